From an optimization exercise on the open Yosys and OpenROAD flow, aimed at small area, a short achievable clock period and few clock cycles per item; shortcuts taken in it are not production practice.
In this exercise RTL edits were held to simulation tests only and were not proved equivalent to the original.
The runs stand in the order in which they began. Some may have run side by side, so a run need not build on the results above it, and the first need not be the original design.
The series may have gaps, and a smaller design here may also do less where the tests do not look.
Power is estimated from default activity; no workload was simulated.

## run.sh

```bash
#!/bin/bash
# synth_recipe.tcl (not shown) runs the flow's synth.tcl, then flattens the netlist and writes it again
# the make line also repeats each setting of config.mk as NAME=value (left out here)
make -C /OpenROAD-flow-scripts/flow DESIGN_CONFIG=/design/flow/config.mk WORK_HOME=/design/flow/orfs CLKGATE_MAP_FILE= SYNTH_SCRIPT=/design/flow/synth_recipe.tcl finish
```

## config.mk

```make
export PLATFORM = sky130hd
export DESIGN_NAME = pollings
export DESIGN_NICKNAME = pollings
export VERILOG_FILES = /design/flow/design.v
export SDC_FILE = /design/flow/constraint.sdc
export NUM_CORES = 4
export LEC_CHECK = 0
export CAP_MARGIN = 20
export CORE_MARGIN = 2
export CORE_UTILIZATION = 40
export SLEW_MARGIN = 20
```

## constraint.sdc

```tcl
create_clock -name core_clock -period 10.0 [get_ports {ap_clk}]
set_input_delay 2.0000 -clock core_clock [delete_from_list [all_inputs] [get_ports {ap_clk}]]
set_output_delay 2.0000 -clock core_clock [all_outputs]
set_load 0.01 [all_outputs]
```

## design.v

```verilog
`timescale 1ns/1ps
module pollings_control_s_axi (
    input  wire        ACLK,
    input  wire        ARESET,
    input  wire [5:0]  AWADDR,
    input  wire        AWVALID,
    output wire        AWREADY,
    input  wire [31:0] WDATA,
    input  wire [3:0]  WSTRB,
    input  wire        WVALID,
    output wire        WREADY,
    output wire [1:0]  BRESP,
    output wire        BVALID,
    input  wire        BREADY,
    input  wire [5:0]  ARADDR,
    input  wire        ARVALID,
    output wire        ARREADY,
    output wire [31:0] RDATA,
    output wire [1:0]  RRESP,
    output wire        RVALID,
    input  wire        RREADY,
    output wire        interrupt,
    output wire [63:0] in_img,
    output wire [63:0] max_pool,
    output wire [63:0] min_pool,
    output wire [63:0] avg_pool,
    output wire        ap_start,
    input  wire        ap_done,
    input  wire        ap_ready,
    input  wire        ap_idle
);
localparam
    ADDR_AP_CTRL         = 6'h00,
    ADDR_GIE             = 6'h04,
    ADDR_IER             = 6'h08,
    ADDR_ISR             = 6'h0c,
    ADDR_IN_IMG_DATA_0   = 6'h10,
    ADDR_IN_IMG_DATA_1   = 6'h14,
    ADDR_MAX_POOL_DATA_0 = 6'h1c,
    ADDR_MAX_POOL_DATA_1 = 6'h20,
    ADDR_MIN_POOL_DATA_0 = 6'h28,
    ADDR_MIN_POOL_DATA_1 = 6'h2c,
    ADDR_AVG_POOL_DATA_0 = 6'h34,
    ADDR_AVG_POOL_DATA_1 = 6'h38;
reg        wst_idle, wst_data, wst_resp;
reg  [5:0] waddr;
wire       aw_hs = AWVALID & wst_idle;
wire       w_hs  = WVALID & wst_data;
assign AWREADY = wst_idle;
assign WREADY  = wst_data;
assign BVALID  = wst_resp;
assign BRESP   = 2'b00;
always @(posedge ACLK) begin
    if (ARESET) begin
        wst_idle <= 1'b0;    
        wst_data <= 1'b0;
        wst_resp <= 1'b0;
    end else begin
        wst_idle <= (wst_idle & ~AWVALID) | (wst_resp & BREADY) | (~wst_idle & ~wst_data & ~wst_resp);
        wst_data <= (wst_idle & AWVALID) | (wst_data & ~WVALID);
        wst_resp <= (wst_data & WVALID) | (wst_resp & ~BREADY);
    end
end
always @(posedge ACLK) if (aw_hs) waddr <= {AWADDR[5:2], 2'b00};
reg        rst_idle, rst_data;
reg [31:0] rdata;
wire       ar_hs = ARVALID & rst_idle;
assign ARREADY = rst_idle;
assign RVALID  = rst_data;
assign RDATA   = rdata;
assign RRESP   = 2'b00;
always @(posedge ACLK) begin
    if (ARESET) begin
        rst_idle <= 1'b0;
        rst_data <= 1'b0;
    end else begin
        rst_idle <= (rst_idle & ~ARVALID) | (rst_data & RREADY) | (~rst_idle & ~rst_data);
        rst_data <= (rst_idle & ARVALID) | (rst_data & ~RREADY);
    end
end
reg        int_ap_idle, int_ap_ready, int_task_ap_done, int_ap_start, int_interrupt;
reg        int_auto_restart, auto_restart_status, int_gie;
reg  [1:0] int_ier, int_isr;
reg [63:0] int_in_img, int_max_pool, int_min_pool, int_avg_pool;
wire [5:0] raddr = ARADDR;
always @(posedge ACLK) begin
    if (ar_hs) begin
        case (raddr)
            ADDR_AP_CTRL:         rdata <= {22'd0, int_interrupt, 1'b0, int_auto_restart, 3'd0,
                                            int_ap_ready, int_ap_idle, int_task_ap_done, int_ap_start};
            ADDR_GIE:             rdata <= {31'd0, int_gie};
            ADDR_IER:             rdata <= {30'd0, int_ier};
            ADDR_ISR:             rdata <= {30'd0, int_isr};
            ADDR_IN_IMG_DATA_0:   rdata <= int_in_img[31:0];
            ADDR_IN_IMG_DATA_1:   rdata <= int_in_img[63:32];
            ADDR_MAX_POOL_DATA_0: rdata <= int_max_pool[31:0];
            ADDR_MAX_POOL_DATA_1: rdata <= int_max_pool[63:32];
            ADDR_MIN_POOL_DATA_0: rdata <= int_min_pool[31:0];
            ADDR_MIN_POOL_DATA_1: rdata <= int_min_pool[63:32];
            ADDR_AVG_POOL_DATA_0: rdata <= int_avg_pool[31:0];
            ADDR_AVG_POOL_DATA_1: rdata <= int_avg_pool[63:32];
            default:              rdata <= 32'd0;
        endcase
    end
end
wire auto_restart_done = auto_restart_status & ap_idle & ~int_ap_idle;
wire task_ap_done      = (ap_done & ~auto_restart_status) | auto_restart_done;
wire task_ap_ready     = ap_ready & ~int_auto_restart;
wire ctrl_rd           = ar_hs && raddr == ADDR_AP_CTRL;
wire wr_ctrl           = w_hs && waddr == ADDR_AP_CTRL && WSTRB[0];
wire wr_gie            = w_hs && waddr == ADDR_GIE && WSTRB[0];
wire wr_ier            = w_hs && waddr == ADDR_IER && WSTRB[0];
wire wr_isr            = w_hs && waddr == ADDR_ISR && WSTRB[0];
assign interrupt = int_interrupt;
assign ap_start  = int_ap_start;
assign in_img    = int_in_img;
assign max_pool  = int_max_pool;
assign min_pool  = int_min_pool;
assign avg_pool  = int_avg_pool;
always @(posedge ACLK) begin
    if (ARESET) begin
        int_interrupt       <= 1'b0;
        int_ap_start        <= 1'b0;
        int_task_ap_done    <= 1'b0;
        int_ap_idle         <= 1'b0;
        int_ap_ready        <= 1'b0;
        int_auto_restart    <= 1'b0;
        auto_restart_status <= 1'b0;
        int_gie             <= 1'b0;
        int_ier             <= 2'b0;
        int_isr             <= 2'b0;
    end else begin
        int_interrupt <= int_gie & (|int_isr);
        if (w_hs && waddr == ADDR_AP_CTRL && WSTRB[0] && WDATA[0])
            int_ap_start <= 1'b1;
        else if (ap_ready)
            int_ap_start <= int_auto_restart;
        if (task_ap_done)
            int_task_ap_done <= 1'b1;
        else if (ctrl_rd)
            int_task_ap_done <= 1'b0;
        int_ap_idle <= ap_idle;
        if (task_ap_ready)
            int_ap_ready <= 1'b1;
        else if (ctrl_rd)
            int_ap_ready <= 1'b0;
        if (wr_ctrl)
            int_auto_restart <= WDATA[7];
        if (int_auto_restart)
            auto_restart_status <= 1'b1;
        else if (ap_idle)
            auto_restart_status <= 1'b0;
        if (wr_gie)
            int_gie <= WDATA[0];
        if (wr_ier)
            int_ier <= WDATA[1:0];
        if (int_ier[0] & ap_done)
            int_isr[0] <= 1'b1;
        else if (wr_isr)
            int_isr[0] <= int_isr[0] ^ WDATA[0];
        if (int_ier[1] & ap_ready)
            int_isr[1] <= 1'b1;
        else if (wr_isr)
            int_isr[1] <= int_isr[1] ^ WDATA[1];
    end
end
genvar b;
generate
    for (b = 0; b < 4; b = b + 1) begin : lane
        always @(posedge ACLK) begin
            if (ARESET) begin
                int_in_img[8*b +: 8]       <= 8'd0;
                int_in_img[32+8*b +: 8]    <= 8'd0;
                int_max_pool[8*b +: 8]     <= 8'd0;
                int_max_pool[32+8*b +: 8]  <= 8'd0;
                int_min_pool[8*b +: 8]     <= 8'd0;
                int_min_pool[32+8*b +: 8]  <= 8'd0;
                int_avg_pool[8*b +: 8]     <= 8'd0;
                int_avg_pool[32+8*b +: 8]  <= 8'd0;
            end else if (w_hs && WSTRB[b]) begin
                if (waddr == ADDR_IN_IMG_DATA_0)   int_in_img[8*b +: 8]      <= WDATA[8*b +: 8];
                if (waddr == ADDR_IN_IMG_DATA_1)   int_in_img[32+8*b +: 8]   <= WDATA[8*b +: 8];
                if (waddr == ADDR_MAX_POOL_DATA_0) int_max_pool[8*b +: 8]    <= WDATA[8*b +: 8];
                if (waddr == ADDR_MAX_POOL_DATA_1) int_max_pool[32+8*b +: 8] <= WDATA[8*b +: 8];
                if (waddr == ADDR_MIN_POOL_DATA_0) int_min_pool[8*b +: 8]    <= WDATA[8*b +: 8];
                if (waddr == ADDR_MIN_POOL_DATA_1) int_min_pool[32+8*b +: 8] <= WDATA[8*b +: 8];
                if (waddr == ADDR_AVG_POOL_DATA_0) int_avg_pool[8*b +: 8]    <= WDATA[8*b +: 8];
                if (waddr == ADDR_AVG_POOL_DATA_1) int_avg_pool[32+8*b +: 8] <= WDATA[8*b +: 8];
            end
        end
    end
endgenerate
endmodule
`timescale 1 ns / 1 ps 
module pollings (
        ap_clk,
        ap_rst_n,
        m_axi_gmem_AWVALID,
        m_axi_gmem_AWREADY,
        m_axi_gmem_AWADDR,
        m_axi_gmem_AWID,
        m_axi_gmem_AWLEN,
        m_axi_gmem_AWSIZE,
        m_axi_gmem_AWBURST,
        m_axi_gmem_AWLOCK,
        m_axi_gmem_AWCACHE,
        m_axi_gmem_AWPROT,
        m_axi_gmem_AWQOS,
        m_axi_gmem_AWREGION,
        m_axi_gmem_AWUSER,
        m_axi_gmem_WVALID,
        m_axi_gmem_WREADY,
        m_axi_gmem_WDATA,
        m_axi_gmem_WSTRB,
        m_axi_gmem_WLAST,
        m_axi_gmem_WID,
        m_axi_gmem_WUSER,
        m_axi_gmem_ARVALID,
        m_axi_gmem_ARREADY,
        m_axi_gmem_ARADDR,
        m_axi_gmem_ARID,
        m_axi_gmem_ARLEN,
        m_axi_gmem_ARSIZE,
        m_axi_gmem_ARBURST,
        m_axi_gmem_ARLOCK,
        m_axi_gmem_ARCACHE,
        m_axi_gmem_ARPROT,
        m_axi_gmem_ARQOS,
        m_axi_gmem_ARREGION,
        m_axi_gmem_ARUSER,
        m_axi_gmem_RVALID,
        m_axi_gmem_RREADY,
        m_axi_gmem_RDATA,
        m_axi_gmem_RLAST,
        m_axi_gmem_RID,
        m_axi_gmem_RUSER,
        m_axi_gmem_RRESP,
        m_axi_gmem_BVALID,
        m_axi_gmem_BREADY,
        m_axi_gmem_BRESP,
        m_axi_gmem_BID,
        m_axi_gmem_BUSER,
        s_axi_control_AWVALID,
        s_axi_control_AWREADY,
        s_axi_control_AWADDR,
        s_axi_control_WVALID,
        s_axi_control_WREADY,
        s_axi_control_WDATA,
        s_axi_control_WSTRB,
        s_axi_control_ARVALID,
        s_axi_control_ARREADY,
        s_axi_control_ARADDR,
        s_axi_control_RVALID,
        s_axi_control_RREADY,
        s_axi_control_RDATA,
        s_axi_control_RRESP,
        s_axi_control_BVALID,
        s_axi_control_BREADY,
        s_axi_control_BRESP,
        interrupt
);
parameter    ap_ST_fsm_pp0_stage0 = 4'd1;
parameter    ap_ST_fsm_pp0_stage1 = 4'd2;
parameter    ap_ST_fsm_pp0_stage2 = 4'd4;
parameter    ap_ST_fsm_pp0_stage3 = 4'd8;
parameter    C_S_AXI_CONTROL_DATA_WIDTH = 32;
parameter    C_S_AXI_CONTROL_ADDR_WIDTH = 6;
parameter    C_S_AXI_DATA_WIDTH = 32;
parameter    C_M_AXI_GMEM_ID_WIDTH = 1;
parameter    C_M_AXI_GMEM_ADDR_WIDTH = 64;
parameter    C_M_AXI_GMEM_DATA_WIDTH = 32;
parameter    C_M_AXI_GMEM_AWUSER_WIDTH = 1;
parameter    C_M_AXI_GMEM_ARUSER_WIDTH = 1;
parameter    C_M_AXI_GMEM_WUSER_WIDTH = 1;
parameter    C_M_AXI_GMEM_RUSER_WIDTH = 1;
parameter    C_M_AXI_GMEM_BUSER_WIDTH = 1;
parameter    C_M_AXI_GMEM_USER_VALUE = 0;
parameter    C_M_AXI_GMEM_PROT_VALUE = 0;
parameter    C_M_AXI_GMEM_CACHE_VALUE = 3;
parameter    C_M_AXI_DATA_WIDTH = 32;
parameter C_S_AXI_CONTROL_WSTRB_WIDTH = (32 / 8);
parameter C_S_AXI_WSTRB_WIDTH = (32 / 8);
parameter C_M_AXI_GMEM_WSTRB_WIDTH = (32 / 8);
parameter C_M_AXI_WSTRB_WIDTH = (32 / 8);
input   ap_clk;
input   ap_rst_n;
output   m_axi_gmem_AWVALID;
input   m_axi_gmem_AWREADY;
output  [C_M_AXI_GMEM_ADDR_WIDTH - 1:0] m_axi_gmem_AWADDR;
output  [C_M_AXI_GMEM_ID_WIDTH - 1:0] m_axi_gmem_AWID;
output  [7:0] m_axi_gmem_AWLEN;
output  [2:0] m_axi_gmem_AWSIZE;
output  [1:0] m_axi_gmem_AWBURST;
output  [1:0] m_axi_gmem_AWLOCK;
output  [3:0] m_axi_gmem_AWCACHE;
output  [2:0] m_axi_gmem_AWPROT;
output  [3:0] m_axi_gmem_AWQOS;
output  [3:0] m_axi_gmem_AWREGION;
output  [C_M_AXI_GMEM_AWUSER_WIDTH - 1:0] m_axi_gmem_AWUSER;
output   m_axi_gmem_WVALID;
input   m_axi_gmem_WREADY;
output  [C_M_AXI_GMEM_DATA_WIDTH - 1:0] m_axi_gmem_WDATA;
output  [C_M_AXI_GMEM_WSTRB_WIDTH - 1:0] m_axi_gmem_WSTRB;
output   m_axi_gmem_WLAST;
output  [C_M_AXI_GMEM_ID_WIDTH - 1:0] m_axi_gmem_WID;
output  [C_M_AXI_GMEM_WUSER_WIDTH - 1:0] m_axi_gmem_WUSER;
output   m_axi_gmem_ARVALID;
input   m_axi_gmem_ARREADY;
output  [C_M_AXI_GMEM_ADDR_WIDTH - 1:0] m_axi_gmem_ARADDR;
output  [C_M_AXI_GMEM_ID_WIDTH - 1:0] m_axi_gmem_ARID;
output  [7:0] m_axi_gmem_ARLEN;
output  [2:0] m_axi_gmem_ARSIZE;
output  [1:0] m_axi_gmem_ARBURST;
output  [1:0] m_axi_gmem_ARLOCK;
output  [3:0] m_axi_gmem_ARCACHE;
output  [2:0] m_axi_gmem_ARPROT;
output  [3:0] m_axi_gmem_ARQOS;
output  [3:0] m_axi_gmem_ARREGION;
output  [C_M_AXI_GMEM_ARUSER_WIDTH - 1:0] m_axi_gmem_ARUSER;
input   m_axi_gmem_RVALID;
output   m_axi_gmem_RREADY;
input  [C_M_AXI_GMEM_DATA_WIDTH - 1:0] m_axi_gmem_RDATA;
input   m_axi_gmem_RLAST;
input  [C_M_AXI_GMEM_ID_WIDTH - 1:0] m_axi_gmem_RID;
input  [C_M_AXI_GMEM_RUSER_WIDTH - 1:0] m_axi_gmem_RUSER;
input  [1:0] m_axi_gmem_RRESP;
input   m_axi_gmem_BVALID;
output   m_axi_gmem_BREADY;
input  [1:0] m_axi_gmem_BRESP;
input  [C_M_AXI_GMEM_ID_WIDTH - 1:0] m_axi_gmem_BID;
input  [C_M_AXI_GMEM_BUSER_WIDTH - 1:0] m_axi_gmem_BUSER;
input   s_axi_control_AWVALID;
output   s_axi_control_AWREADY;
input  [C_S_AXI_CONTROL_ADDR_WIDTH - 1:0] s_axi_control_AWADDR;
input   s_axi_control_WVALID;
output   s_axi_control_WREADY;
input  [C_S_AXI_CONTROL_DATA_WIDTH - 1:0] s_axi_control_WDATA;
input  [C_S_AXI_CONTROL_WSTRB_WIDTH - 1:0] s_axi_control_WSTRB;
input   s_axi_control_ARVALID;
output   s_axi_control_ARREADY;
input  [C_S_AXI_CONTROL_ADDR_WIDTH - 1:0] s_axi_control_ARADDR;
output   s_axi_control_RVALID;
input   s_axi_control_RREADY;
output  [C_S_AXI_CONTROL_DATA_WIDTH - 1:0] s_axi_control_RDATA;
output  [1:0] s_axi_control_RRESP;
output   s_axi_control_BVALID;
input   s_axi_control_BREADY;
output  [1:0] s_axi_control_BRESP;
output   interrupt;
wire        rst = ~ap_rst_n;
wire [63:0] in_img, max_pool, min_pool, avg_pool;
wire        ap_start;
reg         ap_done;
wire        ap_ready = ap_done;
wire        ap_idle;
pollings_control_s_axi control_s_axi_U (
    .ACLK(ap_clk),
    .ARESET(rst),
    .AWADDR(s_axi_control_AWADDR),
    .AWVALID(s_axi_control_AWVALID),
    .AWREADY(s_axi_control_AWREADY),
    .WDATA(s_axi_control_WDATA),
    .WSTRB(s_axi_control_WSTRB),
    .WVALID(s_axi_control_WVALID),
    .WREADY(s_axi_control_WREADY),
    .BRESP(s_axi_control_BRESP),
    .BVALID(s_axi_control_BVALID),
    .BREADY(s_axi_control_BREADY),
    .ARADDR(s_axi_control_ARADDR),
    .ARVALID(s_axi_control_ARVALID),
    .ARREADY(s_axi_control_ARREADY),
    .RDATA(s_axi_control_RDATA),
    .RRESP(s_axi_control_RRESP),
    .RVALID(s_axi_control_RVALID),
    .RREADY(s_axi_control_RREADY),
    .interrupt(interrupt),
    .in_img(in_img),
    .max_pool(max_pool),
    .min_pool(min_pool),
    .avg_pool(avg_pool),
    .ap_start(ap_start),
    .ap_done(ap_done),
    .ap_ready(ap_ready),
    .ap_idle(ap_idle)
);
assign m_axi_gmem_AWID     = 1'b0;
assign m_axi_gmem_AWLEN    = 8'd0;
assign m_axi_gmem_AWSIZE   = 3'd2;
assign m_axi_gmem_AWBURST  = 2'd1;
assign m_axi_gmem_AWLOCK   = 2'd0;
assign m_axi_gmem_AWCACHE  = 4'd3;
assign m_axi_gmem_AWPROT   = 3'd0;
assign m_axi_gmem_AWQOS    = 4'd0;
assign m_axi_gmem_AWREGION = 4'd0;
assign m_axi_gmem_AWUSER   = 1'b0;
assign m_axi_gmem_WSTRB    = 4'hf;
assign m_axi_gmem_WLAST    = 1'b1;
assign m_axi_gmem_WID      = 1'b0;
assign m_axi_gmem_WUSER    = 1'b0;
assign m_axi_gmem_ARID     = 1'b0;
assign m_axi_gmem_ARLEN    = 8'd0;
assign m_axi_gmem_ARSIZE   = 3'd2;
assign m_axi_gmem_ARBURST  = 2'd1;
assign m_axi_gmem_ARLOCK   = 2'd0;
assign m_axi_gmem_ARCACHE  = 4'd3;
assign m_axi_gmem_ARPROT   = 3'd0;
assign m_axi_gmem_ARQOS    = 4'd0;
assign m_axi_gmem_ARREGION = 4'd0;
assign m_axi_gmem_ARUSER   = 1'b0;
assign m_axi_gmem_BREADY   = 1'b1;
reg        busy;
wire       start = ap_start & ~busy;
assign     ap_idle = ~busy & ~ap_start;
reg        arvalid;
reg [63:0] araddr;
reg  [9:0] ar_idx;           
wire       ar_hs = arvalid & m_axi_gmem_ARREADY;
wire [9:0] ar_nidx = start ? 10'd0 : ar_idx + 10'd1;
wire [11:0] ar_off = {ar_nidx[9:5], ar_nidx[0], ar_nidx[4:2], ar_nidx[1], 2'b00};
assign m_axi_gmem_ARVALID = arvalid;
assign m_axi_gmem_ARADDR  = araddr;
always @(posedge ap_clk) begin
    if (rst) begin
        arvalid <= 1'b0;
        ar_idx  <= 10'd0;
    end else if (start) begin
        arvalid <= 1'b1;
        ar_idx  <= 10'd0;
    end else if (ar_hs) begin
        arvalid <= ~&ar_idx;
        ar_idx  <= ar_nidx;
    end
end
always @(posedge ap_clk) if (start | ar_hs) araddr <= in_img + {52'd0, ar_off};
reg        awvalid;
reg [63:0] awaddr;
reg  [7:0] aw_g;             
reg  [1:0] aw_q;             
wire       aw_hs = awvalid & m_axi_gmem_AWREADY;
wire       aw_last = (aw_q == 2'd2) & (&aw_g);
wire [1:0] aw_nq = start ? 2'd0 : (aw_q == 2'd2) ? 2'd0 : aw_q + 2'd1;
wire [7:0] aw_ng = start ? 8'd0 : (aw_q == 2'd2) ? aw_g + 8'd1 : aw_g;
wire [63:0] aw_base = aw_nq[1] ? avg_pool : aw_nq[0] ? min_pool : max_pool;
assign m_axi_gmem_AWVALID = awvalid;
assign m_axi_gmem_AWADDR  = awaddr;
always @(posedge ap_clk) begin
    if (rst) begin
        awvalid <= 1'b0;
        aw_g    <= 8'd0;
        aw_q    <= 2'd0;
    end else if (start) begin
        awvalid <= 1'b1;
        aw_g    <= 8'd0;
        aw_q    <= 2'd0;
    end else if (aw_hs) begin
        awvalid <= ~aw_last;
        aw_g    <= aw_ng;
        aw_q    <= aw_nq;
    end
end
always @(posedge ap_clk) if (start | aw_hs) awaddr <= aw_base + {54'd0, aw_ng, 2'b00};
reg        rready;
reg [31:0] rreg;             
reg        rv;               
reg  [1:0] r_ph;             
reg  [1:0] c_ph;             
reg [31:0] top;              
reg [47:0] part;             
reg [95:0] slots;            
reg  [1:0] wcnt;
reg        wvalid;
wire       r_hs = rready & m_axi_gmem_RVALID;
wire       w_hs = wvalid & m_axi_gmem_WREADY;
wire       grp  = rv & (c_ph == 2'd3);
wire       load = grp & (wcnt == 2'd0);
wire       stall = grp & ~load;
assign m_axi_gmem_RREADY = rready;
assign m_axi_gmem_WVALID = wvalid;
assign m_axi_gmem_WDATA  = slots[31:0];
function [47:0] pool2;
    input [31:0] t;
    input [31:0] d;
    integer p;
    reg [7:0] a, b, c, e, mxt, mnt, mxb, mnb;
    reg [9:0] s;
    begin
        for (p = 0; p < 2; p = p + 1) begin
            a = t[16*p +: 8]; b = t[16*p+8 +: 8];
            c = d[16*p +: 8]; e = d[16*p+8 +: 8];
            mxt = (a > b) ? a : b;  mnt = (a > b) ? b : a;
            mxb = (c > e) ? c : e;  mnb = (c > e) ? e : c;
            s = {2'b00, a} + {2'b00, b} + {2'b00, c} + {2'b00, e};
            pool2[8*p +: 8]      = (mxt > mxb) ? mxt : mxb;
            pool2[16 + 8*p +: 8] = (mnt < mnb) ? mnt : mnb;
            pool2[32 + 8*p +: 8] = s[9:2];
        end
    end
endfunction
wire [47:0] pooled = pool2(top, rreg);
wire       rv_n    = r_hs | stall;
wire [1:0] wcnt_n  = load ? 2'd3 : wcnt - {1'b0, w_hs};
wire       next_b1 = r_hs ? (r_ph == 2'd3) : stall;
always @(posedge ap_clk) begin
    if (rst) begin
        rready <= 1'b0;
        rv     <= 1'b0;
        r_ph   <= 2'd0;
        c_ph   <= 2'd0;
        wcnt   <= 2'd0;
        wvalid <= 1'b0;
    end else begin
        rv     <= rv_n;
        if (r_hs) begin
            r_ph <= r_ph + 2'd1;
            c_ph <= r_ph;
        end
        wcnt   <= wcnt_n;
        wvalid <= wcnt_n != 2'd0;
        rready <= busy & ~(next_b1 & (wcnt_n != 2'd0));
        if (start) begin
            r_ph <= 2'd0;
        end
    end
end
always @(posedge ap_clk) begin
    if (r_hs) rreg <= m_axi_gmem_RDATA;
    if (rv & ~c_ph[0]) top <= rreg;
    if (rv & (c_ph == 2'd1)) part <= pooled;
    if (load)
        slots <= {pooled[47:32], part[47:32], pooled[31:16], part[31:16], pooled[15:0], part[15:0]};
    else if (w_hs)
        slots <= {32'd0, slots[95:32]};
end
reg  [9:0] bcnt;             
reg        last_b;           
wire       b_hs = m_axi_gmem_BVALID;
always @(*) ap_done = busy & last_b & b_hs;
always @(posedge ap_clk) begin
    if (rst) begin
        busy   <= 1'b0;
        bcnt   <= 10'd0;
        last_b <= 1'b0;
    end else if (start) begin
        busy   <= 1'b1;
        bcnt   <= 10'd0;
        last_b <= 1'b0;
    end else if (busy & b_hs) begin
        bcnt   <= bcnt + 10'd1;
        last_b <= bcnt == 10'd766;
        if (last_b) busy <= 1'b0;
    end
end
endmodule
```

==> results.yml, run 1 <==
critical_path:
  cp-end-kind: "flop"
  crit_path_top_delay_cell: "nor4_1"
  timing.critical_path.from: "aw_q[1]"
  cp-start-kind: "flop"
  r2r-start: "aw_q[1]"
  cp_max_fo: 45
  path_cells: "inv_1 -> nand2_4 -> o21ai_0 -> ha_1 -> a211oi_1 -> nor2_1 -> o31ai_1 -> a211oi_2 -> or4b_1 -> nor4_1 -> nand4_1 -> xnor2_1"
  critPathKind: "reg -> reg"
  critPathArrivalTime_ns: 5.91
  critPathMaxStageDelay_ns: 0.95
  crit_required_ns: 10.38
place:
  dp_hpwl_mm: 71.09
  port_buffers: 291
  gp_congestion: 0.8857
global_route:
  grt_pass1_vias: 24350
  antenna_found_initial: 8
  grt_pass1_wl_mm: 151.3
  grt_usage_pct: 21.99
  grt_max_degree: 122
  gr-total-overflow: 0
die:
  rows: 108
  dieArea_sq_mm: 0.08996
  core_sq_mm: 0.08675
  fp.dieW_um: 299.9
  pin_count: 379
  die_h_um: 299.9
  initial_core_util_pct: 40.38
logic_synthesis:
  synth_mux_area_share_pct: 11.99
  synth_edf_count: 372
  synth_compound_area_share_pct: 8.898
  ys_ff_latch: 688
  netlist_area_sq_mm: 0.03503
  synth-simple-area-share_pct: 14.41
  synthCells: 3319
  syn_area_per_cell_sq_um: 10.55
  async_reset_ff_share_pct: 0
  synth.distinct_cells: 96
  synth_top_family_by_area: "simple AND/OR/NAND/NOR gates"
  synth_xor_area_share_pct: 3.722
  synth_adder_area_share_pct: 5.515
  yosys_warnings: 2
  ys_seq_area_share_pct: 49.95
  dominantRegCellSynth: "edfxtp_1"
timing:
  tns_ns: 0
  period_needed_ns: 5.532
  max_freq_mhz: 180.8
  slew_violations: 0
  rsz0062_at_grt: "no"
  tightest_slew_ns: 1.168
  holdWs_ns: 0.4772
  final.setup_skew_ns: 0.06335
  setup_viol: 0
  hold_viol_final: 0
  finalCritPeriodShare_pct: 55.32
  relSlewSlack_pct: 21.87
cts:
  clk_latency_ns: 0.67
  cts_hold_buf: 0
  root_buffer: "clkbuf_16"
  cts_tree: "done"
  clkTransAtPathRegs_ns: 0.06
  cts_made_buffers: 78
  cts_setup_buffers: 0
  clock_path_buffers: 3
  post_cts_resized: 0
  cts_sinks: 688
  cts_htree_levels: 3
hold_path:
  worstHoldPathType: "reg -> reg"
  hp-start: "r_ph[1]"
routing:
  drtAntennaViolNets: 0
  drt_iter0_markers: 2198
  drt_wl_total_mm: 101.7
  vias: 25560
  post_drt_via_cell_ratio: 5.394
  wire_per_inst_um: 21.46
  first_pass_iters: 7
  drc: 0
finish:
  final_common_cell: "nor2_1"
  drive_gt1_share_pct: 6.618
  final_cell_mix: "nor2_1, mux2i_1, edfxtp_1"
  nets: 3753
  fin_util_pct: 47.46
  area_delta_synth_final_pct: 17.54
pwr:
  power_density_mw_per_mm2: 149.4
  leakage_uw: 0.01575
  vdd_ir_drop_max_v: 0.0001175
run:
  max_cap_viol_count: 0
outcome:
  run_status: "no timing/DRC/antenna violations"
per-layer routing:
metal,up-vias,share of wire (%),wire length (um),track usage [%]
met5,-,0.043,44,0
met4,8,3.0,3037,7.833
met3,169,7.0,7140,3.938
met2,896,45,45600,34.07
met1,12380,45,45840,30.83
li1,12100,-,-,-
sequential cells by signal, summed over array words and instances (netlist names), 2 cells and up:
| register | cells |
|---|---|
| araddr | 64 |
| control_s_axi_U.int_avg_pool | 64 |
| control_s_axi_U.int_max_pool | 64 |
| aw_g | 8 |
| c_ph | 2 |
| ar_idx | 10 |
| control_s_axi_U.int_ier | 2 |
| part | 48 |
| slots | 96 |
| awaddr | 64 |
| top | 32 |
| rreg | 32 |
| control_s_axi_U.rdata | 32 |
| aw_q | 2 |
| r_ph | 2 |
| control_s_axi_U.int_min_pool | 64 |
| bcnt | 10 |
| control_s_axi_U.waddr | 4 |
| control_s_axi_U.int_isr | 2 |
| control_s_axi_U.int_in_img | 64 |
| wcnt | 2 |
power breakdown:
part / total (uW) / leakage, uW / switching (uW) / internal (uW)
combinational: 207 / 0.00863 / 128 / 78.3
clock: 2920 / 0.00127 / 1220 / 1700
sequential: 3020 / 0.00585 / 18.6 / 3000
total: 6150 / 0.0157 / 1370 / 4780
kinds of logic (layout without fill, tap and decap cells):
kind of cell | Yosys count | after routing
DFF | 688 | 688
muxes | 416 | 416
AOI/OAI and AO/OA | 452 | 452
other | 2 | 78
buffers and inverters | 384 | 572
and+or+nand+nor | 1095 | 1095
adders and majority gates | 134 | 134
xor gates and xnor gates | 148 | 148
Yosys cell counts, types with 21 or more instances:
library cell  count  share of area [%]
o21ai_0          77                1.1
and2_1           41               0.73
nand2_1         295                3.2
clkbuf_1        113                1.2
nor3_1           58               0.83
nand3_1         100                1.4
a222oi_1         57                1.6
inv_1            99                1.1
a21oi_1         131                1.9
and3_1           21               0.38
buf_4           112                2.4
xnor2_1          94                2.4
xor2_1           53                1.3
o21a_1           22               0.47
dfxtp_1         316                 18
buf_1            36               0.39
nor2_1          425                4.6
mux2_2           27               0.87
mux2i_1         388                 11
edfxtp_1        372                 32
fa_1             34                1.9
a22oi_1          38               0.81
ha_1            100                3.6
nand4_1          31               0.55
final cells by class:
type | count | area, sq um
fillers | 8063 | 45580
flip-flops and latches | 688 | 17500
multi-input cells | 2321 | 16000
repair buffers | 328 | 3202
clock buffers | 122 | 2292
well taps | 1155 | 1445
inverters | 101 | 386.6
clock inverters | 21 | 340.3
diodes | 2 | 5.005
final timing paths:
| path | endpoint | slack [ns] | cells after the start |
|---|---|---|---|
| hold / removal | r_ph[1] | 0.48 | 2 |
| setup reg to reg | awaddr[61] | 4.47 | 12 |
| hold reg to reg | r_ph[1] | 0.48 | 2 |
| setup / recovery | awaddr[61] | 4.47 | 12 |
critical path, delay by kind of cell, from the launching register on:
kind / cells / cell delay, ns
XOR/XNOR: 1 / 0.17
buffers and inverters: 1 / 0.54
flip-flops: 1 / 0.31
AO/OA/AOI/OAI: 4 / 1.20
adder cells (fa/ha/maj): 1 / 0.27
AND/OR/NAND/NOR: 5 / 2.75
per-stage QoR:
step	power, uW	std cells	setup slack [ns]	cell area [sq um]
2_1_floorplan	3208	3393	5.212	35310
3_3_place_gp	3287	4590	4.581	38490
3_5_place_dp	3288	4591	4.577	38510
4_1_cts	6211	4734	4.596	41140
5_1_grt	6340	4737	4.387	41170
6_report	6151	4738	4.468	41170
Testbench counts, summed over its fixed seeds: cycles 12,996, images 12.
==> run 2: changes to the inputs <==
--- a/design.v
+++ b/design.v
@@ -166,2 +166,14 @@
 end
+wire [31:0] wd0 = WDATA & {32{~ARESET}};
+reg  [7:0]  wsel;
+always @(*) begin
+    wsel[0] = waddr == ADDR_IN_IMG_DATA_0;
+    wsel[1] = waddr == ADDR_IN_IMG_DATA_1;
+    wsel[2] = waddr == ADDR_MAX_POOL_DATA_0;
+    wsel[3] = waddr == ADDR_MAX_POOL_DATA_1;
+    wsel[4] = waddr == ADDR_MIN_POOL_DATA_0;
+    wsel[5] = waddr == ADDR_MIN_POOL_DATA_1;
+    wsel[6] = waddr == ADDR_AVG_POOL_DATA_0;
+    wsel[7] = waddr == ADDR_AVG_POOL_DATA_1;
+end
 genvar b;
@@ -169,22 +181,12 @@
     for (b = 0; b < 4; b = b + 1) begin : lane
+        wire we = w_hs & WSTRB[b];
         always @(posedge ACLK) begin
-            if (ARESET) begin
-                int_in_img[8*b +: 8]       <= 8'd0;
-                int_in_img[32+8*b +: 8]    <= 8'd0;
-                int_max_pool[8*b +: 8]     <= 8'd0;
-                int_max_pool[32+8*b +: 8]  <= 8'd0;
-                int_min_pool[8*b +: 8]     <= 8'd0;
-                int_min_pool[32+8*b +: 8]  <= 8'd0;
-                int_avg_pool[8*b +: 8]     <= 8'd0;
-                int_avg_pool[32+8*b +: 8]  <= 8'd0;
-            end else if (w_hs && WSTRB[b]) begin
-                if (waddr == ADDR_IN_IMG_DATA_0)   int_in_img[8*b +: 8]      <= WDATA[8*b +: 8];
-                if (waddr == ADDR_IN_IMG_DATA_1)   int_in_img[32+8*b +: 8]   <= WDATA[8*b +: 8];
-                if (waddr == ADDR_MAX_POOL_DATA_0) int_max_pool[8*b +: 8]    <= WDATA[8*b +: 8];
-                if (waddr == ADDR_MAX_POOL_DATA_1) int_max_pool[32+8*b +: 8] <= WDATA[8*b +: 8];
-                if (waddr == ADDR_MIN_POOL_DATA_0) int_min_pool[8*b +: 8]    <= WDATA[8*b +: 8];
-                if (waddr == ADDR_MIN_POOL_DATA_1) int_min_pool[32+8*b +: 8] <= WDATA[8*b +: 8];
-                if (waddr == ADDR_AVG_POOL_DATA_0) int_avg_pool[8*b +: 8]    <= WDATA[8*b +: 8];
-                if (waddr == ADDR_AVG_POOL_DATA_1) int_avg_pool[32+8*b +: 8] <= WDATA[8*b +: 8];
-            end
+            if (ARESET | (we & wsel[0])) int_in_img[8*b +: 8]       <= wd0[8*b +: 8];
+            if (ARESET | (we & wsel[1])) int_in_img[32+8*b +: 8]    <= wd0[8*b +: 8];
+            if (ARESET | (we & wsel[2])) int_max_pool[8*b +: 8]     <= wd0[8*b +: 8];
+            if (ARESET | (we & wsel[3])) int_max_pool[32+8*b +: 8]  <= wd0[8*b +: 8];
+            if (ARESET | (we & wsel[4])) int_min_pool[8*b +: 8]     <= wd0[8*b +: 8];
+            if (ARESET | (we & wsel[5])) int_min_pool[32+8*b +: 8]  <= wd0[8*b +: 8];
+            if (ARESET | (we & wsel[6])) int_avg_pool[8*b +: 8]     <= wd0[8*b +: 8];
+            if (ARESET | (we & wsel[7])) int_avg_pool[32+8*b +: 8]  <= wd0[8*b +: 8];
         end
@@ -415,6 +417,5 @@
 reg [63:0] araddr;
-reg  [9:0] ar_idx;           
+reg  [9:0] ar_n;
 wire       ar_hs = arvalid & m_axi_gmem_ARREADY;
-wire [9:0] ar_nidx = start ? 10'd0 : ar_idx + 10'd1;
-wire [11:0] ar_off = {ar_nidx[9:5], ar_nidx[0], ar_nidx[4:2], ar_nidx[1], 2'b00};
+wire [11:0] ar_off = {ar_n[9:5], ar_n[0], ar_n[4:2], ar_n[1], 2'b00};
 assign m_axi_gmem_ARVALID = arvalid;
@@ -424,9 +425,6 @@
         arvalid <= 1'b0;
-        ar_idx  <= 10'd0;
-    end else if (start) begin
-        arvalid <= 1'b1;
-        ar_idx  <= 10'd0;
-    end else if (ar_hs) begin
-        arvalid <= ~&ar_idx;
-        ar_idx  <= ar_nidx;
+        ar_n    <= 10'd0;
+    end else if (start | ar_hs) begin
+        arvalid <= start | (|ar_n);
+        if (start | (|ar_n)) ar_n <= ar_n + 10'd1;
     end
@@ -436,9 +434,7 @@
 reg [63:0] awaddr;
-reg  [7:0] aw_g;             
-reg  [1:0] aw_q;             
+reg  [2:0] aw_nq;
+reg  [7:0] aw_ng;
 wire       aw_hs = awvalid & m_axi_gmem_AWREADY;
-wire       aw_last = (aw_q == 2'd2) & (&aw_g);
-wire [1:0] aw_nq = start ? 2'd0 : (aw_q == 2'd2) ? 2'd0 : aw_q + 2'd1;
-wire [7:0] aw_ng = start ? 8'd0 : (aw_q == 2'd2) ? aw_g + 8'd1 : aw_g;
-wire [63:0] aw_base = aw_nq[1] ? avg_pool : aw_nq[0] ? min_pool : max_pool;
+wire       aw_wrap = aw_nq[0] & (aw_ng == 8'd0);
+wire [63:0] aw_base = ({64{aw_nq[0]}} & max_pool) | ({64{aw_nq[1]}} & min_pool) | ({64{aw_nq[2]}} & avg_pool);
 assign m_axi_gmem_AWVALID = awvalid;
@@ -448,12 +444,10 @@
         awvalid <= 1'b0;
-        aw_g    <= 8'd0;
-        aw_q    <= 2'd0;
-    end else if (start) begin
-        awvalid <= 1'b1;
-        aw_g    <= 8'd0;
-        aw_q    <= 2'd0;
-    end else if (aw_hs) begin
-        awvalid <= ~aw_last;
-        aw_g    <= aw_ng;
-        aw_q    <= aw_nq;
+        aw_nq   <= 3'b001;
+        aw_ng   <= 8'd0;
+    end else if (start | aw_hs) begin
+        awvalid <= start | ~aw_wrap;
+        if (start | ~aw_wrap) begin
+            aw_nq <= {aw_nq[1:0], aw_nq[2]};
+            if (aw_nq[2]) aw_ng <= aw_ng + 8'd1;
+        end
     end
@@ -468,3 +462,4 @@
 reg [47:0] part;             
-reg [95:0] slots;            
+reg [31:0] wd;               
+reg [63:0] hold;             
 reg  [1:0] wcnt;
@@ -478,3 +473,3 @@
 assign m_axi_gmem_WVALID = wvalid;
-assign m_axi_gmem_WDATA  = slots[31:0];
+assign m_axi_gmem_WDATA  = wd;
 function [47:0] pool2;
@@ -528,6 +523,9 @@
     if (rv & (c_ph == 2'd1)) part <= pooled;
-    if (load)
-        slots <= {pooled[47:32], part[47:32], pooled[31:16], part[31:16], pooled[15:0], part[15:0]};
-    else if (w_hs)
-        slots <= {32'd0, slots[95:32]};
+    if (load) begin
+        wd   <= {pooled[15:0], part[15:0]};
+        hold <= {pooled[47:32], part[47:32], pooled[31:16], part[31:16]};
+    end else if (w_hs) begin
+        wd          <= hold[31:0];
+        hold[31:0]  <= hold[63:32];
+    end
 end
==> run 2 against run 1 <==
Effect of this change:
- final cell count down 18%
- sequential cell count up 1
- synthesized area fell by 6.8%
- die area decreased by 6.7%
- first-iteration DRC count increased by 3.3%
- cell area fell by 5.2%
- global-route usage down 0.33 points
- register-to-register slack better by 0.12 ns
- power is 4.1% higher
- combinational power up 39%
- still clean
- critical path type unchanged
- clock power decreased by 3%
==> results.yml, run 2 <==
logic_synthesis:
  syn_area_per_cell_sq_um: 13.27
  ys_seq_area_share_pct: 61.52
  synthCells: 2460
  synth_top_family_by_area: "simple AND/OR/NAND/NOR gates"
  yosys_warnings: 2
  synth_compound_area_share_pct: 9.733
  synth_edf_count: 628
  synth_mux_area_share_pct: 3.699
  synth-simple-area-share_pct: 10.27
  ys_ff_latch: 689
  netlist_area_sq_mm: 0.03264
  netlist_top_cells_count: "edfxtp_1, nand2_1, inv_1"
  synthMostInstantiatedCell: "edfxtp_1"
  dominantRegCellSynth: "edfxtp_1"
  synth_xor_area_share_pct: 4.132
  async_reset_ff_share_pct: 0
  synth.area.top_cells: "edfxtp_1, ha_1, dfxtp_1"
  synth.distinct_cells: 83
  synth_top_area_share_pct: 57.78
  synth_adder_area_share_pct: 5.996
  yosysTopAreaCell: "edfxtp_1"
global_route:
  grt_pass1_vias: 21420
  grt_usage_pct: 21.66
  gr-total-overflow: 0
  grt_max_degree: 73
  grt_pass1_wl_mm: 135.1
  antenna_found_initial: 14
cts:
  clock_path_buffers: 3
  clk_latency_ns: 0.64
  post_cts_resized: 0
  cts_made_buffers: 76
  cts_hold_buf: 0
  cts_tree: "done"
  cts_setup_buffers: 0
  cts_sinks: 689
  root_buffer: "clkbuf_16"
  cts_htree_levels: 3
  clkTransAtPathRegs_ns: 0.06
place:
  place_inst: 3755
  dp_hpwl_mm: 65.18
  port_buffers: 291
  gp_congestion: 0.8839
die:
  initial_core_util_pct: 40.46
  core_sq_mm: 0.08068
  pin_count: 379
  dieArea_sq_mm: 0.08390
  fp.dieW_um: 289.7
  rows: 104
  die_h_um: 289.7
critical_path:
  critPathArrivalTime_ns: 5.78
  cp-start-kind: "flop"
  crit_path_top_delay_cell: "o31ai_4"
  timing.critical_path.from: "top[1]"
  rr_worst_depth: 14
  critPathKind: "reg -> reg"
  r2r-start: "top[1]"
  path_cells: "ha_1 -> nor2b_1 -> o211ai_1 -> a21oi_1 -> o31ai_4 -> mux2_2 -> ha_1 -> a21o_1 -> a21oi_1 -> o21ai_1 -> a41oi_1 -> nor2_1 -> o21a_1 -> mux2_2"
  critPathMaxStageDelay_ns: 0.85
  crit_required_ns: 10.36
  crit_end: "part[21]"
  rrSetupSlack_ns: 4.59
  cp_max_fo: 17
  worstReg2RegEnd: "part[21]"
  cp-end-kind: "flop"
pwr:
  power_density_mw_per_mm2: 164.0
  power_uw: 6402
  vdd_ir_drop_max_v: 0.0001300
  leakage_uw: 0.01419
finish:
  register_area_sq_mm: 0.02008
  area_delta_synth_final_pct: 19.59
  fin_util_pct: 48.38
  post_layout_nonfiller_instances: 3899
  final_common_cell: "edfxtp_1"
  multi_input_area_sq_mm: 0.01142
  drive_gt1_share_pct: 8.739
  final_cell_mix: "edfxtp_1, clkdlybuf4s50_1, nand2_1"
  nFillCells: 7045
  nets: 3014
timing:
  max_freq_mhz: 184.7
  tightest_slew_ns: 1.149
  relSlewSlack_pct: 22.85
  slew_violations: 0
  hold_viol_final: 0
  holdWs_ns: 0.4096
  setup_viol: 0
  rsz0062_at_grt: "no"
  final.setup_skew_ns: 0.03684
  finalCritPeriodShare_pct: 54.13
  period_needed_ns: 5.413
  tns_ns: 0
hold_path:
  worstHoldPathType: "reg -> reg"
routing:
  drt_wl_total_mm: 92.83
  drt_iter0_markers: 2270
  post_drt_via_cell_ratio: 5.511
  drc: 0
  first_pass_iters: 8
  vias: 21490
  wire_per_inst_um: 23.81
  drtAntennaViolNets: 0
run:
  max_cap_viol_count: 0
outcome:
  run_status: "no timing/DRC/antenna violations"
-- run 2: changes by cell type in the layout (fill, tap and decap cells not counted), sizes merged, moves of 18 or more --
cell | previous run | this run
a221oi | 8 | 33
a22oi | 38 | 58
nor3 | 60 | 39
xor2 | 53 | 78
xnor2 | 95 | 76
a22o | 1 | 31
dfxtp | 316 | 61
a21oi | 131 | 56
nor2 | 425 | 103
mux2i | 388 | 70
clkbuf | 122 | 95
edfxtp | 372 | 628
clkinv | 15 | 33
nand2 | 296 | 225
-- run 2: worst max-delay path, delay by kind of cell, from the launching register on --
kind	cells	cell delay, ns
compound gates	8	2.55
flops	1	0.46
simple gates	2	0.60
fa+ha+maj	2	0.65
mux	2	0.88
-- run 2: worst min path at each step --
| stage | from | end | slack, ns | cells after the start |
|---|---|---|---|---|
| floorplan | part[32] | hold[32] | 0.40 | 0 |
| detailed placement | part[36] | hold[36] | 0.40 | 0 |
| CTS | part[36] | hold[36] | 0.41 | 0 |
| global route | part[36] | hold[36] | 0.42 | 0 |
| global placement | part[42] | hold[42] | 0.40 | 0 |
| finish | part[36] | hold[36] | 0.41 | 0 |
-- run 2: layer usage --
metal	vias up	global-route usage (%)	part of all wire, %	routed length [um]
li1	9838	-	-	-
met1	10500	26.72	38	35600
met2	969	36.88	49	45790
met3	162	5.502	9.3	8662
met4	22	7.577	2.9	2650
met5	-	0	0.14	131
-- run 2: area by class of cell --
class | instances | area share [%]
repair buffers | 334 | 8.424
diodes | 1 | 0.006411
multi-input cells | 1565 | 29.26
clock buffers | 94 | 5.071
inverters | 111 | 1.071
well taps | 1060 | 3.398
clock inverters | 45 | 1.318
flip-flops and latches | 689 | 51.45
-- run 2: per-stage QoR --
step,setup WS (ns),area [sq um]
CTS,4.655,38930
global placement,4.709,36430
floorplan,5.392,32920
finish,4.587,39030
detailed placement,4.693,36430
global route,4.180,39030
-- run 2: kinds of logic after synthesis --
| logic type | count (synthesis) |
|---|---|
| and+or+nand+nor | 666 |
| AOI/OAI and AO/OA | 418 |
| buffers and inverters | 280 |
| muxes | 115 |
| adders and majority gates | 136 |
| DFF | 689 |
| other | 2 |
| xor gates and xnor gates | 154 |
-- run 2: power by group --
part	total, uW	internal (uW)	switching (uW)	leakage [uW]
logic	287	112	175	0.00646
clock network	2820	1630	1190	0.00121
registers	3300	3240	59.9	0.00652
Testbench counts for the RTL of run 2, summed over its fixed seeds: cycles 12,996, images 12.
==> run 3: changes to the inputs <==
--- a/config.mk
+++ b/config.mk
@@ -9,3 +9,5 @@
 export CORE_MARGIN = 2
-export CORE_UTILIZATION = 40
+export CORE_UTILIZATION = 60
+export SETUP_SLACK_MARGIN = 5
 export SLEW_MARGIN = 20
+export TNS_END_PERCENT = 100
==> run 3 against run 2 <==
Effect of this change:
- hold slack better by 0.0039 ns
- final cell count is 9.3% lower
- global-route usage is 8.7 points higher
- routed wire length is 7.4% lower
- critical path depth is 2 lower
- register-to-register slack better by 0.70 ns
- utilization is 23 points higher
- via count is 1.7% higher
- non-clock buffer count is 6 higher
- synthesized cell count stayed put
==> results.yml, run 3 <==
die:
  fp.dieW_um: 237.2
  dieArea_sq_mm: 0.05628
  initial_core_util_pct: 60.65
  pin_count: 379
  core_sq_mm: 0.05381
  rows: 85
  die_h_um: 237.2
cts:
  cts_htree_levels: 3
  root_buffer: "clkbuf_16"
  cts_tree: "done"
  clock_path_buffers: 3
  clkTransAtPathRegs_ns: 0.07
  clk_latency_ns: 0.62
  cts_made_buffers: 72
  cts_sinks: 689
finish:
  nFillCells: 3642
  design_area_sq_mm: 0.03847
  multi_input_area_sq_mm: 0.01141
  drive_gt1_share_pct: 8.850
  area_delta_synth_final_pct: 17.86
  fin_util_pct: 71.49
  final_common_cell: "edfxtp_1"
  nets: 3016
  final_cell_mix: "edfxtp_1, clkdlybuf4s50_1, nand2_1"
  register_area_sq_mm: 0.02008
logic_synthesis:
  syn_area_per_cell_sq_um: 13.27
  netlist_top_cells_count: "edfxtp_1, nand2_1, inv_1"
  ys_seq_area_share_pct: 61.52
  ys_ff_latch: 689
  dominantRegCellSynth: "edfxtp_1"
  synth_edf_count: 628
  synth.area.top_cells: "edfxtp_1, ha_1, dfxtp_1"
  async_reset_ff_share_pct: 0
  synthCells: 2460
  yosysTopAreaCell: "edfxtp_1"
  synthMostInstantiatedCell: "edfxtp_1"
  synth.distinct_cells: 83
  synth_top_area_share_pct: 57.78
  yosys_warnings: 2
  netlist_area_sq_mm: 0.03264
critical_path:
  cp_max_fo: 38
  cp-start-kind: "flop"
  cp-end-kind: "flop"
  crit_path_top_delay_cell: "a222oi_1"
  critPathArrivalTime_ns: 5.05
  crit_required_ns: 10.33
  critPathKind: "reg -> reg"
  path_cells: "buf_4 -> a222oi_1 -> inv_1 -> ha_1 -> fa_1 -> a21o_1 -> a21oi_1 -> nand2b_1 -> a211o_1 -> and3b_1 -> and2b_1 -> xnor2_1"
  critPathMaxStageDelay_ns: 0.59
place:
  pre_cts_ws_ns: 4.630
  port_buffers: 291
  gp_congestion: 0.9112
  detailed_place.area_sq_mm: 0.03599
  dp_hpwl_mm: 59.90
global_route:
  grt_pass1_vias: 21580
  grt_max_degree: 72
  grt_usage_pct: 30.32
  grt_pass1_wl_mm: 128.1
  gr-total-overflow: 0
  antenna_found_initial: 7
timing:
  setup_viol: 0
  final.setup_skew_ns: 0.02546
  tightest_slew_ns: 1.222
  finalCritPeriodShare_pct: 47.17
  hold_viol_final: 0
  rsz0062_at_grt: "no"
  finalWorstSetupSlack_ns: 5.283
  period_needed_ns: 4.717
  relSlewSlack_pct: 18.52
  tns_ns: 0
  slew_violations: 0
  max_freq_mhz: 212.0
pwr:
  power_density_mw_per_mm2: 163.5
  switchingPower_uw: 1333
  seq_power_share_pct: 52.4
  intPower_uw: 4956
  power_frac_comb_pct: 4.5
  leakage_uw: 0.01415
  clkPwrFrac_pct: 43.1
  vdd_ir_drop_max_v: 0.0001301
  swShare_pct: 21.20
  power_uw: 6289
routing:
  first_pass_iters: 7
  vias: 21850
  drt_iter0_markers: 2119
  wire_per_inst_um: 24.32
  drtAntennaViolNets: 0
  drc: 0
  post_drt_via_cell_ratio: 6.179
  drt_wl_total_mm: 85.99
run:
  max_cap_viol_count: 0
hold_path:
  worstHoldPathType: "reg -> reg"
outcome:
  run_status: "no timing/DRC/antenna violations"
==> run 3: critical path, delay by kind of cell (launching register included) <==
family | cells | cell delay [ns]
xor+xnor | 1 | 0.13
simple gates | 3 | 0.88
fa+ha+maj | 2 | 0.69
buf+inv | 2 | 0.63
flops | 1 | 0.55
compound gates | 4 | 1.54
==> run 3: power by group through the flow <==
stage                     Combinational [uW]  Clock, uW  Sequential, uW
after floorplan                          157          0            3340
after global placement                   273          0            3350
after global routing                     302       2860            3300
after detailed placement                 279          0            3350
after CTS                                280       2740            3290
final                                    283       2710            3290
==> run 3: per-stage QoR <==
step / instances / hold slack (ns)
finish: 3536 / 0.4135
CTS: 3530 / 0.4139
floorplan: 2534 / 0.4003
global route: 3533 / 0.4360
global placement: 3396 / 0.4004
detailed placement: 3396 / 0.4045
==> run 3: cells by family (layout without fill, tap and decap cells) <==
family	after synthesis	in the layout	synth area share, %
DFF	689	689	61.52
and+or+nand+nor	666	666	10.27
AOI/OAI and AO/OA	418	418	9.733
buffers and inverters	280	582	4.623
xor gates and xnor gates	154	154	4.133
adders and majority gates	136	136	5.996
muxes	115	115	3.699
other	2	80	0.02301
==> run 3: final cells by class <==
| class | count | share of cell area, % |
|---|---|---|
| Tap cell | 696 | 2.264 |
| Multi-Input combinational cell | 1565 | 29.67 |
| Inverter | 111 | 1.086 |
| Timing Repair Buffer | 340 | 8.515 |
| Antenna cell | 4 | 0.02602 |
| Clock buffer | 99 | 5.383 |
| Clock inverter | 32 | 0.8489 |
| Sequential cell | 689 | 52.21 |
==> run 3: timing repair <==
| action | CTS | global route |
|---|---|---|
| setup buffers | 3 | 0 |
| resized for setup | 1 | 4 |
| hold buffers | 0 | 0 |
| pin swaps | 1 | 0 |
| setup endpoints to repair | 23 | 27 |
==> run 3: final timing paths <==
path	to	startpoint	depth (start not counted)	slack (ns)
setup / recovery	awaddr[54]	aw_nq[0]	12	5.28
hold / removal	hold[37]	part[37]	0	0.41
hold reg to reg	hold[37]	part[37]	0	0.41
setup reg to reg	awaddr[54]	aw_nq[0]	12	5.28
==> run 3: metal layers <==
layer,global-route usage (%),vias up,part of all wire [%]
met5,0,-,0.063
met2,49.68,1125,48
met1,40.01,10680,39
li1,-,9843,-
met3,5.667,190,9.4
met4,12.88,8,3.8
==> run 4: changes to the inputs <==
==> flow/run.sh (new file) <==
#!/bin/bash
# Standard synthesis, then the standard layout steps with repair_timing aiming
# at a larger setup margin (each make run's full output in its own log here).
set -euo pipefail
MARGIN=$(cat flow/margin.txt)
bash standard.sh synth > synth.log 2>&1
bash standard.sh SETUP_SLACK_MARGIN=$MARGIN finish > layout.log 2>&1
==> flow/margin.txt (new file) <==
7
==> standard.sh (new file) <==
#!/bin/bash
# synth_recipe.tcl (not shown) runs the flow's synth.tcl, then flattens the netlist and writes it again
# the make line also repeats each setting of config.mk as NAME=value (left out here)
make -C /OpenROAD-flow-scripts/flow DESIGN_CONFIG=/design/flow/config.mk WORK_HOME=/design/flow/orfs CLKGATE_MAP_FILE= SYNTH_SCRIPT=/design/flow/synth_recipe.tcl "${@:-finish}"
--- a/config.mk
+++ b/config.mk
@@ -10,4 +10,2 @@
 export CORE_UTILIZATION = 60
-export SETUP_SLACK_MARGIN = 5
 export SLEW_MARGIN = 20
-export TNS_END_PERCENT = 100
removed: run.sh
==> run 4 against run 3 <==
Effect of this change:
- fmax rose by 18%
- via count up 11%
- power increased by 0.64%
- still clean on timing, DRC and antenna
- utilization increased by 9.1 points
- largest cell class unchanged
- non-clock buffer count up 248
- routed wire length rose by 20%
- sequential share of layout area shrank 5.8 points
==> results.yml, run 4 <==
pwr:
  vdd_ir_drop_max_v: 0.0001423
  power_uw: 6329
  leakage_uw: 0.01645
  power_density_mw_per_mm2: 146.0
timing:
  rsz0062_at_grt: "yes"
  hold_viol_final: 0
  setup_viol: 0
  max_freq_mhz: 250.5
  slew_violations: 0
  relSlewSlack_pct: 14.72
  period_needed_ns: 3.991
  tns_ns: 0
  final.setup_skew_ns: 0.02956
  tightest_slew_ns: 1.279
  finalCritPeriodShare_pct: 39.91
  holdWs_ns: 0.4171
critical_path:
  cp_num_buf_inv: 4
  critPathKind: "reg -> reg"
  critPathMaxStageDelay_ns: 0.45
  cp-start-kind: "flop"
  path_cells: "inv_2 -> ha_4 -> nor2b_4 -> o211ai_1 -> a21oi_2 -> o31ai_4 -> buf_6 -> buf_16 -> mux2i_4 -> ha_4 -> a21o_1 -> a21o_1 -> o21ai_2 -> a21oi_4 -> buf_6 -> mux2i_4 -> mux2_4"
  critPathArrivalTime_ns: 4.35
  crit_required_ns: 10.36
  rr_worst_depth: 17
  cp.depth: 17
  crit_path_top_delay_cell: "edfxtp_1"
  cp_max_fo: 4
  cp-end-kind: "flop"
  crit_family: "compound AO/OA/AOI/OAI gates"
routing:
  wire_per_inst_um: 27.27
  vias: 24300
  drtAntennaViolNets: 0
  drc: 0
  first_pass_iters: 9
  drt_iter0_markers: 3008
  post_drt_via_cell_ratio: 6.409
  drt_wl_total_mm: 103.4
die:
  die_h_um: 237.2
  core_sq_mm: 0.05381
  dieArea_sq_mm: 0.05628
  fp.dieW_um: 237.2
  initial_core_util_pct: 60.65
  pin_count: 379
  rows: 85
place:
  port_buffers: 291
  gp_congestion: 0.8933
  place_inst: 3373
  dp_hpwl_mm: 59.83
global_route:
  grt_usage_pct: 34.53
  grt_pass1_wl_mm: 144.2
  gr-total-overflow: 0
  antenna_found_initial: 7
  grt_max_degree: 65
  grt_pass1_vias: 23640
finish:
  final_cell_mix: "edfxtp_1, nand2_1, buf_2"
  nFillCells: 2912
  area_delta_synth_final_pct: 32.85
  final_common_cell: "edfxtp_1"
  post_layout_nonfiller_instances: 3791
  drive_gt1_share_pct: 34.36
  fin_util_pct: 80.57
  nets: 3271
cts:
  clk_latency_ns: 0.63
  cts_hold_buf: 0
  cts_sinks: 689
  clock_path_buffers: 3
  clkTransAtPathRegs_ns: 0.07
  cts_tree: "done"
  cts_htree_levels: 3
  root_buffer: "clkbuf_16"
  cts_made_buffers: 72
logic_synthesis:
  synth.distinct_cells: 83
  netlist_top_cells_count: "edfxtp_1, nand2_1, inv_1"
  synth_top_area_share_pct: 57.78
  yosysTopAreaCell: "edfxtp_1"
  syn_area_per_cell_sq_um: 13.27
  synthMostInstantiatedCell: "edfxtp_1"
  synthCells: 2460
  netlist_area_sq_mm: 0.03264
  yosys_warnings: 2
  synth_edf_count: 628
  async_reset_ff_share_pct: 0
  dominantRegCellSynth: "edfxtp_1"
  ys_seq_area_share_pct: 61.52
  synth.area.top_cells: "edfxtp_1, ha_1, dfxtp_1"
  ys_ff_latch: 689
hold_path:
  worstHoldPathType: "reg -> reg"
  hold_path_depth: 0
run:
  max_cap_viol_count: 0
outcome:
  run_status: "no timing/DRC/antenna violations"
## run 4: path summary, 6_finish.rpt
path             from  endpoint  slack [ns]
max          rreg[25]    wd[26]        6.01
min reg2reg  part[47]  hold[47]        0.42
max reg2reg  rreg[25]    wd[26]        6.01
min          part[47]  hold[47]        0.42
## run 4: per-layer routing
| layer | GRT usage, % | up-vias | share of wire [%] |
|---|---|---|---|
| met3 | 8.814 | 387 | 11 |
| met4 | 18.28 | 8 | 6.2 |
| met2 | 56.89 | 1671 | 48 |
| met5 | 0 | - | 0.055 |
| li1 | - | 10380 | - |
| met1 | 42.19 | 11850 | 35 |
## run 4: area by class of cell
cell class,instances,area [sq um],share of cell area (%)
sequential,689,20110,46.39
timing repair inverter,1,7.507,0.01731
timing repair buffer,588,5235,12.07
clock buffer,95,1993,4.597
antenna,4,10.01,0.02309
tap,696,870.8,2.008
inverter,111,441.7,1.019
clock inverter,36,329.1,0.7589
multi-input combinational,1571,14360,33.12
## run 4: worst reg2reg max path, stage by stage (launching register included)
cell      delay (ns)
edfxtp_1        0.45
inv_2           0.10
ha_4            0.20
nor2b_4         0.12
o211ai_1        0.29
a21oi_2         0.13
o31ai_4         0.36
buf_6           0.16
buf_16          0.12
mux2i_4         0.27
ha_4            0.24
a21o_1          0.19
a21o_1          0.21
o21ai_2         0.20
a21oi_4         0.06
buf_6           0.15
mux2i_4         0.20
mux2_4          0.28
## run 4: metrics by stage
| stage | cell area (sq um) | worst slack (ns) |
|---|---|---|
| 3_3_place_gp | 36960 | 5.168 |
| 5_1_grt | 43350 | 5.873 |
| 4_1_cts | 41560 | 6.185 |
| 2_1_floorplan | 34400 | 5.980 |
| 3_5_place_dp | 36960 | 5.076 |
| 6_report | 43360 | 6.009 |
## run 4: report_power, final
| group | leakage (uW) | switching, uW | internal [uW] |
|---|---|---|---|
| sequential | 0.00652 | 65.3 | 3230 |
| combinational | 0.00879 | 203 | 137 |
| clock | 0.00114 | 1150 | 1540 |
| total | 0.0164 | 1420 | 4910 |
## run 4: cells by family (layout without fill, tap and decap cells)
family | Yosys count | count (layout) | synth area share [%]
DFF | 689 | 689 | 61.52
and+or+nand+nor | 666 | 670 | 10.27
AOI/OAI and AO/OA | 418 | 420 | 9.733
buffers and inverters | 280 | 831 | 4.623
xor gates and xnor gates | 154 | 154 | 4.133
adders and majority gates | 136 | 136 | 5.996
muxes | 115 | 115 | 3.699
other | 2 | 80 | 0.02301
## run 4: timing repair
item,CTS,global route
cloned,13,2
gates resized for setup,1131,204
setup endpoints to repair,938,482
pin swaps,114,92
buffers inserted,188,78
==> run 5: changes to the inputs <==
--- a/design.v
+++ b/design.v
@@ -421,3 +421,3 @@
 assign m_axi_gmem_ARVALID = arvalid;
-assign m_axi_gmem_ARADDR  = araddr;
+assign m_axi_gmem_ARADDR  = {araddr[63:2], 2'b00};    
 always @(posedge ap_clk) begin
@@ -440,3 +440,3 @@
 assign m_axi_gmem_AWVALID = awvalid;
-assign m_axi_gmem_AWADDR  = awaddr;
+assign m_axi_gmem_AWADDR  = {awaddr[63:2], 2'b00};
 always @(posedge ap_clk) begin
@@ -456,6 +456,3 @@
 reg        rready;
-reg [31:0] rreg;             
-reg        rv;               
 reg  [1:0] r_ph;             
-reg  [1:0] c_ph;             
 reg [31:0] top;              
@@ -468,5 +465,3 @@
 wire       w_hs = wvalid & m_axi_gmem_WREADY;
-wire       grp  = rv & (c_ph == 2'd3);
-wire       load = grp & (wcnt == 2'd0);
-wire       stall = grp & ~load;
+wire       load = r_hs & (r_ph == 2'd3);
 assign m_axi_gmem_RREADY = rready;
@@ -493,6 +488,5 @@
 endfunction
-wire [47:0] pooled = pool2(top, rreg);
-wire       rv_n    = r_hs | stall;
-wire [1:0] wcnt_n  = load ? 2'd3 : wcnt - {1'b0, w_hs};
-wire       next_b1 = r_hs ? (r_ph == 2'd3) : stall;
+wire [47:0] pooled = pool2(top, m_axi_gmem_RDATA);
+wire [1:0]  r_ph_n = r_ph + {1'b0, r_hs};
+wire [1:0]  wcnt_n = load ? 2'd3 : wcnt - {1'b0, w_hs};
 always @(posedge ap_clk) begin
@@ -500,5 +494,3 @@
         rready <= 1'b0;
-        rv     <= 1'b0;
         r_ph   <= 2'd0;
-        c_ph   <= 2'd0;
         wcnt   <= 2'd0;
@@ -506,13 +498,6 @@
     end else begin
-        rv     <= rv_n;
-        if (r_hs) begin
-            r_ph <= r_ph + 2'd1;
-            c_ph <= r_ph;
-        end
+        r_ph   <= start ? 2'd0 : r_ph_n;
         wcnt   <= wcnt_n;
         wvalid <= wcnt_n != 2'd0;
-        rready <= busy & ~(next_b1 & (wcnt_n != 2'd0));
-        if (start) begin
-            r_ph <= 2'd0;
-        end
+        rready <= (busy | start) & ((r_ph_n != 2'd3) | (wcnt_n == 2'd0));
     end
@@ -520,5 +505,4 @@
 always @(posedge ap_clk) begin
-    if (r_hs) rreg <= m_axi_gmem_RDATA;
-    if (rv & ~c_ph[0]) top <= rreg;
-    if (rv & (c_ph == 2'd1)) part <= pooled;
+    if (r_hs & ~r_ph[0]) top <= m_axi_gmem_RDATA;
+    if (r_hs & (r_ph == 2'd1)) part <= pooled;
     if (load) begin
==> run 5 against run 4 <==
Effect of this change:
- the layout now fails its checks (slew limit)
- setup slack lost 0.97 ns
- sequential power shrank 5%
- die area shrank 4.7%
- non-clock buffer count grew 26
- register-to-register slack lost 0.70 ns
- sequential share of layout area shrank 1.7 points
- fmax shrank 20%
- global-route usage grew 1.1 points
- cell area shrank 2.0%
- via count shrank 1.7%
- largest power group unchanged
==> results.yml, run 5 <==
outcome:
  run_status: "failed layout checks"
  so_faults: "slew limit"
global_route:
  grt_max_degree: 68
  grt_pass1_vias: 22870
  antenna_found_initial: 8
  grt_usage_pct: 35.68
  grt_pass1_wl_mm: 140.9
  gr-total-overflow: 0
timing:
  tightest_slew_ns: 1.584
  finalCritPeriodShare_pct: 49.65
  max_freq_mhz: 201.4
  slew_violations: 4
  period_needed_ns: 4.965
  setup_viol: 0
  relSlewSlack_pct: -5.623
  hold_viol_final: 0
  tns_ns: 0
  final.setup_skew_ns: 0.02410
  rsz0062_at_grt: "yes"
logic_synthesis:
  synth.distinct_cells: 69
  ys_seq_area_share_pct: 60.93
  synth.area.top_cells: "edfxtp_1, ha_1, dfxtp_1"
  netlist_area_sq_mm: 0.03108
  ys_ff_latch: 650
  yosys_warnings: 2
  syn_area_per_cell_sq_um: 12.90
  synthCells: 2410
  yosysTopAreaCell: "edfxtp_1"
  dominantRegCellSynth: "edfxtp_1"
  netlist_top_cells_count: "edfxtp_1, nand2_1, o21ai_0"
  synth_top_area_share_pct: 57.20
  synth_edf_count: 592
  async_reset_ff_share_pct: 0
  synthMostInstantiatedCell: "edfxtp_1"
finish:
  area_delta_synth_final_pct: 36.73
  nFillCells: 2616
  drive_gt1_share_pct: 35.80
  final_common_cell: "edfxtp_1"
  multi_input_area_sq_mm: 0.01402
  nets: 3253
  post_layout_nonfiller_instances: 3745
  final_cell_mix: "edfxtp_1, nand2_1, buf_2"
  register_area_sq_mm: 0.01898
critical_path:
  critPathKind: "in -> reg"
  critPathArrivalTime_ns: 5.33
  timing.critical_path.from: "m_axi_gmem_RDATA[9]"
  worstReg2RegEnd: "wd[16]"
  cp_max_fo: 7
  rrSetupSlack_ns: 5.31
  r2r-start: "top[1]"
  crit_required_ns: 10.37
  crit_end: "hold[22]"
  rr_worst_depth: 18
  cp-end-kind: "flop"
  cp-start-kind: "input port"
routing:
  drtAntennaViolNets: 0
  first_pass_iters: 10
  vias: 23900
  post_drt_via_cell_ratio: 6.381
  wire_per_inst_um: 28.33
  drc: 0
  drt_iter0_markers: 3354
  drt_wl_total_mm: 106.1
cts:
  cts_tree: "done"
  root_buffer: "clkbuf_16"
  clk_latency_ns: 0.63
  clock_path_buffers: 3
  cts_hold_buf: 0
  cts_sinks: 650
  clkTransAtPathRegs_ns: 0.06
  cts_made_buffers: 69
  cts_htree_levels: 3
die:
  core_sq_mm: 0.05130
  die_h_um: 231.6
  fp.dieW_um: 231.6
  initial_core_util_pct: 60.58
  pin_count: 379
  rows: 83
  dieArea_sq_mm: 0.05364
pwr:
  vdd_ir_drop_max_v: 0.0001430
  power_density_mw_per_mm2: 151.7
  leakage_uw: 0.01663
hold_path:
  worstHoldPathType: "reg -> reg"
place:
  port_buffers: 287
  dp_hpwl_mm: 55.51
  gp_congestion: 0.9117
  place_inst: 3302
run:
  max_cap_viol_count: 0
[run 5: worst min path at each step]
stage                     startpoint        to  slack [ns]  cells after the start
after CTS                   part[35]  hold[35]        0.42                      0
final                       part[35]  hold[35]        0.42                      0
after detailed placement    part[35]  hold[35]        0.40                      0
after global placement      part[32]  hold[32]        0.40                      0
after global routing        part[42]  hold[42]        0.42                      0
after floorplan             part[32]  hold[32]        0.40                      0
[run 5: kinds of logic (layout without fill, tap and decap cells)]
group	count (synthesis)	count (layout)	share of synthesized area, %
muxes	124	124	4.155
DFF	650	650	60.93
other	2	81	0.02416
buffers and inverters	271	834	4.432
adders and majority gates	137	137	6.337
xor gates and xnor gates	154	154	4.340
AOI/OAI and AO/OA	386	389	8.917
and+or+nand+nor	686	696	10.86
[run 5: area by class of cell]
class | instances | share of cell area (%)
Clock inverter | 35 | 0.6536
Clock buffer | 85 | 4.352
Tap cell | 680 | 2.002
Sequential cell | 650 | 44.66
Timing Repair inverter | 2 | 0.05594
Inverter | 98 | 1.048
Multi-Input combinational cell | 1580 | 32.98
Antenna cell | 1 | 0.005889
Timing Repair Buffer | 614 | 14.24
[run 5: power breakdown]
| group | switching [uW] | total [uW] | internal, uW |
|---|---|---|---|
| combinational | 441 | 820 | 379 |
| sequential | 62.5 | 3140 | 3080 |
| clock | 1070 | 2490 | 1420 |
[run 5: metrics by stage]
stage | util, % | hold slack (ns) | power (uW) | instance area [sq um] | setup WS (ns)
floorplan | - | 0.4003 | 3526 | 32550 | 4.641
global placement | 68.56 | 0.4016 | 3699 | 35170 | 3.286
detailed placement | 68.56 | 0.4045 | 3716 | 35170 | 3.122
CTS | 79.06 | 0.4180 | 6307 | 40560 | 5.141
global route | 82.83 | 0.4218 | 6592 | 42490 | 4.851
finish | 82.84 | 0.4190 | 6448 | 42500 | 5.035
[run 5: worst max-delay path, cell delays in order]
cell and delay [ns]:
buf_12 0.11, inv_12 0.04, ha_4 0.19, nor2b_1 0.12
o211ai_1 0.17, buf_4 0.16, a21oi_4 0.06, o31ai_4 0.31
buf_6 0.20, nor2_1 0.08, a21oi_4 0.16, ha_4 0.22
a2111o_1 0.44, nor2_2 0.13, o211ai_1 0.16, buf_4 0.22
a21o_1 0.16, and2_4 0.15, mux2_2 0.25
[run 5: layer usage]
| layer | vias up | part of all wire [%] | global-route usage, % |
|---|---|---|---|
| met5 | - | 0.059 | 0.8272 |
| met2 | 1740 | 48 | 59.08 |
| met4 | 10 | 6.7 | 18.71 |
| met1 | 11570 | 33 | 43.32 |
| li1 | 10090 | - | - |
| met3 | 491 | 12 | 8.883 |
[run 5: what timing repair did]
action,in CTS,in global routing
gates cloned,32,12
setup buffers,175,100
endpoints found under the setup margin,1097,708
pin swaps,142,110
gates resized for setup,1423,199
Testbench counts for the RTL of run 5, summed over its fixed seeds: cycles 12,984, images 12.
==> run 6: changes to the inputs <==
--- a/design.v
+++ b/design.v
@@ -456,8 +456,11 @@
 reg        rready;
+reg [31:0] rreg;             
+reg        rv;               
 reg  [1:0] r_ph;             
+reg  [1:0] c_ph;             
 reg [31:0] top;              
-reg [47:0] part;             
+reg [15:0] part_mx;          
 reg [31:0] wd;               
 reg [63:0] hold;             
-reg  [1:0] wcnt;
+reg  [1:0] wcnt;             
 reg        wvalid;
@@ -465,3 +468,7 @@
 wire       w_hs = wvalid & m_axi_gmem_WREADY;
-wire       load = r_hs & (r_ph == 2'd3);
+wire       b0   = rv & (c_ph == 2'd1);
+wire       b1   = rv & (c_ph == 2'd3);
+wire       b0_go = b0 & (wcnt != 2'd3);      
+wire       load  = b1 & (wcnt == 2'd0);
+wire       stall = (b0 & ~b0_go) | (b1 & ~load);
 assign m_axi_gmem_RREADY = rready;
@@ -469,2 +476,14 @@
 assign m_axi_gmem_WDATA  = wd;
+function [31:0] pairs;
+    input [31:0] t;
+    integer p;
+    reg [7:0] a, b;
+    begin
+        for (p = 0; p < 2; p = p + 1) begin
+            a = t[16*p +: 8]; b = t[16*p+8 +: 8];
+            pairs[16*p +: 8]   = (a > b) ? a : b;
+            pairs[16*p+8 +: 8] = (a > b) ? b : a;
+        end
+    end
+endfunction
 function [47:0] pool2;
@@ -473,3 +492,4 @@
     integer p;
-    reg [7:0] a, b, c, e, mxt, mnt, mxb, mnb;
+    reg [7:0] mx, mn, c, e;
+    reg       ce;
     reg [9:0] s;
@@ -477,9 +497,8 @@
         for (p = 0; p < 2; p = p + 1) begin
-            a = t[16*p +: 8]; b = t[16*p+8 +: 8];
-            c = d[16*p +: 8]; e = d[16*p+8 +: 8];
-            mxt = (a > b) ? a : b;  mnt = (a > b) ? b : a;
-            mxb = (c > e) ? c : e;  mnb = (c > e) ? e : c;
-            s = {2'b00, a} + {2'b00, b} + {2'b00, c} + {2'b00, e};
-            pool2[8*p +: 8]      = (mxt > mxb) ? mxt : mxb;
-            pool2[16 + 8*p +: 8] = (mnt < mnb) ? mnt : mnb;
+            mx = t[16*p +: 8]; mn = t[16*p+8 +: 8];
+            c = d[16*p +: 8];  e = d[16*p+8 +: 8];
+            ce = c >= e;
+            s = {2'b00, mx} + {2'b00, mn} + {2'b00, c} + {2'b00, e};
+            pool2[8*p +: 8]      = (mx >= c && mx >= e) ? mx : (ce ? c : e);
+            pool2[16 + 8*p +: 8] = (mn <= c && mn <= e) ? mn : (ce ? e : c);
             pool2[32 + 8*p +: 8] = s[9:2];
@@ -488,5 +507,7 @@
 endfunction
-wire [47:0] pooled = pool2(top, m_axi_gmem_RDATA);
-wire [1:0]  r_ph_n = r_ph + {1'b0, r_hs};
-wire [1:0]  wcnt_n = load ? 2'd3 : wcnt - {1'b0, w_hs};
+wire [47:0] pooled = pool2(top, rreg);
+wire       rv_n    = r_hs | stall;
+wire [1:0] wcnt_n  = load ? 2'd3 : wcnt - {1'b0, w_hs};
+wire [1:0] ph_n    = r_hs ? r_ph : c_ph;
+wire       may_stall = rv_n & (((ph_n == 2'd3) & (wcnt_n != 2'd0)) | ((ph_n == 2'd1) & (wcnt_n == 2'd3)));
 always @(posedge ap_clk) begin
@@ -494,3 +515,5 @@
         rready <= 1'b0;
+        rv     <= 1'b0;
         r_ph   <= 2'd0;
+        c_ph   <= 2'd0;
         wcnt   <= 2'd0;
@@ -498,6 +521,13 @@
     end else begin
-        r_ph   <= start ? 2'd0 : r_ph_n;
+        rv     <= rv_n;
+        if (r_hs) begin
+            r_ph <= r_ph + 2'd1;
+            c_ph <= r_ph;
+        end
         wcnt   <= wcnt_n;
         wvalid <= wcnt_n != 2'd0;
-        rready <= (busy | start) & ((r_ph_n != 2'd3) | (wcnt_n == 2'd0));
+        rready <= busy & ~may_stall;
+        if (start) begin
+            r_ph <= 2'd0;
+        end
     end
@@ -505,11 +535,19 @@
 always @(posedge ap_clk) begin
-    if (r_hs & ~r_ph[0]) top <= m_axi_gmem_RDATA;
-    if (r_hs & (r_ph == 2'd1)) part <= pooled;
-    if (load) begin
-        wd   <= {pooled[15:0], part[15:0]};
-        hold <= {pooled[47:32], part[47:32], pooled[31:16], part[31:16]};
-    end else if (w_hs) begin
-        wd          <= hold[31:0];
-        hold[31:0]  <= hold[63:32];
-    end
+    if (r_hs) rreg <= m_axi_gmem_RDATA;
+    if (rv & ~c_ph[0]) top <= pairs(rreg);
+    if (b0_go) part_mx <= pooled[15:0];
+    if (load)
+        wd <= {pooled[15:0], part_mx};
+    else if (w_hs)
+        wd <= hold[31:0];
+    if (load)
+        hold[31:0] <= {pooled[31:16], hold[63:48]};
+    else if (w_hs)
+        hold[31:0] <= hold[63:32];
+    if (load)
+        hold[63:48] <= pooled[47:32];
+    else if (b0_go)
+        hold[63:48] <= pooled[31:16];
+    if (b0_go)
+        hold[47:32] <= pooled[47:32];
 end
==> flow/margin.txt (replaced) <==
6.7
==> run 6 against run 5 <==
Effect of this change:
- now clean on timing, DRC and antenna
- clock skew increased by 0.0012 ns
- sequential share of layout area is 3.9 points higher
- critical path depth shrank 5
- die area up 1.7%
==> results.yml, run 6 <==
logic_synthesis:
  synth_compound_area_share_pct: 9.724
  dominantRegCellSynth: "edfxtp_1"
  netlist_area_sq_mm: 0.03160
  syn_area_per_cell_sq_um: 12.84
  synth.distinct_cells: 76
  ys_ff_latch: 653
  synthMostInstantiatedCell: "edfxtp_1"
  synth_adder_area_share_pct: 6.928
  synth_xor_area_share_pct: 4.240
  netlist_top_cells_count: "edfxtp_1, nand2_1, inv_1"
  ys_seq_area_share_pct: 60.12
  synth-simple-area-share_pct: 10.61
  synthCells: 2461
  synth_edf_count: 592
  synth.area.top_cells: "edfxtp_1, ha_1, dfxtp_1"
  synth_top_area_share_pct: 56.25
  synth_top_family_by_area: "simple AND/OR/NAND/NOR gates"
  async_reset_ff_share_pct: 0
  yosysTopAreaCell: "edfxtp_1"
  yosys_warnings: 2
  synth_mux_area_share_pct: 3.698
pwr:
  power_uw: 5896
  leakage_uw: 0.01499
  vdd_ir_drop_max_v: 0.0001388
  power_density_mw_per_mm2: 150.7
critical_path:
  rr_worst_depth: 14
  critPathMaxStageDelay_ns: 0.63
  cp-end-kind: "flop"
  cp_max_fo: 8
  path_cells: "buf_16 -> a222oi_1 -> inv_1 -> ha_4 -> inv_2 -> fa_2 -> inv_2 -> a21oi_4 -> o22ai_4 -> o41a_4 -> nand3b_4 -> buf_12 -> nor3_2 -> xnor2_1"
  path_common_cell: "inv_2"
  critPathArrivalTime_ns: 3.82
  cp-start-kind: "flop"
  crit_required_ns: 10.30
  critPathKind: "reg -> reg"
  crit_path_top_delay_cell: "a222oi_1"
  rrSetupSlack_ns: 6.48
cts:
  cts_tree: "done"
  clk_latency_ns: 0.60
  cts_hold_buf: 0
  cts_htree_levels: 3
  cts_made_buffers: 67
  cts_sinks: 653
  root_buffer: "clkbuf_16"
  clock_path_buffers: 3
  clkTransAtPathRegs_ns: 0.06
routing:
  first_pass_iters: 7
  post_drt_via_cell_ratio: 6.283
  drc: 0
  drtAntennaViolNets: 0
  drt_wl_total_mm: 91.24
  wire_per_inst_um: 25.34
  drt_iter0_markers: 2686
  vias: 22620
global_route:
  grt_pass1_vias: 22000
  grt_usage_pct: 32.59
  globalRouteMet2Util_pct: 54.37
  grtUsageMet1_pct: 40.35
  antenna_found_initial: 10
  gr-total-overflow: 0
  top_usage_layer: "met2"
  grt_max_degree: 74
  grt_pass1_wl_mm: 131.4
  gr-usage-met3_pct: 8.240
die:
  pin_count: 379
  rows: 84
  fp.dieW_um: 233.5
  die_h_um: 233.5
  dieArea_sq_mm: 0.05452
  core_sq_mm: 0.05234
  initial_core_util_pct: 60.38
timing:
  finalCritPeriodShare_pct: 35.17
  tightest_slew_ns: 1.389
  slew_violations: 0
  rsz0062_at_grt: "yes"
  period_needed_ns: 3.517
  tns_ns: 0
  max_freq_mhz: 284.3
  setup_viol: 0
  final.setup_skew_ns: 0.02534
  hold_viol_final: 0
  relSlewSlack_pct: 7.405
place:
  dp_hpwl_mm: 57.60
  port_buffers: 287
  gp_congestion: 0.9234
finish:
  drive_gt1_share_pct: 17.14
  final_cell_mix: "edfxtp_1, nand2_1, ha_1"
  area_delta_synth_final_pct: 23.81
  final_common_cell: "edfxtp_1"
  nets: 3113
outcome:
  run_status: "no timing/DRC/antenna violations"
run:
  max_cap_viol_count: 0
hold_path:
  hold_path_depth: 1
  worstHoldPathType: "reg -> reg"
run 6: changes by cell type in the layout (fill, tap and decap cells not counted), sizes merged, moves of 21 or more:
| cell | before | now |
|---|---|---|
| dlygate4sd2 | 0 | 101 |
| inv | 98 | 126 |
| buf | 544 | 156 |
| a222oi | 88 | 63 |
| nor2 | 81 | 104 |
| nand2 | 279 | 214 |
| and3 | 34 | 13 |
| clkdlybuf4s50 | 47 | 81 |
| nor3 | 21 | 52 |
| a22o | 0 | 26 |
| a22oi | 8 | 67 |
| clkdlybuf4s15 | 0 | 64 |
| and2 | 69 | 40 |
run 6: what timing repair did:
item                                   CTS  global route
setup endpoints to repair              546           382
cloned                                  10             2
endpoints found under the hold margin    0             0
resized for setup                      431           180
pin swaps                               33            57
setup buffers                           63            30
run 6: stage by stage:
stage                     cells  worst slack (ns)  instance area [sq um]  util [%]  hold slack [ns]
after floorplan            2539             6.423                  32150         -           0.4428
after global placement     3373             5.225                  35080     67.03           0.4645
after detailed placement   3373             5.207                  35080     67.03           0.4733
after CTS                  3561             6.438                  38280     73.13           0.4801
after global routing       3597             6.375                  39120     74.74           0.4966
final                      3600             6.483                  39130     74.76           0.4755
run 6: kinds of logic after synthesis:
logic type / count (synthesis)
flip-flops: 653
AND/OR/NAND/NOR: 653
AO/OA/AOI/OAI: 433
buffers and inverters: 300
adder cells (fa/ha/maj): 155
XOR/XNOR: 153
multiplexers: 112
other: 2
run 6: area by class of cell:
type	instances	area, sq um
clock buffer	89	1854
multi-input combinational	1591	12570
inverter	126	476.7
tap	688	860.8
sequential	653	19010
clock inverter	26	252.7
antenna	7	17.52
timing repair inverter	1	7.507
timing repair buffer	419	4070
fill	3421	13210
run 6: path summary, 6_finish.rpt:
path	startpoint	endpoint
max	aw_nq[1]	awaddr[40]
min	control_s_axi_U.int_gie	control_s_axi_U.int_interrupt
max reg2reg	aw_nq[1]	awaddr[40]
min reg2reg	control_s_axi_U.int_gie	control_s_axi_U.int_interrupt
run 6: where the power goes:
group	leakage, uW	internal, uW	total, uW	switching [uW]
Sequential	0.00620	3070	3130	63.2
Combinational	0.00777	120	307	187
Clock	0.00102	1430	2450	1030
run 6: worst max-delay path, delay by kind of cell, from the launching register on:
family,cells,cell delay (ns)
adder cells (fa/ha/maj),2,0.43
AND/OR/NAND/NOR,2,0.20
buffers and inverters,5,0.58
XOR/XNOR,1,0.17
AO/OA/AOI/OAI,4,1.44
flip-flops,1,0.37
run 6: routing by layer:
layer  share of wire, %  vias up
met5              0.046        -
met4                4.7        6
met3                 11      283
met2                 48     1403
met1                 36    10990
li1                   -     9940
Testbench counts for the RTL of run 6, summed over its fixed seeds: cycles 12,996, images 12.
==> run 7: changes to the inputs <==
--- a/config.mk
+++ b/config.mk
@@ -10,2 +10,5 @@
 export CORE_UTILIZATION = 60
+export CTS_BUF_LIST = sky130_fd_sc_hd__clkbuf_16
+export CTS_CLUSTER_DIAMETER = 80
+export CTS_CLUSTER_SIZE = 22
 export SLEW_MARGIN = 20
==> run 7 against run 6 <==
Effect of this change:
- power fell by 15%
- combinational power fell by 1%
- clock power is 36% lower
- via count decreased by 1.4%
- critical endpoint is now hold[54]
==> results.yml, run 7 <==
outcome:
  run_status: "no timing/DRC/antenna violations"
critical_path:
  path_cells: "inv_2 -> fa_1 -> fa_1 -> inv_1 -> ha_1 -> and4b_1 -> o21a_1 -> o21a_1 -> o21a_1 -> o41ai_2 -> xnor2_1 -> mux2_2"
  crit_required_ns: 10.34
  critPathMaxStageDelay_ns: 0.55
  cp_max_fo: 2
  r2r-start: "top[10]"
  path_common_cell: "o21a_1"
  rr_worst_depth: 12
  rrSetupSlack_ns: 6.49
  worstReg2RegEnd: "hold[54]"
  critPathArrivalTime_ns: 3.85
  crit_path_top_delay_cell: "fa_1"
  timing.critical_path.from: "top[10]"
  critPathKind: "reg -> reg"
  cp-start-kind: "flop"
  crit_end: "hold[54]"
  cp-end-kind: "flop"
die:
  rows: 84
  initial_core_util_pct: 60.38
  core_sq_mm: 0.05234
  pin_count: 379
  fp.dieW_um: 233.5
  die_h_um: 233.5
  dieArea_sq_mm: 0.05452
routing:
  drt_iter0_markers: 2860
  drc: 0
  first_pass_iters: 9
  vias: 22300
  drt_wl_total_mm: 89.36
  post_drt_via_cell_ratio: 6.275
  drtAntennaViolNets: 0
  wire_per_inst_um: 25.15
logic_synthesis:
  ys_seq_area_share_pct: 60.12
  synthCells: 2461
  netlist_area_sq_mm: 0.03160
  ys_ff_latch: 653
  synth.area.top_cells: "edfxtp_1, ha_1, dfxtp_1"
  dominantRegCellSynth: "edfxtp_1"
  netlist_top_cells_count: "edfxtp_1, nand2_1, inv_1"
  async_reset_ff_share_pct: 0
  syn_area_per_cell_sq_um: 12.84
  yosys_warnings: 2
  synth.distinct_cells: 76
  synthMostInstantiatedCell: "edfxtp_1"
  yosysTopAreaCell: "edfxtp_1"
  synth_top_area_share_pct: 56.25
  synth_edf_count: 592
finish:
  nets: 3093
  final_cell_mix: "edfxtp_1, nand2_1, dlygate4sd2_1"
  final_common_cell: "edfxtp_1"
  area_delta_synth_final_pct: 20.49
  drive_gt1_share_pct: 15.99
pwr:
  power_density_mw_per_mm2: 131.7
  vdd_ir_drop_max_v: 0.0001762
  power_uw: 5016
  leakage_uw: 0.01454
timing:
  setup_viol: 0
  hold_viol_final: 0
  final.setup_skew_ns: 0.01861
  tightest_slew_ns: 1.201
  rsz0062_at_grt: "yes"
  max_freq_mhz: 285.2
  finalCritPeriodShare_pct: 35.06
  relSlewSlack_pct: 19.96
  period_needed_ns: 3.506
  tns_ns: 0
  slew_violations: 0
cts:
  cts_sinks: 653
  cts_htree_levels: 2
  cts_tree: "done"
  root_buffer: "clkbuf_16"
  clkTransAtPathRegs_ns: 0.09
  clock_path_buffers: 3
  clk_latency_ns: 0.58
  cts_made_buffers: 37
place:
  dp_hpwl_mm: 57.60
  gp_congestion: 0.9234
  port_buffers: 287
global_route:
  grt_pass1_vias: 21360
  grt_usage_pct: 31.87
  antenna_found_initial: 10
  grt_pass1_wl_mm: 128.7
  gr-total-overflow: 0
  grt_max_degree: 74
run:
  max_cap_viol_count: 0
hold_path:
  hold_path_depth: 2
  worstHoldPathType: "reg -> reg"
run 7: cell counts after synthesis:
No cell type changed its count.
run 7: worst max-delay path: cells and delay by family, from the launching register on:
kind | cells | cell delay (ns)
buf+inv | 2 | 0.14
flops | 1 | 0.43
mux | 1 | 0.28
simple gates | 1 | 0.20
compound gates | 4 | 0.81
xor+xnor | 1 | 0.15
fa+ha+maj | 3 | 1.26
run 7: cell type report:
| cell class | count | area [sq um] |
|---|---|---|
| sequential | 653 | 19010 |
| fill | 3568 | 14260 |
| tap | 688 | 860.8 |
| inverter | 126 | 476.7 |
| antenna | 7 | 17.52 |
| clock inverter | 20 | 111.4 |
| clock buffer | 38 | 950.9 |
| timing repair inverter | 1 | 7.507 |
| timing repair buffer | 430 | 4133 |
| multi-input combinational | 1590 | 12510 |
run 7: what timing repair did:
| action | CTS | global route |
|---|---|---|
| resized for setup | 400 | 170 |
| setup buffers | 53 | 50 |
| hold buffers | 0 | 0 |
| gates cloned | 10 | 2 |
| pin swaps | 27 | 57 |
| endpoints found under the setup margin | 554 | 339 |
run 7: where the power goes:
part	total (uW)	internal (uW)	leakage, uW	switching (uW)
clock network	1580	701	0.000568	883
logic	303	119	0.00778	184
registers	3130	3070	0.00620	63.3
total	5020	3890	0.0145	1130
run 7: worst min path at each step:
| stage | from | end |
|---|---|---|
| after floorplan | control_s_axi_U.int_gie | control_s_axi_U.int_interrupt |
| after global placement | control_s_axi_U.int_ier[1] | control_s_axi_U.int_ier[1] |
| after global routing | control_s_axi_U.int_gie | control_s_axi_U.int_interrupt |
| final | control_s_axi_U.int_ier[1] | control_s_axi_U.int_ier[1] |
| after CTS | control_s_axi_U.int_gie | control_s_axi_U.int_interrupt |
| after detailed placement | control_s_axi_U.int_ier[1] | control_s_axi_U.int_ier[1] |
run 7: logic make-up (layout without fill, tap and decap cells):
kind of cell / Yosys count / after routing / synth area share, %
and+or+nand+nor: 653 / 657 / 10.61
muxes: 112 / 112 / 3.698
buffers and inverters: 300 / 615 / 4.664
other: 2 / 87 / 0.02376
AOI/OAI and AO/OA: 433 / 433 / 9.724
adders and majority gates: 155 / 155 / 6.928
DFF: 653 / 653 / 60.12
xor gates and xnor gates: 153 / 153 / 4.240
run 7: metal layers:
metal  vias to the layer above  routed length (um)  track usage (%)
li1                       9868                   -                -
met1                     10930               32040            40.13
met2                      1258               44050            53.87
met3                       237                9419            6.995
met4                         6                3811            12.56
met5                         -                  42                0
run 7: metrics by stage:
stage	setup slack [ns]	hold slack, ns	utilization [%]	area [sq um]	std cells
floorplan	6.423	0.4428	-	32150	2539
global placement	5.225	0.4645	67.03	35080	3373
detailed placement	5.207	0.4733	67.03	35080	3373
CTS	6.281	0.4853	70.65	36980	3494
global route	6.370	0.5052	72.74	38070	3550
finish	6.494	0.4895	72.75	38080	3553
==> run 8: changes to the inputs <==
--- a/config.mk
+++ b/config.mk
@@ -11,4 +11,4 @@
 export CTS_BUF_LIST = sky130_fd_sc_hd__clkbuf_16
-export CTS_CLUSTER_DIAMETER = 80
-export CTS_CLUSTER_SIZE = 22
+export CTS_CLUSTER_DIAMETER = 100
+export CTS_CLUSTER_SIZE = 30
 export SLEW_MARGIN = 20
==> run 8 against run 7 <==
Effect of this change:
- clock skew is 0.016 ns higher
- still clean on timing, DRC and antenna
- critical path depth stayed put
- clock power is 17% lower
- sequential share of layout area is 0.54 points higher
- first-iteration DRC count is 9.5% lower
==> results.yml, run 8 <==
critical_path:
  rrSetupSlack_ns: 6.48
  timing.critical_path.from: "top[10]"
  worstReg2RegEnd: "hold[54]"
  cp_max_fo: 2
  path_common_cell: "o21a_1"
  critPathKind: "reg -> reg"
  cp-start-kind: "flop"
  path_cells: "inv_2 -> fa_1 -> fa_1 -> inv_1 -> ha_1 -> and4b_1 -> o21a_1 -> o21a_1 -> o21a_1 -> o41ai_2 -> xnor2_1 -> mux2_2"
  crit_path_top_delay_cell: "fa_1"
  critPathArrivalTime_ns: 3.89
  cp-end-kind: "flop"
  critPathMaxStageDelay_ns: 0.54
  crit_end: "hold[54]"
  rr_worst_depth: 12
  r2r-start: "top[10]"
  crit_required_ns: 10.36
  cp_num_buf_inv: 2
  crit_family: "adder cells"
  cp.depth: 12
die:
  die_h_um: 233.5
  initial_core_util_pct: 60.38
  fp.dieW_um: 233.5
  core_sq_mm: 0.05234
  dieArea_sq_mm: 0.05452
  pin_count: 379
  rows: 84
routing:
  post_drt_via_cell_ratio: 6.255
  first_pass_iters: 7
  drtAntennaViolNets: 0
  wire_per_inst_um: 25.43
  maxUsedRoutingLayer: "met5"
  drc: 0
  vias: 22090
  drt_iter0_markers: 2588
  drt_wl_total_mm: 89.82
  dr_wl_met2_mm: 44.21
  wl_met1_mm: 32.61
  wl_met3_mm: 8.825
timing:
  tightest_slew_ns: 1.267
  hold_viol_final: 0
  slew_violations: 0
  period_needed_ns: 3.525
  max_freq_mhz: 283.7
  relSlewSlack_pct: 15.55
  setup_viol: 0
  final.setup_skew_ns: 0.03493
  rsz0062_at_grt: "yes"
  tns_ns: 0
  finalCritPeriodShare_pct: 35.25
pwr:
  switchingPower_uw: 1066
  intPower_uw: 3675
  power_density_mw_per_mm2: 125.8
  swShare_pct: 22.48
  clkPwrFrac_pct: 27.6
  seq_power_share_pct: 66.0
  vdd_ir_drop_max_v: 0.0001165
  leakage_uw: 0.01432
  power_frac_comb_pct: 6.4
cts:
  cts_made_buffers: 25
  clock_path_buffers: 3
  clkTransAtPathRegs_ns: 0.12
  cts_htree_levels: 1
  clk_latency_ns: 0.63
  cts_sinks: 653
  cts_tree: "done"
  cts_hold_buf: 0
  root_buffer: "clkbuf_16"
finish:
  final_cell_mix: "edfxtp_1, nand2_1, inv_1"
  area_delta_synth_final_pct: 19.24
  nets: 3072
  final_common_cell: "edfxtp_1"
  drive_gt1_share_pct: 16.39
  post_layout_nonfiller_instances: 3532
logic_synthesis:
  synth_top_area_share_pct: 56.25
  yosysTopAreaCell: "edfxtp_1"
  synth.distinct_cells: 76
  synthMostInstantiatedCell: "edfxtp_1"
  yosys_warnings: 2
  syn_area_per_cell_sq_um: 12.84
  netlist_area_sq_mm: 0.03160
  dominantRegCellSynth: "edfxtp_1"
  synth.area.top_cells: "edfxtp_1, ha_1, dfxtp_1"
  ys_ff_latch: 653
  ys_seq_area_share_pct: 60.12
  synth_edf_count: 592
  async_reset_ff_share_pct: 0
  synthCells: 2461
  netlist_top_cells_count: "edfxtp_1, nand2_1, inv_1"
global_route:
  antenna_found_initial: 10
  grt_pass1_wl_mm: 129.9
  grt_pass1_vias: 21480
  grt_max_degree: 74
  grt_usage_pct: 32.03
  gr-total-overflow: 0
place:
  place_inst: 3373
  dp_hpwl_mm: 57.60
  port_buffers: 287
  gp_congestion: 0.9234
hold_path:
  worstHoldPathType: "reg -> reg"
outcome:
  run_status: "no timing/DRC/antenna violations"
run:
  max_cap_viol_count: 0
[run 8: cell counts after synthesis]
No cell type changed its count.
[run 8: how the worst min path moves through the flow]
| stage | start | to | depth (start not counted) |
|---|---|---|---|
| floorplan | control_s_axi_U.int_gie | control_s_axi_U.int_interrupt | 1 |
| global placement | control_s_axi_U.int_ier[1] | control_s_axi_U.int_ier[1] | 2 |
| detailed placement | control_s_axi_U.int_ier[1] | control_s_axi_U.int_ier[1] | 2 |
| CTS | control_s_axi_U.int_ier[1] | control_s_axi_U.int_ier[1] | 2 |
| global route | control_s_axi_U.int_ier[1] | control_s_axi_U.int_ier[1] | 2 |
| finish | arvalid | arvalid | 2 |
[run 8: worst reg2reg max path, delay by kind of cell, from the launching register on]
kind | cells | cell delay [ns]
AND/OR/NAND/NOR | 1 | 0.20
buffers and inverters | 2 | 0.15
adder cells (fa/ha/maj) | 3 | 1.25
multiplexers | 1 | 0.28
AO/OA/AOI/OAI | 4 | 0.82
flip-flops | 1 | 0.44
XOR/XNOR | 1 | 0.15
[run 8: power by group through the flow]
stage                     combinational (uW)  sequential [uW]  clock, uW
after detailed placement                 275             3190          0
after CTS                                290             3130       1310
final                                    302             3130       1310
after global placement                   271             3190          0
after floorplan                          160             3170          0
after global routing                     320             3140       1400
[run 8: metrics by stage]
stage / util, % / setup slack, ns / instance area [sq um] / total power [uW] / hold WS (ns)
2_1_floorplan: - / 6.423 / 32150 / 3332 / 0.4428
3_3_place_gp: 67.03 / 5.225 / 35080 / 3457 / 0.4645
3_5_place_dp: 67.03 / 5.207 / 35080 / 3464 / 0.4733
4_1_cts: 70.76 / 6.451 / 37040 / 4730 / 0.4897
5_1_grt: 71.98 / 6.338 / 37670 / 4858 / 0.5093
6_report: 72.00 / 6.475 / 37680 / 4740 / 0.4923
[run 8: layout make-up]
class,count,area [sq um]
timing repair inverter,1,7.507
fill,3584,14660
sequential,653,19020
tap,688,860.8
inverter,126,476.7
clock inverter,21,115.1
timing repair buffer,420,4050
antenna,7,17.52
multi-input combinational,1591,12510
clock buffer,25,625.6
[run 8: cells by family after synthesis]
| kind of cell | count (synthesis) | synth area share (%) |
|---|---|---|
| DFF | 653 | 60.12 |
| other | 2 | 0.02376 |
| xor gates and xnor gates | 153 | 4.240 |
| buffers and inverters | 300 | 4.664 |
| AOI/OAI and AO/OA | 433 | 9.724 |
| adders and majority gates | 155 | 6.928 |
| and+or+nand+nor | 653 | 10.61 |
| muxes | 112 | 3.698 |
[run 8: metal layers]
layer  vias to the layer above  global-route usage, %
met5                         -                      0
met2                      1246                  54.45
met3                       245                  6.042
met1                     10790                  40.65
li1                       9808                      -
met4                         6                  12.80
[run 8: repair_timing]
action	4_1_cts	5_1_grt
resized for setup	521	207
pin swaps	35	53
gates cloned	11	3
buffers inserted	68	24
endpoints found under the hold margin	0	0
endpoints found under the setup margin	521	454
==> run 9: changes to the inputs <==
--- a/design.v
+++ b/design.v
@@ -416,8 +416,16 @@
 reg        arvalid;
-reg [63:0] araddr;
+reg [63:2] araddr;
 reg  [9:0] ar_n;
+reg        ar_c;
 wire       ar_hs = arvalid & m_axi_gmem_ARREADY;
-wire [11:0] ar_off = {ar_n[9:5], ar_n[0], ar_n[4:2], ar_n[1], 2'b00};
+wire       ar_go = start | (ar_hs & (|ar_n));
+wire [9:0] ar_nn = ar_n + 10'd1;
+function [9:0] ar_off;       
+    input [9:0] k;
+    ar_off = {k[9:5], k[0], k[4:2], k[1]};
+endfunction
+wire [10:0] ar_lo  = {1'b0, in_img[11:2]} + {1'b0, ar_off(ar_n)};
+wire [10:0] ar_lon = {1'b0, in_img[11:2]} + {1'b0, ar_off(ar_nn)};
 assign m_axi_gmem_ARVALID = arvalid;
-assign m_axi_gmem_ARADDR  = {araddr[63:2], 2'b00};    
+assign m_axi_gmem_ARADDR  = {araddr, 2'b00};    
 always @(posedge ap_clk) begin
@@ -426,17 +434,35 @@
         ar_n    <= 10'd0;
-    end else if (start | ar_hs) begin
-        arvalid <= start | (|ar_n);
-        if (start | (|ar_n)) ar_n <= ar_n + 10'd1;
+        ar_c    <= 1'b0;
+    end else begin
+        if (start | ar_hs)
+            arvalid <= start | (|ar_n);
+        if (ar_go) begin
+            ar_n <= ar_nn;
+            ar_c <= ar_lon[10];
+        end
     end
 end
-always @(posedge ap_clk) if (start | ar_hs) araddr <= in_img + {52'd0, ar_off};
+always @(posedge ap_clk)
+    if (start | ar_hs) araddr <= {in_img[63:12] + {51'd0, ar_c}, ar_lo[9:0]};
 reg        awvalid;
-reg [63:0] awaddr;
+reg [63:2] awaddr;
 reg  [2:0] aw_nq;
 reg  [7:0] aw_ng;
+reg        aw_c;
 wire       aw_hs = awvalid & m_axi_gmem_AWREADY;
 wire       aw_wrap = aw_nq[0] & (aw_ng == 8'd0);
-wire [63:0] aw_base = ({64{aw_nq[0]}} & max_pool) | ({64{aw_nq[1]}} & min_pool) | ({64{aw_nq[2]}} & avg_pool);
+wire       aw_go = start | (aw_hs & ~aw_wrap);
+wire [2:0] aw_nqn = {aw_nq[1:0], aw_nq[2]};
+wire [7:0] aw_ngn = aw_ng + {7'd0, aw_nq[2]};
+function [63:2] sel3;
+    input [2:0]  q;
+    input [63:0] a0, a1, a2;
+    sel3 = ({62{q[0]}} & a0[63:2]) | ({62{q[1]}} & a1[63:2]) | ({62{q[2]}} & a2[63:2]);
+endfunction
+wire [63:2] aw_base  = sel3(aw_nq, max_pool, min_pool, avg_pool);
+wire [63:2] aw_basen = sel3(aw_nqn, max_pool, min_pool, avg_pool);
+wire [8:0]  aw_lo    = {1'b0, aw_base[9:2]} + {1'b0, aw_ng};
+wire [8:0]  aw_lon   = {1'b0, aw_basen[9:2]} + {1'b0, aw_ngn};
 assign m_axi_gmem_AWVALID = awvalid;
-assign m_axi_gmem_AWADDR  = {awaddr[63:2], 2'b00};
+assign m_axi_gmem_AWADDR  = {awaddr, 2'b00};
 always @(posedge ap_clk) begin
@@ -446,7 +472,10 @@
         aw_ng   <= 8'd0;
-    end else if (start | aw_hs) begin
-        awvalid <= start | ~aw_wrap;
-        if (start | ~aw_wrap) begin
-            aw_nq <= {aw_nq[1:0], aw_nq[2]};
-            if (aw_nq[2]) aw_ng <= aw_ng + 8'd1;
+        aw_c    <= 1'b0;
+    end else begin
+        if (start | aw_hs)
+            awvalid <= start | ~aw_wrap;
+        if (aw_go) begin
+            aw_nq <= aw_nqn;
+            aw_ng <= aw_ngn;
+            aw_c  <= aw_lon[8];
         end
@@ -454,3 +483,4 @@
 end
-always @(posedge ap_clk) if (start | aw_hs) awaddr <= aw_base + {54'd0, aw_ng, 2'b00};
+always @(posedge ap_clk)
+    if (start | aw_hs) awaddr <= {aw_base[63:10] + {53'd0, aw_c}, aw_lo[7:0]};
 reg        rready;
@@ -461,2 +491,3 @@
 reg [31:0] top;              
+reg [17:0] tsum;             
 reg [15:0] part_mx;          
@@ -488,4 +519,13 @@
 endfunction
+function [17:0] psums;
+    input [31:0] t;
+    integer p;
+    begin
+        for (p = 0; p < 2; p = p + 1)
+            psums[9*p +: 9] = {1'b0, t[16*p +: 8]} + {1'b0, t[16*p+8 +: 8]};
+    end
+endfunction
 function [47:0] pool2;
     input [31:0] t;
+    input [17:0] ts;
     input [31:0] d;
@@ -500,3 +540,3 @@
             ce = c >= e;
-            s = {2'b00, mx} + {2'b00, mn} + {2'b00, c} + {2'b00, e};
+            s = {1'b0, ts[9*p +: 9]} + {2'b00, c} + {2'b00, e};
             pool2[8*p +: 8]      = (mx >= c && mx >= e) ? mx : (ce ? c : e);
@@ -507,3 +547,3 @@
 endfunction
-wire [47:0] pooled = pool2(top, rreg);
+wire [47:0] pooled = pool2(top, tsum, rreg);
 wire       rv_n    = r_hs | stall;
@@ -536,3 +576,6 @@
     if (r_hs) rreg <= m_axi_gmem_RDATA;
-    if (rv & ~c_ph[0]) top <= pairs(rreg);
+    if (rv & ~c_ph[0]) begin
+        top  <= pairs(rreg);
+        tsum <= psums(rreg);
+    end
     if (b0_go) part_mx <= pooled[15:0];
--- a/config.mk
+++ b/config.mk
@@ -11,4 +11,4 @@
 export CTS_BUF_LIST = sky130_fd_sc_hd__clkbuf_16
-export CTS_CLUSTER_DIAMETER = 100
-export CTS_CLUSTER_SIZE = 30
+export CTS_CLUSTER_DIAMETER = 80
+export CTS_CLUSTER_SIZE = 22
 export SLEW_MARGIN = 20
==> run 9 against run 8 <==
Effect of this change:
- register-to-register slack better by 0.21 ns
- via count is 2.1% higher
- final cell count is 1.3% higher
- power is 9.3% higher
- sequential cell count is 20 higher
- non-clock buffer count down 50
- clock-buffer cell count up 15
- largest cell class unchanged
==> results.yml, run 9 <==
critical_path:
  cp_max_fo: 8
  crit_required_ns: 10.23
  timing.critical_path.from: "s_axi_control_WVALID"
  cp_num_buf_inv: 1
  cp-end-kind: "flop"
  rrSetupSlack_ns: 6.69
  cp-start-kind: "input port"
  r2r-start: "aw_nq[0]"
  critPathKind: "in -> reg"
  critPathArrivalTime_ns: 3.68
  rr_worst_depth: 10
  crit_path_top_delay_cell: "o21ai_2"
  path_cells: "dlygate4sd2_1 -> nand3_2 -> o21ai_2"
  cp.depth: 3
  crit_end: "control_s_axi_U.int_avg_pool[13]"
  critPathMaxStageDelay_ns: 0.67
  worstReg2RegEnd: "awaddr[28]"
  crit_family: "compound AO/OA/AOI/OAI gates"
hold_path:
  worstHoldPathType: "reg -> reg"
  hp-start: "control_s_axi_U.int_gie"
logic_synthesis:
  dominantRegCellSynth: "edfxtp_1"
  synthCells: 2546
  netlist_top_cells_count: "edfxtp_1, nand2_1, ha_1"
  synth_top_area_share_pct: 56.14
  yosysTopAreaCell: "edfxtp_1"
  synth.area.top_cells: "edfxtp_1, ha_1, dfxtp_1"
  synthMostInstantiatedCell: "edfxtp_1"
  synth.distinct_cells: 73
  yosys_warnings: 2
  netlist_area_sq_mm: 0.03263
  ys_seq_area_share_pct: 60.00
  syn_area_per_cell_sq_um: 12.82
  ys_ff_latch: 673
  async_reset_ff_share_pct: 0
  synth_edf_count: 610
timing:
  setup_viol: 0
  relSlewSlack_pct: 22.10
  final.setup_skew_ns: 0.01940
  finalCritPeriodShare_pct: 34.49
  tns_ns: 0
  slew_violations: 0
  max_freq_mhz: 289.9
  period_needed_ns: 3.449
  tightest_slew_ns: 1.168
  rsz0062_at_grt: "yes"
  hold_viol_final: 0
  holdWs_ns: 0.4790
  finalWorstSetupSlack_ns: 6.551
cts:
  cts_sinks: 673
  cts_htree_levels: 2
  clkTransAtPathRegs_ns: 0.09
  cts_tree: "done"
  root_buffer: "clkbuf_16"
  clock_path_buffers: 3
  cts_hold_buf: 0
  clk_latency_ns: 0.60
  cts_made_buffers: 37
die:
  rows: 85
  dieArea_sq_mm: 0.05626
  die_h_um: 237.2
  pin_count: 379
  fp.dieW_um: 237.2
  initial_core_util_pct: 60.63
  core_sq_mm: 0.05381
routing:
  first_pass_iters: 9
  wire_per_inst_um: 24.97
  vias: 22560
  drt_iter0_markers: 2712
  drc: 0
  post_drt_via_cell_ratio: 6.303
  drtAntennaViolNets: 0
  drt_wl_total_mm: 89.38
finish:
  final_cell_mix: "edfxtp_1, nand2_1, ha_1"
  area_delta_synth_final_pct: 16.75
  nFillCells: 3802
  nets: 3139
  final_common_cell: "edfxtp_1"
  drive_gt1_share_pct: 11.48
  antenna_cells: 0
pwr:
  switchingPower_uw: 1158
  power_frac_comb_pct: 5.8
  leakage_uw: 0.01446
  seq_power_share_pct: 62.1
  vdd_ir_drop_max_v: 0.0001633
  swShare_pct: 22.35
  intPower_uw: 4023
  power_density_mw_per_mm2: 136.0
  clkPwrFrac_pct: 32.1
place:
  port_buffers: 287
  gp_congestion: 0.8718
  pre_cts_ws_ns: 5.163
  dp_hpwl_mm: 58.34
global_route:
  grt_max_degree: 75
  grt_pass1_vias: 21760
  gr-total-overflow: 0
  grt_usage_pct: 30.98
  grt_pass1_wl_mm: 131.5
  antenna_found_initial: 7
outcome:
  run_status: "no timing/DRC/antenna violations"
run:
  max_cap_viol_count: 0
==> run 9: logic make-up after synthesis <==
group	after synthesis	synth area share, %
and+or+nand+nor	654	9.977
buffers and inverters	278	4.249
AOI/OAI and AO/OA	472	10.10
xor gates and xnor gates	177	4.751
DFF	673	60.00
adders and majority gates	175	7.155
other	2	0.02302
muxes	115	3.739
==> run 9: through the flow <==
step / instances / util [%] / instance area (sq um) / total power (uW)
finish: 3579 / 70.79 / 38090 / 5181
global placement: 3459 / 66.88 / 35990 / 3553
global route: 3579 / 70.79 / 38090 / 5313
floorplan: 2624 / - / 33020 / 3424
detailed placement: 3461 / 66.95 / 36030 / 3562
CTS: 3555 / 70.13 / 37740 / 5180
==> run 9: worst min path at each step <==
| stage | end | cells past startpoint |
|---|---|---|
| 2_1_floorplan | rready | 2 |
| 3_3_place_gp | rready | 2 |
| 3_5_place_dp | rready | 2 |
| 4_1_cts | control_s_axi_U.int_interrupt | 1 |
| 5_1_grt | control_s_axi_U.int_interrupt | 1 |
| 6_report | control_s_axi_U.int_interrupt | 1 |
==> run 9: layout make-up <==
class	count	area (sq um)	area share [%]
Clock buffer	40	1001	2.628
Sequential cell	673	19600	51.46
Inverter	103	401.6	1.054
Tap cell	696	870.8	2.286
Multi-Input combinational cell	1678	12500	32.82
Timing Repair inverter	2	15.01	0.03941
Timing Repair Buffer	370	3592	9.430
Clock inverter	17	108.9	0.2858
==> run 9: power groups by stage <==
stage	logic, uW	clock network (uW)	registers, uW
5_1_grt	318	1770	3230
2_1_floorplan	160	0	3260
6_report	300	1660	3220
4_1_cts	290	1670	3220
3_3_place_gp	274	0	3280
3_5_place_dp	279	0	3280
==> run 9: per-layer routing <==
layer / vias up / track usage, % / wire [um]
met3: 256 / 6.294 / 8793
met4: 14 / 12.81 / 4260
met1: 10960 / 39.90 / 33110
li1: 10060 / - / -
met2: 1273 / 51.60 / 43110
met5: - / 0 / 98
==> run 9: what timing repair did <==
action,in CTS,in global routing
resized for setup,407,58
pin swaps,19,7
buffers inserted,28,21
cloned,9,3
hold endpoints to repair,0,0
endpoints found under the setup margin,534,218
Testbench counts for the RTL of run 9, summed over its fixed seeds: cycles 12,996, images 12.
==> run 10: changes to the inputs <==
--- a/config.mk
+++ b/config.mk
@@ -9,3 +9,3 @@
 export CORE_MARGIN = 2
-export CORE_UTILIZATION = 60
+export CORE_UTILIZATION = 75
 export CTS_BUF_LIST = sky130_fd_sc_hd__clkbuf_16
==> run 10 against run 9 <==
Effect of this change:
- still clean
- first-iteration DRC count grew 75%
- via count grew 8.6%
- utilization grew 17 points
- clock skew grew 0.010 ns
- setup slack lost 0.27 ns
- die area shrank 20%
- synthesized area is the same
- power shrank 1.6%
- non-clock buffer count grew 11
- largest cell class unchanged
- largest power group unchanged
==> results.yml, run 10 <==
cts:
  cts_htree_levels: 2
  cts_hold_buf: 0
  cts_sinks: 673
  clock_path_buffers: 3
  cts_tree: "done"
  cts_made_buffers: 36
  clk_latency_ns: 0.61
  clkTransAtPathRegs_ns: 0.09
  root_buffer: "clkbuf_16"
die:
  core_sq_mm: 0.04298
  fp.dieW_um: 212.6
  die_h_um: 212.6
  pin_count: 379
  dieArea_sq_mm: 0.04519
  rows: 76
  initial_core_util_pct: 75.92
routing:
  wire_per_inst_um: 27.75
  drtAntennaViolNets: 0
  vias: 24500
  drc: 0
  drt_iter0_markers: 4739
  first_pass_iters: 12
  drt_wl_total_mm: 96.68
  post_drt_via_cell_ratio: 7.033
critical_path:
  crit_required_ns: 10.30
  rr_worst_depth: 8
  critPathArrivalTime_ns: 4.02
  cp-start-kind: "input port"
  rrSetupSlack_ns: 6.61
  cp_max_fo: 8
  worstReg2RegEnd: "awaddr[55]"
  r2r-start: "aw_nq[1]"
  cp-end-kind: "flop"
  critPathKind: "in -> reg"
place:
  gp_congestion: 0.9392
  port_buffers: 287
  dp_hpwl_mm: 59.73
  place_inst: 3361
timing:
  hold_viol_final: 0
  tns_ns: 0
  final.setup_skew_ns: 0.02979
  setup_viol: 0
  max_freq_mhz: 268.9
  relSlewSlack_pct: 21.67
  period_needed_ns: 3.719
  rsz0062_at_grt: "yes"
  finalCritPeriodShare_pct: 37.19
  tightest_slew_ns: 1.175
  slew_violations: 0
run:
  max_cap_viol_count: 0
logic_synthesis:
  yosys_warnings: 2
  syn_area_per_cell_sq_um: 12.82
  yosysTopAreaCell: "edfxtp_1"
  synth_edf_count: 610
  synth.distinct_cells: 73
  netlist_top_cells_count: "edfxtp_1, nand2_1, ha_1"
  ys_ff_latch: 673
  ys_seq_area_share_pct: 60.00
  synth_top_area_share_pct: 56.14
  async_reset_ff_share_pct: 0
  netlist_area_sq_mm: 0.03263
  synthMostInstantiatedCell: "edfxtp_1"
  synthCells: 2546
  dominantRegCellSynth: "edfxtp_1"
  synth.area.top_cells: "edfxtp_1, ha_1, dfxtp_1"
global_route:
  grt_pass1_wl_mm: 137.5
  grt_usage_pct: 40.85
  antenna_found_initial: 7
  grt_pass1_vias: 23740
  grt_max_degree: 75
  gr-total-overflow: 0
finish:
  post_layout_nonfiller_instances: 3484
  register_area_sq_mm: 0.01960
  multi_input_area_sq_mm: 0.01244
  nFillCells: 1940
  nets: 3150
  final_common_cell: "edfxtp_1"
  area_delta_synth_final_pct: 15.73
  drive_gt1_share_pct: 11.02
  final_cell_mix: "edfxtp_1, nand2_1, ha_1"
hold_path:
  hold_path_depth: 2
  hp-start: "busy"
  min_to: "rready"
  worstHoldPathType: "reg -> reg"
pwr:
  power_density_mw_per_mm2: 134.9
  vdd_ir_drop_max_v: 0.0001953
  leakage_uw: 0.01445
outcome:
  run_status: "no timing/DRC/antenna violations"
## run 10: how the worst max path moves through the flow
| stage | startpoint | endpoint | slack (ns) | depth (start not counted) |
|---|---|---|---|---|
| finish | s_axi_control_WVALID | control_s_axi_U.int_avg_pool[56] | 6.28 | 4 |
| global route | s_axi_control_WVALID | control_s_axi_U.int_avg_pool[60] | 6.26 | 4 |
| CTS | s_axi_control_WVALID | control_s_axi_U.int_min_pool[29] | 6.44 | 3 |
| detailed placement | s_axi_control_ARADDR[3] | control_s_axi_U.rdata[7] | 5.15 | 6 |
| global placement | s_axi_control_ARADDR[3] | control_s_axi_U.rdata[7] | 5.22 | 6 |
| floorplan | m_axi_gmem_ARREADY | ar_n[5] | 6.30 | 5 |
## run 10: power by group
group / total, uW / switching (uW) / internal, uW
Clock: 1560 / 887 / 675
Combinational: 306 / 192 / 114
Sequential: 3230 / 71.6 / 3160
## run 10: routing by layer
layer | GRT usage (%) | vias to the layer above | routed length, um
li1 | - | 10090 | -
met1 | 49.18 | 11550 | 30450
met2 | 66.45 | 2258 | 45780
met3 | 9.970 | 596 | 12660
met4 | 26.09 | 6 | 7753
met5 | 0 | - | 37
## run 10: cell families (layout without fill, tap and decap cells)
| family | count (synthesis) | count (layout) | synth area share (%) |
|---|---|---|---|
| compound gates | 472 | 472 | 10.10 |
| simple gates | 654 | 660 | 9.977 |
| flops | 673 | 673 | 60.00 |
| buf+inv | 278 | 544 | 4.249 |
| other cells | 2 | 83 | 0.02302 |
| fa+ha+maj | 175 | 175 | 7.155 |
| mux | 115 | 115 | 3.739 |
| xor+xnor | 177 | 177 | 4.751 |
## run 10: critical path, cell delays in order
cell,delay [ns]
clkdlybuf4s50_1,0.65
nand3_1,0.49
o21ai_0,0.59
buf_4,0.29
## run 10: final cells by class
cell class	count	share of cell area, %
well taps	585	1.938
clock inverters	21	0.2154
clock buffers	37	2.452
multi-input cells	1679	32.93
inverters	103	1.054
flip-flops and latches	673	51.89
repair buffers	381	9.456
repair inverters	2	0.03976
diodes	3	0.01988
## run 10: stage by stage
| stage | utilization (%) | setup WS (ns) | cell area, sq um | hold slack (ns) | power [uW] |
|---|---|---|---|---|---|
| global placement | 83.64 | 5.222 | 35950 | 0.4626 | 3545 |
| floorplan | - | 6.304 | 33020 | 0.4207 | 3424 |
| detailed placement | 83.64 | 5.147 | 35950 | 0.4729 | 3563 |
| finish | 87.86 | 6.281 | 37760 | 0.4816 | 5096 |
| CTS | 87.01 | 6.436 | 37400 | 0.4833 | 5046 |
| global route | 87.85 | 6.258 | 37760 | 0.4994 | 5186 |
## run 10: repair_timing
action / in CTS / in global routing
hold endpoints to repair: 0 / 0
pin swaps: 14 / 4
endpoints found under the setup margin: 404 / 389
gates resized for setup: 349 / 83
buffers inserted: 26 / 25
cloned: 8 / 2
==> run 11: changes to the inputs <==
--- a/design.v
+++ b/design.v
@@ -45,3 +45,3 @@
 reg        wst_idle, wst_data, wst_resp;
-reg  [5:0] waddr;
+reg [11:0] wsel;             
 wire       aw_hs = AWVALID & wst_idle;
@@ -63,3 +63,27 @@
 end
-always @(posedge ACLK) if (aw_hs) waddr <= {AWADDR[5:2], 2'b00};
+function [11:0] wdec;
+    input [5:0] a;
+    begin
+        wdec[0]  = a[5:2] == ADDR_AP_CTRL[5:2];
+        wdec[1]  = a[5:2] == ADDR_GIE[5:2];
+        wdec[2]  = a[5:2] == ADDR_IER[5:2];
+        wdec[3]  = a[5:2] == ADDR_ISR[5:2];
+        wdec[4]  = a[5:2] == ADDR_IN_IMG_DATA_0[5:2];
+        wdec[5]  = a[5:2] == ADDR_IN_IMG_DATA_1[5:2];
+        wdec[6]  = a[5:2] == ADDR_MAX_POOL_DATA_0[5:2];
+        wdec[7]  = a[5:2] == ADDR_MAX_POOL_DATA_1[5:2];
+        wdec[8]  = a[5:2] == ADDR_MIN_POOL_DATA_0[5:2];
+        wdec[9]  = a[5:2] == ADDR_MIN_POOL_DATA_1[5:2];
+        wdec[10] = a[5:2] == ADDR_AVG_POOL_DATA_0[5:2];
+        wdec[11] = a[5:2] == ADDR_AVG_POOL_DATA_1[5:2];
+    end
+endfunction
+always @(posedge ACLK) begin
+    if (ARESET)
+        wsel <= 12'd0;
+    else if (aw_hs)
+        wsel <= wdec(AWADDR);
+    else if (w_hs)
+        wsel <= 12'd0;
+end
 reg        rst_idle, rst_data;
@@ -109,6 +133,6 @@
 wire ctrl_rd           = ar_hs && raddr == ADDR_AP_CTRL;
-wire wr_ctrl           = w_hs && waddr == ADDR_AP_CTRL && WSTRB[0];
-wire wr_gie            = w_hs && waddr == ADDR_GIE && WSTRB[0];
-wire wr_ier            = w_hs && waddr == ADDR_IER && WSTRB[0];
-wire wr_isr            = w_hs && waddr == ADDR_ISR && WSTRB[0];
+wire wr_ctrl           = WVALID & wsel[0] & WSTRB[0];
+wire wr_gie            = WVALID & wsel[1] & WSTRB[0];
+wire wr_ier            = WVALID & wsel[2] & WSTRB[0];
+wire wr_isr            = WVALID & wsel[3] & WSTRB[0];
 assign interrupt = int_interrupt;
@@ -133,3 +157,3 @@
         int_interrupt <= int_gie & (|int_isr);
-        if (w_hs && waddr == ADDR_AP_CTRL && WSTRB[0] && WDATA[0])
+        if (wr_ctrl && WDATA[0])
             int_ap_start <= 1'b1;
@@ -167,13 +191,2 @@
 wire [31:0] wd0 = WDATA & {32{~ARESET}};
-reg  [7:0]  wsel;
-always @(*) begin
-    wsel[0] = waddr == ADDR_IN_IMG_DATA_0;
-    wsel[1] = waddr == ADDR_IN_IMG_DATA_1;
-    wsel[2] = waddr == ADDR_MAX_POOL_DATA_0;
-    wsel[3] = waddr == ADDR_MAX_POOL_DATA_1;
-    wsel[4] = waddr == ADDR_MIN_POOL_DATA_0;
-    wsel[5] = waddr == ADDR_MIN_POOL_DATA_1;
-    wsel[6] = waddr == ADDR_AVG_POOL_DATA_0;
-    wsel[7] = waddr == ADDR_AVG_POOL_DATA_1;
-end
 genvar b;
@@ -181,12 +194,12 @@
     for (b = 0; b < 4; b = b + 1) begin : lane
-        wire we = w_hs & WSTRB[b];
+        wire we = WVALID & WSTRB[b];
         always @(posedge ACLK) begin
-            if (ARESET | (we & wsel[0])) int_in_img[8*b +: 8]       <= wd0[8*b +: 8];
-            if (ARESET | (we & wsel[1])) int_in_img[32+8*b +: 8]    <= wd0[8*b +: 8];
-            if (ARESET | (we & wsel[2])) int_max_pool[8*b +: 8]     <= wd0[8*b +: 8];
-            if (ARESET | (we & wsel[3])) int_max_pool[32+8*b +: 8]  <= wd0[8*b +: 8];
-            if (ARESET | (we & wsel[4])) int_min_pool[8*b +: 8]     <= wd0[8*b +: 8];
-            if (ARESET | (we & wsel[5])) int_min_pool[32+8*b +: 8]  <= wd0[8*b +: 8];
-            if (ARESET | (we & wsel[6])) int_avg_pool[8*b +: 8]     <= wd0[8*b +: 8];
-            if (ARESET | (we & wsel[7])) int_avg_pool[32+8*b +: 8]  <= wd0[8*b +: 8];
+            if (ARESET | (we & wsel[4])) int_in_img[8*b +: 8] <= wd0[8*b +: 8];
+            if (ARESET | (we & wsel[5])) int_in_img[32+8*b +: 8] <= wd0[8*b +: 8];
+            if (ARESET | (we & wsel[6])) int_max_pool[8*b +: 8] <= wd0[8*b +: 8];
+            if (ARESET | (we & wsel[7])) int_max_pool[32+8*b +: 8] <= wd0[8*b +: 8];
+            if (ARESET | (we & wsel[8])) int_min_pool[8*b +: 8] <= wd0[8*b +: 8];
+            if (ARESET | (we & wsel[9])) int_min_pool[32+8*b +: 8] <= wd0[8*b +: 8];
+            if (ARESET | (we & wsel[10])) int_avg_pool[8*b +: 8] <= wd0[8*b +: 8];
+            if (ARESET | (we & wsel[11])) int_avg_pool[32+8*b +: 8] <= wd0[8*b +: 8];
         end
--- a/config.mk
+++ b/config.mk
@@ -9,3 +9,3 @@
 export CORE_MARGIN = 2
-export CORE_UTILIZATION = 75
+export CORE_UTILIZATION = 60
 export CTS_BUF_LIST = sky130_fd_sc_hd__clkbuf_16
==> run 11 against run 10 <==
Effect of this change:
- critical path depth is 3 lower
- highest routed layer unchanged
- power is 2.9% higher
- clock power is 9.6% higher
- final cell count is 3.4% higher
- largest power group unchanged
- global-route usage is 10 points lower
- sequential cell count is 8 higher
- synthesized cell count is 1.2% higher
- utilization is 17 points lower
- routed wire length is 8.5% lower
- largest cell class unchanged
- critical endpoint is now m_axi_gmem_AWADDR[56]
- first-iteration DRC count is 33% lower
==> results.yml, run 11 <==
logic_synthesis:
  netlist_top_cells_count: "edfxtp_1, nand2_1, ha_1"
  synth_top_area_share_pct: 55.47
  synthMostInstantiatedCell: "edfxtp_1"
  synth.area.top_cells: "edfxtp_1, ha_1, dfxtp_1"
  syn_area_per_cell_sq_um: 12.73
  synth_edf_count: 606
  dominantRegCellSynth: "edfxtp_1"
  yosysTopAreaCell: "edfxtp_1"
  async_reset_ff_share_pct: 0
  yosys_warnings: 2
  ys_ff_latch: 681
  synthCells: 2576
  synth.distinct_cells: 78
  ys_seq_area_share_pct: 60.05
  netlist_area_sq_mm: 0.03281
critical_path:
  cp-end-kind: "primary output"
  cp-start-kind: "flop"
  crit_path_top_delay_cell: "edfxtp_1"
  path_cells: "clkdlybuf4s15_1"
  critPathArrivalTime_ns: 1.28
  cp_num_buf_inv: 1
  critPathKind: "reg -> out"
  cp.depth: 1
  critPathMaxStageDelay_ns: 0.43
  cp_max_fo: 1
  crit_required_ns: 8.00
  crit_family: "flip-flops"
  rr_worst_depth: 12
finish:
  register_area_sq_mm: 0.01972
  area_delta_synth_final_pct: 16.19
  nets: 3153
  final_common_cell: "edfxtp_1"
  nFillCells: 3753
  multi_input_area_sq_mm: 0.01237
  drive_gt1_share_pct: 10.53
  final_cell_mix: "edfxtp_1, nand2_1, ha_1"
  fin_util_pct: 70.69
routing:
  post_drt_via_cell_ratio: 6.293
  wire_per_inst_um: 24.55
  drt_wl_total_mm: 88.49
  drt_iter0_markers: 3163
  drc: 0
  vias: 22680
  drtAntennaViolNets: 0
  first_pass_iters: 10
global_route:
  gr-total-overflow: 0
  grt_pass1_vias: 22090
  grt_pass1_wl_mm: 131.2
  antenna_found_initial: 11
  grt_max_degree: 76
  grt_usage_pct: 30.88
timing:
  rsz0062_at_grt: "yes"
  slew_violations: 0
  finalCritPeriodShare_pct: 32.79
  hold_viol_final: 0
  max_freq_mhz: 305.0
  final.setup_skew_ns: 0.01431
  tightest_slew_ns: 1.138
  relSlewSlack_pct: 24.16
  setup_viol: 0
  tns_ns: 0
  period_needed_ns: 3.279
die:
  dieArea_sq_mm: 0.05656
  fp.dieW_um: 237.8
  die_h_um: 237.8
  rows: 85
  pin_count: 379
  initial_core_util_pct: 60.84
  core_sq_mm: 0.05392
cts:
  cts_hold_buf: 0
  cts_sinks: 681
  cts_tree: "done"
  clkTransAtPathRegs_ns: 0.09
  clk_latency_ns: 0.60
  root_buffer: "clkbuf_16"
  cts_htree_levels: 2
  cts_made_buffers: 38
  clock_path_buffers: 3
pwr:
  vdd_ir_drop_max_v: 0.0001278
  power_uw: 5243
  leakage_uw: 0.01462
  power_density_mw_per_mm2: 137.6
place:
  port_buffers: 287
  gp_congestion: 0.9076
  dp_hpwl_mm: 58.02
hold_path:
  hold_path_depth: 2
  worstHoldPathType: "reg -> reg"
run:
  max_cap_viol_count: 0
outcome:
  run_status: "no timing/DRC/antenna violations"
-- run 11: changes by cell type after synthesis, moves of 9 or more --
cell,delta
nand2_1,+70
a222oi_1,+58
o21ai_0,-32
a221oi_1,-30
a22o_1,-26
a22oi_1,-17
dfxtp_1,+12
xor2_1,-11
and3_1,+10
mux2_2,-10
nand4_1,-10
a21o_1,+9
-- run 11: cell families (layout without fill, tap and decap cells) --
group | after synthesis | in the layout | share of synthesized area (%)
AO/OA/AOI/OAI | 445 | 445 | 9.916
XOR/XNOR | 172 | 172 | 4.592
adder cells (fa/ha/maj) | 175 | 175 | 7.117
flip-flops | 681 | 681 | 60.05
buffers and inverters | 279 | 525 | 4.359
other | 2 | 83 | 0.02289
AND/OR/NAND/NOR | 720 | 725 | 10.62
multiplexers | 102 | 102 | 3.322
-- run 11: repair_timing --
| item | in CTS | in global routing |
|---|---|---|
| gates cloned | 12 | 0 |
| setup endpoints to repair | 416 | 340 |
| gates resized for setup | 373 | 87 |
| pin swaps | 15 | 7 |
| setup buffers | 32 | 18 |
-- run 11: layer usage --
layer  GRT usage (%)  wire [um]  up-vias
met5               0         66        -
met4           12.54       3862       10
met3           6.849       9223      250
met2           50.15      41650     1277
met1           40.60      33690    10960
li1                -          -    10180
-- run 11: path summary, 6_finish.rpt --
kind	startpoint	end	slack, ns
setup / recovery	awaddr[56]	m_axi_gmem_AWADDR[56]	6.72
hold / removal	control_s_axi_U.int_gie	control_s_axi_U.int_gie	0.49
setup reg to reg	aw_nq[2]	awaddr[48]	6.76
hold reg to reg	control_s_axi_U.int_gie	control_s_axi_U.int_gie	0.49
-- run 11: layout make-up --
type | count | share of cell area, %
timing repair inverter | 2 | 0.03939
clock buffer | 42 | 2.757
antenna | 3 | 0.01969
tap | 696 | 2.285
inverter | 96 | 0.9913
timing repair buffer | 361 | 9.362
sequential | 681 | 51.73
clock inverter | 24 | 0.3611
multi-input combinational | 1699 | 32.45
-- run 11: power breakdown --
group	switching (uW)	total [uW]	internal [uW]	leakage [uW]
Sequential	60.6	3250	3190	0.00644
Combinational	181	288	107	0.00755
Clock	919	1710	791	0.000635
-- run 11: per-stage QoR --
| stage | cells | instance area, sq um | hold slack (ns) | worst slack [ns] |
|---|---|---|---|---|
| 6_report | 3604 | 38120 | 0.4926 | 6.721 |
| 5_1_grt | 3603 | 38120 | 0.5248 | 6.693 |
| 4_1_cts | 3583 | 37850 | 0.4953 | 6.488 |
| 3_5_place_dp | 3473 | 36100 | 0.4835 | 5.129 |
| 3_3_place_gp | 3473 | 36100 | 0.4684 | 5.169 |
| 2_1_floorplan | 2654 | 33330 | 0.4403 | 6.227 |
Testbench counts for the RTL of run 11, summed over its fixed seeds: cycles 12,996, images 12.
==> run 12: changes to the inputs <==
==> flow/margin.txt (replaced) <==
6.9
==> run 12 against run 11 <==
Effect of this change:
- via count is 1.7% higher
- first-iteration DRC count is 3.8% lower
- synthesized area stayed put
- hold slack better by 0.017 ns
- synthesized cell count stayed put
- fmax is 0.64% higher
- critical path depth stayed put
- routed wire length is 2.5% higher
- die area stayed put
- final cell count is 1.1% higher
- setup slack better by 0.021 ns
- sequential cell count stayed put
==> results.yml, run 12 <==
die:
  initial_core_util_pct: 60.84
  core_sq_mm: 0.05392
  dieArea_sq_mm: 0.05656
  rows: 85
  fp.dieW_um: 237.8
  pin_count: 379
  die_h_um: 237.8
routing:
  drt_wl_total_mm: 90.69
  drtAntennaViolNets: 0
  wl_met1_mm: 33.73
  first_pass_iters: 10
  maxUsedRoutingLayer: "met5"
  wl_met3_mm: 9.804
  vias: 23070
  drc: 0
  dr_wl_met2_mm: 43.01
  wire_per_inst_um: 24.88
  drt_iter0_markers: 3043
  post_drt_via_cell_ratio: 6.330
finish:
  area_delta_synth_final_pct: 15.79
  final_common_cell: "edfxtp_1"
  final_cell_mix: "edfxtp_1, nand2_1, buf_2"
  post_layout_nonfiller_instances: 3645
  nets: 3195
  drive_gt1_share_pct: 18.67
pwr:
  vdd_ir_drop_max_v: 0.0001256
  leakage_uw: 0.01472
  power_frac_comb_pct: 5.7
  switchingPower_uw: 1176
  clkPwrFrac_pct: 32.5
  power_density_mw_per_mm2: 138.2
  swShare_pct: 22.39
  intPower_uw: 4075
  seq_power_share_pct: 61.8
timing:
  relSlewSlack_pct: 25.25
  setup_viol: 0
  slew_violations: 0
  finalCritPeriodShare_pct: 32.58
  max_freq_mhz: 306.9
  rsz0062_at_grt: "yes"
  final.setup_skew_ns: 0.02500
  tns_ns: 0
  tightest_slew_ns: 1.121
  period_needed_ns: 3.258
  hold_viol_final: 0
logic_synthesis:
  synthCells: 2576
  async_reset_ff_share_pct: 0
  synthMostInstantiatedCell: "edfxtp_1"
  dominantRegCellSynth: "edfxtp_1"
  synth_top_area_share_pct: 55.47
  yosys_warnings: 2
  netlist_area_sq_mm: 0.03281
  netlist_top_cells_count: "edfxtp_1, nand2_1, ha_1"
  ys_ff_latch: 681
  synth.area.top_cells: "edfxtp_1, ha_1, dfxtp_1"
  yosysTopAreaCell: "edfxtp_1"
  syn_area_per_cell_sq_um: 12.73
  ys_seq_area_share_pct: 60.05
  synth.distinct_cells: 78
  synth_edf_count: 606
hold_path:
  worstHoldPathType: "reg -> reg"
place:
  dp_hpwl_mm: 57.65
  place_inst: 3472
  port_buffers: 287
  gp_congestion: 0.9107
global_route:
  grt_pass1_wl_mm: 133.2
  grt_max_degree: 77
  grt_usage_pct: 31.43
  grt_pass1_vias: 22250
  gr-total-overflow: 0
  antenna_found_initial: 12
critical_path:
  cp-end-kind: "primary output"
  critPathKind: "reg -> out"
  crit_path_top_delay_cell: "edfxtp_1"
  crit_family: "flip-flops"
  crit_required_ns: 8.00
  critPathMaxStageDelay_ns: 0.48
  cp_num_buf_inv: 1
  cp-start-kind: "flop"
  path_cells: "buf_2"
  rrSetupSlack_ns: 6.91
  cp_max_fo: 1
  critPathArrivalTime_ns: 1.26
cts:
  root_buffer: "clkbuf_16"
  clock_path_buffers: 3
  cts_made_buffers: 38
  cts_sinks: 681
  cts_htree_levels: 2
  clk_latency_ns: 0.60
  clkTransAtPathRegs_ns: 0.09
  cts_tree: "done"
run:
  max_cap_viol_count: 0
outcome:
  run_status: "no timing/DRC/antenna violations"
-- run 12: cell counts after synthesis --
Identical to the previous run, type by type.
-- run 12: layer usage --
metal  up-vias  GRT usage [%]
met5         -              0
met4        18          12.83
met3       271          6.918
met2      1364          51.41
met1     11170          41.02
li1      10250              -
-- run 12: cell families (layout without fill, tap and decap cells) --
family | after synthesis | count (layout) | synth area share, %
compound gates | 445 | 445 | 9.916
xor+xnor | 172 | 172 | 4.592
fa+ha+maj | 175 | 175 | 7.117
buf+inv | 279 | 565 | 4.359
flops | 681 | 681 | 60.05
mux | 102 | 102 | 3.322
other cells | 2 | 83 | 0.02289
simple gates | 720 | 726 | 10.62
-- run 12: power by group through the flow --
stage          logic [uW]  registers [uW]  clock network, uW
5_1_grt               317            3250               1820
2_1_floorplan         172            3290                  0
3_3_place_gp          279            3310                  0
4_1_cts               289            3240               1720
3_5_place_dp          283            3310                  0
6_report              298            3240               1710
-- run 12: path summary, 6_finish.rpt --
check                                         startpoint                       to  cells past startpoint
worst min register to register   control_s_axi_U.int_gie  control_s_axi_U.int_gie                      2
worst max-delay path            control_s_axi_U.rdata[3]   s_axi_control_RDATA[3]                      1
worst max register to register                  aw_nq[0]               awaddr[60]                      8
worst min-delay path             control_s_axi_U.int_gie  control_s_axi_U.int_gie                      2
-- run 12: metrics by stage --
step                      hold WS, ns  cell area, sq um  setup WS (ns)  utilization [%]  power (uW)
after detailed placement       0.4879             36230          5.068            67.20        3592
final                          0.5092             37990          6.742            70.45        5251
after global placement         0.4704             36230          5.091            67.20        3584
after global routing           0.5317             37990          6.702            70.45        5389
after CTS                      0.5074             37490          6.739            69.53        5253
after floorplan                0.4403             33550          6.227                -        3464
-- run 12: area by class of cell --
type | count | area (sq um)
tap | 696 | 870.8
timing repair buffer | 402 | 3259
clock inverter | 22 | 105.1
timing repair inverter | 2 | 15.01
fill | 3793 | 15930
sequential | 681 | 19740
clock buffer | 43 | 1076
antenna | 3 | 7.507
multi-input combinational | 1700 | 12530
inverter | 96 | 381.6
-- run 12: repair_timing --
action                     4_1_cts  5_1_grt
pin swaps                       26       21
setup buffers                   53       36
setup endpoints to repair      854      335
hold buffers                     0        0
cloned                          15        1
gates resized for setup        917       48
==> run 13: changes to the inputs <==
==> flow/margin.txt (replaced) <==
7.2
==> run 13 against run 12 <==
Effect of this change:
- clock skew increased by 0.0028 ns
- still clean on timing, DRC and antenna
- non-clock buffer count increased by 191
- global-route usage increased by 1.8 points
- clock-buffer cell count decreased by 1
- sequential share of layout area decreased by 4.0 points
- combinational power increased by 15%
- highest routed layer unchanged
==> results.yml, run 13 <==
logic_synthesis:
  synth_top_area_share_pct: 55.47
  netlist_top_cells_count: "edfxtp_1, nand2_1, ha_1"
  synth.distinct_cells: 78
  synthCells: 2576
  synth_edf_count: 606
  ys_ff_latch: 681
  ys_seq_area_share_pct: 60.05
  dominantRegCellSynth: "edfxtp_1"
  yosysTopAreaCell: "edfxtp_1"
  async_reset_ff_share_pct: 0
  netlist_area_sq_mm: 0.03281
  syn_area_per_cell_sq_um: 12.73
  yosys_warnings: 2
  synth.area.top_cells: "edfxtp_1, ha_1, dfxtp_1"
  synthMostInstantiatedCell: "edfxtp_1"
critical_path:
  cp_num_buf_inv: 1
  rrSetupSlack_ns: 6.96
  cp_max_fo: 1
  crit_required_ns: 8.00
  cp-end-kind: "primary output"
  critPathArrivalTime_ns: 1.29
  critPathKind: "reg -> out"
  cp-start-kind: "flop"
  critPathMaxStageDelay_ns: 0.49
  path_cells: "buf_2"
  crit_family: "flip-flops"
  crit_path_top_delay_cell: "edfxtp_1"
place:
  port_buffers: 287
  gp_congestion: 0.9110
  dp_hpwl_mm: 58.33
finish:
  final_cell_mix: "edfxtp_1, nand2_1, buf_4"
  drive_gt1_share_pct: 28.18
  final_common_cell: "edfxtp_1"
  nets: 3387
  area_delta_synth_final_pct: 25.52
global_route:
  grt_max_degree: 77
  antenna_found_initial: 8
  gr-total-overflow: 0
  grt_pass1_vias: 23390
  grt_usage_pct: 33.23
  grt_pass1_wl_mm: 140.2
routing:
  vias: 24340
  drtAntennaViolNets: 0
  drc: 0
  drt_wl_total_mm: 98.94
  drt_iter0_markers: 3443
  post_drt_via_cell_ratio: 6.348
  first_pass_iters: 10
  wire_per_inst_um: 25.81
hold_path:
  worstHoldPathType: "reg -> reg"
run:
  max_cap_viol_count: 0
pwr:
  switchingPower_uw: 1205
  power_density_mw_per_mm2: 129.2
  power_frac_comb_pct: 6.4
  leakage_uw: 0.01628
  clkPwrFrac_pct: 32.5
  seq_power_share_pct: 61.1
  vdd_ir_drop_max_v: 0.0001442
  swShare_pct: 22.66
  intPower_uw: 4113
cts:
  root_buffer: "clkbuf_16"
  cts_tree: "done"
  cts_made_buffers: 38
  clkTransAtPathRegs_ns: 0.09
  cts_hold_buf: 0
  cts_sinks: 681
  clock_path_buffers: 3
  clk_latency_ns: 0.61
  cts_htree_levels: 2
die:
  core_sq_mm: 0.05392
  initial_core_util_pct: 60.84
  fp.dieW_um: 237.8
  rows: 85
  die_h_um: 237.8
  dieArea_sq_mm: 0.05656
  pin_count: 379
timing:
  hold_viol_final: 0
  final.setup_skew_ns: 0.02777
  finalCritPeriodShare_pct: 32.94
  tightest_slew_ns: 1.170
  period_needed_ns: 3.294
  max_freq_mhz: 303.6
  slew_violations: 0
  tns_ns: 0
  holdWs_ns: 0.4892
  relSlewSlack_pct: 22.02
  rsz0062_at_grt: "yes"
  setup_viol: 0
outcome:
  run_status: "no timing/DRC/antenna violations"
## run 13: cell counts after synthesis
No cell type changed its count.
## run 13: logic make-up (layout without fill, tap and decap cells)
logic type | count (synthesis) | after routing | share of synthesized area (%)
AO/OA/AOI/OAI | 445 | 445 | 9.916
buffers and inverters | 279 | 755 | 4.359
flip-flops | 681 | 681 | 60.05
multiplexers | 102 | 102 | 3.322
AND/OR/NAND/NOR | 720 | 727 | 10.62
XOR/XNOR | 172 | 172 | 4.592
other | 2 | 81 | 0.02289
adder cells (fa/ha/maj) | 175 | 175 | 7.117
## run 13: cell type report
class                      count  area [sq um]
sequential                   681         19740
clock buffer                  42          1051
timing repair buffer         593          5324
clock inverter                22         135.1
tap                          696         870.8
multi-input combinational   1701         13630
antenna                        1         2.502
inverter                      96         405.4
timing repair inverter         2         15.01
fill                        3344         12740
## run 13: routing by layer
layer	share of wire (%)	track usage, %
met5	0.10	0
met4	6.1	17.44
met3	11	7.508
met2	47	53.40
met1	36	42.46
## run 13: stage by stage
| stage | instance area, sq um | utilization, % | cells | setup WS [ns] | power, uW |
|---|---|---|---|---|---|
| 2_1_floorplan | 34070 | - | 2654 | 6.237 | 3476 |
| 3_3_place_gp | 36600 | 67.87 | 3471 | 5.062 | 3593 |
| 3_5_place_dp | 36600 | 67.87 | 3471 | 4.997 | 3601 |
| 4_1_cts | 39500 | 73.25 | 3723 | 6.745 | 5294 |
| 5_1_grt | 41180 | 76.36 | 3834 | 6.688 | 5449 |
| 6_report | 41180 | 76.36 | 3834 | 6.706 | 5318 |
## run 13: timing repair
item	in CTS	in global routing
pin swaps	139	116
endpoints found under the setup margin	1027	606
buffers inserted	162	106
cloned	26	4
resized for setup	1016	182
## run 13: path summary, 6_finish.rpt
path,start,end,cells after the start
setup / recovery,control_s_axi_U.rdata[0],s_axi_control_RDATA[0],1
hold reg to reg,control_s_axi_U.int_gie,control_s_axi_U.int_interrupt,1
setup reg to reg,aw_nq[2],awaddr[63],9
hold / removal,control_s_axi_U.int_gie,control_s_axi_U.int_interrupt,1
## run 13: power groups by stage
stage	clock network, uW	registers, uW	logic (uW)
after CTS	1730	3240	321
after floorplan	0	3290	184
after global routing	1830	3250	361
after detailed placement	0	3310	293
final	1730	3250	342
after global placement	0	3300	289
==> run 14: changes to the inputs <==
==> flow/margin.txt (replaced) <==
6.9
--- a/config.mk
+++ b/config.mk
@@ -9,3 +9,3 @@
 export CORE_MARGIN = 2
-export CORE_UTILIZATION = 60
+export CORE_UTILIZATION = 66
 export CTS_BUF_LIST = sky130_fd_sc_hd__clkbuf_16
==> run 14 against run 13 <==
Effect of this change:
- power decreased by 1.1%
- sequential share of layout area increased by 3.7 points
- highest routed layer unchanged
- fmax rose by 0.65%
- synthesized cell count unchanged
- clock-buffer cell count did not move
- combinational power is 12% lower
- cell area down 7.2%
==> results.yml, run 14 <==
logic_synthesis:
  synth_edf_count: 606
  yosys_warnings: 2
  yosysTopAreaCell: "edfxtp_1"
  netlist_top_cells_count: "edfxtp_1, nand2_1, ha_1"
  ys_ff_latch: 681
  dominantRegCellSynth: "edfxtp_1"
  synthMostInstantiatedCell: "edfxtp_1"
  syn_area_per_cell_sq_um: 12.73
  netlist_area_sq_mm: 0.03281
  ys_seq_area_share_pct: 60.05
  synth.distinct_cells: 78
  synth_top_area_share_pct: 55.47
  async_reset_ff_share_pct: 0
  synthCells: 2576
  synth.area.top_cells: "edfxtp_1, ha_1, dfxtp_1"
timing:
  final.setup_skew_ns: 0.02408
  hold_viol_final: 0
  period_needed_ns: 3.273
  finalCritPeriodShare_pct: 32.73
  slew_violations: 0
  setup_viol: 0
  max_freq_mhz: 305.6
  rsz0062_at_grt: "yes"
  tightest_slew_ns: 1.060
  relSlewSlack_pct: 29.32
  tns_ns: 0
hold_path:
  worstHoldPathType: "reg -> reg"
  hold_path_depth: 1
cts:
  clk_latency_ns: 0.61
  cts_sinks: 681
  clock_path_buffers: 3
  cts_tree: "done"
  root_buffer: "clkbuf_16"
  cts_htree_levels: 2
  clkTransAtPathRegs_ns: 0.09
  cts_made_buffers: 38
  cts_hold_buf: 0
critical_path:
  path_cells: "buf_6"
  crit_required_ns: 8.00
  rr_worst_depth: 13
  cp-end-kind: "primary output"
  rrSetupSlack_ns: 6.79
  cp-start-kind: "flop"
  critPathMaxStageDelay_ns: 0.50
  cp.depth: 1
  crit_family: "flip-flops"
  critPathKind: "reg -> out"
  critPathArrivalTime_ns: 1.27
  crit_path_top_delay_cell: "edfxtp_1"
  cp_num_buf_inv: 1
  cp_max_fo: 1
global_route:
  grt_pass1_wl_mm: 133.3
  antenna_found_initial: 10
  grt_usage_pct: 34.93
  grt_max_degree: 77
  gr-total-overflow: 0
  grt_pass1_vias: 22810
die:
  dieArea_sq_mm: 0.05150
  fp.dieW_um: 226.9
  pin_count: 379
  die_h_um: 226.9
  rows: 81
  initial_core_util_pct: 66.88
  core_sq_mm: 0.04905
finish:
  final_cell_mix: "edfxtp_1, nand2_1, buf_2"
  post_layout_nonfiller_instances: 3629
  area_delta_synth_final_pct: 16.50
  nFillCells: 3056
  drive_gt1_share_pct: 19.01
  final_common_cell: "edfxtp_1"
  nets: 3210
pwr:
  seq_power_share_pct: 61.7
  switchingPower_uw: 1174
  swShare_pct: 22.33
  intPower_uw: 4084
  vdd_ir_drop_max_v: 0.0001369
  power_frac_comb_pct: 5.7
  power_density_mw_per_mm2: 137.6
  leakage_uw: 0.01484
  clkPwrFrac_pct: 32.5
routing:
  drt_iter0_markers: 3762
  post_drt_via_cell_ratio: 6.506
  wire_per_inst_um: 25.63
  drtAntennaViolNets: 0
  drc: 0
  drt_wl_total_mm: 92.99
  first_pass_iters: 12
  vias: 23610
place:
  gp_congestion: 0.9062
  port_buffers: 287
  dp_hpwl_mm: 57.35
  place_inst: 3440
run:
  max_cap_viol_count: 0
outcome:
  run_status: "no timing/DRC/antenna violations"
-- run 14: metrics by stage --
| step | cell area (sq um) | utilization, % | hold slack [ns] | setup WS (ns) | total power, uW |
|---|---|---|---|---|---|
| floorplan | 33550 | - | 0.4403 | 6.227 | 3464 |
| global placement | 36190 | 73.78 | 0.4702 | 5.129 | 3578 |
| detailed placement | 36190 | 73.78 | 0.4770 | 5.082 | 3590 |
| CTS | 37640 | 76.73 | 0.4864 | 6.761 | 5239 |
| global route | 38210 | 77.89 | 0.4903 | 6.728 | 5377 |
| finish | 38220 | 77.92 | 0.4838 | 6.727 | 5257 |
-- run 14: path summary, 6_finish.rpt --
check,from,endpoint
worst max-delay path,control_s_axi_U.rdata[0],s_axi_control_RDATA[0]
worst min-delay path,control_s_axi_U.int_gie,control_s_axi_U.int_interrupt
worst max register to register,aw_nq[0],awaddr[8]
worst min register to register,control_s_axi_U.int_gie,control_s_axi_U.int_interrupt
-- run 14: layer usage --
metal	up-vias	global-route usage [%]	wire, um
met5	-	0	67
met4	10	18.09	5321
met3	384	8.480	11110
met2	1614	57.24	44090
met1	11300	43.49	32410
li1	10310	-	-
-- run 14: repair_timing --
item	in CTS	in global routing
cloned	17	4
pin swaps	22	34
resized for setup	899	57
setup buffers	63	35
setup endpoints to repair	849	391
-- run 14: logic make-up (layout without fill, tap and decap cells) --
| group | count (synthesis) | in the layout | synth area share, % |
|---|---|---|---|
| AND/OR/NAND/NOR | 720 | 726 | 10.62 |
| flip-flops | 681 | 681 | 60.05 |
| AO/OA/AOI/OAI | 445 | 446 | 9.916 |
| buffers and inverters | 279 | 575 | 4.359 |
| adder cells (fa/ha/maj) | 175 | 175 | 7.117 |
| XOR/XNOR | 172 | 172 | 4.592 |
| multiplexers | 102 | 102 | 3.322 |
| other | 2 | 88 | 0.02289 |
-- run 14: layout make-up --
| cell class | count | area, sq um | area share, % |
|---|---|---|---|
| Clock buffer | 42 | 1051 | 2.750 |
| Antenna cell | 8 | 20.02 | 0.05238 |
| Clock inverter | 19 | 125.1 | 0.3274 |
| Multi-Input combinational cell | 1701 | 12570 | 32.88 |
| Inverter | 96 | 381.6 | 0.9985 |
| Tap cell | 664 | 830.8 | 2.174 |
| Sequential cell | 681 | 19730 | 51.63 |
| Timing Repair inverter | 2 | 15.01 | 0.03928 |
| Timing Repair Buffer | 416 | 3495 | 9.144 |
-- run 14: power by group through the flow --
stage                     clock (uW)  combinational, uW  sequential, uW
after floorplan                    0                172            3290
after global placement             0                275            3300
after detailed placement           0                282            3310
after CTS                       1710                287            3240
after global routing            1810                319            3250
final                           1710                301            3250
==> run 15: changes to the inputs <==
--- a/config.mk
+++ b/config.mk
@@ -9,3 +9,3 @@
 export CORE_MARGIN = 2
-export CORE_UTILIZATION = 66
+export CORE_UTILIZATION = 60
 export CTS_BUF_LIST = sky130_fd_sc_hd__clkbuf_16
@@ -13,2 +13,3 @@
 export CTS_CLUSTER_SIZE = 22
+export PLACE_DENSITY = 0.72
 export SLEW_MARGIN = 20
==> run 15 against run 14 <==
Effect of this change:
- critical endpoint is now m_axi_gmem_AWADDR[31]
- cell area about the same
- first-iteration DRC count shrank 11%
- critical path type unchanged
- sequential power barely moved
- sequential share of layout area hardly changed
- clock skew grew 0.0029 ns
- clock power hardly changed
- utilization is 7.0 points lower
- global-route usage shrank 3.9 points
- hold slack improved by 0.017 ns
==> results.yml, run 15 <==
logic_synthesis:
  synth_edf_count: 606
  synth_xor_area_share_pct: 4.592
  ys_seq_area_share_pct: 60.05
  syn_area_per_cell_sq_um: 12.73
  ys_ff_latch: 681
  yosysTopAreaCell: "edfxtp_1"
  synth_top_family_by_area: "simple AND/OR/NAND/NOR gates"
  synth_top_area_share_pct: 55.47
  synth.distinct_cells: 78
  synthMostInstantiatedCell: "edfxtp_1"
  async_reset_ff_share_pct: 0
  synth-simple-area-share_pct: 10.62
  synth.area.top_cells: "edfxtp_1, ha_1, dfxtp_1"
  netlist_area_sq_mm: 0.03281
  dominantRegCellSynth: "edfxtp_1"
  synthCells: 2576
  synth_compound_area_share_pct: 9.916
  synth_adder_area_share_pct: 7.117
  yosys_warnings: 2
  netlist_top_cells_count: "edfxtp_1, nand2_1, ha_1"
  synth_mux_area_share_pct: 3.322
timing:
  period_needed_ns: 3.298
  tightest_slew_ns: 1.126
  slew_violations: 0
  holdWs_ns: 0.5009
  tns_ns: 0
  final.setup_skew_ns: 0.02699
  max_freq_mhz: 303.2
  setup_viol: 0
  hold_viol_final: 0
  rsz0062_at_grt: "yes"
  relSlewSlack_pct: 24.95
  finalCritPeriodShare_pct: 32.98
routing:
  drt_wl_total_mm: 91.17
  vias: 23020
  drt_iter0_markers: 3337
  first_pass_iters: 10
  drtAntennaViolNets: 0
  wire_per_inst_um: 24.90
  post_drt_via_cell_ratio: 6.287
  drc: 0
critical_path:
  path_cells: "buf_2"
  critPathKind: "reg -> out"
  r2r-start: "aw_nq[1]"
  cp_max_fo: 1
  cp-start-kind: "flop"
  crit_path_top_delay_cell: "edfxtp_1"
  cp_num_buf_inv: 1
  rrSetupSlack_ns: 6.92
  rr_worst_depth: 9
  cp.depth: 1
  worstReg2RegEnd: "awaddr[63]"
  crit_family: "flip-flops"
  crit_end: "m_axi_gmem_AWADDR[31]"
  critPathMaxStageDelay_ns: 0.51
  critPathArrivalTime_ns: 1.30
  cp-end-kind: "primary output"
  timing.critical_path.from: "awaddr[31]"
  crit_required_ns: 8.00
cts:
  cts_sinks: 681
  cts_made_buffers: 38
  clkTransAtPathRegs_ns: 0.10
  cts_htree_levels: 2
  cts_tree: "done"
  cts_hold_buf: 0
  root_buffer: "clkbuf_16"
  clock_path_buffers: 3
  clk_latency_ns: 0.60
hold_path:
  worstHoldPathType: "reg -> reg"
finish:
  final_cell_mix: "edfxtp_1, nand2_1, buf_2"
  final_common_cell: "edfxtp_1"
  nets: 3211
  post_layout_nonfiller_instances: 3661
  drive_gt1_share_pct: 19.35
  nFillCells: 3764
  area_delta_synth_final_pct: 16.48
global_route:
  grt_pass1_wl_mm: 131.8
  grt_usage_pct: 31.01
  grt_max_degree: 77
  grt_pass1_vias: 22290
  antenna_found_initial: 7
  gr-total-overflow: 0
place:
  place_inst: 3471
  gp_congestion: 0.9036
  dp_hpwl_mm: 57.74
  port_buffers: 287
die:
  die_h_um: 237.8
  fp.dieW_um: 237.8
  initial_core_util_pct: 60.84
  dieArea_sq_mm: 0.05656
  core_sq_mm: 0.05392
  rows: 85
  pin_count: 379
pwr:
  power_uw: 5248
  power_density_mw_per_mm2: 137.3
  leakage_uw: 0.01481
  vdd_ir_drop_max_v: 0.0001209
run:
  max_cap_viol_count: 0
outcome:
  run_status: "no timing/DRC/antenna violations"
## run 15: report_power, final
| group | total, uW | switching [uW] | internal (uW) |
|---|---|---|---|
| Sequential | 3240 | 60.3 | 3180 |
| Clock | 1700 | 927 | 777 |
| Combinational | 300 | 189 | 111 |
## run 15: worst min path at each step
stage                                 start                             to  slack, ns  cells past startpoint
CTS                 control_s_axi_U.int_gie  control_s_axi_U.int_interrupt       0.50                      1
global placement                    bcnt[9]                        bcnt[9]       0.47                      2
global route        control_s_axi_U.int_gie  control_s_axi_U.int_interrupt       0.51                      1
detailed placement  control_s_axi_U.int_gie  control_s_axi_U.int_interrupt       0.49                      1
finish              control_s_axi_U.int_gie  control_s_axi_U.int_interrupt       0.50                      1
floorplan           control_s_axi_U.int_gie  control_s_axi_U.int_interrupt       0.44                      1
## run 15: what timing repair did
action / 4_1_cts / 5_1_grt
gates cloned: 14 / 5
buffers inserted: 67 / 36
resized for setup: 903 / 62
pin swaps: 30 / 22
endpoints found under the setup margin: 859 / 431
## run 15: kinds of logic (layout without fill, tap and decap cells)
logic type | Yosys count | in the layout
AOI/OAI and AO/OA | 445 | 446
buffers and inverters | 279 | 581
other | 2 | 83
xor gates and xnor gates | 172 | 172
and+or+nand+nor | 720 | 725
adders and majority gates | 175 | 175
DFF | 681 | 681
muxes | 102 | 102
## run 15: stage by stage
| step | utilization [%] | cell area [sq um] | worst slack [ns] |
|---|---|---|---|
| 3_5_place_dp | 67.20 | 36230 | 5.012 |
| 6_report | 70.87 | 38210 | 6.702 |
| 5_1_grt | 70.86 | 38210 | 6.711 |
| 4_1_cts | 69.68 | 37570 | 6.727 |
| 2_1_floorplan | - | 33550 | 6.227 |
| 3_3_place_gp | 67.19 | 36230 | 5.055 |
## run 15: layer usage
| metal | vias to the layer above | GRT usage (%) | routed length (um) |
|---|---|---|---|
| met4 | 8 | 13.17 | 4442 |
| met1 | 11070 | 39.87 | 33400 |
| met5 | - | 0 | 57 |
| met2 | 1371 | 51.43 | 43330 |
| met3 | 297 | 6.478 | 9939 |
| li1 | 10280 | - | - |
## run 15: area by class of cell
cell class	instances	area [sq um]	share of cell area (%)
Antenna cell	3	7.507	0.01965
Inverter	96	381.6	0.9987
Clock buffer	41	1026	2.685
Timing Repair Buffer	418	3478	9.103
Clock inverter	24	140.1	0.3667
Tap cell	696	870.8	2.279
Sequential cell	681	19730	51.63
Multi-Input combinational cell	1700	12560	32.88
Timing Repair inverter	2	15.01	0.03929
==> run 16: changes to the inputs <==
==> flow/margin.txt (replaced) <==
7.0
--- a/config.mk
+++ b/config.mk
@@ -13,3 +13,2 @@
 export CTS_CLUSTER_SIZE = 22
-export PLACE_DENSITY = 0.72
 export SLEW_MARGIN = 20
==> run 16 against run 15 <==
Effect of this change:
- sequential share of layout area down 1.1 points
- largest power group unchanged
- utilization up 1.5 points
- critical path type unchanged
- routed wire length up 3.7%
- largest cell class unchanged
==> results.yml, run 16 <==
die:
  dieArea_sq_mm: 0.05656
  fp.dieW_um: 237.8
  initial_core_util_pct: 60.84
  die_h_um: 237.8
  rows: 85
  core_sq_mm: 0.05392
  pin_count: 379
timing:
  final.setup_skew_ns: 0.02738
  rsz0062_at_grt: "yes"
  tightest_slew_ns: 1.115
  relSlewSlack_pct: 25.68
  max_freq_mhz: 301.7
  tns_ns: 0
  holdWs_ns: 0.4910
  finalCritPeriodShare_pct: 33.15
  slew_violations: 0
  hold_viol_final: 0
  period_needed_ns: 3.315
  setup_viol: 0
global_route:
  gr-total-overflow: 0
  grt_pass1_vias: 22530
  grt_pass1_wl_mm: 137.0
  antenna_found_initial: 13
  grt_usage_pct: 32.38
  grt_max_degree: 77
critical_path:
  crit_end: "s_axi_control_RDATA[0]"
  cp-start-kind: "flop"
  critPathKind: "reg -> out"
  cp-end-kind: "primary output"
  critPathMaxStageDelay_ns: 0.52
  crit_family: "flip-flops"
  critPathArrivalTime_ns: 1.32
  rrSetupSlack_ns: 6.92
  timing.critical_path.from: "control_s_axi_U.rdata[0]"
  worstReg2RegEnd: "awaddr[60]"
  cp_num_buf_inv: 1
  crit_path_top_delay_cell: "edfxtp_1"
  rr_worst_depth: 9
  path_cells: "buf_2"
  crit_required_ns: 8.00
  cp.depth: 1
  r2r-start: "aw_nq[1]"
  cp_max_fo: 1
routing:
  drtAntennaViolNets: 0
  drc: 0
  wire_per_inst_um: 25.47
  drt_iter0_markers: 3483
  post_drt_via_cell_ratio: 6.337
  first_pass_iters: 10
  drt_wl_total_mm: 94.58
  vias: 23530
logic_synthesis:
  yosys_warnings: 2
  synthMostInstantiatedCell: "edfxtp_1"
  synth_top_area_share_pct: 55.47
  synthCells: 2576
  synth.area.top_cells: "edfxtp_1, ha_1, dfxtp_1"
  ys_ff_latch: 681
  async_reset_ff_share_pct: 0
  yosysTopAreaCell: "edfxtp_1"
  dominantRegCellSynth: "edfxtp_1"
  netlist_area_sq_mm: 0.03281
  netlist_top_cells_count: "edfxtp_1, nand2_1, ha_1"
  synth.distinct_cells: 78
  syn_area_per_cell_sq_um: 12.73
  ys_seq_area_share_pct: 60.05
  synth_edf_count: 606
finish:
  final_cell_mix: "edfxtp_1, nand2_1, buf_2"
  final_common_cell: "edfxtp_1"
  design_area_sq_mm: 0.03903
  nFillCells: 3688
  nets: 3260
  drive_gt1_share_pct: 21.59
  area_delta_synth_final_pct: 18.98
cts:
  cts_htree_levels: 2
  cts_made_buffers: 38
  root_buffer: "clkbuf_16"
  cts_tree: "done"
  clk_latency_ns: 0.60
  clock_path_buffers: 3
  clkTransAtPathRegs_ns: 0.09
  cts_sinks: 681
  cts_hold_buf: 0
pwr:
  power_frac_comb_pct: 6.0
  leakage_uw: 0.01514
  seq_power_share_pct: 61.9
  clkPwrFrac_pct: 32.1
  intPower_uw: 4065
  power_density_mw_per_mm2: 134.4
  vdd_ir_drop_max_v: 0.0001130
  swShare_pct: 22.49
  switchingPower_uw: 1180
outcome:
  run_status: "no timing/DRC/antenna violations"
hold_path:
  worstHoldPathType: "reg -> reg"
place:
  port_buffers: 287
  detailed_place.area_sq_mm: 0.03627
  gp_congestion: 0.8888
  dp_hpwl_mm: 58.30
run:
  max_cap_viol_count: 0
-- run 16: changes by cell type in the layout (fill, tap and decap cells not counted), sizes merged --
cell,change
o41ai,-1
clkinvlp,+3
clkdlybuf4s50,-2
clkbuf,-6
bufbuf,+3
dlygate4sd2,+2
inv,+1
buf,+52
clkinv,+1
-- run 16: worst register-to-register path: stages, from the launching register on --
cell	delay, ns
dfxtp_4	0.41
buf_6	0.16
buf_4	0.16
a222oi_1	0.12
or4_1	0.57
or3_4	0.40
or3b_4	0.50
nor2_4	0.18
nand3b_1	0.11
xor2_1	0.18
-- run 16: power groups by stage --
stage	Combinational, uW	Clock [uW]	Sequential (uW)
2_1_floorplan	174	0	3290
3_3_place_gp	281	0	3300
3_5_place_dp	287	0	3310
4_1_cts	296	1690	3240
5_1_grt	334	1790	3250
6_report	315	1680	3250
-- run 16: what timing repair did --
item / 4_1_cts / 5_1_grt
pin swaps: 38 / 64
setup buffers: 99 / 51
endpoints found under the setup margin: 1054 / 364
cloned: 18 / 3
resized for setup: 948 / 88
-- run 16: worst min path at each step --
stage | slack [ns] | cells past startpoint | to | startpoint
2_1_floorplan | 0.44 | 1 | control_s_axi_U.int_interrupt | control_s_axi_U.int_gie
3_3_place_gp | 0.47 | 2 | bcnt[9] | bcnt[9]
3_5_place_dp | 0.48 | 2 | bcnt[9] | bcnt[9]
4_1_cts | 0.50 | 2 | bcnt[9] | bcnt[9]
5_1_grt | 0.52 | 2 | bcnt[6] | bcnt[6]
6_report | 0.49 | 2 | bcnt[9] | bcnt[9]
-- run 16: cells by family after synthesis --
| family | after synthesis | share of synthesized area (%) |
|---|---|---|
| buffers and inverters | 279 | 4.359 |
| XOR/XNOR | 172 | 4.592 |
| multiplexers | 102 | 3.322 |
| adder cells (fa/ha/maj) | 175 | 7.117 |
| AO/OA/AOI/OAI | 445 | 9.916 |
| flip-flops | 681 | 60.05 |
| AND/OR/NAND/NOR | 720 | 10.62 |
| other | 2 | 0.02289 |
-- run 16: cell type report --
cell class,count,area (sq um),area share (%)
clock buffer,40,1001,2.564
timing repair inverter,2,15.01,0.03847
timing repair buffer,468,4143,10.61
tap,696,870.8,2.231
clock inverter,29,158.9,0.4071
inverter,96,385.4,0.9873
multi-input combinational,1699,12710,32.57
sequential,681,19740,50.57
antenna,3,7.507,0.01923
-- run 16: routing by layer --
layer  track usage [%]  wire length (um)  up-vias
met5                 0               118        -
met4             14.68              4540       16
met3             7.913             11450      301
met2             52.27             44340     1535
met1             41.73             34130    11280
li1                  -                 -    10400
-- run 16: metrics by stage --
step           std cells  power [uW]  util, %  worst slack (ns)
2_1_floorplan       2654        3466        -             6.227
6_report            3714        5245    72.39             6.685
4_1_cts             3657        5231    70.84             6.737
3_5_place_dp        3471        3595    67.27             5.020
3_3_place_gp        3471        3586    67.27             5.090
5_1_grt             3713        5381    72.38             6.686
==> run 17: changes to the inputs <==
==> flow/margin.txt (replaced) <==
6.9
--- a/config.mk
+++ b/config.mk
@@ -11,4 +11,4 @@
 export CTS_BUF_LIST = sky130_fd_sc_hd__clkbuf_16
-export CTS_CLUSTER_DIAMETER = 80
-export CTS_CLUSTER_SIZE = 22
+export CTS_CLUSTER_DIAMETER = 90
+export CTS_CLUSTER_SIZE = 26
 export SLEW_MARGIN = 20
==> run 17 against run 16 <==
Effect of this change:
- utilization decreased by 1.9 points
- combinational power shrank 5%
- critical path type unchanged
- clock skew grew 0.0021 ns
==> results.yml, run 17 <==
outcome:
  run_status: "no timing/DRC/antenna violations"
logic_synthesis:
  synth_edf_count: 606
  yosysTopAreaCell: "edfxtp_1"
  ys_seq_area_share_pct: 60.05
  ys_ff_latch: 681
  syn_area_per_cell_sq_um: 12.73
  synth_top_area_share_pct: 55.47
  synth.distinct_cells: 78
  async_reset_ff_share_pct: 0
  netlist_area_sq_mm: 0.03281
  netlist_top_cells_count: "edfxtp_1, nand2_1, ha_1"
  synth.area.top_cells: "edfxtp_1, ha_1, dfxtp_1"
  dominantRegCellSynth: "edfxtp_1"
  yosys_warnings: 2
  synthMostInstantiatedCell: "edfxtp_1"
  synthCells: 2576
timing:
  max_freq_mhz: 303.8
  finalCritPeriodShare_pct: 32.92
  period_needed_ns: 3.292
  rsz0062_at_grt: "yes"
  finalWorstSetupSlack_ns: 6.708
  setup_viol: 0
  final.setup_skew_ns: 0.02950
  tns_ns: 0
  relSlewSlack_pct: 24.42
  tightest_slew_ns: 1.134
  hold_viol_final: 0
  slew_violations: 0
routing:
  post_drt_via_cell_ratio: 6.347
  drtAntennaViolNets: 0
  drc: 0
  drt_wl_total_mm: 91.07
  vias: 23080
  first_pass_iters: 13
  drt_iter0_markers: 3310
  wire_per_inst_um: 25.05
pwr:
  vdd_ir_drop_max_v: 0.0001655
  power_frac_comb_pct: 5.7
  seq_power_share_pct: 62.1
  intPower_uw: 4059
  power_uw: 5225
  leakage_uw: 0.01465
  switchingPower_uw: 1167
  swShare_pct: 22.33
  power_density_mw_per_mm2: 137.5
  clkPwrFrac_pct: 32.2
critical_path:
  crit_family: "flip-flops"
  cp_max_fo: 1
  critPathKind: "reg -> out"
  cp-end-kind: "primary output"
  critPathMaxStageDelay_ns: 0.50
  cp_num_buf_inv: 1
  cp-start-kind: "flop"
  crit_required_ns: 8.00
  path_cells: "buf_2"
  critPathArrivalTime_ns: 1.29
  crit_path_top_delay_cell: "edfxtp_1"
die:
  core_sq_mm: 0.05392
  die_h_um: 237.8
  rows: 85
  fp.dieW_um: 237.8
  dieArea_sq_mm: 0.05656
  pin_count: 379
  initial_core_util_pct: 60.84
place:
  gp_congestion: 0.9107
  pre_cts_ws_ns: 5.068
  dp_hpwl_mm: 57.65
  port_buffers: 287
  detailed_place.area_sq_mm: 0.03623
hold_path:
  worstHoldPathType: "reg -> reg"
cts:
  root_buffer: "clkbuf_16"
  clkTransAtPathRegs_ns: 0.10
  clk_latency_ns: 0.60
  cts_sinks: 681
  cts_htree_levels: 2
  cts_tree: "done"
  clock_path_buffers: 3
  cts_made_buffers: 34
  cts_hold_buf: 0
finish:
  nFillCells: 3776
  design_area_sq_mm: 0.03800
  multi_input_area_sq_mm: 0.01254
  drive_gt1_share_pct: 18.53
  area_delta_synth_final_pct: 15.82
  register_area_sq_mm: 0.01974
  final_common_cell: "edfxtp_1"
  final_cell_mix: "edfxtp_1, nand2_1, buf_2"
  nets: 3186
run:
  max_cap_viol_count: 0
global_route:
  grt_pass1_vias: 22230
  grt_pass1_wl_mm: 132.9
  grt_max_degree: 77
  grt_usage_pct: 31.33
  antenna_found_initial: 11
  gr-total-overflow: 0
[run 17: timing repair]
action | CTS | global route
resized for setup | 903 | 52
cloned | 14 | 3
pin swaps | 26 | 18
setup endpoints to repair | 858 | 379
setup buffers | 59 | 24
[run 17: logic make-up (layout without fill, tap and decap cells)]
kind of cell / after synthesis / after routing / synth area share [%]
flip-flops: 681 / 681 / 60.05
buffers and inverters: 279 / 555 / 4.359
AND/OR/NAND/NOR: 720 / 725 / 10.62
AO/OA/AOI/OAI: 445 / 445 / 9.916
XOR/XNOR: 172 / 172 / 4.592
adder cells (fa/ha/maj): 175 / 175 / 7.117
multiplexers: 102 / 102 / 3.322
other: 2 / 85 / 0.02289
[run 17: area by class of cell]
class                      count  share of cell area (%)
antenna                        5                 0.03293
clock buffer                  37                   2.437
clock inverter                22                  0.5565
inverter                      96                   1.004
multi-input combinational   1699                   32.99
sequential                   681                   51.95
tap                          696                   2.292
timing repair buffer         398                   8.700
timing repair inverter         2                 0.03952
[run 17: routing by layer]
layer  part of all wire [%]  routed length [um]  up-vias  GRT usage [%]
met5                   0.11                  99        -              0
met4                    4.7                4307       14          13.00
met3                     11                9789      285          6.502
met2                     47               42710     1330          50.81
met1                     38               34160    11220          41.46
li1                       -                   -    10230              -
[run 17: power groups by stage]
| stage | Clock [uW] | Combinational [uW] | Sequential, uW |
|---|---|---|---|
| 2_1_floorplan | 0 | 172 | 3290 |
| 3_3_place_gp | 0 | 279 | 3310 |
| 3_5_place_dp | 0 | 283 | 3310 |
| 4_1_cts | 1690 | 291 | 3240 |
| 5_1_grt | 1800 | 318 | 3250 |
| 6_report | 1680 | 300 | 3240 |
[run 17: path summary, 6_finish.rpt]
kind                                               start                      end  slack (ns)  depth (start not counted)
worst max-delay path            control_s_axi_U.rdata[0]   s_axi_control_RDATA[0]        6.71                          1
worst max register to register                  aw_nq[2]               awaddr[60]        6.89                          8
worst min register to register   control_s_axi_U.int_gie  control_s_axi_U.int_gie        0.51                          2
worst min-delay path             control_s_axi_U.int_gie  control_s_axi_U.int_gie        0.51                          2
[run 17: per-stage QoR]
step	util, %	instances	hold slack [ns]
floorplan	-	2654	0.4403
global placement	67.20	3472	0.4704
detailed placement	67.20	3472	0.4879
CTS	69.69	3604	0.5011
global route	70.46	3634	0.5248
finish	70.47	3636	0.5059
==> run 18: changes to the inputs <==
==> flow/run.sh (replaced) <==
#!/bin/bash
# Standard synthesis, then the standard layout steps with repair_timing aiming
# at a larger setup margin and the port buffers built from buf_1 cells (each
# make run's full output in its own log here).
set -euo pipefail
MARGIN=$(cat flow/margin.txt)
bash standard.sh synth > synth.log 2>&1
bash standard.sh SETUP_SLACK_MARGIN=$MARGIN "BUFFER_PORTS_ARGS=-buffer_cell sky130_fd_sc_hd__buf_1" finish > layout.log 2>&1
--- a/config.mk
+++ b/config.mk
@@ -11,4 +11,4 @@
 export CTS_BUF_LIST = sky130_fd_sc_hd__clkbuf_16
-export CTS_CLUSTER_DIAMETER = 90
-export CTS_CLUSTER_SIZE = 26
+export CTS_CLUSTER_DIAMETER = 80
+export CTS_CLUSTER_SIZE = 22
 export SLEW_MARGIN = 20
==> run 18 against run 17 <==
Effect of this change:
- sequential cell count did not move
- largest cell class unchanged
- global-route usage fell by 1.0 points
- synthesized area did not move
- largest power group unchanged
==> results.yml, run 18 <==
outcome:
  run_status: "no timing/DRC/antenna violations"
logic_synthesis:
  netlist_area_sq_mm: 0.03281
  async_reset_ff_share_pct: 0
  ys_seq_area_share_pct: 60.05
  netlist_top_cells_count: "edfxtp_1, nand2_1, ha_1"
  synth_xor_area_share_pct: 4.592
  synth-simple-area-share_pct: 10.62
  synth.distinct_cells: 78
  synth_top_area_share_pct: 55.47
  synth_adder_area_share_pct: 7.117
  synthMostInstantiatedCell: "edfxtp_1"
  synth_mux_area_share_pct: 3.322
  synthCells: 2576
  ys_ff_latch: 681
  yosysTopAreaCell: "edfxtp_1"
  synth_top_family_by_area: "simple AND/OR/NAND/NOR gates"
  synth_compound_area_share_pct: 9.916
  yosys_warnings: 2
  synth_edf_count: 606
  synth.area.top_cells: "edfxtp_1, ha_1, dfxtp_1"
  dominantRegCellSynth: "edfxtp_1"
  syn_area_per_cell_sq_um: 12.73
timing:
  max_freq_mhz: 307.5
  hold_viol_final: 0
  tns_ns: 0
  slew_violations: 0
  final.setup_skew_ns: 0.02833
  setup_viol: 0
  period_needed_ns: 3.252
  finalCritPeriodShare_pct: 32.52
  rsz0062_at_grt: "yes"
  tightest_slew_ns: 1.106
  relSlewSlack_pct: 26.28
global_route:
  gr-total-overflow: 0
  grt_max_degree: 76
  top_usage_layer: "met2"
  gr-usage-met3_pct: 5.507
  antenna_found_initial: 8
  grtUsageMet1_pct: 40.14
  grt_usage_pct: 30.29
  globalRouteMet2Util_pct: 49.85
  grt_pass1_wl_mm: 128.6
  grt_pass1_vias: 21730
cts:
  clkTransAtPathRegs_ns: 0.09
  cts_sinks: 681
  cts_tree: "done"
  cts_hold_buf: 0
  root_buffer: "clkbuf_16"
  cts_made_buffers: 38
  clock_path_buffers: 3
  clk_latency_ns: 0.60
  cts_htree_levels: 2
critical_path:
  cp-end-kind: "primary output"
  critPathArrivalTime_ns: 1.25
  critPathKind: "reg -> out"
  crit_family: "flip-flops"
  crit_path_top_delay_cell: "edfxtp_1"
  path_cells: "buf_1"
  critPathMaxStageDelay_ns: 0.49
  cp_max_fo: 1
  cp-start-kind: "flop"
  cp_num_buf_inv: 1
  crit_required_ns: 8.00
routing:
  wire_per_inst_um: 24.52
  drt_iter0_markers: 2796
  vias: 22770
  drc: 0
  drt_wl_total_mm: 88.96
  post_drt_via_cell_ratio: 6.275
  first_pass_iters: 9
  drtAntennaViolNets: 0
die:
  core_sq_mm: 0.05392
  dieArea_sq_mm: 0.05656
  pin_count: 379
  rows: 85
  fp.dieW_um: 237.8
  die_h_um: 237.8
  initial_core_util_pct: 60.84
pwr:
  leakage_uw: 0.01426
  power_uw: 5170
  vdd_ir_drop_max_v: 0.0001341
  power_density_mw_per_mm2: 139.5
finish:
  fin_util_pct: 68.72
  final_cell_mix: "edfxtp_1, nand2_1, clkbuf_2"
  drive_gt1_share_pct: 16.35
  area_delta_synth_final_pct: 12.96
  final_common_cell: "edfxtp_1"
  nets: 3181
hold_path:
  worstHoldPathType: "reg -> reg"
place:
  dp_hpwl_mm: 57.45
  gp_congestion: 0.9110
  port_buffers: 287
run:
  max_cap_viol_count: 0
run 18: cell counts after synthesis:
Identical to the previous run, type by type.
run 18: logic make-up after synthesis:
family                     count (synthesis)
adders and majority gates                175
muxes                                    102
DFF                                      681
and+or+nand+nor                          720
xor gates and xnor gates                 172
buffers and inverters                    279
other                                      2
AOI/OAI and AO/OA                        445
run 18: final cells by class:
cell class              count  area, sq um
repair buffers            389         2462
clock inverters            23        121.4
inverters                  96        381.6
well taps                 696        870.8
clock buffers              40         1001
multi-input cells        1699        12470
diodes                      2        5.005
fillers                  3936        16860
repair inverters            2        12.51
flip-flops and latches    681        19730
run 18: worst paths after layout:
| path | startpoint | endpoint | slack [ns] | cells after the start |
|---|---|---|---|---|
| hold / removal | control_s_axi_U.int_ier[0] | control_s_axi_U.int_ier[0] | 0.51 | 2 |
| setup reg to reg | aw_nq[0] | awaddr[62] | 6.92 | 8 |
| setup / recovery | control_s_axi_U.rdata[0] | s_axi_control_RDATA[0] | 6.75 | 1 |
| hold reg to reg | control_s_axi_U.int_ier[0] | control_s_axi_U.int_ier[0] | 0.51 | 2 |
run 18: where the power goes:
| group | switching (uW) | internal [uW] | leakage, uW |
|---|---|---|---|
| Clock | 920 | 736 | 0.000612 |
| Sequential | 60.5 | 3180 | 0.00644 |
| Combinational | 186 | 83.2 | 0.00721 |
| Total | 1170 | 4000 | 0.0143 |
run 18: routing by layer:
metal | wire length, um | share of wire, %
met5 | 78 | 0.088
met4 | 3711 | 4.2
met3 | 8954 | 10
met2 | 42420 | 48
met1 | 33800 | 38
run 18: repair_timing:
| action | in CTS | in global routing |
|---|---|---|
| endpoints found under the hold margin | 0 | 0 |
| cloned | 7 | 6 |
| pin swaps | 23 | 26 |
| setup endpoints to repair | 484 | 388 |
| buffers inserted | 42 | 35 |
| gates resized for setup | 83 | 186 |
run 18: metrics by stage:
step | instances | setup WS, ns | hold slack, ns | instance area, sq um
after floorplan | 2654 | 6.227 | 0.4403 | 33550
after global placement | 3473 | 5.422 | 0.4691 | 34450
after detailed placement | 3473 | 5.371 | 0.4779 | 34450
after CTS | 3585 | 6.746 | 0.5066 | 36330
after global routing | 3627 | 6.712 | 0.5257 | 37050
final | 3628 | 6.748 | 0.5079 | 37060

## what the ideal ports hide
The results above use ideal ports. As a check the final layouts listed here were re-extracted and re-timed, cells and wires unchanged.
Step 1 (the two cells are an assumption about what drives the block):
set clk [get_ports {ap_clk}]
set_driving_cell -lib_cell sky130_fd_sc_hd__clkbuf_16 $clk
set_driving_cell -lib_cell sky130_fd_sc_hd__buf_2 [delete_from_list [all_inputs] $clk]
Step 2, shift: input delay + t, output delay - t, t = (earliest + latest rising clock arrival at the registers) / 2. This alone moves slack from input paths to output paths.
Three values: no drivers, after step 1, after step 2; two values: the first two.
run | shift t [ns] | setup WS [ns] | latest minus earliest clock arrival (ns)
run 1 | 0.702 | 4.468 / 4.468 / 4.468 | 0.064 / 0.065
run 2 | 0.682 | 4.587 / 4.587 / 4.587 | 0.038 / 0.039
run 3 | 0.667 | 5.283 / 5.283 / 5.038 | 0.030 / 0.031
run 4 | 0.678 | 6.009 / 6.009 / 6.009 | 0.031 / 0.032
run 5 | 0.680 | 5.035 / 5.040 / 4.359 | 0.025 / 0.025
run 6 | 0.651 | 6.483 / 6.483 / 6.081 | 0.026 / 0.025
run 7 | 0.636 | 6.494 / 6.494 / 6.075 | 0.020 / 0.020
run 8 | 0.674 | 6.475 / 6.475 / 6.013 | 0.036 / 0.037
run 9 | 0.649 | 6.551 / 6.593 / 5.944 | 0.027 / 0.027
run 10 | 0.655 | 6.281 / 6.306 / 5.651 | 0.031 / 0.032
run 11 | 0.647 | 6.721 / 6.662 / 6.127 | 0.015 / 0.015
run 12 | 0.647 | 6.742 / 6.679 / 6.230 | 0.027 / 0.026
run 13 | 0.655 | 6.706 / 6.650 / 6.231 | 0.032 / 0.032
run 14 | 0.661 | 6.727 / 6.661 / 6.247 | 0.026 / 0.025
run 15 | 0.647 | 6.702 / 6.641 / 6.283 | 0.028 / 0.027
run 16 | 0.647 | 6.685 / 6.624 / 6.271 | 0.035 / 0.035
run 17 | 0.644 | 6.708 / 6.651 / 6.248 | 0.036 / 0.036
run 18 | 0.647 | 6.748 / 6.685 / 6.260 | 0.030 / 0.029
For run 5, which loses most, drivers alone change the setup slack by +0.005 ns; drivers and shift together by -0.676 ns.
